This design comes from an exercise in tuning for small area, a short achievable clock period and few clock cycles per item on the open sky130 flow, not from production work.
At most, simulation tests tie the RTL to the original design; equivalence was not proved.
Runs are listed by start time; runs that overlapped did not see each other's results, and the first one shown may already differ from the original design.
Some runs may be left out. An edit can pass the tests and still lose a function that they never use.
For runs 4 and 5, only the layout was checked, not whether the RTL still works.

File: flow/design.v
`timescale 1ns / 1ps
module karray(
		input wire [5:0] idx, output reg [31:0] k
	);
	always @(*) begin
		case (idx)
			6'b000000: k = 32'h428a2f98;
			6'b000001: k = 32'h71374491;
			6'b000010: k = 32'hb5c0fbcf;
			6'b000011: k = 32'he9b5dba5;
			6'b000100: k = 32'h3956c25b;
			6'b000101: k = 32'h59f111f1;
			6'b000110: k = 32'h923f82a4;
			6'b000111: k = 32'hab1c5ed5;
			6'b001000: k = 32'hd807aa98;
			6'b001001: k = 32'h12835b01;
			6'b001010: k = 32'h243185be;
			6'b001011: k = 32'h550c7dc3;
			6'b001100: k = 32'h72be5d74;
			6'b001101: k = 32'h80deb1fe;
			6'b001110: k = 32'h9bdc06a7;
			6'b001111: k = 32'hc19bf174;
			6'b010000: k = 32'he49b69c1;
			6'b010001: k = 32'hefbe4786;
			6'b010010: k = 32'h0fc19dc6;
			6'b010011: k = 32'h240ca1cc;
			6'b010100: k = 32'h2de92c6f;
			6'b010101: k = 32'h4a7484aa;
			6'b010110: k = 32'h5cb0a9dc;
			6'b010111: k = 32'h76f988da;
			6'b011000: k = 32'h983e5152;
			6'b011001: k = 32'ha831c66d;
			6'b011010: k = 32'hb00327c8;
			6'b011011: k = 32'hbf597fc7;
			6'b011100: k = 32'hc6e00bf3;
			6'b011101: k = 32'hd5a79147;
			6'b011110: k = 32'h06ca6351;
			6'b011111: k = 32'h14292967;
			6'b100000: k = 32'h27b70a85;
			6'b100001: k = 32'h2e1b2138;
			6'b100010: k = 32'h4d2c6dfc;
			6'b100011: k = 32'h53380d13;
			6'b100100: k = 32'h650a7354;
			6'b100101: k = 32'h766a0abb;
			6'b100110: k = 32'h81c2c92e;
			6'b100111: k = 32'h92722c85;
			6'b101000: k = 32'ha2bfe8a1;
			6'b101001: k = 32'ha81a664b;
			6'b101010: k = 32'hc24b8b70;
			6'b101011: k = 32'hc76c51a3;
			6'b101100: k = 32'hd192e819;
			6'b101101: k = 32'hd6990624;
			6'b101110: k = 32'hf40e3585;
			6'b101111: k = 32'h106aa070;
			6'b110000: k = 32'h19a4c116;
			6'b110001: k = 32'h1e376c08;
			6'b110010: k = 32'h2748774c;
			6'b110011: k = 32'h34b0bcb5;
			6'b110100: k = 32'h391c0cb3;
			6'b110101: k = 32'h4ed8aa4a;
			6'b110110: k = 32'h5b9cca4f;
			6'b110111: k = 32'h682e6ff3;
			6'b111000: k = 32'h748f82ee;
			6'b111001: k = 32'h78a5636f;
			6'b111010: k = 32'h84c87814;
			6'b111011: k = 32'h8cc70208;
			6'b111100: k = 32'h90befffa;
			6'b111101: k = 32'ha4506ceb;
			6'b111110: k = 32'hbef9a3f7;
			6'b111111: k = 32'hc67178f2;
		endcase
	end
endmodule
module dsha_finisher #(parameter START_ROUND=0) (input wire clk, input wire rst, input wire [255:0] X, input wire [95:0] Y, input wire [31:0] in_nonce, output reg [255:0] hash, output reg [31:0] out_nonce, output wire accepted);
	wire [511:0] data1;
	assign data1[95:0] = Y;
	assign data1[127:96] = in_nonce;
	assign data1[135:128] = 8'h80;
	assign data1[495:136] = 0;
	assign data1[511:496] = 16'h8002;
	sha256_chunk #(.START_ROUND(START_ROUND)) chunk1(.clk(clk), .rst(rst), .data(data1), .V_in(X), .hash(hash1), .valid(valid1));
	wire valid1;
	wire [255:0] hash1;
	wire [511:0] data2;
	assign data2[255:0] = hash1;
	assign data2[263:256] = 8'h80;
	assign data2[495:264] = 0;
	assign data2[511:496] = 16'h0001;
	sha256_chunk #(.START_ROUND(START_ROUND)) chunk2(.clk(clk), .rst(rst), .data(data2), .V_in(256'h5be0cd191f83d9ab9b05688c510e527fa54ff53a3c6ef372bb67ae856a09e667), .hash(hash2), .valid(valid2));
	wire [255:0] hash2;
	wire valid2;
	assign accepted = valid2;
	reg [31:0] nonce1, nonce2;
	always @(posedge clk) begin
		if (valid2) begin
			hash <= hash2;
			nonce1 <= in_nonce;
			nonce2 <= nonce1;
			out_nonce <= nonce2;
		end
	end
endmodule
module sha256_chunk #(parameter START_ROUND=0) (
		input wire clk, input wire rst, input wire [511:0] data, input wire [255:0] V_in, output wire [255:0] hash, output wire accepted, output wire valid
	);
	function [31:0] rotate (input [31:0] data, input [4:0] shift);
		reg [63:0] tmp;
		begin
		  tmp = {data, data} >> shift;
		  rotate = tmp[31:0];
		end
	endfunction
	function [31:0] flipbytes (input [31:0] data);
		flipbytes = {data[7:0], data[15:8], data[23:16], data[31:24]};
	endfunction
	reg [5:0] roundnum;
	reg [255:0] V;
	reg [31:0] R[7:0];  
	reg [31:0] w[15:0];
	reg [31:0] nw, nR[7:0], s0, s1, S1, ch, temp1, S0, maj, temp2;
	wire [31:0] k;
	karray karray(.idx(roundnum), .k(k));
	assign hash[31:0] = flipbytes(V[31:0] + nR[0]);
	assign hash[63:32] = flipbytes(V[63:32] + nR[1]);
	assign hash[95:64] = flipbytes(V[95:64] + nR[2]);
	assign hash[127:96] = flipbytes(V[127:96] + nR[3]);
	assign hash[159:128] = flipbytes(V[159:128] + nR[4]);
	assign hash[191:160] = flipbytes(V[191:160] + nR[5]);
	assign hash[223:192] = flipbytes(V[223:192] + nR[6]);
	assign hash[255:224] = flipbytes(V[255:224] + nR[7]);
	assign accepted = (roundnum == 6'b111111);
	assign valid = (roundnum == 6'b111111);
	always @(*) begin
		s0 = rotate(w[1], 7) ^ rotate(w[1], 18) ^ (w[1] >> 3);
		s1 = rotate(w[14], 17) ^ rotate(w[14], 19) ^ (w[14] >> 10);
		nw = w[0] + s0 + w[9] + s1;
		S1 = rotate(R[4], 6) ^ rotate(R[4], 11) ^ rotate(R[4], 25);
		ch = (R[4] & R[5]) ^ ((~R[4]) & R[6]);
		temp1 = R[7] + S1 + ch + k + w[0];
		S0 = rotate(R[0], 2) ^ rotate(R[0], 13) ^ rotate(R[0], 22);
		maj = (R[0] & R[1]) ^ (R[0] & R[2]) ^ (R[1] & R[2]);
		temp2 = S0 + maj;
		nR[7] = R[6];
		nR[6] = R[5];
		nR[5] = R[4];
		nR[4] = R[3] + temp1;
		nR[3] = R[2];
		nR[2] = R[1];
		nR[1] = R[0];
		nR[0] = temp1 + temp2;
	end
	always @(posedge clk) begin
		if (roundnum == 6'b111111) begin
			V <= V_in;
			R[0] <= V_in[31:0];
			R[1] <= V_in[63:32];
			R[2] <= V_in[95:64];
			R[3] <= V_in[127:96];
			R[4] <= V_in[159:128];
			R[5] <= V_in[191:160];
			R[6] <= V_in[223:192];
			R[7] <= V_in[255:224];
			w[0] <= flipbytes(data[31:0]);
			w[1] <= flipbytes(data[63:32]);
			w[2] <= flipbytes(data[95:64]);
			w[3] <= flipbytes(data[127:96]);
			w[4] <= flipbytes(data[159:128]);
			w[5] <= flipbytes(data[191:160]);
			w[6] <= flipbytes(data[223:192]);
			w[7] <= flipbytes(data[255:224]);
			w[8] <= flipbytes(data[287:256]);
			w[9] <= flipbytes(data[319:288]);
			w[10] <= flipbytes(data[351:320]);
			w[11] <= flipbytes(data[383:352]);
			w[12] <= flipbytes(data[415:384]);
			w[13] <= flipbytes(data[447:416]);
			w[14] <= flipbytes(data[479:448]);
			w[15] <= flipbytes(data[511:480]);
		end else begin
			R[0] <= nR[0];
			R[1] <= nR[1];
			R[2] <= nR[2];
			R[3] <= nR[3];
			R[4] <= nR[4];
			R[5] <= nR[5];
			R[6] <= nR[6];
			R[7] <= nR[7];
			w[0] <= w[1];
			w[1] <= w[2];
			w[2] <= w[3];
			w[3] <= w[4];
			w[4] <= w[5];
			w[5] <= w[6];
			w[6] <= w[7];
			w[7] <= w[8];
			w[8] <= w[9];
			w[9] <= w[10];
			w[10] <= w[11];
			w[11] <= w[12];
			w[12] <= w[13];
			w[13] <= w[14];
			w[14] <= w[15];
			w[15] <= nw;
		end
		if (rst) roundnum <= START_ROUND;
		else roundnum <= roundnum + 1'b1;
	end
endmodule
`timescale 1ns / 1ps
`default_nettype none
module miner (
		input wire clk,
		input wire rst,
		input wire [255:0] X,
		input wire [95:0] Y,
		input wire [31:0] nonce_start,
		output reg hash_valid,
		output reg [255:0] hash,
		output reg [31:0] hash_nonce
	);
	localparam NUM_COPIES = 1;
	reg [31:0] in_nonce;
	wire accepted;
	always @(posedge clk) begin
		if (rst) in_nonce <= nonce_start;
		else if (accepted) in_nonce <= in_nonce + 1;
	end
	wire [255:0] _out_hash[NUM_COPIES-1:0];
	wire [31:0] _out_nonce[NUM_COPIES-1:0];
	wire [NUM_COPIES-1:0] _dsha_accepted;
	reg [1:0] _primed[NUM_COPIES-1:0];
	reg [NUM_COPIES-1:0] _out_valid;
	genvar idx;
	generate
		for (idx = 0; idx < NUM_COPIES; idx = idx + 1) begin: block_dsha
			dsha_finisher #(.START_ROUND(idx)) dsha(.clk(clk), .rst(rst), .X(X), .Y(Y), .in_nonce(in_nonce), .hash(_out_hash[idx]), .out_nonce(_out_nonce[idx]), .accepted(_dsha_accepted[idx]));
			always @(posedge clk) begin
				if (rst) begin
					_primed[idx] <= 2'd0;
					_out_valid[idx] <= 1'b0;
				end else begin
					if (_dsha_accepted[idx] && !_primed[idx][1]) _primed[idx] <= _primed[idx] + 1'b1;
					_out_valid[idx] <= _dsha_accepted[idx] && _primed[idx][1];
				end
			end
		end
	endgenerate
	assign accepted = (_dsha_accepted != 0);
	integer i;
	always @(*) begin
		hash_valid = (_out_valid != 0);
		hash = _out_hash[0];
		hash_nonce = _out_nonce[0];
		for (i = 1; i < NUM_COPIES; i = i + 1) begin
			if (_out_valid[i]) begin
				hash = _out_hash[i];
				hash_nonce = _out_nonce[i];
			end
		end
	end
endmodule
File: flow/run.sh
#!/bin/bash
# synth_recipe.tcl (not shown) runs the flow's synth.tcl, then flattens the netlist and writes it again
# the make line also repeats each setting of config.mk as NAME=value (left out here)
make -C /OpenROAD-flow-scripts/flow DESIGN_CONFIG=/design/flow/config.mk WORK_HOME=/design/flow/orfs CLKGATE_MAP_FILE= SYNTH_SCRIPT=/design/flow/synth_recipe.tcl finish
File: flow/config.mk
export PLATFORM = sky130hd
export DESIGN_NAME = miner
export DESIGN_NICKNAME = miner
export VERILOG_FILES = /design/flow/design.v
export SDC_FILE = /design/flow/constraint.sdc
export NUM_CORES = 4
export LEC_CHECK = 0
export CAP_MARGIN = 20
export CORE_MARGIN = 2
export CORE_UTILIZATION = 35
export PLACE_DENSITY = 0.5
export SLEW_MARGIN = 20
File: flow/constraint.sdc
create_clock -name core_clock -period 11.0 [get_ports {clk}]
set_input_delay 2.2000 -clock core_clock [delete_from_list [all_inputs] [get_ports {clk}]]
set_output_delay 2.2000 -clock core_clock [all_outputs]
set_load 0.01 [all_outputs]
==> qor.csv, run 1 <==
metric,value,unit
outcome,timing/DRC/antenna clean,
grt_start_max_net_pins,223,
drt_first_pass_iters,6,
grt_setup_unrepaired,no,
synth_area,112900,sq um
cpPeakStageDelay,0.62,ns
drc,0,
synth_seq_cells,2255,
postCtsHoldBufs,0,
r2r_start,block_dsha[0].dsha.chunk1.R[4][1]$_DFF_P_,
holdPathEnd,block_dsha[0].dsha.chunk1.w[12][16]$_SDFF_PP0_,
slew_viol_final,0,
place_congestion,0.9173,
clk_latency,0.91,ns
detail-route-antenna-nets,0,
regArea,51550,sq um
grt_usage,0.2584,
die_h,572.0,microns
fillers,31410,
yosysSeqAreaShare,0.4565,
hold_class,reg -> reg,
synthCells,11460,
syn-num-nets,12770,
cts_htree_levels,5,
yosysWarnings,9,
viasPerCell,5.109,
synth_cell_types,108,
hold_violations,0,
cts_tree,built,
path_class,reg -> reg,
routedWlPerCell,26.22,microns
cp-start-kind,flop,
slew_headroom,0.2049,
ys.flop_type,dfxtp_1,
cts.repair.resized,0,
min_from,block_dsha[0].dsha.chunk1.w[13][16]$_SDFF_PP0_,
arrival,10.45,ns
setup-violations-final,0,
reg2reg_slack,1.33,ns
clockBufferDepth,4,
reg2regPathDepth,41,
routed_wl,433600,microns
syn_avg_cell_area,9.854,sq um
max_cap_viol_count,0,
cp.depth,41,
antenna_found_initial,76,
clock-sinks,2255,
required,11.78,ns
worstReg2RegEnd,block_dsha[0].dsha.chunk2.w[0][31]$_DFF_P_,
grt_pass1_vias,83930,
slowest_stage,dfxtp_1,
fp.dieW,572.0,microns
layout-drive-gt1-share,0.05553,
cp_max_fo,7,
period_share,0.8791,
overflow,0,
areaGrowthSynthToFinish,17.67,%
initial_core_util,0.3516,
hold_path_depth,1,
cts-root-buf,clkbuf_16,
vias,84470,
path_clk_slew,0.06,ns
drt_iter0_markers,7327,
core-area,321100,sq um
max_freq,0.1034,GHz
finClkSkew,0.06016,ns
num_rows,208,
dieArea,327200,sq um
portBuffers,674,
nets,13300,
synth_enable_flop_cells,640,
setup_tns,0,ns
worst_slew_pin_slew,1.180,ns
multi_input_area,57630,sq um
end_kind,flop,
grt_pass1_wl,610500,microns
post-cts-setup-buffers,0,
dpl.hpwl,341600,microns
fin_crit,9.670,ns
cts_inserted_buffers,268,
pin_count,675,
async_flop_share,0,
crit_buf_inv,6,
path_delay_family,compound AO/OA/AOI/OAI gates,
worst max path at each step:
stage	from	end	slack, ns
finish	block_dsha[0].dsha.chunk1.R[4][1]$_DFF_P_	block_dsha[0].dsha.chunk2.w[0][31]$_DFF_P_	1.33
global route	block_dsha[0].dsha.chunk1.R[4][1]$_DFF_P_	block_dsha[0].dsha.chunk2.w[0][31]$_DFF_P_	0.59
CTS	block_dsha[0].dsha.chunk1.R[4][1]$_DFF_P_	block_dsha[0].dsha.chunk2.w[0][31]$_DFF_P_	1.29
detailed placement	block_dsha[0].dsha.chunk1.R[4][1]$_DFF_P_	block_dsha[0].dsha.chunk2.w[0][31]$_DFF_P_	1.36
global placement	block_dsha[0].dsha.chunk1.R[4][1]$_DFF_P_	block_dsha[0].dsha.chunk2.w[0][31]$_DFF_P_	1.34
floorplan	block_dsha[0].dsha.chunk2.roundnum[0]$_SDFF_PP0_	block_dsha[0].dsha.hash[0]$_DFFE_PP_	0.28
through the flow:
step                      setup slack [ns]  cell area [sq um]  hold slack (ns)  std cells    util
after floorplan                     0.2753             112900           0.3863      11460       -
after global placement               1.342             124000           0.3930      16030  0.3862
after detailed placement             1.364             124100           0.3974      16030  0.3863
after CTS                            1.293             132800           0.3872      16510  0.4136
after global routing                0.5932             132800           0.4154      16520  0.4137
final                                1.330             132900           0.3860      16540  0.4137
placed cells by master (no fill, tap or decap), types with 22 or more instances in the layout:
master	instances
a211oi_1	88
a21boi_0	27
a21o_1	227
a21oi_1	497
a311oi_1	26
a31oi_1	70
and2_1	703
and3_1	53
buf_4	107
clkbuf_1	73
clkbuf_16	273
clkbuf_8	23
clkdlybuf4s50_1	673
clkinv_2	48
dfxtp_1	1615
edfxtp_1	640
fa_1	382
ha_1	543
inv_1	486
mux2_2	68
mux2i_1	23
nand2_1	1831
nand2b_1	200
nand3_1	141
nand4_1	31
nor2_1	480
nor2b_1	76
nor3_1	147
nor3b_1	22
o211ai_1	57
o21a_1	91
o21ai_0	661
o21bai_1	67
o311ai_0	32
o31ai_1	62
or2_2	26
or3_1	44
xnor2_1	808
xor2_1	363
sequential cells by signal (all words and copies together) (netlist names), 256 cells and up:
name                      cells
block_dsha.dsha.chunk2.R    256
block_dsha.dsha.chunk1.V    256
block_dsha.dsha.chunk2.w    512
block_dsha.dsha.chunk1.w    512
block_dsha.dsha.chunk1.R    256
block_dsha.dsha.hash        256
cell usage after synthesis (70+ instances only):
| master | number | area share |
|---|---|---|
| nand2_1 | 1831 | 0.061 |
| dfxtp_1 | 1615 | 0.29 |
| xnor2_1 | 812 | 0.063 |
| and2_1 | 703 | 0.039 |
| o21ai_0 | 663 | 0.029 |
| edfxtp_1 | 640 | 0.17 |
| ha_1 | 543 | 0.060 |
| a21oi_1 | 497 | 0.022 |
| inv_1 | 487 | 0.016 |
| clkbuf_1 | 484 | 0.016 |
| nor2_1 | 480 | 0.016 |
| fa_1 | 382 | 0.068 |
| xor2_1 | 364 | 0.028 |
| a21o_1 | 227 | 0.015 |
| nand2b_1 | 201 | 0.011 |
| nor3_1 | 147 | 0.0065 |
| nand3_1 | 143 | 0.0063 |
| o21a_1 | 91 | 0.0060 |
| a211oi_1 | 89 | 0.0059 |
| nor2b_1 | 76 | 0.0042 |
| a31oi_1 | 70 | 0.0039 |
layer usage:
layer  vias up  routed length [microns]  global-route usage
li1      39750                        -                   -
met1     41260                   189100              0.3411
met2      2812                   203500              0.4318
met3       642                    24760             0.03814
met4        12                    16230             0.08616
met5         -                       70                   0
cell families after synthesis:
group                    synth area share
adder cells (fa/ha/maj)            0.1292
AO/OA/AOI/OAI                      0.1204
AND/OR/NAND/NOR                    0.1588
multiplexers                     0.009019
buffers and inverters             0.03382
flip-flops                         0.4565
XOR/XNOR                          0.09217
area by class of cell:
cell class	instances	share of cell area
Antenna cell	21	0.0003955
Tap cell	4305	0.04054
Timing Repair Buffer	785	0.05743
Sequential cell	2255	0.3880
Clock inverter	118	0.009991
Inverter	495	0.01410
Multi-Input combinational cell	8187	0.4337
Clock buffer	369	0.05586
Testbench counts, summed over its fixed seeds: cycles 21,504, items 320.
Power of run 1 is not shown: default switching activity piles up to over one toggle a cycle in this logic, so the estimate is an artifact.
==> run 2, diff against run 1 <==
==> flow/design.v (replaced) <==
`timescale 1ns / 1ps
`default_nettype none
module sha_engine #(parameter CONST_IV = 0) (
		input wire clk,
		input wire [5:0] rnd,
		input wire r0, input wire r62, input wire r63, input wire ge48,
		input wire [255:0] iv_in,
		input wire [31:0] tail_m,
		input wire ld_en,
		input wire [255:0] ld_data,
		output wire [255:0] state
	);
	localparam [255:0] IV2 = 256'h5be0cd191f83d9ab9b05688c510e527fa54ff53a3c6ef372bb67ae856a09e667;
	function [31:0] rotr(input [31:0] x, input integer s);
		rotr = (x >> s) | (x << (32 - s));
	endfunction
	function [31:0] kconst(input [5:0] i);
		case (i)
			6'd0: kconst = 32'h428a2f98; 6'd1: kconst = 32'h71374491; 6'd2: kconst = 32'hb5c0fbcf; 6'd3: kconst = 32'he9b5dba5;
			6'd4: kconst = 32'h3956c25b; 6'd5: kconst = 32'h59f111f1; 6'd6: kconst = 32'h923f82a4; 6'd7: kconst = 32'hab1c5ed5;
			6'd8: kconst = 32'hd807aa98; 6'd9: kconst = 32'h12835b01; 6'd10: kconst = 32'h243185be; 6'd11: kconst = 32'h550c7dc3;
			6'd12: kconst = 32'h72be5d74; 6'd13: kconst = 32'h80deb1fe; 6'd14: kconst = 32'h9bdc06a7; 6'd15: kconst = 32'hc19bf174;
			6'd16: kconst = 32'he49b69c1; 6'd17: kconst = 32'hefbe4786; 6'd18: kconst = 32'h0fc19dc6; 6'd19: kconst = 32'h240ca1cc;
			6'd20: kconst = 32'h2de92c6f; 6'd21: kconst = 32'h4a7484aa; 6'd22: kconst = 32'h5cb0a9dc; 6'd23: kconst = 32'h76f988da;
			6'd24: kconst = 32'h983e5152; 6'd25: kconst = 32'ha831c66d; 6'd26: kconst = 32'hb00327c8; 6'd27: kconst = 32'hbf597fc7;
			6'd28: kconst = 32'hc6e00bf3; 6'd29: kconst = 32'hd5a79147; 6'd30: kconst = 32'h06ca6351; 6'd31: kconst = 32'h14292967;
			6'd32: kconst = 32'h27b70a85; 6'd33: kconst = 32'h2e1b2138; 6'd34: kconst = 32'h4d2c6dfc; 6'd35: kconst = 32'h53380d13;
			6'd36: kconst = 32'h650a7354; 6'd37: kconst = 32'h766a0abb; 6'd38: kconst = 32'h81c2c92e; 6'd39: kconst = 32'h92722c85;
			6'd40: kconst = 32'ha2bfe8a1; 6'd41: kconst = 32'ha81a664b; 6'd42: kconst = 32'hc24b8b70; 6'd43: kconst = 32'hc76c51a3;
			6'd44: kconst = 32'hd192e819; 6'd45: kconst = 32'hd6990624; 6'd46: kconst = 32'hf40e3585; 6'd47: kconst = 32'h106aa070;
			6'd48: kconst = 32'h19a4c116; 6'd49: kconst = 32'h1e376c08; 6'd50: kconst = 32'h2748774c; 6'd51: kconst = 32'h34b0bcb5;
			6'd52: kconst = 32'h391c0cb3; 6'd53: kconst = 32'h4ed8aa4a; 6'd54: kconst = 32'h5b9cca4f; 6'd55: kconst = 32'h682e6ff3;
			6'd56: kconst = 32'h748f82ee; 6'd57: kconst = 32'h78a5636f; 6'd58: kconst = 32'h84c87814; 6'd59: kconst = 32'h8cc70208;
			6'd60: kconst = 32'h90befffa; 6'd61: kconst = 32'ha4506ceb; 6'd62: kconst = 32'hbef9a3f7;
			default: kconst = (CONST_IV != 0) ? 32'hc67178f2 + IV2[31:0] : 32'hc67178f2;
		endcase
	endfunction
	wire [255:0] iv = (CONST_IV != 0) ? IV2 : iv_in;
	wire [31:0] iva = iv[31:0], ivb = iv[63:32], ivc = iv[95:64], ivd = iv[127:96];
	wire [31:0] ive = iv[159:128], ivf = iv[191:160], ivg = iv[223:192], ivh = iv[255:224];
	reg [31:0] a, b, c, d, e, f, g, h, hk;
	reg [31:0] w[0:15];
	wire [31:0] ai = r0 ? iva : a;
	wire [31:0] bi = r0 ? ivb : b;
	wire [31:0] ci = r0 ? ivc : c;
	wire [31:0] di = r0 ? ivd : d;
	wire [31:0] ei = r0 ? ive : e;
	wire [31:0] fi = r0 ? ivf : f;
	wire [31:0] gi = r0 ? ivg : g;
	wire [31:0] S1 = rotr(ei, 6) ^ rotr(ei, 11) ^ rotr(ei, 25);
	wire [31:0] ch = (ei & fi) ^ (~ei & gi);
	wire [31:0] S0 = rotr(ai, 2) ^ rotr(ai, 13) ^ rotr(ai, 22);
	wire [31:0] maj = (ai & bi) ^ (ai & ci) ^ (bi & ci);
	wire [31:0] t1s = hk ^ S1 ^ ch;
	wire [31:0] t1c = {((hk & S1) | (hk & ch) | (S1 & ch)), 1'b0} ;
	wire [31:0] es = t1s ^ t1c ^ di;
	wire [31:0] ec = {((t1s & t1c) | (t1s & di) | (t1c & di)), 1'b0};
	wire [31:0] e_new = es + ec;
	wire [31:0] as1 = t1s ^ t1c ^ S0;
	wire [31:0] ac1 = {((t1s & t1c) | (t1s & S0) | (t1c & S0)), 1'b0};
	wire [31:0] as2 = as1 ^ ac1 ^ maj;
	wire [31:0] ac2 = {((as1 & ac1) | (as1 & maj) | (ac1 & maj)), 1'b0};
	wire [31:0] a_new = as2 + ac2;
	wire [31:0] hsrc = r63 ? ivh : gi;
	wire [31:0] kn = kconst(rnd + 6'd1);
	wire [31:0] wsrc = ld_en ? ld_data[31:0] : w[1];
	wire [31:0] hx = (CONST_IV == 0 && r62) ? iva : 32'd0;
	wire [31:0] hs1 = hsrc ^ kn ^ wsrc;
	wire [31:0] hc1 = {((hsrc & kn) | (hsrc & wsrc) | (kn & wsrc)), 1'b0};
	wire [31:0] hs2 = hs1 ^ hc1 ^ hx;
	wire [31:0] hc2 = {((hs1 & hc1) | (hs1 & hx) | (hc1 & hx)), 1'b0};
	wire [31:0] hk_new = hs2 + hc2;
	wire [31:0] dx = r62 ? ive : r63 ? ivd : 32'd0;
	wire [31:0] dy = r62 ? ~iva : 32'd0;
	wire dcin = r62;
	wire [31:0] ds = ci ^ dx ^ dy;
	wire [31:0] dc = {((ci & dx) | (ci & dy) | (dx & dy)), dcin};
	wire [31:0] d_new = ds + dc;
	wire [31:0] s0 = rotr(w[1], 7) ^ rotr(w[1], 18) ^ (w[1] >> 3);
	wire [31:0] s1 = rotr(w[14], 17) ^ rotr(w[14], 19) ^ (w[14] >> 10);
	wire [31:0] ws1 = s0 ^ s1 ^ w[9];
	wire [31:0] wc1 = {((s0 & s1) | (s0 & w[9]) | (s1 & w[9])), 1'b0};
	wire [31:0] ws2 = ws1 ^ wc1 ^ w[0];
	wire [31:0] wc2 = {((ws1 & wc1) | (ws1 & w[0]) | (wc1 & w[0])), 1'b0};
	wire [31:0] nw = ws2 + wc2;
	wire [31:0] tail = ge48 ? tail_m : nw;
	integer i;
	always @(posedge clk) begin
		a <= a_new;
		b <= ai + (r63 ? ivb : 32'd0);
		c <= bi + (r63 ? ivc : 32'd0);
		d <= d_new;
		e <= e_new;
		f <= ei + (r63 ? ivf : 32'd0);
		g <= fi + (r63 ? ivg : 32'd0);
		h <= g + (r63 ? ivh : 32'd0);
		hk <= hk_new;
		for (i = 0; i < 15; i = i + 1) w[i] <= w[i + 1];
		w[15] <= tail;
		if (ld_en) begin
			w[0] <= ld_data[31:0];
			w[1] <= ld_data[63:32];
			w[2] <= ld_data[95:64];
			w[3] <= ld_data[127:96];
			w[4] <= ld_data[159:128];
			w[5] <= ld_data[191:160];
			w[6] <= ld_data[223:192];
			w[7] <= ld_data[255:224];
		end
	end
	assign state = {h, g, f, e, d, c, b, a};
endmodule
`timescale 1ns / 1ps
`default_nettype none
module miner (
		input wire clk,
		input wire rst,
		input wire [255:0] X,
		input wire [95:0] Y,
		input wire [31:0] nonce_start,
		output reg hash_valid,
		output reg [255:0] hash,
		output reg [31:0] hash_nonce
	);
	function [31:0] flip(input [31:0] v);
		flip = {v[7:0], v[15:8], v[23:16], v[31:24]};
	endfunction
	reg [255:0] Xr;
	always @(posedge clk) Xr <= X;
	reg [5:0] phase;
	reg [1:0] primed;       
	reg [31:0] N;           
	reg valid_r;
	reg e1_r0, e1_r62, e1_r63, e1_ge48;
	reg e2_r0, e2_r62, e2_r63, e2_ge48;
	wire [5:0] phase_n = rst ? 6'd48 : phase + 6'd1;
	always @(posedge clk) begin
		phase <= phase_n;
		e1_r0 <= (phase_n == 6'd0);
		e1_r62 <= (phase_n == 6'd62);
		e1_r63 <= (phase_n == 6'd63);
		e1_ge48 <= (phase_n >= 6'd48);
		e2_r0 <= (phase_n == 6'd1);
		e2_r62 <= (phase_n == 6'd63);
		e2_r63 <= (phase_n == 6'd0);
		e2_ge48 <= (phase_n >= 6'd49) || (phase_n == 6'd0);
		if (rst) begin
			primed <= 2'd0;
			valid_r <= 1'b0;
			N <= nonce_start;
		end else begin
			if (phase == 6'd0 && primed != 2'd3) primed <= primed + 2'd1;
			valid_r <= (phase == 6'd0) && primed[1];
			if (valid_r) N <= N + 32'd1;
		end
	end
	wire [31:0] n1 = N + {30'd0, primed[1], primed[0] & ~primed[1]};
	reg [31:0] m1;
	always @(*) begin
		case (phase[3:0])
			4'd0: m1 = flip(Y[31:0]);
			4'd1: m1 = flip(Y[63:32]);
			4'd2: m1 = flip(Y[95:64]);
			4'd3: m1 = flip(n1);
			4'd4: m1 = 32'h80000000;
			4'd15: m1 = 32'h00000280;
			default: m1 = 32'd0;
		endcase
	end
	wire [5:0] rnd2 = phase - 6'd1;
	wire [31:0] m2 = (rnd2[3:0] == 4'd8) ? 32'h80000000 : (rnd2[3:0] == 4'd15) ? 32'h00000100 : 32'd0;
	wire [255:0] st1, st2;
	sha_engine #(.CONST_IV(0)) eng1(.clk(clk), .rnd(phase),
		.r0(e1_r0), .r62(e1_r62), .r63(e1_r63), .ge48(e1_ge48),
		.iv_in(Xr), .tail_m(m1), .ld_en(1'b0), .ld_data(256'd0), .state(st1));
	sha_engine #(.CONST_IV(1)) eng2(.clk(clk), .rnd(rnd2),
		.r0(e2_r0), .r62(e2_r62), .r63(e2_r63), .ge48(e2_ge48),
		.iv_in(256'd0), .tail_m(m2), .ld_en(e2_r63), .ld_data(st1), .state(st2));
	integer j;
	always @(*) begin
		hash_valid = valid_r;
		hash_nonce = N;
		for (j = 0; j < 8; j = j + 1) hash[32*j +: 32] = flip(st2[32*j +: 32]);
	end
endmodule
==> run 2 against run 1 <==
  * Global-route usage is 1.2 points higher
  * Register-to-register slack better by 0.77 ns
  * Wire length is 5.3% lower
  * Synthesized area decreased by 9.8%
  * Cell count down 9.6%
  * Critical path depth fell by 12
  * Final area is 9.1% lower
  * Non-clock buffer count is 17 higher
  * Synthesized cell count shrank 11%
  * Critical path type unchanged
  * Largest cell class unchanged
==> qor.csv, run 2 <==
metric,value,unit,change
outcome,timing/DRC/antenna clean,,
fin_crit,8.900,ns,-0.7702 ns
die_h,543.4,microns,-5.0%
cts_inserted_buffers,218,,-19%
synth_cell_types,95,,-12%
detail-route-antenna-nets,0,,unchanged
yosysWarnings,5,,-4
synth_area,101800,sq um,-9.8%
period_share,0.8090,,-0.07002
synthCells,10220,,-11%
max_cap_viol_count,0,,unchanged
grt_setup_unrepaired,no,,
finClkSkew,0.07365,ns,+0.01349 ns
drc,0,,unchanged
slew_viol_final,0,,unchanged
place_congestion,0.9693,,+5.7%
syn_avg_cell_area,9.965,sq um,+1.1%
stdcell_area,120800,sq um,-9.1%
fp.dieW,543.4,microns,-5.0%
path_class,reg -> reg,,
post-cts-setup-buffers,0,,unchanged
cts.repair.resized,0,,unchanged
synth_enable_flop_cells,32,,-95%
antenna_found_initial,42,,-45%
grt_start_max_net_pins,109,,-51%
dpl_cell_area,113100,sq um,-8.9%
routedWlPerCell,27.47,microns,+4.7%
drt_first_pass_iters,6,,unchanged
max_freq,0.1124,GHz,+8.7%
crit_buf_inv,6,,unchanged
setup_ws,2.100,ns,+0.7702 ns
nets,12380,,-7.0%
cp-start-kind,flop,,
cts_tree,built,,
overflow,0,,unchanged
reg_top3,"eng1.w: 512 flops, eng2.w: 512 flops, Xr: 256 flops",,
fillers,28340,,-9.8%
layout-drive-gt1-share,0.1010,,+0.04551
slowest_stage,ha_1,,
worst_slew_pin_slew,1.158,ns,-0.02252 ns
dpl.hpwl,330500,microns,-3.2%
final_common_cell,dfxtp_1,,
cts_htree_levels,4,,-1
synth_seq_cells,1903,,-16%
dp.cells,14520,,-9.4%
yosysTopAreaCell,dfxtp_1,,
synth.most_common_cell,dfxtp_1,,
slew_headroom,0.2061,,+0.001250
grt_usage,0.2706,,+0.01221
cp_max_fo,35,,+28
clockBufferDepth,4,,unchanged
postCtsHoldBufs,0,,unchanged
cpPeakStageDelay,0.66,ns,+0.04 ns
num_rows,198,,-4.8%
end_kind,flop,,
synth_top_area_frac,0.3678,,+0.08147
pin_count,675,,unchanged
dp_slack,2.322,ns,+0.9579 ns
path_clk_slew,0.07,ns,about the same
clk_latency,0.92,ns,about the same
regArea,38430,sq um,-25%
drt_iter0_markers,6310,,-14%
hold_class,reg -> reg,,
grt_pass1_vias,78370,,-6.6%
routed_wl,410600,microns,-5.3%
async_flop_share,0,,unchanged
initial_core_util,0.3508,,-0.0008598
core-area,290300,sq um,-9.6%
portBuffers,674,,unchanged
setup-violations-final,0,,unchanged
ys.flop_type,dfxtp_1,,
viasPerCell,5.226,,+2.3%
yosysSeqAreaShare,0.3772,,-0.07929
hold_violations,0,,unchanged
grt_pass1_wl,575900,microns,-5.7%
syn-num-nets,11750,,-8.0%
multi_input_area,59460,sq um,+3.2%
setup_tns,0,ns,unchanged
final_cell_count_no_fill,14950,,-9.6%
layout_common_cells,"dfxtp_1 (1866), xnor2_1 (878), inv_1 (680), clkdlybuf4s50_1 (673), ha_1 (631)",,
areaGrowthSynthToFinish,18.60,%,
cts-root-buf,clkbuf_16,,
vias,78130,,-7.5%
dieArea,295300,sq um,-9.7%
path_delay_family,compound AO/OA/AOI/OAI gates,,
clock-sinks,1903,,-16%
synth.area.top_cells,"dfxtp_1 (37%), fa_1 (10%), ha_1 (7.8%), xnor2_1 (7.6%), mux2_2 (4.8%)",,
required,11.77,ns,about the same
arrival,9.67,ns,-0.78 ns
synth_common_cells,"dfxtp_1 (1871), xnor2_1 (885), inv_1 (681)",,
[run 2: cell count changes after synthesis, sizes merged, moves of 99 or more]
cell	delta
clkbuf	-189
mux2i	+122
fa	+132
nor2b	+99
nand2b	-132
mux2	+370
edfxtp	-608
inv	+195
dfxtp	+256
xor2	-127
nor2	+104
nand2	-1225
and2	-518
o21ai	-220
[run 2: per-layer routing]
| metal | part of all wire | GRT usage |
|---|---|---|
| met4 | 0.044 | 0.1074 |
| met2 | 0.45 | 0.4332 |
| met3 | 0.054 | 0.03442 |
| met5 | 0.00027 | 0 |
| met1 | 0.45 | 0.3690 |
[run 2: cells by family after synthesis]
family,share of synthesized area
xor gates and xnor gates,0.09674
adders and majority gates,0.1823
DFF,0.3772
AOI/OAI and AO/OA,0.1301
buffers and inverters,0.04073
and+or+nand+nor,0.1083
muxes,0.06467
[run 2: layout make-up]
class	instances	share of cell area
Sequential cell	1903	0.3182
Antenna cell	25	0.0005180
Clock inverter	121	0.01279
Timing Repair Buffer	802	0.06398
Multi-Input combinational cell	7229	0.4923
Clock buffer	283	0.05046
Inverter	687	0.02136
Tap cell	3900	0.04040
[run 2: worst paths after layout]
kind	depth (start not counted)	from	slack, ns	to
max reg2reg	29	phase[1]$_DFF_P_	2.10	eng2.hk[30]$_DFF_P_
min	0	eng1.w[8][10]$_DFF_P_	0.31	eng1.w[7][10]$_DFF_P_
max	29	phase[1]$_DFF_P_	2.10	eng2.hk[30]$_DFF_P_
min reg2reg	0	eng1.w[8][10]$_DFF_P_	0.31	eng1.w[7][10]$_DFF_P_
[run 2: metrics by stage]
step / hold slack (ns) / util
after floorplan: 0.3096 / -
after global placement: 0.3096 / 0.3894
after detailed placement: 0.3121 / 0.3895
after CTS: 0.3056 / 0.4158
after global routing: 0.3132 / 0.4159
final: 0.3127 / 0.4160
Testbench counts for the RTL of run 2, summed over its fixed seeds: cycles 21,128, items 320.
Power of run 2 is left out for the same reason.
==> run 3, diff against run 2 <==
==> flow/design.v (replaced) <==
`timescale 1ns / 1ps
`default_nettype none
module sha_eng1 (
		input wire clk,
		input wire [5:0] kidx,           
		input wire r62, input wire r63, input wire ge48,
		input wire [255:0] iv,
		input wire [31:0] tail_m,
		output wire [255:0] h1           
	);
	function [31:0] rotr(input [31:0] x, input integer s);
		rotr = (x >> s) | (x << (32 - s));
	endfunction
	localparam [2047:0] KTAB = {
		32'hc67178f2,
		32'hbef9a3f7,
		32'ha4506ceb,
		32'h90befffa,
		32'h8cc70208,
		32'h84c87814,
		32'h78a5636f,
		32'h748f82ee,
		32'h682e6ff3,
		32'h5b9cca4f,
		32'h4ed8aa4a,
		32'h391c0cb3,
		32'h34b0bcb5,
		32'h2748774c,
		32'h1e376c08,
		32'h19a4c116,
		32'h106aa070,
		32'hf40e3585,
		32'hd6990624,
		32'hd192e819,
		32'hc76c51a3,
		32'hc24b8b70,
		32'ha81a664b,
		32'ha2bfe8a1,
		32'h92722c85,
		32'h81c2c92e,
		32'h766a0abb,
		32'h650a7354,
		32'h53380d13,
		32'h4d2c6dfc,
		32'h2e1b2138,
		32'h27b70a85,
		32'h14292967,
		32'h06ca6351,
		32'hd5a79147,
		32'hc6e00bf3,
		32'hbf597fc7,
		32'hb00327c8,
		32'ha831c66d,
		32'h983e5152,
		32'h76f988da,
		32'h5cb0a9dc,
		32'h4a7484aa,
		32'h2de92c6f,
		32'h240ca1cc,
		32'h0fc19dc6,
		32'hefbe4786,
		32'he49b69c1,
		32'hc19bf174,
		32'h9bdc06a7,
		32'h80deb1fe,
		32'h72be5d74,
		32'h550c7dc3,
		32'h243185be,
		32'h12835b01,
		32'hd807aa98,
		32'hab1c5ed5,
		32'h923f82a4,
		32'h59f111f1,
		32'h3956c25b,
		32'he9b5dba5,
		32'hb5c0fbcf,
		32'h71374491,
		32'h428a2f98};
	wire [31:0] iva = iv[31:0], ivb = iv[63:32], ivc = iv[95:64], ivd = iv[127:96];
	wire [31:0] ive = iv[159:128], ivf = iv[191:160], ivg = iv[223:192], ivh = iv[255:224];
	reg [31:0] a, b, c, d, e, f, g, hk;
	reg [31:0] w[0:15];
	wire [31:0] S1 = rotr(e, 6) ^ rotr(e, 11) ^ rotr(e, 25);
	wire [31:0] ch = (e & f) ^ (~e & g);
	wire [31:0] S0 = rotr(a, 2) ^ rotr(a, 13) ^ rotr(a, 22);
	wire [31:0] maj = (a & b) ^ (a & c) ^ (b & c);
	wire [31:0] t1s = hk ^ S1 ^ ch;
	wire [31:0] t1c = {((hk & S1) | (hk & ch) | (S1 & ch)), 1'b0};
	wire [31:0] es = t1s ^ t1c ^ d;
	wire [31:0] ec = {((t1s & t1c) | (t1s & d) | (t1c & d)), 1'b0};
	wire [31:0] e_new = es + ec;
	wire [31:0] as1 = t1s ^ t1c ^ S0;
	wire [31:0] ac1 = {((t1s & t1c) | (t1s & S0) | (t1c & S0)), 1'b0};
	wire [31:0] as2 = as1 ^ ac1 ^ maj;
	wire [31:0] ac2 = {((as1 & ac1) | (as1 & maj) | (ac1 & maj)), 1'b0};
	wire [31:0] a_new = as2 + ac2;
	wire [31:0] hsrc = r63 ? ivh : g;
	wire [31:0] kn = KTAB[32*kidx +: 32];
	wire [31:0] hx = r62 ? iva : 32'd0;
	wire [31:0] hs1 = hsrc ^ kn ^ w[1];
	wire [31:0] hc1 = {((hsrc & kn) | (hsrc & w[1]) | (kn & w[1])), 1'b0};
	wire [31:0] hs2 = hs1 ^ hc1 ^ hx;
	wire [31:0] hc2 = {((hs1 & hc1) | (hs1 & hx) | (hc1 & hx)), 1'b0};
	wire [31:0] hk_new = hs2 + hc2;
	wire [31:0] dx = r62 ? ive : r63 ? ivd : 32'd0;
	wire [31:0] dy = r62 ? ~iva : 32'd0;
	wire [31:0] ds = c ^ dx ^ dy;
	wire [31:0] dc = {((c & dx) | (c & dy) | (dx & dy)), r62};
	wire [31:0] dsum = ds + dc;
	wire [31:0] s0 = rotr(w[1], 7) ^ rotr(w[1], 18) ^ (w[1] >> 3);
	wire [31:0] s1 = rotr(w[14], 17) ^ rotr(w[14], 19) ^ (w[14] >> 10);
	wire [31:0] ws1 = s0 ^ s1 ^ w[9];
	wire [31:0] wc1 = {((s0 & s1) | (s0 & w[9]) | (s1 & w[9])), 1'b0};
	wire [31:0] ws2 = ws1 ^ wc1 ^ w[0];
	wire [31:0] wc2 = {((ws1 & wc1) | (ws1 & w[0]) | (wc1 & w[0])), 1'b0};
	wire [31:0] nw = ws2 + wc2;
	integer i;
	always @(posedge clk) begin
		a <= r63 ? iva : a_new;
		b <= r63 ? ivb : a;
		c <= r63 ? ivc : b;
		d <= r63 ? ivd : dsum;
		e <= r63 ? ive : e_new;
		f <= r63 ? ivf : e;
		g <= r63 ? ivg : f;
		hk <= hk_new;
		for (i = 0; i < 15; i = i + 1) w[i] <= w[i + 1];
		w[15] <= ge48 ? tail_m : nw;
	end
	assign h1 = {g + ivh, f + ivg, e + ivf, e_new, dsum, b + ivc, a + ivb, a_new};
endmodule
module sha_eng2 (
		input wire clk,
		input wire [5:0] kidx,           
		input wire r0, input wire r62, input wire r63, input wire ge48,
		input wire [31:0] tail_m,
		input wire ld_en,
		input wire [255:0] ld_data,
		output wire [255:0] digest
	);
	function [31:0] rotr(input [31:0] x, input integer s);
		rotr = (x >> s) | (x << (32 - s));
	endfunction
	localparam [2047:0] KTAB = {
		32'h307b5f59,
		32'hbef9a3f7,
		32'ha4506ceb,
		32'h90befffa,
		32'h8cc70208,
		32'h84c87814,
		32'h78a5636f,
		32'h748f82ee,
		32'h682e6ff3,
		32'h5b9cca4f,
		32'h4ed8aa4a,
		32'h391c0cb3,
		32'h34b0bcb5,
		32'h2748774c,
		32'h1e376c08,
		32'h19a4c116,
		32'h106aa070,
		32'hf40e3585,
		32'hd6990624,
		32'hd192e819,
		32'hc76c51a3,
		32'hc24b8b70,
		32'ha81a664b,
		32'ha2bfe8a1,
		32'h92722c85,
		32'h81c2c92e,
		32'h766a0abb,
		32'h650a7354,
		32'h53380d13,
		32'h4d2c6dfc,
		32'h2e1b2138,
		32'h27b70a85,
		32'h14292967,
		32'h06ca6351,
		32'hd5a79147,
		32'hc6e00bf3,
		32'hbf597fc7,
		32'hb00327c8,
		32'ha831c66d,
		32'h983e5152,
		32'h76f988da,
		32'h5cb0a9dc,
		32'h4a7484aa,
		32'h2de92c6f,
		32'h240ca1cc,
		32'h0fc19dc6,
		32'hefbe4786,
		32'he49b69c1,
		32'hc19bf174,
		32'h9bdc06a7,
		32'h80deb1fe,
		32'h72be5d74,
		32'h550c7dc3,
		32'h243185be,
		32'h12835b01,
		32'hd807aa98,
		32'hab1c5ed5,
		32'h923f82a4,
		32'h59f111f1,
		32'h3956c25b,
		32'he9b5dba5,
		32'hb5c0fbcf,
		32'h71374491,
		32'hfc08884d};
	localparam [31:0] IVA = 32'h6a09e667, IVB = 32'hbb67ae85, IVC = 32'h3c6ef372, IVD = 32'ha54ff53a;
	localparam [31:0] IVE = 32'h510e527f, IVF = 32'h9b05688c, IVG = 32'h1f83d9ab, IVH = 32'h5be0cd19;
	localparam [31:0] IVE_MINUS_A = 32'he7046c18;
	localparam [31:0] E0_MINUS_A0 = 32'h9cbf5a55;
	reg [31:0] a, b, c, d, e, f, g, h, hk;
	reg [31:0] w[0:15];
	wire [31:0] S1 = rotr(e, 6) ^ rotr(e, 11) ^ rotr(e, 25);
	wire [31:0] ch = (e & f) ^ (~e & g);
	wire [31:0] S0 = rotr(a, 2) ^ rotr(a, 13) ^ rotr(a, 22);
	wire [31:0] maj = (a & b) ^ (a & c) ^ (b & c);
	wire [31:0] t1s = hk ^ S1 ^ ch;
	wire [31:0] t1c = {((hk & S1) | (hk & ch) | (S1 & ch)), 1'b0};
	wire [31:0] es = t1s ^ t1c ^ d;
	wire [31:0] ec = {((t1s & t1c) | (t1s & d) | (t1c & d)), 1'b0};
	wire [31:0] e_new = es + ec;
	wire [31:0] as1 = t1s ^ t1c ^ S0;
	wire [31:0] ac1 = {((t1s & t1c) | (t1s & S0) | (t1c & S0)), 1'b0};
	wire [31:0] as2 = as1 ^ ac1 ^ maj;
	wire [31:0] ac2 = {((as1 & ac1) | (as1 & maj) | (ac1 & maj)), 1'b0};
	wire [31:0] a_new = as2 + ac2;
	wire [31:0] hsrc = r63 ? 32'd0 : r0 ? IVG : g;
	wire [31:0] kn = KTAB[32*kidx +: 32];
	wire [31:0] hs1 = hsrc ^ kn ^ w[1];
	wire [31:0] hc1 = {((hsrc & kn) | (hsrc & w[1]) | (kn & w[1])), 1'b0};
	wire [31:0] hk_new = hs1 + hc1;
	wire [31:0] dop = r0 ? hk : c;
	wire [31:0] dx = r62 ? IVE_MINUS_A : r63 ? IVD : r0 ? E0_MINUS_A0 : 32'd0;
	wire [31:0] dsum = dop + dx;
	wire [31:0] s0 = rotr(w[1], 7) ^ rotr(w[1], 18) ^ (w[1] >> 3);
	wire [31:0] s1 = rotr(w[14], 17) ^ rotr(w[14], 19) ^ (w[14] >> 10);
	wire [31:0] ws1 = s0 ^ s1 ^ w[9];
	wire [31:0] wc1 = {((s0 & s1) | (s0 & w[9]) | (s1 & w[9])), 1'b0};
	wire [31:0] ws2 = ws1 ^ wc1 ^ w[0];
	wire [31:0] wc2 = {((ws1 & wc1) | (ws1 & w[0]) | (wc1 & w[0])), 1'b0};
	wire [31:0] nw = ws2 + wc2;
	integer i;
	always @(posedge clk) begin
		a <= r0 ? hk : a_new;
		e <= r0 ? dsum : e_new;
		b <= r0 ? IVA : a + (r63 ? IVB : 32'd0);
		c <= r0 ? IVB : b + (r63 ? IVC : 32'd0);
		d <= r0 ? IVC : dsum;
		f <= r0 ? IVE : e + (r63 ? IVF : 32'd0);
		g <= r0 ? IVF : f + (r63 ? IVG : 32'd0);
		h <= g + IVH;
		hk <= hk_new;
		w[0] <= w[1];
		for (i = 1; i < 9; i = i + 1) w[i] <= ld_en ? ld_data[32*(i-1) +: 32] : w[i + 1];
		for (i = 9; i < 15; i = i + 1) w[i] <= w[i + 1];
		w[15] <= ge48 ? tail_m : nw;
	end
	assign digest = {h, g, f, e, d, c, b, a};
endmodule
`timescale 1ns / 1ps
`default_nettype none
module miner (
		input wire clk,
		input wire rst,
		input wire [255:0] X,
		input wire [95:0] Y,
		input wire [31:0] nonce_start,
		output reg hash_valid,
		output reg [255:0] hash,
		output reg [31:0] hash_nonce
	);
	function [31:0] flip(input [31:0] v);
		flip = {v[7:0], v[15:8], v[23:16], v[31:24]};
	endfunction
	reg [255:0] Xr;
	always @(posedge clk) Xr <= X;
	reg [5:0] phase, kidx1;
	reg [1:0] primed;       
	reg [31:0] N;           
	reg valid_r;
	reg e1_r62, e1_r63, e1_ge48;
	reg e2_r0, e2_r62, e2_r63, e2_ge48;
	wire [5:0] phase_n = rst ? 6'd48 : phase + 6'd1;
	always @(posedge clk) begin
		phase <= phase_n;
		kidx1 <= phase_n + 6'd1;
		e1_r62 <= (phase_n == 6'd62);
		e1_r63 <= (phase_n == 6'd63);
		e1_ge48 <= (phase_n >= 6'd48);
		e2_r0 <= (phase_n == 6'd1);
		e2_r62 <= (phase_n == 6'd63);
		e2_r63 <= (phase_n == 6'd0);
		e2_ge48 <= (phase_n >= 6'd49) || (phase_n == 6'd0);
		if (rst) begin
			primed <= 2'd0;
			valid_r <= 1'b0;
			N <= nonce_start;
		end else begin
			if (phase == 6'd0 && primed != 2'd3) primed <= primed + 2'd1;
			valid_r <= (phase == 6'd0) && primed[1];
			if (valid_r) N <= N + 32'd1;
		end
	end
	wire [31:0] n1 = N + {30'd0, primed[1], primed[0] & ~primed[1]};
	reg [31:0] m1;
	always @(*) begin
		case (phase[3:0])
			4'd0: m1 = flip(Y[31:0]);
			4'd1: m1 = flip(Y[63:32]);
			4'd2: m1 = flip(Y[95:64]);
			4'd3: m1 = flip(n1);
			4'd4: m1 = 32'h80000000;
			4'd15: m1 = 32'h00000280;
			default: m1 = 32'd0;
		endcase
	end
	wire [3:0] r2lo = phase[3:0] - 4'd1;
	wire [31:0] m2 = (r2lo == 4'd8) ? 32'h80000000 : (r2lo == 4'd15) ? 32'h00000100 : 32'd0;
	wire [255:0] h1, st2;
	sha_eng1 eng1(.clk(clk), .kidx(kidx1), .r62(e1_r62), .r63(e1_r63), .ge48(e1_ge48),
		.iv(Xr), .tail_m(m1), .h1(h1));
	sha_eng2 eng2(.clk(clk), .kidx(phase), .r0(e2_r0), .r62(e2_r62), .r63(e2_r63), .ge48(e2_ge48),
		.tail_m(m2), .ld_en(e2_r62), .ld_data(h1), .digest(st2));
	integer j;
	always @(*) begin
		hash_valid = valid_r;
		hash_nonce = N;
		for (j = 0; j < 8; j = j + 1) hash[32*j +: 32] = flip(st2[32*j +: 32]);
	end
endmodule
==> run 3 against run 2 <==
  * Final area fell by 2.9%
  * Cell count fell by 2.4%
  * Hold slack got worse by 0.031 ns
==> qor.csv, run 3 <==
metric,value,unit,change
synth.area.top_cells,"dfxtp_1 (37%), fa_1 (10%), ha_1 (7.4%), xnor2_1 (6.9%), mux2_2 (5.2%)",,
worstPathCellList,buf_4 -> inv_1 -> ha_1 -> inv_1 -> nor2_1 -> o311a_1 -> nor3_1 -> a31oi_1 -> fa_1 -> inv_1 -> fa_1 -> inv_1 -> ha_1 -> fa_1 -> a211o_1 -> a2111oi_0 -> o32ai_1 -> a221oi_2 -> o21bai_1 -> a21oi_1 -> o21ai_0 -> a21oi_1 -> o21bai_1 -> xor2_1,,
synth_compound_area_frac,0.1372,,+0.007143
arrival,8.08,ns,-1.59 ns
yosysTopAreaCell,dfxtp_1,,
slew_viol_final,0,,unchanged
areaGrowthSynthToFinish,18.27,%,
grt_usage,0.2754,,+0.004788
crit_buf_inv,5,,-1
nets,12120,,-2.0%
drt_first_pass_iters,7,,+1
hold_violations,0,,unchanged
vias,77030,,-1.4%
fp.dieW,536.4,microns,-1.3%
reg2regPathDepth,24,,-17%
initial_core_util,0.3517,,+0.0009699
synth.most_common_cell,dfxtp_1,,
synth_top_family_by_area,adder cells,,
grt_pass1_vias,76230,,-2.7%
synth_cell_types,100,,+5.3%
fillers,27730,,-2.1%
grt_setup_unrepaired,no,,
setup_tns,0,ns,unchanged
worst_slew_pin_slew,1.145,ns,-0.01235 ns
async_flop_share,0,,unchanged
clockBufferDepth,4,,unchanged
cp_max_fo,20,,-43%
synth_top_area_frac,0.3723,,+0.004536
layout-drive-gt1-share,0.09646,,-0.004582
end_kind,flop,,
synth.area.mux_share,0.05822,,-0.006453
period_share,0.6638,,-0.1452
antenna_found_initial,47,,+12%
die_h,536.4,microns,-1.3%
synthCells,10060,,-1.6%
cts-root-buf,clkbuf_16,,
path_clk_slew,0.06,ns,about the same
worstReg2RegEnd,eng1.hk[29]$_DFF_P_,,
path_class,reg -> reg,,
drt_iter0_markers,7390,,+17%
drc,0,,unchanged
dp_slack,3.734,ns,+1.413 ns
slowest_stage,fa_1,,
routed_wl,407300,microns,-0.81%
grt_pass1_wl,566200,microns,-1.7%
hold_path_depth,0,,unchanged
postCtsHoldBufs,0,,unchanged
synth_seq_cells,1877,,-1.4%
synth-simple-area-share,0.1002,,-0.008142
hold_class,reg -> reg,,
cts_tree,built,,
ys.flop_type,dfxtp_1,,
whs,0.2818,ns,-0.03094 ns
yosysWarnings,5,,unchanged
syn-num-nets,11540,,-1.9%
cts.repair.resized,0,,unchanged
overflow,0,,unchanged
post-cts-setup-buffers,0,,unchanged
cp-start-kind,flop,,
num_rows,195,,-1.5%
core-area,282000,sq um,-2.9%
clock-sinks,1877,,-1.4%
path_delay_family,compound AO/OA/AOI/OAI gates,,
yosysSeqAreaShare,0.3820,,+0.004787
portBuffers,674,,unchanged
clk_latency,0.93,ns,about the same
regArea,37930,sq um,-1.3%
detail-route-antenna-nets,0,,unchanged
setup_ws,3.698,ns,+1.598 ns
outcome,timing/DRC/antenna clean,,
max_cap_viol_count,0,,unchanged
slew_headroom,0.2284,,+0.02224
required,11.78,ns,about the same
dpl.hpwl,330100,microns,-0.13%
place_congestion,0.9748,,+0.57%
setup-violations-final,0,,unchanged
synth_xor_area_frac,0.09685,,+0.0001137
viasPerCell,5.280,,+1.0%
holdPathEnd,eng1.w[12][7]$_DFF_P_,,
final_common_cell,dfxtp_1,,
synth_enable_flop_cells,32,,unchanged
dieArea,287700,sq um,-2.6%
max_freq,0.1370,GHz,+22%
fin_crit,7.302,ns,-1.598 ns
finClkSkew,0.08677,ns,+0.01311 ns
cpMostUsedCell,inv_1,,
yosys.area_share.adder,0.1817,,-0.0005750
routedWlPerCell,27.92,microns,+1.6%
min_from,eng1.w[13][7]$_DFF_P_,,
layout_common_cells,"dfxtp_1 (1832), xnor2_1 (781), nand2_1 (751), inv_1 (750), clkdlybuf4s50_1 (673)",,
cts_inserted_buffers,211,,-3.2%
synth_area,99200,sq um,-2.6%
reg2reg_slack,3.70,ns,+1.60 ns
syn_avg_cell_area,9.860,sq um,-1.1%
r2r_start,kidx1[0]$_DFF_P_,,
reg_top3,"eng1.w: 512 flops, eng2.w: 512 flops, Xr: 256 flops",,
cts_htree_levels,4,,unchanged
multi_input_area,56970,sq um,-4.2%
cpPeakStageDelay,0.58,ns,-0.08 ns
grt_start_max_net_pins,117,,+7.3%
synth_common_cells,"dfxtp_1 (1845), xnor2_1 (781), inv_1 (752)",,
pin_count,675,,unchanged
[run 3: cell types whose count changed in the layout (fill, tap and decap cells not counted), sizes merged, moves of 51 or more]
cell | previous run | this run
nand2 | 606 | 751
and2 | 189 | 61
ha | 634 | 583
xnor2 | 886 | 781
xor2 | 238 | 316
a22o | 64 | 11
mux2i | 145 | 28
nor2b | 176 | 112
inv | 705 | 771
o21ai | 463 | 557
[run 3: final cells by class]
type / instances / area share
Antenna cell: 24 / 0.0005119
Clock buffer: 271 / 0.04940
Clock inverter: 117 / 0.01306
Inverter: 760 / 0.02436
Multi-Input combinational cell: 7028 / 0.4855
Sequential cell: 1877 / 0.3233
Tap cell: 3743 / 0.03992
Timing Repair Buffer: 770 / 0.06392
[run 3: through the flow]
stage | cell area, sq um | cells | util
floorplan | 99200 | 10060 | -
global placement | 109900 | 14180 | 0.3898
detailed placement | 109900 | 14180 | 0.3898
CTS | 117300 | 14570 | 0.4158
global route | 117300 | 14580 | 0.4159
finish | 117300 | 14590 | 0.4160
[run 3: routing by layer]
| layer | routed length, microns | vias up | GRT usage |
|---|---|---|---|
| met5 | 50 | - | 0 |
| met3 | 25980 | 551 | 0.03985 |
| met1 | 180600 | 38050 | 0.3760 |
| met2 | 182400 | 2946 | 0.4332 |
| met4 | 18200 | 8 | 0.1174 |
| li1 | - | 35480 | - |
[run 3: how the worst max path moves through the flow]
| stage | slack (ns) | cells past startpoint | from | end |
|---|---|---|---|---|
| after floorplan | 5.17 | 24 | kidx1[1]$_DFF_P_ | eng1.hk[29]$_DFF_P_ |
| after global placement | 3.71 | 24 | kidx1[0]$_DFF_P_ | eng1.hk[29]$_DFF_P_ |
| after detailed placement | 3.73 | 24 | kidx1[0]$_DFF_P_ | eng1.hk[29]$_DFF_P_ |
| after CTS | 3.76 | 23 | kidx1[0]$_DFF_P_ | eng1.hk[29]$_DFF_P_ |
| after global routing | 3.36 | 23 | kidx1[1]$_DFF_P_ | eng1.hk[29]$_DFF_P_ |
| final | 3.70 | 24 | kidx1[0]$_DFF_P_ | eng1.hk[29]$_DFF_P_ |
[run 3: kinds of logic after synthesis]
family / count (synthesis)
xor+xnor: 1097
fa+ha+maj: 1150
flops: 1877
compound gates: 2152
buf+inv: 1156
simple gates: 2129
mux: 500
Testbench counts for the RTL of run 3, summed over its fixed seeds: cycles 21,128, items 320.
Power of run 3 is left out for the same reason.
==> run 4, diff against run 3 <==
--- a/flow/design.v
+++ b/flow/design.v
@@ -2,7 +2,7 @@
 `default_nettype none
 module sha_eng1 (
 		input wire clk,
-		input wire [5:0] kidx,           
+		input wire [31:0] kn,            
 		input wire r62, input wire r63, input wire ge48,
 		input wire [255:0] iv,
 		input wire [31:0] tail_m,
@@ -11,71 +11,6 @@
 	function [31:0] rotr(input [31:0] x, input integer s);
 		rotr = (x >> s) | (x << (32 - s));
 	endfunction
-	localparam [2047:0] KTAB = {
-		32'hc67178f2,
-		32'hbef9a3f7,
-		32'ha4506ceb,
-		32'h90befffa,
-		32'h8cc70208,
-		32'h84c87814,
-		32'h78a5636f,
-		32'h748f82ee,
-		32'h682e6ff3,
-		32'h5b9cca4f,
-		32'h4ed8aa4a,
-		32'h391c0cb3,
-		32'h34b0bcb5,
-		32'h2748774c,
-		32'h1e376c08,
-		32'h19a4c116,
-		32'h106aa070,
-		32'hf40e3585,
-		32'hd6990624,
-		32'hd192e819,
-		32'hc76c51a3,
-		32'hc24b8b70,
-		32'ha81a664b,
-		32'ha2bfe8a1,
-		32'h92722c85,
-		32'h81c2c92e,
-		32'h766a0abb,
-		32'h650a7354,
-		32'h53380d13,
-		32'h4d2c6dfc,
-		32'h2e1b2138,
-		32'h27b70a85,
-		32'h14292967,
-		32'h06ca6351,
-		32'hd5a79147,
-		32'hc6e00bf3,
-		32'hbf597fc7,
-		32'hb00327c8,
-		32'ha831c66d,
-		32'h983e5152,
-		32'h76f988da,
-		32'h5cb0a9dc,
-		32'h4a7484aa,
-		32'h2de92c6f,
-		32'h240ca1cc,
-		32'h0fc19dc6,
-		32'hefbe4786,
-		32'he49b69c1,
-		32'hc19bf174,
-		32'h9bdc06a7,
-		32'h80deb1fe,
-		32'h72be5d74,
-		32'h550c7dc3,
-		32'h243185be,
-		32'h12835b01,
-		32'hd807aa98,
-		32'hab1c5ed5,
-		32'h923f82a4,
-		32'h59f111f1,
-		32'h3956c25b,
-		32'he9b5dba5,
-		32'hb5c0fbcf,
-		32'h71374491,
-		32'h428a2f98};
 	wire [31:0] iva = iv[31:0], ivb = iv[63:32], ivc = iv[95:64], ivd = iv[127:96];
 	wire [31:0] ive = iv[159:128], ivf = iv[191:160], ivg = iv[223:192], ivh = iv[255:224];
 	reg [31:0] a, b, c, d, e, f, g, hk;
@@ -95,14 +30,13 @@
 	wire [31:0] ac2 = {((as1 & ac1) | (as1 & maj) | (ac1 & maj)), 1'b0};
 	wire [31:0] a_new = as2 + ac2;
 	wire [31:0] hsrc = r63 ? ivh : g;
-	wire [31:0] kn = KTAB[32*kidx +: 32];
 	wire [31:0] hx = r62 ? iva : 32'd0;
 	wire [31:0] hs1 = hsrc ^ kn ^ w[1];
 	wire [31:0] hc1 = {((hsrc & kn) | (hsrc & w[1]) | (kn & w[1])), 1'b0};
 	wire [31:0] hs2 = hs1 ^ hc1 ^ hx;
 	wire [31:0] hc2 = {((hs1 & hc1) | (hs1 & hx) | (hc1 & hx)), 1'b0};
 	wire [31:0] hk_new = hs2 + hc2;
-	wire [31:0] dx = r62 ? ive : r63 ? ivd : 32'd0;
+	wire [31:0] dx = r62 ? ive : 32'd0;
 	wire [31:0] dy = r62 ? ~iva : 32'd0;
 	wire [31:0] ds = c ^ dx ^ dy;
 	wire [31:0] dc = {((c & dx) | (c & dy) | (dx & dy)), r62};
@@ -127,85 +61,21 @@
 		for (i = 0; i < 15; i = i + 1) w[i] <= w[i + 1];
 		w[15] <= ge48 ? tail_m : nw;
 	end
-	assign h1 = {g + ivh, f + ivg, e + ivf, e_new, dsum, b + ivc, a + ivb, a_new};
+	assign h1 = {g, f, e, e_new, c, b, a, a_new};
 endmodule
 module sha_eng2 (
 		input wire clk,
-		input wire [5:0] kidx,           
+		input wire [31:0] kn,            
 		input wire r0, input wire r62, input wire r63, input wire ge48,
 		input wire [31:0] tail_m,
 		input wire ld_en,
-		input wire [255:0] ld_data,
+		input wire [255:0] ld_data,      
+		input wire [31:0] conv_x,        
 		output wire [255:0] digest
 	);
 	function [31:0] rotr(input [31:0] x, input integer s);
 		rotr = (x >> s) | (x << (32 - s));
 	endfunction
-	localparam [2047:0] KTAB = {
-		32'h307b5f59,
-		32'hbef9a3f7,
-		32'ha4506ceb,
-		32'h90befffa,
-		32'h8cc70208,
-		32'h84c87814,
-		32'h78a5636f,
-		32'h748f82ee,
-		32'h682e6ff3,
-		32'h5b9cca4f,
-		32'h4ed8aa4a,
-		32'h391c0cb3,
-		32'h34b0bcb5,
-		32'h2748774c,
-		32'h1e376c08,
-		32'h19a4c116,
-		32'h106aa070,
-		32'hf40e3585,
-		32'hd6990624,
-		32'hd192e819,
-		32'hc76c51a3,
-		32'hc24b8b70,
-		32'ha81a664b,
-		32'ha2bfe8a1,
-		32'h92722c85,
-		32'h81c2c92e,
-		32'h766a0abb,
-		32'h650a7354,
-		32'h53380d13,
-		32'h4d2c6dfc,
-		32'h2e1b2138,
-		32'h27b70a85,
-		32'h14292967,
-		32'h06ca6351,
-		32'hd5a79147,
-		32'hc6e00bf3,
-		32'hbf597fc7,
-		32'hb00327c8,
-		32'ha831c66d,
-		32'h983e5152,
-		32'h76f988da,
-		32'h5cb0a9dc,
-		32'h4a7484aa,
-		32'h2de92c6f,
-		32'h240ca1cc,
-		32'h0fc19dc6,
-		32'hefbe4786,
-		32'he49b69c1,
-		32'hc19bf174,
-		32'h9bdc06a7,
-		32'h80deb1fe,
-		32'h72be5d74,
-		32'h550c7dc3,
-		32'h243185be,
-		32'h12835b01,
-		32'hd807aa98,
-		32'hab1c5ed5,
-		32'h923f82a4,
-		32'h59f111f1,
-		32'h3956c25b,
-		32'he9b5dba5,
-		32'hb5c0fbcf,
-		32'h71374491,
-		32'hfc08884d};
 	localparam [31:0] IVA = 32'h6a09e667, IVB = 32'hbb67ae85, IVC = 32'h3c6ef372, IVD = 32'ha54ff53a;
 	localparam [31:0] IVE = 32'h510e527f, IVF = 32'h9b05688c, IVG = 32'h1f83d9ab, IVH = 32'h5be0cd19;
 	localparam [31:0] IVE_MINUS_A = 32'he7046c18;
@@ -227,7 +97,6 @@
 	wire [31:0] ac2 = {((as1 & ac1) | (as1 & maj) | (ac1 & maj)), 1'b0};
 	wire [31:0] a_new = as2 + ac2;
 	wire [31:0] hsrc = r63 ? 32'd0 : r0 ? IVG : g;
-	wire [31:0] kn = KTAB[32*kidx +: 32];
 	wire [31:0] hs1 = hsrc ^ kn ^ w[1];
 	wire [31:0] hc1 = {((hsrc & kn) | (hsrc & w[1]) | (kn & w[1])), 1'b0};
 	wire [31:0] hk_new = hs1 + hc1;
@@ -241,6 +110,7 @@
 	wire [31:0] ws2 = ws1 ^ wc1 ^ w[0];
 	wire [31:0] wc2 = {((ws1 & wc1) | (ws1 & w[0]) | (wc1 & w[0])), 1'b0};
 	wire [31:0] nw = ws2 + wc2;
+	wire [31:0] conv = w[2] + conv_x;
 	integer i;
 	always @(posedge clk) begin
 		a <= r0 ? hk : a_new;
@@ -253,7 +123,8 @@
 		h <= g + IVH;
 		hk <= hk_new;
 		w[0] <= w[1];
-		for (i = 1; i < 9; i = i + 1) w[i] <= ld_en ? ld_data[32*(i-1) +: 32] : w[i + 1];
+		w[1] <= ld_en ? ld_data[31:0] : conv;
+		for (i = 2; i < 9; i = i + 1) w[i] <= ld_en ? ld_data[32*(i-1) +: 32] : w[i + 1];
 		for (i = 9; i < 15; i = i + 1) w[i] <= w[i + 1];
 		w[15] <= ge48 ? tail_m : nw;
 	end
@@ -274,18 +145,86 @@
 	function [31:0] flip(input [31:0] v);
 		flip = {v[7:0], v[15:8], v[23:16], v[31:24]};
 	endfunction
+	localparam [2047:0] KTAB = {
+		32'hc67178f2,
+		32'hbef9a3f7,
+		32'ha4506ceb,
+		32'h90befffa,
+		32'h8cc70208,
+		32'h84c87814,
+		32'h78a5636f,
+		32'h748f82ee,
+		32'h682e6ff3,
+		32'h5b9cca4f,
+		32'h4ed8aa4a,
+		32'h391c0cb3,
+		32'h34b0bcb5,
+		32'h2748774c,
+		32'h1e376c08,
+		32'h19a4c116,
+		32'h106aa070,
+		32'hf40e3585,
+		32'hd6990624,
+		32'hd192e819,
+		32'hc76c51a3,
+		32'hc24b8b70,
+		32'ha81a664b,
+		32'ha2bfe8a1,
+		32'h92722c85,
+		32'h81c2c92e,
+		32'h766a0abb,
+		32'h650a7354,
+		32'h53380d13,
+		32'h4d2c6dfc,
+		32'h2e1b2138,
+		32'h27b70a85,
+		32'h14292967,
+		32'h06ca6351,
+		32'hd5a79147,
+		32'hc6e00bf3,
+		32'hbf597fc7,
+		32'hb00327c8,
+		32'ha831c66d,
+		32'h983e5152,
+		32'h76f988da,
+		32'h5cb0a9dc,
+		32'h4a7484aa,
+		32'h2de92c6f,
+		32'h240ca1cc,
+		32'h0fc19dc6,
+		32'hefbe4786,
+		32'he49b69c1,
+		32'hc19bf174,
+		32'h9bdc06a7,
+		32'h80deb1fe,
+		32'h72be5d74,
+		32'h550c7dc3,
+		32'h243185be,
+		32'h12835b01,
+		32'hd807aa98,
+		32'hab1c5ed5,
+		32'h923f82a4,
+		32'h59f111f1,
+		32'h3956c25b,
+		32'he9b5dba5,
+		32'hb5c0fbcf,
+		32'h71374491,
+		32'h428a2f98};
 	reg [255:0] Xr;
 	always @(posedge clk) Xr <= X;
-	reg [5:0] phase, kidx1;
+	reg [5:0] phase;
+	reg [31:0] k1, k2;
 	reg [1:0] primed;       
 	reg [31:0] N;           
 	reg valid_r;
 	reg e1_r62, e1_r63, e1_ge48;
 	reg e2_r0, e2_r62, e2_r63, e2_ge48;
 	wire [5:0] phase_n = rst ? 6'd48 : phase + 6'd1;
+	wire [5:0] kidx1 = phase + 6'd2;
 	always @(posedge clk) begin
 		phase <= phase_n;
-		kidx1 <= phase_n + 6'd1;
+		k1 <= rst ? KTAB[32*49 +: 32] : KTAB[32*kidx1 +: 32];
+		k2 <= e1_r63 ? 32'hfc08884d : e1_r62 ? 32'h307b5f59 : k1;
 		e1_r62 <= (phase_n == 6'd62);
 		e1_r63 <= (phase_n == 6'd63);
 		e1_ge48 <= (phase_n >= 6'd48);
@@ -318,11 +257,23 @@
 	end
 	wire [3:0] r2lo = phase[3:0] - 4'd1;
 	wire [31:0] m2 = (r2lo == 4'd8) ? 32'h80000000 : (r2lo == 4'd15) ? 32'h00000100 : 32'd0;
+	reg [31:0] conv_x;
+	always @(*) begin
+		case (phase)
+			6'd0: conv_x = Xr[63:32];
+			6'd1: conv_x = Xr[95:64];
+			6'd2: conv_x = Xr[127:96];
+			6'd4: conv_x = Xr[191:160];
+			6'd5: conv_x = Xr[223:192];
+			6'd6: conv_x = Xr[255:224];
+			default: conv_x = 32'd0;
+		endcase
+	end
 	wire [255:0] h1, st2;
-	sha_eng1 eng1(.clk(clk), .kidx(kidx1), .r62(e1_r62), .r63(e1_r63), .ge48(e1_ge48),
+	sha_eng1 eng1(.clk(clk), .kn(k1), .r62(e1_r62), .r63(e1_r63), .ge48(e1_ge48),
 		.iv(Xr), .tail_m(m1), .h1(h1));
-	sha_eng2 eng2(.clk(clk), .kidx(phase), .r0(e2_r0), .r62(e2_r62), .r63(e2_r63), .ge48(e2_ge48),
-		.tail_m(m2), .ld_en(e2_r62), .ld_data(h1), .digest(st2));
+	sha_eng2 eng2(.clk(clk), .kn(k2), .r0(e2_r0), .r62(e2_r62), .r63(e2_r63), .ge48(e2_ge48),
+		.tail_m(m2), .ld_en(e2_r62), .ld_data(h1), .conv_x(conv_x), .digest(st2));
 	integer j;
 	always @(*) begin
 		hash_valid = valid_r;
--- a/flow/config.mk
+++ b/flow/config.mk
@@ -9,4 +9,5 @@
 export CORE_MARGIN = 2
 export CORE_UTILIZATION = 35
 export PLACE_DENSITY = 0.5
+export SETUP_SLACK_MARGIN = 5
 export SLEW_MARGIN = 20
==> run 4 against run 3 <==
  * Still clean
  * Final area is 5.4% lower
  * Register-to-register slack better by 1.3 ns
  * Fmax grew 22%
  * Critical path depth is 7 lower
  * First-iteration DRC count fell by 6.5%
  * Core utilization is 0.59 points higher
  * Clock skew rose by 0.042 ns
  * Sequential share of layout area rose by 2.9 points
  * Hold slack got worse by 0.0053 ns
  * Wire length decreased by 9.3%
  * Synthesized area shrank 6.6%
  * Die area shrank 6.5%
  * Critical endpoint is now eng1.d[31]$_DFF_P_
  * Highest routed layer unchanged
==> qor.csv, run 4 <==
metric,value,unit,change
max_freq,0.1676,GHz,+22%
grt_start_max_net_pins,158,,+35%
vias,69370,,-9.9%
cts_htree_levels,4,,unchanged
synth_enable_flop_cells,32,,unchanged
dpl.hpwl,294300,microns,-11%
clockBufferDepth,4,,unchanged
period_share,0.5426,,-0.1213
nets,10910,,-10%
grt_setup_unrepaired,yes,,
max_cap_viol_count,0,,unchanged
outcome,timing/DRC/antenna clean,,
initial_core_util,0.3524,,+0.0006802
overflow,0,,unchanged
clk_latency,0.94,ns,about the same
drt_first_pass_iters,6,,-1
antenna_found_initial,26,,-45%
synth.most_common_cell,dfxtp_1,,
reg2reg_slack,5.03,ns,+1.33 ns
slew_viol_final,0,,unchanged
synth.area.top_cells,"dfxtp_1 (41%), fa_1 (11%), xnor2_1 (6.4%), ha_1 (5.8%), mux2_2 (5.6%)",,
fin_crit,5.968,ns,-1.334 ns
setup_tns,0,ns,unchanged
synth_cell_types,105,,+5.0%
cp-start-kind,flop,,
drc,0,,unchanged
fillers,25510,,-8.0%
path_clk_slew,0.06,ns,about the same
end_kind,flop,,
cts_tree,built,,
dp_slack,3.978,ns,+0.2442 ns
postCtsHoldBufs,0,,unchanged
grt_pass1_vias,68910,,-9.6%
synth_seq_cells,1935,,+3.1%
drt_iter0_markers,6909,,-6.5%
cts_inserted_buffers,216,,+2.4%
synth_top_area_frac,0.4111,,+0.03875
yosysSeqAreaShare,0.4214,,+0.03943
fp.dieW,518.6,microns,-3.3%
path_class,reg -> reg,,
place_congestion,0.9815,,+0.69%
required,11.73,ns,-0.05 ns
syn_avg_cell_area,10.32,sq um,+4.7%
final_common_cell,dfxtp_1,,
num_rows,188,,-3.6%
cp_max_fo,31,,+55%
synth_area,92680,sq um,-6.6%
yosysWarnings,5,,unchanged
routed_wl,369300,microns,-9.3%
viasPerCell,5.216,,-1.2%
setup_ws,5.032,ns,+1.334 ns
portBuffers,674,,unchanged
finClkSkew,0.1284,ns,+0.04162 ns
core-area,263000,sq um,-6.8%
grt_usage,0.2671,,-0.008306
layout_common_cells,"dfxtp_1 (1889), inv_1 (705), clkdlybuf4s50_1 (673), xnor2_1 (668), nand2_1 (557)",,
async_flop_share,0,,unchanged
pin_count,675,,unchanged
arrival,6.70,ns,-1.38 ns
reg_top3,"eng1.w: 512 flops, eng2.w: 512 flops, Xr: 256 flops",,
layout-drive-gt1-share,0.1070,,+0.01059
hold_violations,0,,unchanged
routedWlPerCell,27.76,microns,-0.54%
yosysTopAreaCell,dfxtp_1,,
worst_slew_pin_slew,1.070,ns,-0.07559 ns
syn-num-nets,10290,,-11%
hold_class,reg -> reg,,
die_h,518.6,microns,-3.3%
synth_common_cells,"dfxtp_1 (1903), inv_1 (708), xnor2_1 (675)",,
synthCells,8977,,-11%
setup-violations-final,0,,unchanged
clock-sinks,1935,,+3.1%
slew_headroom,0.2803,,+0.05188
grt_pass1_wl,517700,microns,-8.6%
dieArea,268900,sq um,-6.5%
ys.flop_type,dfxtp_1,,
cts-root-buf,clkbuf_16,,
detail-route-antenna-nets,0,,unchanged
areaGrowthSynthToFinish,19.73,%,
run 4: cell types whose count changed after synthesis, moves of 60 or more:
cell | previous run | this run
ha_1 | 583 | 430
a21oi_1 | 630 | 396
a21o_1 | 209 | 149
o21ai_0 | 552 | 351
o21ai_1 | 5 | 113
nand2_1 | 751 | 557
xnor2_1 | 781 | 675
a22oi_1 | 10 | 96
run 4: final timing paths:
path                         startpoint                     to  cells after the start
setup / recovery         e1_r62$_DFF_P_     eng1.d[31]$_DFF_P_                     17
hold / removal    eng2.w[12][7]$_DFF_P_  eng2.w[11][7]$_DFF_P_                      0
setup reg to reg         e1_r62$_DFF_P_     eng1.d[31]$_DFF_P_                     17
hold reg to reg   eng2.w[12][7]$_DFF_P_  eng2.w[11][7]$_DFF_P_                      0
run 4: through the flow:
stage          area [sq um]  hold slack, ns  instances    util
2_1_floorplan         92680          0.3096       8977       -
3_3_place_gp         103300          0.3097      12880  0.3928
3_5_place_dp         103300          0.3121      12880  0.3928
4_1_cts              110800          0.2845      13270  0.4212
5_1_grt              110900          0.2950      13280  0.4217
6_report             111000          0.2765      13300  0.4219
run 4: critical path, cell delays in order (launching register included):
cell and delay [ns]:
dfxtp_4 0.46, inv_2 0.23, buf_4 0.63, nor2_1 0.16, fa_1 0.53, ha_1 0.33, a211o_1 0.26, o211ai_1 0.21
a21oi_1 0.12, buf_4 0.21, a211o_1 0.33, a41o_1 0.30, buf_4 0.19, a31oi_1 0.72, nor3_1 0.21, a2111oi_4 0.47
o41ai_1 0.14, a31oi_1 0.20
run 4: routing by layer:
| metal | global-route usage | vias up | share of wire |
|---|---|---|---|
| met5 | 0 | - | 0.000092 |
| met4 | 0.08586 | 6 | 0.037 |
| met3 | 0.04756 | 536 | 0.074 |
| met2 | 0.4148 | 2959 | 0.44 |
| met1 | 0.3743 | 34250 | 0.45 |
| li1 | - | 31620 | - |
run 4: area by class of cell:
type	instances	area, sq um	share of cell area
multi-input cells	5944	49780	0.4486
clock inverters	90	1057	0.009528
clock buffers	299	6212	0.05599
repair buffers	782	7685	0.06926
flip-flops and latches	1935	39090	0.3523
inverters	712	2685	0.02420
well taps	3515	4398	0.03964
diodes	23	57.56	0.0005187
run 4: cell families after synthesis:
group                    synth area share
XOR/XNOR                          0.09328
AND/OR/NAND/NOR                   0.08974
buffers and inverters             0.04455
AO/OA/AOI/OAI                      0.1190
multiplexers                      0.05889
flip-flops                         0.4214
adder cells (fa/ha/maj)            0.1731
run 4: timing repair:
action,CTS,global route
setup endpoints to repair,20,23
pin swaps,2,1
gates resized for setup,31,21
gates cloned,2,0
setup buffers,1,4
Power of run 4 is left out for the same reason.
==> run 5, diff against run 4 <==
--- a/flow/design.v
+++ b/flow/design.v
@@ -3,7 +3,7 @@
 module sha_eng1 (
 		input wire clk,
 		input wire [31:0] kn,            
-		input wire r62, input wire r63, input wire ge48,
+		input wire r63, input wire ge48,
 		input wire [255:0] iv,
 		input wire [31:0] tail_m,
 		output wire [255:0] h1           
@@ -30,17 +30,9 @@
 	wire [31:0] ac2 = {((as1 & ac1) | (as1 & maj) | (ac1 & maj)), 1'b0};
 	wire [31:0] a_new = as2 + ac2;
 	wire [31:0] hsrc = r63 ? ivh : g;
-	wire [31:0] hx = r62 ? iva : 32'd0;
 	wire [31:0] hs1 = hsrc ^ kn ^ w[1];
 	wire [31:0] hc1 = {((hsrc & kn) | (hsrc & w[1]) | (kn & w[1])), 1'b0};
-	wire [31:0] hs2 = hs1 ^ hc1 ^ hx;
-	wire [31:0] hc2 = {((hs1 & hc1) | (hs1 & hx) | (hc1 & hx)), 1'b0};
-	wire [31:0] hk_new = hs2 + hc2;
-	wire [31:0] dx = r62 ? ive : 32'd0;
-	wire [31:0] dy = r62 ? ~iva : 32'd0;
-	wire [31:0] ds = c ^ dx ^ dy;
-	wire [31:0] dc = {((c & dx) | (c & dy) | (dx & dy)), r62};
-	wire [31:0] dsum = ds + dc;
+	wire [31:0] hk_new = hs1 + hc1;
 	wire [31:0] s0 = rotr(w[1], 7) ^ rotr(w[1], 18) ^ (w[1] >> 3);
 	wire [31:0] s1 = rotr(w[14], 17) ^ rotr(w[14], 19) ^ (w[14] >> 10);
 	wire [31:0] ws1 = s0 ^ s1 ^ w[9];
@@ -53,7 +45,7 @@
 		a <= r63 ? iva : a_new;
 		b <= r63 ? ivb : a;
 		c <= r63 ? ivc : b;
-		d <= r63 ? ivd : dsum;
+		d <= r63 ? ivd : c;
 		e <= r63 ? ive : e_new;
 		f <= r63 ? ivf : e;
 		g <= r63 ? ivg : f;
@@ -123,9 +115,9 @@
 		h <= g + IVH;
 		hk <= hk_new;
 		w[0] <= w[1];
-		w[1] <= ld_en ? ld_data[31:0] : conv;
-		for (i = 2; i < 9; i = i + 1) w[i] <= ld_en ? ld_data[32*(i-1) +: 32] : w[i + 1];
-		for (i = 9; i < 15; i = i + 1) w[i] <= w[i + 1];
+		w[1] <= conv;
+		for (i = 2; i < 10; i = i + 1) w[i] <= ld_en ? ld_data[32*(i-2) +: 32] : w[i + 1];
+		for (i = 10; i < 15; i = i + 1) w[i] <= w[i + 1];
 		w[15] <= ge48 ? tail_m : nw;
 	end
 	assign digest = {h, g, f, e, d, c, b, a};
@@ -213,32 +205,32 @@
 	reg [255:0] Xr;
 	always @(posedge clk) Xr <= X;
 	reg [5:0] phase;
-	reg [31:0] k1, k2;
+	reg [31:0] k1, kd, k2;
 	reg [1:0] primed;       
 	reg [31:0] N;           
 	reg valid_r;
-	reg e1_r62, e1_r63, e1_ge48;
+	reg e1_r63, e1_ge48;
 	reg e2_r0, e2_r62, e2_r63, e2_ge48;
 	wire [5:0] phase_n = rst ? 6'd48 : phase + 6'd1;
 	wire [5:0] kidx1 = phase + 6'd2;
 	always @(posedge clk) begin
 		phase <= phase_n;
 		k1 <= rst ? KTAB[32*49 +: 32] : KTAB[32*kidx1 +: 32];
-		k2 <= e1_r63 ? 32'hfc08884d : e1_r62 ? 32'h307b5f59 : k1;
-		e1_r62 <= (phase_n == 6'd62);
+		kd <= k1;
+		k2 <= (phase == 6'd0) ? 32'hfc08884d : (phase == 6'd63) ? 32'h307b5f59 : kd;
 		e1_r63 <= (phase_n == 6'd63);
 		e1_ge48 <= (phase_n >= 6'd48);
-		e2_r0 <= (phase_n == 6'd1);
-		e2_r62 <= (phase_n == 6'd63);
-		e2_r63 <= (phase_n == 6'd0);
-		e2_ge48 <= (phase_n >= 6'd49) || (phase_n == 6'd0);
+		e2_r0 <= (phase_n == 6'd2);
+		e2_r62 <= (phase_n == 6'd0);
+		e2_r63 <= (phase_n == 6'd1);
+		e2_ge48 <= (phase_n >= 6'd50) || (phase_n < 6'd2);
 		if (rst) begin
 			primed <= 2'd0;
 			valid_r <= 1'b0;
 			N <= nonce_start;
 		end else begin
 			if (phase == 6'd0 && primed != 2'd3) primed <= primed + 2'd1;
-			valid_r <= (phase == 6'd0) && primed[1];
+			valid_r <= (phase == 6'd1) && (primed == 2'd3);
 			if (valid_r) N <= N + 32'd1;
 		end
 	end
@@ -255,25 +247,14 @@
 			default: m1 = 32'd0;
 		endcase
 	end
-	wire [3:0] r2lo = phase[3:0] - 4'd1;
+	wire [3:0] r2lo = phase[3:0] - 4'd2;
 	wire [31:0] m2 = (r2lo == 4'd8) ? 32'h80000000 : (r2lo == 4'd15) ? 32'h00000100 : 32'd0;
-	reg [31:0] conv_x;
-	always @(*) begin
-		case (phase)
-			6'd0: conv_x = Xr[63:32];
-			6'd1: conv_x = Xr[95:64];
-			6'd2: conv_x = Xr[127:96];
-			6'd4: conv_x = Xr[191:160];
-			6'd5: conv_x = Xr[223:192];
-			6'd6: conv_x = Xr[255:224];
-			default: conv_x = 32'd0;
-		endcase
-	end
+	wire [31:0] conv_x = (phase < 6'd8) ? Xr[32*phase[2:0] +: 32] : 32'd0;
 	wire [255:0] h1, st2;
-	sha_eng1 eng1(.clk(clk), .kn(k1), .r62(e1_r62), .r63(e1_r63), .ge48(e1_ge48),
+	sha_eng1 eng1(.clk(clk), .kn(k1), .r63(e1_r63), .ge48(e1_ge48),
 		.iv(Xr), .tail_m(m1), .h1(h1));
 	sha_eng2 eng2(.clk(clk), .kn(k2), .r0(e2_r0), .r62(e2_r62), .r63(e2_r63), .ge48(e2_ge48),
-		.tail_m(m2), .ld_en(e2_r62), .ld_data(h1), .conv_x(conv_x), .digest(st2));
+		.tail_m(m2), .ld_en(e1_r63), .ld_data(h1), .conv_x(conv_x), .digest(st2));
 	integer j;
 	always @(*) begin
 		hash_valid = valid_r;
==> run 5 against run 4 <==
  * Wire length shrank 3.9%
  * Via count shrank 5.2%
  * Die area shrank 1.6%
  * Cell count shrank 4.0%
  * Global-route usage shrank 0.46 points
  * Sequential cell count grew 32
  * Core utilization grew 0.070 points
  * Critical path depth is the same
  * Synthesized cell count shrank 4.6%
  * Synthesized area shrank 1.6%
  * Clock-buffer cell count shrank 20
  * Critical path type unchanged
==> qor.csv, run 5 <==
metric,value,unit,change
outcome,timing/DRC/antenna clean,,
grt_start_max_net_pins,156,,-1.3%
async_flop_share,0,,unchanged
drt_iter0_markers,5628,,-19%
hold_class,reg -> reg,,
overflow,0,,unchanged
slew_headroom,0.1815,,-0.09878
ys.flop_type,dfxtp_1,,
multi_input_area,47560,sq um,-4.5%
dpl.hpwl,289500,microns,-1.6%
drc,0,,unchanged
grt_usage,0.2625,,-0.004557
detail-route-antenna-nets,0,,unchanged
final_common_cell,dfxtp_1,,
synth_common_cells,"dfxtp_1 (1935), inv_1 (719), xnor2_1 (682)",,
synth.area.top_cells,"dfxtp_1 (42%), fa_1 (9.6%), mux2_2 (6.9%), xnor2_1 (6.6%), ha_1 (5.5%)",,
period_share,0.5449,,+0.002345
portBuffers,674,,unchanged
cts_htree_levels,4,,unchanged
grt_pass1_wl,495800,microns,-4.2%
areaGrowthSynthToFinish,20.17,%,
die_h,514.4,microns,-0.81%
synth_top_area_frac,0.4249,,+0.01381
synth_seq_cells,1967,,+1.7%
clock-sinks,1967,,+1.7%
core-area,259200,sq um,-1.4%
fin_crit,5.994,ns,+0.02579 ns
required,11.75,ns,+0.02 ns
num_rows,187,,-0.53%
antenna_found_initial,21,,-19%
dieArea,264600,sq um,-1.6%
finClkSkew,0.08039,ns,-0.04799 ns
syn-num-nets,9787,,-4.9%
layout-drive-gt1-share,0.1261,,+0.01906
fillers,24790,,-2.8%
vias,65780,,-5.2%
slew_viol_final,0,,unchanged
drt_first_pass_iters,6,,unchanged
yosysTopAreaCell,dfxtp_1,,
max_cap_viol_count,0,,unchanged
setup-violations-final,0,,unchanged
synth.most_common_cell,dfxtp_1,,
reg_top3,"eng1.w: 512 flops, eng2.w: 512 flops, Xr: 256 flops",,
synthCells,8563,,-4.6%
clk_latency,0.90,ns,-0.04 ns
synth_cell_types,90,,-14%
hold_path_depth,0,,unchanged
cts-root-buf,clkbuf_16,,
syn_avg_cell_area,10.65,sq um,+3.1%
pin_count,675,,unchanged
postCtsHoldBufs,0,,unchanged
nets,10390,,-4.7%
cts_tree,built,,
yosysSeqAreaShare,0.4354,,+0.01398
max_freq,0.1668,GHz,-0.43%
cts_inserted_buffers,213,,-1.4%
setup_tns,0,ns,unchanged
place_congestion,0.9411,,-4.1%
synth_enable_flop_cells,32,,unchanged
hold_violations,0,,unchanged
cp_max_fo,6,,-81%
initial_core_util,0.3517,,-0.0007191
end_kind,flop,,
fp.dieW,514.4,microns,-0.81%
clockBufferDepth,3,,-1
post-route-util,0.4226,,+0.0006980
arrival,6.75,ns,+0.05 ns
yosysWarnings,5,,unchanged
reg2reg_slack,5.01,ns,-0.03 ns
path_class,reg -> reg,,
path_clk_slew,0.07,ns,about the same
grt_pass1_vias,66100,,-4.1%
grt_setup_unrepaired,no,,
synth_area,91170,sq um,-1.6%
worst_slew_pin_slew,1.228,ns,+0.1580 ns
reg2regPathDepth,17,,unchanged
routed_wl,355000,microns,-3.9%
layout_common_cells,"dfxtp_1 (1922), inv_1 (718), xnor2_1 (676), clkdlybuf4s50_1 (673), mux2_2 (555)",,
routedWlPerCell,27.81,microns,+0.18%
cp-start-kind,flop,,
viasPerCell,5.153,,-1.2%
regArea,39730,sq um,+1.6%
run 5: worst paths after layout:
check	from	end
worst min-delay path	eng1.w[2][18]$_DFF_P_	eng1.w[1][18]$_DFF_P_
worst max-delay path	eng1.e[27]$_DFF_P_	eng1.a[30]$_DFF_P_
worst min register to register	eng1.w[2][18]$_DFF_P_	eng1.w[1][18]$_DFF_P_
worst max register to register	eng1.e[27]$_DFF_P_	eng1.a[30]$_DFF_P_
run 5: cell families after synthesis:
kind of cell / after synthesis / share of synthesized area
AO/OA/AOI/OAI: 1499 / 0.1054
flip-flops: 1967 / 0.4354
AND/OR/NAND/NOR: 1488 / 0.07544
XOR/XNOR: 970 / 0.09318
multiplexers: 648 / 0.08768
buffers and inverters: 1091 / 0.04496
adder cells (fa/ha/maj): 900 / 0.1580
run 5: worst max-delay path, stage by stage, from the launching register on:
cell and delay [ns]:
dfxtp_1 0.63, xnor2_1 0.16, xnor2_1 0.63, fa_1 0.57, inv_1 0.14, fa_1 0.42, inv_1 0.08, fa_1 0.42
ha_1 0.39, a21o_1 0.18, a21oi_1 0.17, o21ai_0 0.18, a21oi_2 0.46, o211ai_1 0.23, a2111oi_2 0.61, o21ai_0 0.31
mux2i_1 0.22, nand2_1 0.07
run 5: metrics by stage:
stage / cell area (sq um) / instances / setup slack [ns] / hold WS, ns
6_report: 109600 / 12770 / 5.006 / 0.2816
5_1_grt: 109500 / 12750 / 5.019 / 0.2946
4_1_cts: 109400 / 12750 / 5.086 / 0.2851
3_5_place_dp: 101600 / 12350 / 4.597 / 0.3121
3_3_place_gp: 101600 / 12350 / 4.570 / 0.3098
2_1_floorplan: 91170 / 8563 / 5.716 / 0.3096
run 5: routing by layer:
layer,global-route usage,vias to the layer above,routed length [microns],share of wire
li1,-,30180,-,-
met1,0.3664,32890,163200,0.46
met2,0.4215,2321,161700,0.46
met3,0.03917,390,20460,0.058
met4,0.07084,2,9687,0.027
met5,0,-,12,0.000034
run 5: layout make-up:
cell class,instances,area share
clock inverter,116,0.01656
antenna,14,0.0003198
sequential,1967,0.3626
multi-input combinational,5505,0.4341
clock buffer,279,0.05498
inverter,721,0.02471
timing repair buffer,761,0.06789
tap,3402,0.03885
run 5: repair_timing:
item,CTS,global route
resized for setup,7,14
endpoints found under the setup margin,14,28
hold endpoints to repair,0,0
pin swaps,0,1
buffers inserted,0,2
Power of run 5 is left out for the same reason.
==> run 6, diff against run 5 <==
--- a/flow/design.v
+++ b/flow/design.v
@@ -202,8 +202,7 @@
 		32'hb5c0fbcf,
 		32'h71374491,
 		32'h428a2f98};
-	reg [255:0] Xr;
-	always @(posedge clk) Xr <= X;
+	wire [255:0] Xr = X;
 	reg [5:0] phase;
 	reg [31:0] k1, kd, k2;
 	reg [1:0] primed;       
==> run 6 against run 5 <==
  * Still clean
  * Setup slack better by 0.038 ns
  * Final area down 5.8%
  * Wire length is 3.6% lower
  * Largest cell class unchanged
==> qor.csv, run 6 <==
metric,value,unit,change
outcome,timing/DRC/antenna clean,,
clockBufferDepth,3,,unchanged
cts_inserted_buffers,192,,-9.9%
finClkSkew,0.04826,ns,-0.03213 ns
setup_tns,0,ns,unchanged
crit_buf_inv,3,,+1
synth_seq_cells,1711,,-13%
synth_common_cells,"dfxtp_1 (1679), inv_1 (709), xnor2_1 (679)",,
place_congestion,0.9644,,+2.5%
cpMostUsedCell,fa_1,,
grt_pass1_wl,480600,microns,-3.1%
grt_setup_unrepaired,yes,,
fp.dieW,499.2,microns,-3.0%
yosysSeqAreaShare,0.4028,,-0.03257
dieArea,249200,sq um,-5.8%
layout-drive-gt1-share,0.1237,,-0.002361
clk_latency,0.87,ns,-0.03 ns
vias,64540,,-1.9%
cp_max_fo,6,,unchanged
arrival,6.67,ns,-0.08 ns
die_h,499.2,microns,-3.0%
layout_common_cells,"dfxtp_1 (1668), inv_1 (708), xnor2_1 (675), clkdlybuf4s50_1 (673), nand2_1 (556)",,
path_delay_family,adder cells,,
hold_path_depth,0,,unchanged
synth.area.top_cells,"dfxtp_1 (39%), fa_1 (10%), mux2_2 (7.0%), xnor2_1 (6.9%), ha_1 (5.8%)",,
overflow,0,,unchanged
portBuffers,674,,unchanged
max_freq,0.1679,GHz,+0.63%
grt_start_max_net_pins,121,,-22%
cts-root-buf,clkbuf_16,,
detail-route-antenna-nets,0,,unchanged
slew_headroom,0.2523,,+0.07081
routed_wl,342300,microns,-3.6%
path_clk_slew,0.06,ns,about the same
synth_top_area_frac,0.3916,,-0.03322
postCtsHoldBufs,0,,unchanged
clock-sinks,1711,,-13%
setup-violations-final,0,,unchanged
synthCells,8304,,-3.0%
reg_top3,"eng1.w: 512 flops, eng2.w: 512 flops",,
end_kind,flop,,
nets,10160,,-2.3%
hold_violations,0,,unchanged
routedWlPerCell,27.82,microns,about the same
antenna_found_initial,40,,+90%
areaGrowthSynthToFinish,20.22,%,about the same
worstPathCellList,xnor2_1 -> fa_1 -> inv_1 -> fa_1 -> inv_1 -> fa_1 -> ha_1 -> a21oi_1 -> o21ai_1 -> o21ba_2 -> a311oi_4 -> buf_12 -> a21oi_2 -> a221o_1 -> a211o_1 -> nor4bb_1 -> or3_1,,
worstReg2RegEnd,eng1.a[30]$_DFF_P_,,
r2r_start,eng1.e[28]$_DFF_P_,,
syn_avg_cell_area,10.34,sq um,-2.9%
drt_first_pass_iters,7,,+1
reg2reg_slack,5.04,ns,+0.04 ns
worst_slew_pin_slew,1.122,ns,-0.1062 ns
max_cap_viol_count,0,,unchanged
drc,0,,unchanged
synth.most_common_cell,dfxtp_1,,
initial_core_util,0.3525,,+0.0008310
cts_htree_levels,4,,unchanged
async_flop_share,0,,unchanged
viasPerCell,5.244,,+1.8%
hold_class,reg -> reg,,
fin_crit,5.956,ns,-0.03759 ns
slew_viol_final,0,,unchanged
yosysTopAreaCell,dfxtp_1,,
synth_area,85820,sq um,-5.9%
final_common_cell,dfxtp_1,,
syn-num-nets,9528,,-2.6%
cts_tree,built,,
required,11.71,ns,-0.04 ns
period_share,0.5415,,-0.003417
core-area,243500,sq um,-6.1%
min_from,eng1.w[7][5]$_DFF_P_,,
cp-start-kind,flop,,
grt_pass1_vias,64440,,-2.5%
holdPathEnd,eng1.w[6][5]$_DFF_P_,,
pin_count,675,,unchanged
num_rows,181,,-3.2%
slowest_stage,dfxtp_1,,
dpl.hpwl,273100,microns,-5.7%
drt_iter0_markers,5844,,+3.8%
synth_enable_flop_cells,32,,unchanged
fillers,23460,,-5.4%
ys.flop_type,dfxtp_1,,
yosysWarnings,5,,unchanged
synth_cell_types,92,,+2.2%
cpPeakStageDelay,0.81,ns,+0.18 ns
reg2regPathDepth,17,,unchanged
grt_usage,0.2688,,+0.006224
path_class,reg -> reg,,
==> run 6: cells by family (layout without fill, tap and decap cells) <==
family | count (synthesis) | after routing | synth area share
XOR/XNOR | 959 | 959 | 0.09787
AO/OA/AOI/OAI | 1482 | 1482 | 0.1113
other | 0 | 14 | 0
flip-flops | 1711 | 1711 | 0.4028
buffers and inverters | 1077 | 1864 | 0.04715
AND/OR/NAND/NOR | 1556 | 1556 | 0.08376
adder cells (fa/ha/maj) | 901 | 901 | 0.1679
multiplexers | 618 | 618 | 0.08921
==> run 6: worst max path at each step <==
stage | end | startpoint | cells after the start
5_1_grt | eng1.a[30]$_DFF_P_ | eng1.e[9]$_DFF_P_ | 19
6_report | eng1.a[30]$_DFF_P_ | eng1.e[28]$_DFF_P_ | 17
3_3_place_gp | eng2.w[1][30]$_DFF_P_ | X[228] | 15
2_1_floorplan | eng1.hk[31]$_DFF_P_ | X[225] | 15
3_5_place_dp | eng2.w[1][30]$_DFF_P_ | X[228] | 15
4_1_cts | eng1.a[30]$_DFF_P_ | eng1.e[27]$_DFF_P_ | 19
==> run 6: through the flow <==
| step | worst slack, ns | instance area [sq um] | hold WS (ns) | util | std cells |
|---|---|---|---|---|---|
| finish | 5.044 | 103200 | 0.3036 | 0.4238 | 12310 |
| global route | 4.897 | 103200 | 0.3153 | 0.4237 | 12300 |
| CTS | 5.038 | 103100 | 0.3146 | 0.4234 | 12290 |
| detailed placement | 4.241 | 96260 | 0.3121 | 0.3954 | 11940 |
| global placement | 3.777 | 96250 | 0.3097 | 0.3954 | 11940 |
| floorplan | 5.630 | 85820 | 0.3096 | - | 8304 |
==> run 6: area by class of cell <==
| type | instances | area (sq um) | share of cell area |
|---|---|---|---|
| clock buffers | 259 | 5468 | 0.05300 |
| flip-flops and latches | 1711 | 34600 | 0.3354 |
| inverters | 715 | 2686 | 0.02604 |
| well taps | 3202 | 4006 | 0.03883 |
| multi-input cells | 5516 | 47370 | 0.4591 |
| repair buffers | 797 | 7729 | 0.07491 |
| diodes | 14 | 35.03 | 0.0003396 |
| clock inverters | 93 | 1280 | 0.01241 |
==> run 6: what timing repair did <==
action,in CTS,in global routing
cloned,0,0
hold endpoints to repair,0,0
setup endpoints to repair,9,22
buffers inserted,3,0
pin swaps,2,1
gates resized for setup,2,12
==> run 6: per-layer routing <==
metal,vias to the layer above,part of all wire,global-route usage
met3,406,0.068,0.04001
met5,-,0.00016,0
met4,8,0.028,0.07569
li1,29380,-,-
met2,2473,0.45,0.4231
met1,32270,0.46,0.3812
==> run 6: worst register-to-register path: cells and delay by family, from the launching register on <==
| family | cells | cell delay, ns |
|---|---|---|
| XOR/XNOR | 1 | 0.42 |
| AND/OR/NAND/NOR | 2 | 0.55 |
| flip-flops | 1 | 0.81 |
| AO/OA/AOI/OAI | 7 | 1.84 |
| buffers and inverters | 3 | 0.29 |
| adder cells (fa/ha/maj) | 4 | 1.88 |
Testbench counts for the RTL of run 6, summed over its fixed seeds: cycles 21,136, items 320.
Power of run 6 is left out for the same reason.
==> run 7, diff against run 6 <==
--- a/flow/design.v
+++ b/flow/design.v
@@ -32,14 +32,16 @@
 	wire [31:0] hsrc = r63 ? ivh : g;
 	wire [31:0] hs1 = hsrc ^ kn ^ w[1];
 	wire [31:0] hc1 = {((hsrc & kn) | (hsrc & w[1]) | (kn & w[1])), 1'b0};
-	wire [31:0] hk_new = hs1 + hc1;
+	wire [31:0] hk_new;
+	add_sk hk_add(.x(hs1), .y(hc1), .s(hk_new));
 	wire [31:0] s0 = rotr(w[1], 7) ^ rotr(w[1], 18) ^ (w[1] >> 3);
 	wire [31:0] s1 = rotr(w[14], 17) ^ rotr(w[14], 19) ^ (w[14] >> 10);
 	wire [31:0] ws1 = s0 ^ s1 ^ w[9];
 	wire [31:0] wc1 = {((s0 & s1) | (s0 & w[9]) | (s1 & w[9])), 1'b0};
 	wire [31:0] ws2 = ws1 ^ wc1 ^ w[0];
 	wire [31:0] wc2 = {((ws1 & wc1) | (ws1 & w[0]) | (wc1 & w[0])), 1'b0};
-	wire [31:0] nw = ws2 + wc2;
+	wire [31:0] nw;
+	add_sk nw_add(.x(ws2), .y(wc2), .s(nw));
 	integer i;
 	always @(posedge clk) begin
 		a <= r63 ? iva : a_new;
@@ -91,28 +93,38 @@
 	wire [31:0] hsrc = r63 ? 32'd0 : r0 ? IVG : g;
 	wire [31:0] hs1 = hsrc ^ kn ^ w[1];
 	wire [31:0] hc1 = {((hsrc & kn) | (hsrc & w[1]) | (kn & w[1])), 1'b0};
-	wire [31:0] hk_new = hs1 + hc1;
+	wire [31:0] hk_new;
+	add_sk hk_add(.x(hs1), .y(hc1), .s(hk_new));
 	wire [31:0] dop = r0 ? hk : c;
 	wire [31:0] dx = r62 ? IVE_MINUS_A : r63 ? IVD : r0 ? E0_MINUS_A0 : 32'd0;
-	wire [31:0] dsum = dop + dx;
+	wire [31:0] dsum;
+	add_bk d_add(.x(dop), .y(dx), .s(dsum));
 	wire [31:0] s0 = rotr(w[1], 7) ^ rotr(w[1], 18) ^ (w[1] >> 3);
 	wire [31:0] s1 = rotr(w[14], 17) ^ rotr(w[14], 19) ^ (w[14] >> 10);
 	wire [31:0] ws1 = s0 ^ s1 ^ w[9];
 	wire [31:0] wc1 = {((s0 & s1) | (s0 & w[9]) | (s1 & w[9])), 1'b0};
 	wire [31:0] ws2 = ws1 ^ wc1 ^ w[0];
 	wire [31:0] wc2 = {((ws1 & wc1) | (ws1 & w[0]) | (wc1 & w[0])), 1'b0};
-	wire [31:0] nw = ws2 + wc2;
-	wire [31:0] conv = w[2] + conv_x;
+	wire [31:0] nw;
+	add_sk nw_add(.x(ws2), .y(wc2), .s(nw));
+	wire [31:0] conv;
+	add_bk conv_add(.x(w[2]), .y(conv_x), .s(conv));
+	wire [31:0] fb, fc, ff, fg, fh;
+	add_bk fb_add(.x(a), .y(IVB), .s(fb));
+	add_bk fc_add(.x(b), .y(IVC), .s(fc));
+	add_bk ff_add(.x(e), .y(IVF), .s(ff));
+	add_bk fg_add(.x(f), .y(IVG), .s(fg));
+	add_bk fh_add(.x(g), .y(IVH), .s(fh));
 	integer i;
 	always @(posedge clk) begin
 		a <= r0 ? hk : a_new;
 		e <= r0 ? dsum : e_new;
-		b <= r0 ? IVA : a + (r63 ? IVB : 32'd0);
-		c <= r0 ? IVB : b + (r63 ? IVC : 32'd0);
+		b <= r0 ? IVA : r63 ? fb : a;
+		c <= r0 ? IVB : r63 ? fc : b;
 		d <= r0 ? IVC : dsum;
-		f <= r0 ? IVE : e + (r63 ? IVF : 32'd0);
-		g <= r0 ? IVF : f + (r63 ? IVG : 32'd0);
-		h <= g + IVH;
+		f <= r0 ? IVE : r63 ? ff : e;
+		g <= r0 ? IVF : r63 ? fg : f;
+		h <= fh;
 		hk <= hk_new;
 		w[0] <= w[1];
 		w[1] <= conv;
@@ -122,6 +134,290 @@
 	end
 	assign digest = {h, g, f, e, d, c, b, a};
 endmodule
+module add_sk(input wire [31:0] x, input wire [31:0] y, output wire [31:0] s);
+	wire [31:0] g0 = x & y;
+	wire [31:0] p0 = x ^ y;
+	wire G1_1 = g0[1] | (p0[1] & g0[0]);
+	wire P1_1 = p0[1] & p0[0];
+	wire G1_3 = g0[3] | (p0[3] & g0[2]);
+	wire P1_3 = p0[3] & p0[2];
+	wire G1_5 = g0[5] | (p0[5] & g0[4]);
+	wire P1_5 = p0[5] & p0[4];
+	wire G1_7 = g0[7] | (p0[7] & g0[6]);
+	wire P1_7 = p0[7] & p0[6];
+	wire G1_9 = g0[9] | (p0[9] & g0[8]);
+	wire P1_9 = p0[9] & p0[8];
+	wire G1_11 = g0[11] | (p0[11] & g0[10]);
+	wire P1_11 = p0[11] & p0[10];
+	wire G1_13 = g0[13] | (p0[13] & g0[12]);
+	wire P1_13 = p0[13] & p0[12];
+	wire G1_15 = g0[15] | (p0[15] & g0[14]);
+	wire P1_15 = p0[15] & p0[14];
+	wire G1_17 = g0[17] | (p0[17] & g0[16]);
+	wire P1_17 = p0[17] & p0[16];
+	wire G1_19 = g0[19] | (p0[19] & g0[18]);
+	wire P1_19 = p0[19] & p0[18];
+	wire G1_21 = g0[21] | (p0[21] & g0[20]);
+	wire P1_21 = p0[21] & p0[20];
+	wire G1_23 = g0[23] | (p0[23] & g0[22]);
+	wire P1_23 = p0[23] & p0[22];
+	wire G1_25 = g0[25] | (p0[25] & g0[24]);
+	wire P1_25 = p0[25] & p0[24];
+	wire G1_27 = g0[27] | (p0[27] & g0[26]);
+	wire P1_27 = p0[27] & p0[26];
+	wire G1_29 = g0[29] | (p0[29] & g0[28]);
+	wire P1_29 = p0[29] & p0[28];
+	wire G1_31 = g0[31] | (p0[31] & g0[30]);
+	wire P1_31 = p0[31] & p0[30];
+	wire G2_2 = g0[2] | (p0[2] & G1_1);
+	wire P2_2 = p0[2] & P1_1;
+	wire G2_3 = G1_3 | (P1_3 & G1_1);
+	wire P2_3 = P1_3 & P1_1;
+	wire G2_6 = g0[6] | (p0[6] & G1_5);
+	wire P2_6 = p0[6] & P1_5;
+	wire G2_7 = G1_7 | (P1_7 & G1_5);
+	wire P2_7 = P1_7 & P1_5;
+	wire G2_10 = g0[10] | (p0[10] & G1_9);
+	wire P2_10 = p0[10] & P1_9;
+	wire G2_11 = G1_11 | (P1_11 & G1_9);
+	wire P2_11 = P1_11 & P1_9;
+	wire G2_14 = g0[14] | (p0[14] & G1_13);
+	wire P2_14 = p0[14] & P1_13;
+	wire G2_15 = G1_15 | (P1_15 & G1_13);
+	wire P2_15 = P1_15 & P1_13;
+	wire G2_18 = g0[18] | (p0[18] & G1_17);
+	wire P2_18 = p0[18] & P1_17;
+	wire G2_19 = G1_19 | (P1_19 & G1_17);
+	wire P2_19 = P1_19 & P1_17;
+	wire G2_22 = g0[22] | (p0[22] & G1_21);
+	wire P2_22 = p0[22] & P1_21;
+	wire G2_23 = G1_23 | (P1_23 & G1_21);
+	wire P2_23 = P1_23 & P1_21;
+	wire G2_26 = g0[26] | (p0[26] & G1_25);
+	wire P2_26 = p0[26] & P1_25;
+	wire G2_27 = G1_27 | (P1_27 & G1_25);
+	wire P2_27 = P1_27 & P1_25;
+	wire G2_30 = g0[30] | (p0[30] & G1_29);
+	wire P2_30 = p0[30] & P1_29;
+	wire G2_31 = G1_31 | (P1_31 & G1_29);
+	wire P2_31 = P1_31 & P1_29;
+	wire G3_4 = g0[4] | (p0[4] & G2_3);
+	wire P3_4 = p0[4] & P2_3;
+	wire G3_5 = G1_5 | (P1_5 & G2_3);
+	wire P3_5 = P1_5 & P2_3;
+	wire G3_6 = G2_6 | (P2_6 & G2_3);
+	wire P3_6 = P2_6 & P2_3;
+	wire G3_7 = G2_7 | (P2_7 & G2_3);
+	wire P3_7 = P2_7 & P2_3;
+	wire G3_12 = g0[12] | (p0[12] & G2_11);
+	wire P3_12 = p0[12] & P2_11;
+	wire G3_13 = G1_13 | (P1_13 & G2_11);
+	wire P3_13 = P1_13 & P2_11;
+	wire G3_14 = G2_14 | (P2_14 & G2_11);
+	wire P3_14 = P2_14 & P2_11;
+	wire G3_15 = G2_15 | (P2_15 & G2_11);
+	wire P3_15 = P2_15 & P2_11;
+	wire G3_20 = g0[20] | (p0[20] & G2_19);
+	wire P3_20 = p0[20] & P2_19;
+	wire G3_21 = G1_21 | (P1_21 & G2_19);
+	wire P3_21 = P1_21 & P2_19;
+	wire G3_22 = G2_22 | (P2_22 & G2_19);
+	wire P3_22 = P2_22 & P2_19;
+	wire G3_23 = G2_23 | (P2_23 & G2_19);
+	wire P3_23 = P2_23 & P2_19;
+	wire G3_28 = g0[28] | (p0[28] & G2_27);
+	wire P3_28 = p0[28] & P2_27;
+	wire G3_29 = G1_29 | (P1_29 & G2_27);
+	wire P3_29 = P1_29 & P2_27;
+	wire G3_30 = G2_30 | (P2_30 & G2_27);
+	wire P3_30 = P2_30 & P2_27;
+	wire G3_31 = G2_31 | (P2_31 & G2_27);
+	wire P3_31 = P2_31 & P2_27;
+	wire G4_8 = g0[8] | (p0[8] & G3_7);
+	wire P4_8 = p0[8] & P3_7;
+	wire G4_9 = G1_9 | (P1_9 & G3_7);
+	wire P4_9 = P1_9 & P3_7;
+	wire G4_10 = G2_10 | (P2_10 & G3_7);
+	wire P4_10 = P2_10 & P3_7;
+	wire G4_11 = G2_11 | (P2_11 & G3_7);
+	wire P4_11 = P2_11 & P3_7;
+	wire G4_12 = G3_12 | (P3_12 & G3_7);
+	wire P4_12 = P3_12 & P3_7;
+	wire G4_13 = G3_13 | (P3_13 & G3_7);
+	wire P4_13 = P3_13 & P3_7;
+	wire G4_14 = G3_14 | (P3_14 & G3_7);
+	wire P4_14 = P3_14 & P3_7;
+	wire G4_15 = G3_15 | (P3_15 & G3_7);
+	wire P4_15 = P3_15 & P3_7;
+	wire G4_24 = g0[24] | (p0[24] & G3_23);
+	wire P4_24 = p0[24] & P3_23;
+	wire G4_25 = G1_25 | (P1_25 & G3_23);
+	wire P4_25 = P1_25 & P3_23;
+	wire G4_26 = G2_26 | (P2_26 & G3_23);
+	wire P4_26 = P2_26 & P3_23;
+	wire G4_27 = G2_27 | (P2_27 & G3_23);
+	wire P4_27 = P2_27 & P3_23;
+	wire G4_28 = G3_28 | (P3_28 & G3_23);
+	wire P4_28 = P3_28 & P3_23;
+	wire G4_29 = G3_29 | (P3_29 & G3_23);
+	wire P4_29 = P3_29 & P3_23;
+	wire G4_30 = G3_30 | (P3_30 & G3_23);
+	wire P4_30 = P3_30 & P3_23;
+	wire G4_31 = G3_31 | (P3_31 & G3_23);
+	wire P4_31 = P3_31 & P3_23;
+	wire G5_16 = g0[16] | (p0[16] & G4_15);
+	wire P5_16 = p0[16] & P4_15;
+	wire G5_17 = G1_17 | (P1_17 & G4_15);
+	wire P5_17 = P1_17 & P4_15;
+	wire G5_18 = G2_18 | (P2_18 & G4_15);
+	wire P5_18 = P2_18 & P4_15;
+	wire G5_19 = G2_19 | (P2_19 & G4_15);
+	wire P5_19 = P2_19 & P4_15;
+	wire G5_20 = G3_20 | (P3_20 & G4_15);
+	wire P5_20 = P3_20 & P4_15;
+	wire G5_21 = G3_21 | (P3_21 & G4_15);
+	wire P5_21 = P3_21 & P4_15;
+	wire G5_22 = G3_22 | (P3_22 & G4_15);
+	wire P5_22 = P3_22 & P4_15;
+	wire G5_23 = G3_23 | (P3_23 & G4_15);
+	wire P5_23 = P3_23 & P4_15;
+	wire G5_24 = G4_24 | (P4_24 & G4_15);
+	wire P5_24 = P4_24 & P4_15;
+	wire G5_25 = G4_25 | (P4_25 & G4_15);
+	wire P5_25 = P4_25 & P4_15;
+	wire G5_26 = G4_26 | (P4_26 & G4_15);
+	wire P5_26 = P4_26 & P4_15;
+	wire G5_27 = G4_27 | (P4_27 & G4_15);
+	wire P5_27 = P4_27 & P4_15;
+	wire G5_28 = G4_28 | (P4_28 & G4_15);
+	wire P5_28 = P4_28 & P4_15;
+	wire G5_29 = G4_29 | (P4_29 & G4_15);
+	wire P5_29 = P4_29 & P4_15;
+	wire G5_30 = G4_30 | (P4_30 & G4_15);
+	wire P5_30 = P4_30 & P4_15;
+	wire G5_31 = G4_31 | (P4_31 & G4_15);
+	wire P5_31 = P4_31 & P4_15;
+	assign s = p0 ^ {G5_30,G5_29,G5_28,G5_27,G5_26,G5_25,G5_24,G5_23,G5_22,G5_21,G5_20,G5_19,G5_18,G5_17,G5_16,G4_15,G4_14,G4_13,G4_12,G4_11,G4_10,G4_9,G4_8,G3_7,G3_6,G3_5,G3_4,G2_3,G2_2,G1_1,g0[0], 1'b0};
+endmodule
+module add_bk(input wire [31:0] x, input wire [31:0] y, output wire [31:0] s);
+	wire [31:0] g0 = x & y;
+	wire [31:0] p0 = x ^ y;
+	wire G_1 = g0[1] | (p0[1] & g0[0]);
+	wire P_1 = p0[1] & p0[0];
+	wire G_2 = g0[3] | (p0[3] & g0[2]);
+	wire P_2 = p0[3] & p0[2];
+	wire G_3 = g0[5] | (p0[5] & g0[4]);
+	wire P_3 = p0[5] & p0[4];
+	wire G_4 = g0[7] | (p0[7] & g0[6]);
+	wire P_4 = p0[7] & p0[6];
+	wire G_5 = g0[9] | (p0[9] & g0[8]);
+	wire P_5 = p0[9] & p0[8];
+	wire G_6 = g0[11] | (p0[11] & g0[10]);
+	wire P_6 = p0[11] & p0[10];
+	wire G_7 = g0[13] | (p0[13] & g0[12]);
+	wire P_7 = p0[13] & p0[12];
+	wire G_8 = g0[15] | (p0[15] & g0[14]);
+	wire P_8 = p0[15] & p0[14];
+	wire G_9 = g0[17] | (p0[17] & g0[16]);
+	wire P_9 = p0[17] & p0[16];
+	wire G_10 = g0[19] | (p0[19] & g0[18]);
+	wire P_10 = p0[19] & p0[18];
+	wire G_11 = g0[21] | (p0[21] & g0[20]);
+	wire P_11 = p0[21] & p0[20];
+	wire G_12 = g0[23] | (p0[23] & g0[22]);
+	wire P_12 = p0[23] & p0[22];
+	wire G_13 = g0[25] | (p0[25] & g0[24]);
+	wire P_13 = p0[25] & p0[24];
+	wire G_14 = g0[27] | (p0[27] & g0[26]);
+	wire P_14 = p0[27] & p0[26];
+	wire G_15 = g0[29] | (p0[29] & g0[28]);
+	wire P_15 = p0[29] & p0[28];
+	wire G_16 = g0[31] | (p0[31] & g0[30]);
+	wire P_16 = p0[31] & p0[30];
+	wire G_17 = G_2 | (P_2 & G_1);
+	wire P_17 = P_2 & P_1;
+	wire G_18 = G_4 | (P_4 & G_3);
+	wire P_18 = P_4 & P_3;
+	wire G_19 = G_6 | (P_6 & G_5);
+	wire P_19 = P_6 & P_5;
+	wire G_20 = G_8 | (P_8 & G_7);
+	wire P_20 = P_8 & P_7;
+	wire G_21 = G_10 | (P_10 & G_9);
+	wire P_21 = P_10 & P_9;
+	wire G_22 = G_12 | (P_12 & G_11);
+	wire P_22 = P_12 & P_11;
+	wire G_23 = G_14 | (P_14 & G_13);
+	wire P_23 = P_14 & P_13;
+	wire G_24 = G_16 | (P_16 & G_15);
+	wire P_24 = P_16 & P_15;
+	wire G_25 = G_18 | (P_18 & G_17);
+	wire P_25 = P_18 & P_17;
+	wire G_26 = G_20 | (P_20 & G_19);
+	wire P_26 = P_20 & P_19;
+	wire G_27 = G_22 | (P_22 & G_21);
+	wire P_27 = P_22 & P_21;
+	wire G_28 = G_24 | (P_24 & G_23);
+	wire P_28 = P_24 & P_23;
+	wire G_29 = G_26 | (P_26 & G_25);
+	wire P_29 = P_26 & P_25;
+	wire G_30 = G_28 | (P_28 & G_27);
+	wire P_30 = P_28 & P_27;
+	wire G_31 = G_30 | (P_30 & G_29);
+	wire P_31 = P_30 & P_29;
+	wire G_32 = G_27 | (P_27 & G_29);
+	wire P_32 = P_27 & P_29;
+	wire G_33 = G_19 | (P_19 & G_25);
+	wire P_33 = P_19 & P_25;
+	wire G_34 = G_21 | (P_21 & G_29);
+	wire P_34 = P_21 & P_29;
+	wire G_35 = G_23 | (P_23 & G_32);
+	wire P_35 = P_23 & P_32;
+	wire G_36 = G_3 | (P_3 & G_17);
+	wire P_36 = P_3 & P_17;
+	wire G_37 = G_5 | (P_5 & G_25);
+	wire P_37 = P_5 & P_25;
+	wire G_38 = G_7 | (P_7 & G_33);
+	wire P_38 = P_7 & P_33;
+	wire G_39 = G_9 | (P_9 & G_29);
+	wire P_39 = P_9 & P_29;
+	wire G_40 = G_11 | (P_11 & G_34);
+	wire P_40 = P_11 & P_34;
+	wire G_41 = G_13 | (P_13 & G_32);
+	wire P_41 = P_13 & P_32;
+	wire G_42 = G_15 | (P_15 & G_35);
+	wire P_42 = P_15 & P_35;
+	wire G_43 = g0[2] | (p0[2] & G_1);
+	wire P_43 = p0[2] & P_1;
+	wire G_44 = g0[4] | (p0[4] & G_17);
+	wire P_44 = p0[4] & P_17;
+	wire G_45 = g0[6] | (p0[6] & G_36);
+	wire P_45 = p0[6] & P_36;
+	wire G_46 = g0[8] | (p0[8] & G_25);
+	wire P_46 = p0[8] & P_25;
+	wire G_47 = g0[10] | (p0[10] & G_37);
+	wire P_47 = p0[10] & P_37;
+	wire G_48 = g0[12] | (p0[12] & G_33);
+	wire P_48 = p0[12] & P_33;
+	wire G_49 = g0[14] | (p0[14] & G_38);
+	wire P_49 = p0[14] & P_38;
+	wire G_50 = g0[16] | (p0[16] & G_29);
+	wire P_50 = p0[16] & P_29;
+	wire G_51 = g0[18] | (p0[18] & G_39);
+	wire P_51 = p0[18] & P_39;
+	wire G_52 = g0[20] | (p0[20] & G_34);
+	wire P_52 = p0[20] & P_34;
+	wire G_53 = g0[22] | (p0[22] & G_40);
+	wire P_53 = p0[22] & P_40;
+	wire G_54 = g0[24] | (p0[24] & G_32);
+	wire P_54 = p0[24] & P_32;
+	wire G_55 = g0[26] | (p0[26] & G_41);
+	wire P_55 = p0[26] & P_41;
+	wire G_56 = g0[28] | (p0[28] & G_35);
+	wire P_56 = p0[28] & P_35;
+	wire G_57 = g0[30] | (p0[30] & G_42);
+	wire P_57 = p0[30] & P_42;
+	assign s = p0 ^ {G_57,G_42,G_56,G_35,G_55,G_41,G_54,G_32,G_53,G_40,G_52,G_34,G_51,G_39,G_50,G_29,G_49,G_38,G_48,G_33,G_47,G_37,G_46,G_25,G_45,G_36,G_44,G_17,G_43,G_1,g0[0], 1'b0};
+endmodule
 `timescale 1ns / 1ps
 `default_nettype none
 module miner (
--- a/flow/config.mk
+++ b/flow/config.mk
@@ -8,6 +8,7 @@
 export CAP_MARGIN = 20
 export CORE_MARGIN = 2
 export CORE_UTILIZATION = 35
+export CTS_BUF_LIST = sky130_fd_sc_hd__clkbuf_8
 export PLACE_DENSITY = 0.5
 export SETUP_SLACK_MARGIN = 5
 export SLEW_MARGIN = 20
==> run 7 against run 6 <==
  * Non-clock buffer count is 9 lower
  * Cell count fell by 4.0%
  * Wire length down 4.4%
  * First-iteration DRC count is 15% lower
  * Critical endpoint is now eng2.w[6][25]$_DFF_P_
  * Critical path type unchanged
  * Fmax down 4.5%
  * Die area shrank 3.0%
  * Hold slack worse by 0.024 ns
  * Global-route usage fell by 0.42 points
  * Clock skew rose by 0.061 ns
==> qor.csv, run 7 <==
metric,value,unit,change
synth.area.top_cells,"dfxtp_1 (40%), fa_1 (12%), mux2_2 (7.4%), xnor2_1 (6.7%), ha_1 (6.1%)",,
overflow,0,,unchanged
async_flop_share,0,,unchanged
syn_avg_cell_area,10.77,sq um,+4.2%
die_h,491.7,microns,-1.5%
place_congestion,0.9737,,+0.96%
drc,0,,unchanged
fin_crit,6.236,ns,+0.2800 ns
synthCells,7728,,-6.9%
initial_core_util,0.3509,,-0.001601
synth_seq_cells,1711,,unchanged
clk_latency,1.10,ns,+0.23 ns
syn-num-nets,8996,,-5.6%
final_cell_count_no_fill,11810,,-4.0%
core-area,237200,sq um,-2.6%
synth_top_area_frac,0.4038,,+0.01219
routedWlPerCell,27.71,microns,-0.38%
cts_tree,built,,
clock-sinks,1711,,unchanged
slowest_stage,nor4_1,,
max_freq,0.1604,GHz,-4.5%
clockBufferDepth,4,,+1
nets,9689,,-4.6%
grt_pass1_vias,60860,,-5.6%
yosysTopAreaCell,dfxtp_1,,
pin_count,675,,unchanged
final_common_cell,dfxtp_1,,
fp.dieW,491.7,microns,-1.5%
grt_pass1_wl,456200,microns,-5.1%
grt_start_max_net_pins,87,,-28%
drt_first_pass_iters,5,,-2
finClkSkew,0.1090,ns,+0.06070 ns
dp.cells,11270,,-5.6%
worstPathCellList,mux2_2 -> fa_1 -> inv_1 -> fa_1 -> inv_1 -> ha_1 -> nand3_1 -> nor4_1 -> a31oi_1 -> o21ai_1 -> a211oi_1 -> or3b_1 -> a21oi_1 -> xor2_1 -> mux2_2,,
areaGrowthSynthToFinish,19.94,%,
cts-root-buf,clkbuf_8,,
required,11.90,ns,+0.19 ns
synth.most_common_cell,dfxtp_1,,
cp-start-kind,flop,,
layout-drive-gt1-share,0.1467,,+0.02296
hold_class,reg -> reg,,
outcome,timing/DRC/antenna clean,,
arrival,7.13,ns,+0.46 ns
dieArea,241700,sq um,-3.0%
setup_tns,0,ns,unchanged
num_rows,179,,-1.1%
worst_slew_pin_slew,1.242,ns,+0.1201 ns
synth_area,83230,sq um,-3.0%
cp_max_fo,6,,unchanged
end_kind,flop,,
synth_cell_types,88,,-4.3%
fillers,22790,,-2.8%
antenna_found_initial,32,,-20%
viasPerCell,5.111,,-2.5%
whs,0.2796,ns,-0.02405 ns
layout_common_cells,"dfxtp_1 (1663), inv_1 (698), clkdlybuf4s50_1 (673), xnor2_1 (625), mux2_2 (548)",,
cpPeakStageDelay,0.87,ns,+0.06 ns
dpl.hpwl,259800,microns,-4.9%
hold_violations,0,,unchanged
drt_iter0_markers,4991,,-15%
slew_viol_final,0,,unchanged
grt_setup_unrepaired,no,,
post-route-util,0.4209,,-0.002912
path_clk_slew,0.06,ns,about the same
path_class,reg -> reg,,
cts_htree_levels,5,,+1
ys.flop_type,dfxtp_1,,
vias,60380,,-6.4%
period_share,0.5669,,+0.02545
grt_usage,0.2646,,-0.004158
max_cap_viol_count,0,,unchanged
yosysSeqAreaShare,0.4154,,+0.01254
reg_top3,"eng1.w: 512 flops, eng2.w: 512 flops",,
synth_common_cells,"dfxtp_1 (1679), xnor2_1 (635), inv_1 (623)",,
slew_headroom,0.1617,,-0.09057
detail-route-antenna-nets,0,,unchanged
cts_inserted_buffers,318,,+66%
yosysWarnings,6,,+1
portBuffers,674,,unchanged
synth_enable_flop_cells,32,,unchanged
setup-violations-final,0,,unchanged
routed_wl,327300,microns,-4.4%
## run 7: cell types whose count changed in the layout (fill, tap and decap cells not counted), sizes merged, moves of 42 or more
cell    change
clkbuf    +131
nand2      -89
nor2       -65
nand3      -54
xor2       -53
a21oi      -46
xnor2      -44
o21ai      -42
## run 7: worst paths after layout
kind | from | to | slack (ns) | depth (start not counted)
max | eng1.e[16]$_DFF_P_ | eng2.w[6][25]$_DFF_P_ | 4.76 | 15
min | eng1.w[7][27]$_DFF_P_ | eng1.w[6][27]$_DFF_P_ | 0.28 | 0
max reg2reg | eng1.e[16]$_DFF_P_ | eng2.w[6][25]$_DFF_P_ | 4.76 | 15
min reg2reg | eng1.w[7][27]$_DFF_P_ | eng1.w[6][27]$_DFF_P_ | 0.28 | 0
## run 7: cells by family after synthesis
family,after synthesis,synth area share
flip-flops,1711,0.4154
AND/OR/NAND/NOR,1254,0.06900
AO/OA/AOI/OAI,1253,0.09626
buffers and inverters,1043,0.04804
adder cells (fa/ha/maj),940,0.1828
XOR/XNOR,862,0.09071
multiplexers,665,0.09783
## run 7: worst max-delay path: cells and delay by family, from the launching register on
kind	cells	cell delay (ns)
buffers and inverters	2	0.38
adders and majority gates	3	1.42
muxes	2	0.78
DFF	1	0.70
AOI/OAI and AO/OA	4	0.97
and+or+nand+nor	3	1.70
xor gates and xnor gates	1	0.10
## run 7: per-stage QoR
stage / setup slack [ns] / area (sq um)
final: 4.764 / 99820
after CTS: 5.010 / 99660
after floorplan: 5.570 / 83230
after global placement: 3.876 / 93280
after global routing: 5.000 / 99800
after detailed placement: 3.886 / 93280
## run 7: layout make-up
class	count	area (sq um)	area share
clock buffers	390	5368	0.05377
repair buffers	788	7649	0.07662
diodes	10	25.02	0.0002507
well taps	3167	3963	0.03970
inverters	628	2362	0.02366
flip-flops and latches	1711	34610	0.3467
clock inverters	145	960.9	0.009626
multi-input cells	4974	44890	0.4497
## run 7: per-layer routing
layer	global-route usage	part of all wire
met4	0.08325	0.032
met2	0.4184	0.45
met1	0.3552	0.44
met3	0.06376	0.079
met5	0	0.00027
## run 7: timing repair
action	in CTS	in global routing
setup buffers	0	3
hold buffers	0	0
endpoints found under the setup margin	21	27
gates resized for setup	12	20
Testbench counts for the RTL of run 7, summed over its fixed seeds: cycles 21,136, items 320.
Power of run 7 is left out for the same reason.
==> run 8, diff against run 7 <==
==> flow/flow/run.sh (new file) <==
#!/bin/bash
# The standard layout (standard.sh: standard synthesis, floorplan, power
# grid, placement, CTS, routing), with two changes to how the layout is made:
#  - every input and output port still gets a buffer, but a plain
#    sky130_fd_sc_hd__buf_1 instead of the delay buffer the resizer picks;
#  - the clock tree is built from clkbuf_8 buffers without dummy loads.
# make's full output goes to flow_make.log in the work folder; ORFS writes each
# step's own log under orfs/logs.
set -euo pipefail
bash standard.sh \
  "BUFFER_PORTS_ARGS=-buffer_cell sky130_fd_sc_hd__buf_1" \
  "CTS_ARGS=-sink_clustering_enable -repair_clock_nets -buf_list sky130_fd_sc_hd__clkbuf_8 -dont_use_dummy_load" \
  finish > flow_make.log 2>&1
==> flow/standard.sh (new file) <==
#!/bin/bash
# synth_recipe.tcl (not shown) runs the flow's synth.tcl, then flattens the netlist and writes it again
# the make line also repeats each setting of config.mk as NAME=value (left out here)
make -C /OpenROAD-flow-scripts/flow DESIGN_CONFIG=/design/flow/config.mk WORK_HOME=/design/flow/orfs CLKGATE_MAP_FILE= SYNTH_SCRIPT=/design/flow/synth_recipe.tcl "${@:-finish}"
--- a/flow/config.mk
+++ b/flow/config.mk
@@ -5,10 +5,10 @@
 export SDC_FILE = /design/flow/constraint.sdc
 export NUM_CORES = 4
 export LEC_CHECK = 0
+export ABC_AREA = 1
 export CAP_MARGIN = 20
 export CORE_MARGIN = 2
 export CORE_UTILIZATION = 35
-export CTS_BUF_LIST = sky130_fd_sc_hd__clkbuf_8
 export PLACE_DENSITY = 0.5
 export SETUP_SLACK_MARGIN = 5
 export SLEW_MARGIN = 20
removed: flow/run.sh
==> run 8 against run 7 <==
  * Clock-buffer cell count is 59 lower
  * Hold slack worse by 0.012 ns
  * First-iteration DRC count is 72% higher
  * Register-to-register slack better by 0.51 ns
  * Synthesized cell count is 40% higher
  * Cell count is 25% higher
  * Critical path depth is 5 higher
  * Via count is 28% higher
  * Clock skew is 0.0023 ns higher
  * Core utilization is 2.9 points lower
  * Die area is 5.8% higher
  * Critical path type unchanged
  * Largest cell class unchanged
==> qor.csv, run 8 <==
metric,value,unit,change
slew_viol_final,0,,unchanged
fp.dieW,505.6,microns,+2.8%
pin_count,675,,unchanged
syn_avg_cell_area,8.148,sq um,-24%
yosysTopAreaCell,dfxtp_1,,
grt_pass1_vias,75210,,+24%
synth_top_area_frac,0.3816,,-0.02221
synth_enable_flop_cells,32,,unchanged
hold_class,reg -> reg,,
whs,0.2680,ns,-0.01153 ns
cp.depth,20,,+5
num_rows,184,,+2.8%
core-area,250700,sq um,+5.7%
setup_ws,5.276,ns,+0.5123 ns
required,11.98,ns,+0.08 ns
reg2reg_slack,5.28,ns,+0.51 ns
synth.most_common_cell,nand2_1,,
fin_crit,5.724,ns,-0.5123 ns
clk_latency,1.10,ns,about the same
detail-route-antenna-nets,0,,unchanged
final_cell_count_no_fill,14820,,+25%
dp_slack,4.759,ns,+0.8734 ns
max_freq,0.1747,GHz,+9.0%
dp.cells,14470,,+28%
slowest_stage,fa_1,,
worstReg2RegEnd,eng1.a[28]$_DFF_P_,,
worstPathCellList,xnor2_1 -> xor2_1 -> inv_1 -> fa_1 -> inv_1 -> fa_1 -> inv_1 -> fa_1 -> ha_1 -> a21oi_1 -> nor2_1 -> nor2_1 -> nand2_1 -> nand2_1 -> nand2_1 -> nand2_1 -> nand2_1 -> nand2_1 -> nand3_1 -> nand2_1,,
setup-violations-final,0,,unchanged
path_clk_slew,0.06,ns,about the same
final_common_cell,nand2_1,,
period_share,0.5204,,-0.04658
layout_common_cells,"nand2_1 (2437), dfxtp_1 (1674), inv_1 (1533), o21ai_0 (844), buf_1 (673)",,
cts_htree_levels,5,,unchanged
synth_common_cells,"nand2_1 (2437), dfxtp_1 (1679), inv_1 (1536)",,
critPathLaunch,eng1.e[16]$_DFF_P_,,
grt_start_max_net_pins,197,,+130%
cp-start-kind,flop,,
setup_tns,0,ns,unchanged
routedWlPerCell,29.02,microns,+4.7%
worst_slew_pin_slew,1.183,ns,-0.05842 ns
crit_end,eng1.a[28]$_DFF_P_,,
overflow,0,,unchanged
syn-num-nets,12080,,+34%
reg_top3,"eng1.w: 512 flops, eng2.w: 512 flops",,
routed_wl,430100,microns,+31%
cpMostUsedCell,nand2_1,,
cts_inserted_buffers,331,,+4.1%
cp_max_fo,6,,unchanged
max_cap_viol_count,0,,unchanged
postCtsHoldBufs,0,,unchanged
layout-drive-gt1-share,0.04768,,-0.09903
drt_first_pass_iters,6,,+1
hold_violations,0,,unchanged
slew_headroom,0.2039,,+0.04218
path_class,reg -> reg,,
outcome,timing/DRC/antenna clean,,
crit_buf_inv,3,,+1
grt_setup_unrepaired,no,,
synth_cell_types,64,,-27%
initial_core_util,0.3513,,+0.0003832
clock-sinks,1711,,unchanged
viasPerCell,5.195,,+1.6%
end_kind,flop,,
vias,77000,,+28%
async_flop_share,0,,unchanged
synth_area,88080,sq um,+5.8%
cts_tree,built,,
antenna_found_initial,45,,+41%
hold_path_depth,0,,unchanged
dieArea,255700,sq um,+5.8%
areaGrowthSynthToFinish,11.47,%,
synth_seq_cells,1711,,unchanged
path_delay_family,adder cells,,
drc,0,,unchanged
cts-root-buf,clkbuf_8,,
grt_pass1_wl,586600,microns,+29%
dpl.hpwl,356100,microns,+37%
synthCells,10810,,+40%
cpPeakStageDelay,0.84,ns,-0.03 ns
place_congestion,1.039,,+6.7%
clockBufferDepth,4,,unchanged
arrival,6.71,ns,-0.42 ns
r2r_start,eng1.e[16]$_DFF_P_,,
grt_usage,0.3283,,+0.06369
ys.flop_type,dfxtp_1,,
nets,12720,,+31%
finClkSkew,0.1113,ns,+0.002333 ns
drt_iter0_markers,8603,,+72%
die_h,505.6,microns,+2.8%
portBuffers,674,,unchanged
reg2regPathDepth,20,,+5
yosysWarnings,6,,unchanged
synth.area.top_cells,"dfxtp_1 (38%), fa_1 (11%), nand2_1 (10%), inv_1 (6.5%), ha_1 (5.7%)",,
yosysSeqAreaShare,0.3925,,-0.02285
run 8: worst min-delay path by stage:
stage | startpoint | endpoint
final | eng2.w[12][29]$_DFF_P_ | eng2.w[11][29]$_DFF_P_
after global routing | eng1.w[2][25]$_DFF_P_ | eng1.w[1][25]$_DFF_P_
after CTS | eng1.w[2][25]$_DFF_P_ | eng1.w[1][25]$_DFF_P_
after detailed placement | eng1.w[11][19]$_DFF_P_ | eng1.w[10][19]$_DFF_P_
after global placement | eng1.w[11][13]$_DFF_P_ | eng1.w[10][13]$_DFF_P_
after floorplan | eng1.w[11][0]$_DFF_P_ | eng1.w[10][0]$_DFF_P_
run 8: repair_timing:
action                                  in CTS  in global routing
resized for setup                            0                  3
endpoints found under the setup margin       0                  1
setup buffers                                0                  0
hold endpoints to repair                     0                  0
run 8: layout make-up:
| cell class | count | area, sq um |
|---|---|---|
| Clock buffer | 331 | 4556 |
| Multi-Input combinational cell | 7098 | 45710 |
| Antenna cell | 22 | 55.05 |
| Fill cell | 26100 | 152500 |
| Tap cell | 3348 | 4189 |
| Timing Repair Buffer | 755 | 3214 |
| Inverter | 1557 | 5864 |
| Sequential cell | 1711 | 34590 |
run 8: per-layer routing:
metal  track usage  routed length (microns)  vias up
li1              -                        -    35240
met1        0.4637                   193800    37570
met2        0.4802                   178800     3603
met3       0.08770                    41670      569
met4        0.1117                    15810       10
met5             0                       65        -
run 8: cell families after synthesis:
| kind of cell | share of synthesized area |
|---|---|
| xor gates and xnor gates | 0.06236 |
| AOI/OAI and AO/OA | 0.1083 |
| buffers and inverters | 0.08880 |
| and+or+nand+nor | 0.1802 |
| muxes | 0.0001137 |
| DFF | 0.3925 |
| adders and majority gates | 0.1677 |
run 8: worst register-to-register path: cells and delay by family (launching register included):
family                     cells  cell delay [ns]
adders and majority gates      4             2.16
and+or+nand+nor               10             1.78
buffers and inverters          3             0.30
xor gates and xnor gates       2             0.49
AOI/OAI and AO/OA              1             0.27
DFF                            1             0.63
run 8: through the flow:
step,instance area (sq um),utilization
after floorplan,88080,-
after global placement,93560,0.3732
after detailed placement,93560,0.3732
after CTS,98110,0.3913
after global routing,98140,0.3914
final,98170,0.3916
Power of run 8 is left out for the same reason.
==> run 9, diff against run 8 <==
==> flow/flow/run.sh (replaced) <==
#!/bin/bash
set -euo pipefail
bash standard.sh \
  "BUFFER_PORTS_ARGS=-buffer_cell sky130_fd_sc_hd__buf_1" \
  "CTS_ARGS=-sink_clustering_enable -repair_clock_nets -buf_list sky130_fd_sc_hd__clkbuf_8 -dont_use_dummy_load" \
  "SETUP_SLACK_MARGIN=6.5" \
  finish > flow_make.log 2>&1
==> run 9 against run 8 <==
  * Critical path depth grew 1
  * Die area is the same
  * Clock-buffer cell count shrank 9
  * Via count grew 0.95%
  * Critical endpoint is now eng2.w[1][31]$_DFF_P_
  * Largest cell class unchanged
==> qor.csv, run 9 <==
metric,value,unit,change
hold_violations,0,,unchanged
cts_tree,built,,
cpMostUsedCell,nand2_2,,
vias,77730,,+0.95%
drt_first_pass_iters,7,,+1
max_freq,0.2206,GHz,+26%
synth_enable_flop_cells,32,,unchanged
arrival,5.51,ns,-1.20 ns
path_clk_slew,0.05,ns,about the same
final_cell_count_no_fill,14860,,+0.28%
r2r_start,eng1.e[13]$_DFF_P_,,
synth_top_area_frac,0.3816,,unchanged
worst_slew_pin_slew,1.109,ns,-0.07406 ns
cp.depth,21,,+5.0%
reg_top3,"eng1.w: 512 flops, eng2.w: 512 flops",,
synth_common_cells,"nand2_1 (2437), dfxtp_1 (1679), inv_1 (1536)",,
synth_area,88080,sq um,unchanged
synth_seq_cells,1711,,unchanged
slew_viol_final,0,,unchanged
grt_pass1_vias,74800,,-0.54%
fillers,25930,,-0.66%
routedWlPerCell,28.71,microns,-1.0%
clockBufferDepth,4,,unchanged
postCtsHoldBufs,0,,unchanged
layout_common_cells,"nand2_1 (2362), dfxtp_1 (1576), inv_1 (1487), o21ai_0 (817), buf_1 (673)",,
grt_usage,0.3228,,-0.005482
synthCells,10810,,unchanged
cts_htree_levels,5,,unchanged
synth.most_common_cell,nand2_1,,
reg2reg_slack,6.50,ns,+1.22 ns
crit_end,eng2.w[1][31]$_DFF_P_,,
dieArea,255700,sq um,unchanged
hold_class,reg -> reg,,
viasPerCell,5.230,,+0.67%
outcome,timing/DRC/antenna clean,,
worstPathCellList,buf_1 -> nand2_1 -> nand4_1 -> o21ai_1 -> a31oi_1 -> ha_1 -> a21oi_2 -> o21ai_1 -> a21oi_1 -> nand2_2 -> nand2_2 -> nand2_4 -> nand2_2 -> nand2_2 -> nand2_1 -> nand2_2 -> fa_2 -> xor2_2 -> inv_1 -> nand4_1 -> nand2_1,,
setup_tns,0,ns,unchanged
portBuffers,674,,unchanged
nets,12770,,+0.35%
initial_core_util,0.3513,,unchanged
required,11.98,ns,about the same
num_rows,184,,unchanged
dpl.hpwl,347100,microns,-2.5%
slew_headroom,0.2527,,+0.04884
critPathLaunch,X[141],,
grt_setup_unrepaired,yes,,
crit_buf_inv,2,,-1
yosysSeqAreaShare,0.3925,,unchanged
antenna_found_initial,38,,-16%
drt_iter0_markers,9044,,+5.1%
areaGrowthSynthToFinish,14.54,%,
ys.flop_type,dfxtp_1,,
die_h,505.6,microns,unchanged
slowest_stage,nand4_1,,
grt_start_max_net_pins,176,,-11%
cp-start-kind,input port,,
cpPeakStageDelay,0.56,ns,-0.28 ns
overflow,0,,unchanged
routed_wl,426800,microns,-0.77%
layout-drive-gt1-share,0.09020,,+0.04252
path_delay_family,simple AND/OR/NAND/NOR gates,,
grt_pass1_wl,579000,microns,-1.3%
pin_count,675,,unchanged
post-route-util,0.4024,,+0.01079
synth_cell_types,64,,unchanged
dp.cells,14470,,+0.0069%
end_kind,flop,,
clock-sinks,1711,,unchanged
syn-num-nets,12080,,unchanged
clk_latency,1.10,ns,about the same
place_congestion,1.072,,+3.2%
synth.area.top_cells,"dfxtp_1 (38%), fa_1 (11%), nand2_1 (10%), inv_1 (6.5%), ha_1 (5.7%)",,
finClkSkew,0.1164,ns,+0.005148 ns
fin_crit,4.533,ns,-1.191 ns
async_flop_share,0,,unchanged
syn_avg_cell_area,8.148,sq um,unchanged
fp.dieW,505.6,microns,unchanged
whs,0.2834,ns,+0.01535 ns
yosysWarnings,6,,unchanged
final_common_cell,nand2_1,,
setup-violations-final,0,,unchanged
period_share,0.4121,,-0.1083
core-area,250700,sq um,unchanged
path_class,in -> reg,,
max_cap_viol_count,0,,unchanged
detail-route-antenna-nets,0,,unchanged
drc,0,,unchanged
cts_inserted_buffers,322,,-2.7%
cp_max_fo,3,,-3
reg2regPathDepth,21,,+5.0%
worstReg2RegEnd,eng2.w[2][31]$_DFF_P_,,
cts-root-buf,clkbuf_8,,
yosysTopAreaCell,dfxtp_1,,
-- run 9: cell types whose count changed in the layout (fill, tap and decap cells not counted), moves of 38 or more --
cell | previous run | this run
nand2_2 | 19 | 76
dfxtp_1 | 1674 | 1576
dfxtp_2 | 2 | 62
dfxtp_4 | 3 | 41
nand2_1 | 2437 | 2362
inv_1 | 1533 | 1487
-- run 9: worst min-delay path by stage --
stage	startpoint	end	slack, ns	cells after the start
after global placement	eng1.w[5][13]$_DFF_P_	eng1.w[4][13]$_DFF_P_	0.31	0
after CTS	eng1.w[13][2]$_DFF_P_	eng1.w[12][2]$_DFF_P_	0.27	0
after detailed placement	eng2.w[15][13]$_SDFF_PP0_	eng2.w[14][13]$_DFF_P_	0.31	0
after floorplan	eng1.w[11][0]$_DFF_P_	eng1.w[10][0]$_DFF_P_	0.31	0
after global routing	eng1.w[6][21]$_DFF_P_	eng1.w[5][21]$_DFF_P_	0.28	0
final	eng1.w[13][2]$_DFF_P_	eng1.w[12][2]$_DFF_P_	0.28	0
-- run 9: timing repair --
action / CTS / global route
setup buffers: 10 / 37
gates resized for setup: 305 / 324
pin swaps: 13 / 58
cloned: 0 / 5
endpoints found under the hold margin: 0 / 0
endpoints found under the setup margin: 147 / 132
-- run 9: per-layer routing --
| layer | global-route usage | vias to the layer above | wire length, microns | share of wire |
|---|---|---|---|---|
| met5 | 0 | - | 470 | 0.0011 |
| met3 | 0.08338 | 647 | 43240 | 0.10 |
| li1 | - | 35310 | - | - |
| met1 | 0.4593 | 37790 | 189600 | 0.44 |
| met2 | 0.4629 | 3970 | 175400 | 0.41 |
| met4 | 0.1265 | 14 | 18050 | 0.042 |
-- run 9: cell type report --
| type | count | area [sq um] | share of cell area |
|---|---|---|---|
| repair inverters | 1 | 8.758 | 0.00008682 |
| repair buffers | 808 | 3935 | 0.03901 |
| clock buffers | 322 | 4432 | 0.04393 |
| multi-input cells | 7098 | 47520 | 0.4711 |
| inverters | 1557 | 5946 | 0.05894 |
| flip-flops and latches | 1711 | 34800 | 0.3450 |
| well taps | 3348 | 4189 | 0.04153 |
| diodes | 18 | 45.04 | 0.0004465 |
-- run 9: per-stage QoR --
stage          area (sq um)  worst slack [ns]
3_3_place_gp          93580             5.182
5_1_grt              100800             6.363
3_5_place_dp          93590             5.336
4_1_cts               99150             6.274
6_report             100900             6.467
2_1_floorplan         88140             6.281
-- run 9: cells by family (layout without fill, tap and decap cells) --
group | Yosys count | in the layout | synth area share
buffers and inverters | 2000 | 2688 | 0.08880
muxes | 1 | 1 | 0.0001137
other | 0 | 18 | 0
xor gates and xnor gates | 625 | 625 | 0.06236
and+or+nand+nor | 3832 | 3832 | 0.1802
adders and majority gates | 896 | 896 | 0.1677
AOI/OAI and AO/OA | 1744 | 1744 | 0.1083
DFF | 1711 | 1711 | 0.3925
Power of run 9 is left out for the same reason.
==> run 10, diff against run 9 <==
--- a/flow/design.v
+++ b/flow/design.v
@@ -23,17 +23,19 @@
 	wire [31:0] t1c = {((hk & S1) | (hk & ch) | (S1 & ch)), 1'b0};
 	wire [31:0] es = t1s ^ t1c ^ d;
 	wire [31:0] ec = {((t1s & t1c) | (t1s & d) | (t1c & d)), 1'b0};
-	wire [31:0] e_new = es + ec;
+	wire [31:0] e_new;
+	add_sk e_add(.x(es), .y(ec), .s(e_new));
 	wire [31:0] as1 = t1s ^ t1c ^ S0;
 	wire [31:0] ac1 = {((t1s & t1c) | (t1s & S0) | (t1c & S0)), 1'b0};
 	wire [31:0] as2 = as1 ^ ac1 ^ maj;
 	wire [31:0] ac2 = {((as1 & ac1) | (as1 & maj) | (ac1 & maj)), 1'b0};
-	wire [31:0] a_new = as2 + ac2;
+	wire [31:0] a_new;
+	add_sk a_add(.x(as2), .y(ac2), .s(a_new));
 	wire [31:0] hsrc = r63 ? ivh : g;
 	wire [31:0] hs1 = hsrc ^ kn ^ w[1];
 	wire [31:0] hc1 = {((hsrc & kn) | (hsrc & w[1]) | (kn & w[1])), 1'b0};
 	wire [31:0] hk_new;
-	add_sk hk_add(.x(hs1), .y(hc1), .s(hk_new));
+	add_bk hk_add(.x(hs1), .y(hc1), .s(hk_new));
 	wire [31:0] s0 = rotr(w[1], 7) ^ rotr(w[1], 18) ^ (w[1] >> 3);
 	wire [31:0] s1 = rotr(w[14], 17) ^ rotr(w[14], 19) ^ (w[14] >> 10);
 	wire [31:0] ws1 = s0 ^ s1 ^ w[9];
@@ -41,7 +43,7 @@
 	wire [31:0] ws2 = ws1 ^ wc1 ^ w[0];
 	wire [31:0] wc2 = {((ws1 & wc1) | (ws1 & w[0]) | (wc1 & w[0])), 1'b0};
 	wire [31:0] nw;
-	add_sk nw_add(.x(ws2), .y(wc2), .s(nw));
+	add_bk nw_add(.x(ws2), .y(wc2), .s(nw));
 	integer i;
 	always @(posedge clk) begin
 		a <= r63 ? iva : a_new;
@@ -84,17 +86,19 @@
 	wire [31:0] t1c = {((hk & S1) | (hk & ch) | (S1 & ch)), 1'b0};
 	wire [31:0] es = t1s ^ t1c ^ d;
 	wire [31:0] ec = {((t1s & t1c) | (t1s & d) | (t1c & d)), 1'b0};
-	wire [31:0] e_new = es + ec;
+	wire [31:0] e_new;
+	add_sk e_add(.x(es), .y(ec), .s(e_new));
 	wire [31:0] as1 = t1s ^ t1c ^ S0;
 	wire [31:0] ac1 = {((t1s & t1c) | (t1s & S0) | (t1c & S0)), 1'b0};
 	wire [31:0] as2 = as1 ^ ac1 ^ maj;
 	wire [31:0] ac2 = {((as1 & ac1) | (as1 & maj) | (ac1 & maj)), 1'b0};
-	wire [31:0] a_new = as2 + ac2;
+	wire [31:0] a_new;
+	add_sk a_add(.x(as2), .y(ac2), .s(a_new));
 	wire [31:0] hsrc = r63 ? 32'd0 : r0 ? IVG : g;
 	wire [31:0] hs1 = hsrc ^ kn ^ w[1];
 	wire [31:0] hc1 = {((hsrc & kn) | (hsrc & w[1]) | (kn & w[1])), 1'b0};
 	wire [31:0] hk_new;
-	add_sk hk_add(.x(hs1), .y(hc1), .s(hk_new));
+	add_bk hk_add(.x(hs1), .y(hc1), .s(hk_new));
 	wire [31:0] dop = r0 ? hk : c;
 	wire [31:0] dx = r62 ? IVE_MINUS_A : r63 ? IVD : r0 ? E0_MINUS_A0 : 32'd0;
 	wire [31:0] dsum;
@@ -106,7 +110,7 @@
 	wire [31:0] ws2 = ws1 ^ wc1 ^ w[0];
 	wire [31:0] wc2 = {((ws1 & wc1) | (ws1 & w[0]) | (wc1 & w[0])), 1'b0};
 	wire [31:0] nw;
-	add_sk nw_add(.x(ws2), .y(wc2), .s(nw));
+	add_bk nw_add(.x(ws2), .y(wc2), .s(nw));
 	wire [31:0] conv;
 	add_bk conv_add(.x(w[2]), .y(conv_x), .s(conv));
 	wire [31:0] fb, fc, ff, fg, fh;
==> run 10 against run 9 <==
  * Still clean on timing, DRC and antenna
  * Non-clock buffer count grew 6
  * Core utilization about the same
  * Setup slack better by 0.042 ns
  * Register-to-register slack hardly changed
  * Clock-buffer cell count fell by 4
  * Wire length down 23%
  * Hold slack improved by 0.0026 ns
  * Sequential share of layout area up 1.7 points
  * Critical path type is now reg -> reg
  * Critical endpoint is now eng2.a[17]$_DFF_P_
  * Highest routed layer unchanged
==> qor.csv, run 10 <==
metric,value,unit,change
yosysTopAreaCell,dfxtp_1,,
cp_max_fo,9,,+6
hold_path_depth,0,,unchanged
synth_enable_flop_cells,32,,unchanged
setup_tns,0,ns,unchanged
synth_area,84390,sq um,-4.2%
reg_top3,"eng1.w: 512 flops, eng2.w: 512 flops",,
fin_crit,4.491,ns,-0.04217 ns
dpl.hpwl,261600,microns,-25%
routedWlPerCell,24.25,microns,-16%
viasPerCell,5.022,,-4.0%
outcome,timing/DRC/antenna clean,,
cp.depth,18,,-14%
fillers,24430,,-5.8%
initial_core_util,0.3515,,about the same
nets,11740,,-8.1%
async_flop_share,0,,unchanged
path_clk_slew,0.06,ns,about the same
portBuffers,674,,unchanged
synth_xor_area_frac,0.06904,,+0.006671
cpPeakStageDelay,0.49,ns,-0.07 ns
detail-route-antenna-nets,0,,unchanged
routed_wl,330000,microns,-23%
yosysWarnings,6,,unchanged
syn-num-nets,11020,,-8.8%
cts_inserted_buffers,318,,-1.2%
synth_common_cells,"nand2_1 (1991), dfxtp_1 (1679), inv_1 (1311)",,
synth.most_common_cell,nand2_1,,
worst_slew_pin_slew,1.106,ns,-0.003156 ns
crit_buf_inv,4,,+2
required,11.90,ns,-0.08 ns
drt_first_pass_iters,9,,+2
ys.flop_type,dfxtp_1,,
setup-violations-final,0,,unchanged
drc,0,,unchanged
clk_latency,1.05,ns,-0.05 ns
reg2reg_slack,6.51,ns,about the same
final_common_cell,nand2_1,,
finClkSkew,0.1269,ns,+0.01042 ns
cts_htree_levels,5,,unchanged
synth_seq_cells,1711,,unchanged
layout-drive-gt1-share,0.08822,,-0.001976
end_kind,flop,,
clock-sinks,1711,,unchanged
synth_cell_types,68,,+6.3%
place_congestion,0.9523,,-11%
antenna_found_initial,31,,-18%
cts-root-buf,clkbuf_8,,
slew_viol_final,0,,unchanged
grt_pass1_vias,67580,,-9.6%
core-area,240100,sq um,-4.2%
overflow,0,,unchanged
slew_headroom,0.2549,,+0.002126
max_freq,0.2227,GHz,+0.94%
cp-start-kind,flop,,
syn_avg_cell_area,8.701,sq um,+6.8%
yosysSeqAreaShare,0.4097,,+0.01716
num_rows,180,,-2.2%
synth_top_area_frac,0.3983,,+0.01669
cts_tree,built,,
grt_start_max_net_pins,111,,-37%
postCtsHoldBufs,0,,unchanged
drt_iter0_markers,5580,,-38%
synth-simple-area-share,0.1480,,-0.03218
worstPathCellList,xnor2_1 -> xor2_2 -> inv_1 -> fa_1 -> inv_1 -> fa_1 -> fa_1 -> inv_1 -> ha_1 -> nand2_1 -> inv_1 -> a21oi_1 -> nand2_2 -> nand2_1 -> nand2_4 -> fa_1 -> xnor2_1 -> a21oi_1,,
path_class,reg -> reg,,
clockBufferDepth,4,,unchanged
arrival,5.39,ns,-0.12 ns
die_h,495.0,microns,-2.1%
synth_top_family_by_area,adder cells,,
dieArea,245000,sq um,-4.2%
slowest_stage,fa_1,,
synth.area.mux_share,0.0002372,,+0.0001236
grt_setup_unrepaired,yes,,
hold_class,reg -> reg,,
reg2regPathDepth,18,,-14%
synth.area.top_cells,"dfxtp_1 (40%), fa_1 (13%), nand2_1 (8.9%), ha_1 (5.9%), inv_1 (5.8%)",,
fp.dieW,495.0,microns,-2.1%
path_delay_family,adder cells,,
max_cap_viol_count,0,,unchanged
grt_usage,0.2632,,-0.05959
vias,68350,,-12%
areaGrowthSynthToFinish,14.53,%,about the same
pin_count,675,,unchanged
hold_violations,0,,unchanged
period_share,0.4082,,-0.003834
grt_pass1_wl,467100,microns,-19%
yosys.area_share.adder,0.1862,,+0.01848
synthCells,9698,,-10%
layout_common_cells,"nand2_1 (1948), dfxtp_1 (1529), inv_1 (1300), o21ai_0 (886), buf_1 (669)",,
synth_compound_area_frac,0.1057,,-0.002590
-- run 10: cell count changes in the layout (fill, tap and decap cells not counted), sizes merged, moves of 26 or more --
cell	change
nand2	-453
nand4	-36
inv	-219
nor3	-26
nor2	-163
nand3	-93
a21oi	-190
xor2	+30
fa	+56
o21ai	+50
-- run 10: through the flow --
| stage | util | hold slack (ns) | instance area [sq um] | setup slack, ns | cells |
|---|---|---|---|---|---|
| floorplan | - | 0.3096 | 84530 | 6.173 | 9698 |
| global placement | 0.3743 | 0.3096 | 89860 | 5.227 | 13230 |
| detailed placement | 0.3743 | 0.3121 | 89860 | 5.373 | 13230 |
| CTS | 0.3969 | 0.2756 | 95280 | 6.402 | 13570 |
| global route | 0.4025 | 0.2924 | 96630 | 6.380 | 13600 |
| finish | 0.4025 | 0.2859 | 96640 | 6.509 | 13610 |
-- run 10: cell families after synthesis --
| kind of cell | count (synthesis) |
|---|---|
| adders and majority gates | 935 |
| buffers and inverters | 1741 |
| muxes | 2 |
| xor gates and xnor gates | 663 |
| and+or+nand+nor | 3034 |
| DFF | 1711 |
| AOI/OAI and AO/OA | 1612 |
-- run 10: timing repair --
item / CTS / global route
buffers inserted: 20 / 36
hold endpoints to repair: 0 / 0
pin swaps: 23 / 44
gates resized for setup: 273 / 252
cloned: 1 / 1
endpoints found under the setup margin: 173 / 70
-- run 10: layer usage --
metal / part of all wire / GRT usage / routed length [microns]
met3: 0.069 / 0.04224 / 22700
met4: 0.044 / 0.1074 / 14600
met1: 0.43 / 0.3506 / 142500
met5: 0.00047 / 0 / 154
met2: 0.45 / 0.4244 / 150000
-- run 10: path summary, 6_finish.rpt --
check                                 to                   start
setup reg to reg      eng2.a[17]$_DFF_P_      eng2.e[12]$_DFF_P_
hold / removal    eng1.w[10][29]$_DFF_P_  eng1.w[11][29]$_DFF_P_
setup / recovery      eng2.a[17]$_DFF_P_      eng2.e[12]$_DFF_P_
hold reg to reg   eng1.w[10][29]$_DFF_P_  eng1.w[11][29]$_DFF_P_
-- run 10: worst register-to-register path, cell delays in order, from the launching register on --
cell and delay [ns]:
dfxtp_4 0.41, xnor2_1 0.27, xor2_2 0.34, inv_1 0.10
fa_1 0.48, inv_1 0.08, fa_1 0.45, fa_1 0.49
inv_1 0.04, ha_1 0.31, nand2_1 0.11, inv_1 0.05
a21oi_1 0.17, nand2_2 0.16, nand2_1 0.14, nand2_4 0.09
fa_1 0.45, xnor2_1 0.16, a21oi_1 0.10
-- run 10: cell type report --
class                           instances  area (sq um)  share of cell area
Sequential cell                      1711         34950              0.3616
Timing Repair Buffer                  814          3940             0.04077
Inverter                             1328          5034             0.05208
Tap cell                             3185          3985             0.04123
Clock buffer                          318          4377             0.04529
Antenna cell                            7         17.52           0.0001813
Multi-Input combinational cell       6246         44340              0.4588
Testbench counts for the RTL of run 10, summed over its fixed seeds: cycles 21,136, items 320.
Power of run 10 is left out for the same reason.

==> port drivers added, routing unchanged <==
How much do the figures lean on ideal ports? The routed layouts below were timed once more, with nothing changed but the port constraints.
Step 1 assumes that a clkbuf_16 drives the clock port and a buf_2 every other input.
Step 2, shift: input delay + t, output delay - t, t = (earliest + latest rising clock arrival at the registers) / 2. This alone moves slack from input paths to output paths.
Slacks: ideal / step 1 / step 2; pairs: ideal / step 1.
run | t, ns | setup slack, ns | hold slack, ns | worst data-port slew with drivers (ns)
run 1 | 0.996 | 1.330 / 1.330 / 1.330 | 0.386 / 0.386 / 0.386 | 0.26
run 2 | 0.992 | 2.100 / 2.100 / 2.100 | 0.313 / 0.313 / 0.313 | 0.16
run 3 | 0.990 | 3.698 / 3.698 / 3.698 | 0.282 / 0.282 / 0.282 | 0.20
run 4 | 0.972 | 5.032 / 5.032 / 5.032 | 0.276 / 0.276 / 0.276 | 0.10
run 5 | 0.958 | 5.006 / 5.006 / 5.006 | 0.282 / 0.282 / 0.282 | 0.10
run 6 | 0.953 | 5.044 / 5.044 / 4.282 | 0.304 / 0.304 / 0.304 | 0.17
run 7 | 1.138 | 4.764 / 4.764 / 4.013 | 0.280 / 0.280 / 0.280 | 0.16
run 8 | 1.149 | 5.276 / 5.276 / 4.779 | 0.268 / 0.268 / 0.268 | 0.14
run 9 | 1.138 | 6.467 / 6.504 / 5.395 | 0.283 / 0.283 / 0.283 | 0.14
run 10 | 1.077 | 6.509 / 6.509 / 5.630 | 0.286 / 0.286 / 0.286 | 0.13
After both steps setup and hold are still met in every run listed. The setup slack of run 9, which loses most, moves by +0.037 ns with the drivers and by -1.072 ns with both steps.
